This design comes from an exercise in tuning for small area, a short achievable clock period and few clock cycles on the open sky130 flow, not from production work. Where RTL was checked, it was by simulation tests only, not by an equivalence proof against the original. Runs are listed by start time; runs that overlapped did not see each other's results, and the first one shown may already differ from the original design. Not every run is shown, and edits may drop behaviour that the tests do not exercise. Only the layout flow was run in runs 5, 7, 8 and 10; the RTL was not checked for function there.

$ cat flow/config.mk
export PLATFORM = sky130hd
export DESIGN_NAME = mips32_core
export DESIGN_NICKNAME = mips32_core
export VERILOG_FILES = /design/flow/design.v
export SDC_FILE = /design/flow/constraint.sdc
export NUM_CORES = 4
export LEC_CHECK = 0
export CAP_MARGIN = 20
export CORE_MARGIN = 2
export CORE_UTILIZATION = 40
export SLEW_MARGIN = 20
$ cat flow/constraint.sdc
create_clock -name core_clock -period 34.0 [get_ports {clk}]
set_input_delay 6.8000 -clock core_clock [delete_from_list [all_inputs] [get_ports {clk}]]
set_output_delay 6.8000 -clock core_clock [all_outputs]
set_load 0.01 [all_outputs]
$ cat flow/design.v
`timescale 1ns / 1ps
module ALU# (parameter WIDTH = 32)(input[WIDTH-1:0] a,
    input[WIDTH-1:0] b,
    output[WIDTH-1:0] Z,
    input[4:0] ALU_func
    );
wire [31:0] add_res, sub_res, and_res, or_res, xor_res, comp_res, shift_left_res,
            shift_right_log_res, shift_right_arith_res, add_4, sub_4;
wire slt_res,sgt_res,seq_res;
wire [31:0] nor_res;
wire [15:0] lui_res;
wire add_carry,add_4c;
wire [3:0] ALU;
wire [7:0] hamm_res;
assign ALU = ALU_func;
Adder_32 ADDER(add_res,add_carry,a,b,1'b0);
EightBitSubtractor SUB(a,b,sub_res);
AND_32 AND_inst(a,b,and_res);
OR_32 OR_inst(a,b,or_res);
XOR_32 XOR_inst(a,b,xor_res);
complementer COMP(comp_res,a);
left_shift_32bit sl(shift_left_res,a,{4'b0,b[0]});
logical_right_shift_32bit srl(shift_right_log_res,a,{4'b0,b[0]});
arithmetic_right_shift_32bit sra(shift_right_arith_res,a,{4'b0,b[0]});
Adder_32 ADDER_4(add_4,add_4c,a,32'd4,1'b0);
EightBitSubtractor Sub_4(a,32'd4,sub_4);
complementer COMP_nor(nor_res,or_res);
comparator_32 COMPARE(a,b,sgt_res,seq_res,slt_res);
HAMM_32bit h(hamm_res,a);
assign lui_res=a[31:16];
assign Z = (ALU_func == 5'b00000) ? add_res :                
       (ALU_func == 5'b00001) ? sub_res :                    
       (ALU_func == 5'b00010) ? and_res :                    
       (ALU_func == 5'b00011) ? or_res  :                    
       (ALU_func == 5'b00100) ? xor_res :                    
       (ALU_func == 5'b00101) ? nor_res :                    
       (ALU_func == 5'b00110) ? comp_res :                   
       (ALU_func == 5'b00111) ? shift_left_res  :            
       (ALU_func == 5'b01000) ? shift_right_log_res :        
       (ALU_func == 5'b01001) ? shift_right_arith_res :      
       (ALU_func == 5'b01010) ? add_4 :                      
       (ALU_func == 5'b01011) ? sub_4 :                      
       (ALU_func == 5'b01100) ? {31'b0,slt_res} :            
       (ALU_func == 5'b01101) ? {31'b0,sgt_res} :            
       (ALU_func == 5'b01110) ? {24'b0,hamm_res} :            
       (ALU_func == 5'b10001) ? {a} : 
       {ALU_func == 5'b10010} ? (b) :
       {ALU_func == 5'b10011} ? {16'b0,lui_res}    :
       {32'b0};
endmodule
`timescale 1ns / 1ps
module ALU_function(func,instr,AB_comp);
    output reg [4:0] func;
    input [31:0] instr;
    input [2:0] AB_comp;
    always @* begin 
        if(instr[31:27]==5'b00000) begin 
            if(instr[4:0]==5'b10000) begin 
                if(AB_comp[0]==1'b1)func=5'b10001;
                else func=5'b10010;
            end 
            else func=instr[4:0];
        end
        else begin 
            if(instr[31:27]<=5'b01010)func=instr[31:27]-1;
            else if(instr[31:27]<=5'b01100)func=instr[31:27]+1;
            else if(instr[31:27]==5'b01101)func=5'b10011;
            else if(instr[31:27]<=5'b10011)func=5'b00000;
            else if(instr[31:27]==5'b10100)func=5'b10001;
            else func=5'b01110;
        end
    end
endmodule
`timescale 1ns / 1ps
module AND # (parameter WIDTH = 8)(s,x,y);
    input[WIDTH-1:0] x,y;
    output [WIDTH-1:0] s;
    and(s[0],x[0],y[0]);
    and(s[1],x[1],y[1]);
    and(s[2],x[2],y[2]);
    and(s[3],x[3],y[3]);
    and(s[4],x[4],y[4]);
    and(s[5],x[5],y[5]);
    and(s[6],x[6],y[6]);
    and(s[7],x[7],y[7]);
endmodule
`timescale 1ns / 1ps
module AND_32 # (parameter WIDTH = 32) (input[WIDTH-1:0] x, 
    input[WIDTH-1:0] y,
    output[WIDTH-1:0] s
    );
    AND part1(s[7:0],x[7:0],y[7:0]);
    AND part2(s[15:8],x[15:8],y[15:8]);
    AND part3(s[23:16],x[23:16],y[23:16]);
    AND part4(s[31:24],x[31:24],y[31:24]);
endmodule
`timescale 1ns / 1ps
module Adder_32(s, cy32, x, y, cy_in);
    input [31:0] x, y;
    input cy_in;
    output [31:0] s;
    output cy32;
    wire cy_out;
    SixteenAdder lower_adder(s[15:0], cy_out, x[15:0], y[15:0], cy_in);
    SixteenAdder upper_adder(s[31:16], cy32, x[31:16], y[31:16], cy_out);
endmodule
`timescale 1ns / 1ps
module EightBitAdder(s, cy8, x, y, cy_in);
    input [7:0] x, y;
    input cy_in;
    output [7:0] s;
    output cy8;
    wire cy_out;
    FourBitAdder lower_adder(s[3:0], cy_out, x[3:0], y[3:0], cy_in);
    FourBitAdder upper_adder(s[7:4], cy8, x[7:4], y[7:4], cy_out);
endmodule
`timescale 1ns / 1ps
module EightBitSubtractor # (parameter WIDTH = 32) (
    input [WIDTH-1:0] x,   
    input [WIDTH-1:0] y,   
    output [WIDTH-1:0] s  
);
    wire [WIDTH-1:0] y_complement;  
    wire carry_out;  
    assign y_complement = ~y;
  wire tmp0;
  wire tmp1;
  assign tmp0=0;
  wire [WIDTH-1:0] partial;
    Adder_32 adder (
        .x(x),
        .y(y_complement),
      .cy_in(tmp0),  
      .s(partial),
        .cy32(carry_out)
    );
  wire [WIDTH-1:0] inp;
  assign inp=32'b1;
  Adder_32 adder1(s,carry_out,partial,inp,tmp0);
endmodule
`timescale 1ns / 1ps
module FourBitAdder(s, cy4, x, y, cy_in);
    input [3:0] x, y;
    input cy_in;
    output [3:0] s;
    output cy4;
    wire [2:0] cy_out;
    full_adder B0 (s[0],cy_out[0],x[0],y[0],cy_in);
    full_adder B1 (s[1],cy_out[1],x[1],y[1],cy_out[0]);
    full_adder B2 (s[2],cy_out[2],x[2],y[2],cy_out[1]);
    full_adder B3 (s[3],cy4,x[3],y[3],cy_out[2]);
endmodule
`timescale 1ns / 1ps
module HAMM(input[7:0] a,
    output [3:0] res
    );
    wire[3:0] s1,s2;
    assign s1[2]=0;
    assign s1[3]=0;
    assign s2[2]=0;
    assign s2[3]=0;
    full_adder FA1(s1[0],s1[1],a[7],a[6],a[5]);
    full_adder FA2(s2[0],s2[1],a[4],a[3],a[2]);
    wire[3:0] s3;
    wire cy;
    FourBitAdder F1(s3,cy,s1,s2,a[1]);
    wire[3:0] s4 = 4'b0;
    wire cy1;
    FourBitAdder F2(res,cy1,s3,s4,a[0]);
endmodule
`timescale 1ns / 1ps
module HAMM_32bit(res,in);
    input [31:0] in;
    output [7:0] res;
    wire [3:0] temp_res[3:0];
    HAMM h1(in[31:24],temp_res[0]);
    HAMM h2(in[23:16],temp_res[1]);
    HAMM h3(in[15:8],temp_res[2]);
    HAMM h4(in[7:0],temp_res[3]);
    wire cy[2:0];
    wire [7:0]partial_sum[1:0];
    EightBitAdder E0(partial_sum[0], cy[0], {4'b0,temp_res[0]}, {4'b0,temp_res[1]}, 1'b0);
    EightBitAdder E1(partial_sum[1], cy[1], {4'b0,temp_res[2]}, {4'b0,temp_res[3]}, 1'b0);
    EightBitAdder E(res,cy[2],partial_sum[0],partial_sum[1],1'b0);
endmodule
`timescale 1ns / 1ps
module IN_REG(input clk,
    input load_ir,
    input [31:0] inp_ins,
    output reg [31:0] out_ins
    );
    always @(posedge clk)
    begin
        if(load_ir) out_ins <= inp_ins;
        else out_ins <= out_ins;
    end
endmodule
`timescale 1ns / 1ps
module LMD(input clk,
    input lmd,
    input [31:0] d_in,
    output reg [31:0] d_out
    );
    always @(posedge clk)
    begin
        if(lmd) d_out <= d_in;
        else d_out <= d_out; 
    end
endmodule
`timescale 1ns / 1ps
module MUX(
    input [3:0] a,
    input [3:0] b,
    output [3:0] out,
    input sel
    );
    assign out = (sel == 1) ? a : b;
endmodule
`timescale 1ns / 1ps
module MUX1(
    input [31:0] a,
    input [31:0] b,
    output [31:0] out,
    input sel
    );
    assign out = (sel == 1) ? a : b;
endmodule
`timescale 1ns / 1ps
module MUX_2_to_1(out,sel,a);
    output out;
    input sel;
    input [1:0] a;
    wire t0,t1,tn;
    and A1(t1,a[1],sel);
    not N(tn,sel);
    and A0(t0,a[0],tn);
    or R(out,t0,t1);
endmodule
`timescale 1ns / 1ps
module MUX_4_to_1(out,sel,a);
    output out;
  	input [1:0] sel;
    input [3:0] a;
    wire [1:0] t;
    MUX_2_to_1 M0(t[0],sel[0],a[1:0]);
    MUX_2_to_1 M1(t[1],sel[0],a[3:2]);
    MUX_2_to_1 M(out,sel[1],t);
endmodule
`timescale 1ns / 1ps
module OR # (parameter WIDTH = 8)(s,x,y);
    input[WIDTH-1:0] x,y;
    output [WIDTH-1:0] s;
    or(s[0],x[0],y[0]);
    or(s[1],x[1],y[1]);
    or(s[2],x[2],y[2]);
    or(s[3],x[3],y[3]);
    or(s[4],x[4],y[4]);
    or(s[5],x[5],y[5]);
    or(s[6],x[6],y[6]);
    or(s[7],x[7],y[7]);
endmodule
`timescale 1ns / 1ps
module OR_32 #(parameter WIDTH = 32) (input[WIDTH-1:0] x, 
    input[WIDTH-1:0] y,
    output[WIDTH-1:0] s
    );
    OR part1(s[7:0],x[7:0],y[7:0]);
    OR part2(s[15:8],x[15:8],y[15:8]);
    OR part3(s[23:16],x[23:16],y[23:16]);
    OR part4(s[31:24],x[31:24],y[31:24]);
endmodule
`timescale 1ns / 1ps
module PC(input clk,
    input LoadPC,
    input [31:0] npc,
    input resetPC,
    output reg [31:0] pc
    );
    always @(posedge clk) 
    begin 
        if(resetPC) pc <= 32'b0;
        else if(LoadPC) pc <= npc;
    end 
endmodule
`timescale 1ns / 1ps
module RB(out1,out2,rs,rt,rd,in1,clk,read,enable,write,reset_all,out);
    input [3:0] rs;
    input [3:0] rt;
    input [3:0] rd;
    input clk;
    input [31:0] in1;
    input read,enable,write,reset_all;
    output reg [31:0] out1;
    output reg [31:0] out2;
    output [15:0] out;
    reg [31:0] R[15:0];
    assign out = {R[4][7:0],R[3][7:0]};
    always @(negedge clk) begin
      if(read && enable) 
      begin
            out1<=R[rs];
            out2<=R[rt];
       end        
    end
    always @(posedge clk) begin
    if(reset_all) begin
        R[0] <= 32'b0;
        R[1] <= 32'b0;
        R[2] <= 32'b0;
        R[3] <= 32'b0;
        R[4] <= 32'b0;
        R[5] <= 32'b0;
        R[6] <= 32'b0;
        R[7] <= 32'b0;
        R[8] <= 32'b0;
        R[9] <= 32'b0;
        R[14] <= 32'b0;
      end
    else if(write && enable) begin
            R[rd]<=in1;
        end
    end 
endmodule
`timescale 1ns / 1ps
module SixteenAdder(s, cy16, x, y, cy_in);
    input [15:0] x, y;
    input cy_in;
    output [15:0] s;
    output cy16;
    wire cy_out;
    EightBitAdder lower_adder(s[7:0], cy_out, x[7:0], y[7:0], cy_in);
    EightBitAdder upper_adder(s[15:8], cy16, x[15:8], y[15:8], cy_out);
endmodule
`timescale 1ns / 1ps
module XOR # (parameter WIDTH = 8)(s,x,y);
    input[WIDTH-1:0] x,y;
    output [WIDTH-1:0] s;
    xor(s[0],x[0],y[0]);
    xor(s[1],x[1],y[1]);
    xor(s[2],x[2],y[2]);
    xor(s[3],x[3],y[3]);
    xor(s[4],x[4],y[4]);
    xor(s[5],x[5],y[5]);
    xor(s[6],x[6],y[6]);
    xor(s[7],x[7],y[7]);
endmodule
`timescale 1ns / 1ps
module XOR_32#(parameter WIDTH = 32) (input[WIDTH-1:0] x, 
    input[WIDTH-1:0] y,
    output[WIDTH-1:0] s
    );
    XOR part1(s[7:0],x[7:0],y[7:0]);
    XOR part2(s[15:8],x[15:8],y[15:8]);
    XOR part3(s[23:16],x[23:16],y[23:16]);
    XOR part4(s[31:24],x[31:24],y[31:24]);
endmodule
`timescale 1ns / 1ps
module arithmetic_right_shift_32bit(out,a,b);
    input [31:0] a;
    input [4:0] b;
    output [31:0] out;
    assign out = $signed(a) >>> b;
endmodule
`timescale 1ns / 1ps
module comparator_32 (
    input [31:0] A,
    input [31:0] B,
    output reg A_gt_B,
    output reg A_eq_B,
    output reg A_lt_B
);
    always @* begin 
        if(A[31]!=B[31]) begin 
            A_eq_B=0;
            A_lt_B=A[31];
            A_gt_B=B[31];
        end
        else if(A[31]==1) begin 
            A_eq_B=(A==B);
            A_lt_B=(A>B);
            A_gt_B=(A<B);
        end
        else begin
            A_eq_B=(A==B);
            A_lt_B=(A<B);
            A_gt_B=(A>B);
        end
    end
endmodule
`timescale 1ns / 1ps
module complementer # (parameter WIDTH = 32)(output[WIDTH-1:0] y,
    input[WIDTH-1:0] x
    );
    assign y = ~x;
endmodule
`timescale 1ns / 1ps
module control_path(LoadIR,LoadPC,ResetPC,EN1,EN,R,W,Src1,Src2,func,SelComp,SelSignal,SelPC,EN2,WEA2,LoadLMD,WriteData,WritePort,isBranch,instr,AB_comp,reset_all,HALT_button,clk,halted);
    output reg LoadPC,ResetPC,EN1,LoadIR,EN,R,W,Src1,Src2;
    output [4:0] func;
    output reg SelComp;
    output reg [1:0] SelSignal;
    output reg SelPC, EN2,WEA2,LoadLMD;
    output reg WriteData,WritePort,isBranch;input [2:0] AB_comp; 
    input [31:0]instr;
    input reset_all,HALT_button,clk;
    output halted;
    wire run;
    wire [3:0] time_step, index;
    wire final_reset; 
    reg reset_SD; 
    step_decoder SD(time_step,final_reset,run,clk);
    instruction_decoder ID(index,instr);
    ALU_function F(func,instr,AB_comp);
    assign run=(((time_step==4'd3)&&(index==4'd10)&&(HALT_button==1'b0))?1'b0:1'b1);
    assign final_reset=(reset_all||reset_SD);
    assign halted=(time_step==4'd3)&&(index==4'd10);
    always @* begin
        LoadPC=1'b0;ResetPC=reset_all;EN1=1'b0;LoadIR=1'b0;EN=1'b0;R=1'b0;W=1'b0;Src1=1'b0;Src2=1'b0;SelComp=1'b0;EN2=1'b0;WEA2=1'b0;LoadLMD=1'b0;WritePort=1'b0;WriteData=1'b0;isBranch=1'b0;SelSignal=2'b00;SelPC=1'b0;reset_SD=1'b1;
        if(time_step<=4'd2)begin 
            LoadPC=1'b0;ResetPC=reset_all;EN1=1'b1;LoadIR=1'b1;
            EN=1'b0;R=1'b0;W=1'b0;Src1=1'b0;
            Src2=1'b0;SelComp=1'b0;EN2=1'b0;WEA2=1'b0;
            LoadLMD=1'b0;WritePort=1'b0;WriteData=1'b0;
            isBranch=1'b0;SelSignal=2'b00;SelPC=1'b0;
            reset_SD=1'b0;
        end
        else begin
            if(index==4'd1) begin 
                if(time_step==4'd3) begin 
                    LoadPC=1'b1;ResetPC=reset_all;EN1=1'b0;
                    LoadIR=1'b0;EN=1'b1;R=1'b0;W=1'b1;Src1=1'b1;Src2=1'b1;
                    SelComp=1'b0;EN2=1'b0;WEA2=1'b0;LoadLMD=1'b0;
                    WritePort=1'b0;WriteData=1'b0;isBranch=1'b1;SelSignal=2'b00;
                    SelPC=1'b1;reset_SD=1'b1; 
                end
                else begin
                    LoadPC=1'b0;ResetPC=reset_all;EN1=1'b0;LoadIR=1'b0;EN=1'b0;R=1'b0;W=1'b0;Src1=1'b0;Src2=1'b0;SelComp=1'b0;EN2=1'b0;WEA2=1'b0;LoadLMD=1'b0;WritePort=1'b0;WriteData=1'b0;isBranch=1'b0;SelSignal=2'b00;SelPC=1'b0;reset_SD=1'b1; 
                end
            end
            else if(index==4'd2) begin
                if(time_step==4'd3) begin 
                    LoadPC=1'b1;ResetPC=reset_all;EN1=1'b0;
                    LoadIR=1'b0;EN=1'b1;R=1'b1;
                    W=1'b1;Src1=1'b1;Src2=1'b1;SelComp=1'b0;EN2=1'b0;
                    WEA2=1'b0;LoadLMD=1'b0;WritePort=1'b0;
                    WriteData=1'b0;isBranch=1'b1;SelSignal=2'b01;
                    SelPC=1'b0;reset_SD=1'b1; 
                end
                else begin
                    LoadPC=1'b0;ResetPC=reset_all;EN1=1'b0;LoadIR=1'b0;EN=1'b0;R=1'b0;W=1'b0;Src1=1'b0;Src2=1'b0;SelComp=1'b0;EN2=1'b0;WEA2=1'b0;LoadLMD=1'b0;WritePort=1'b0;WriteData=1'b0;isBranch=1'b0;SelSignal=2'b00;SelPC=1'b0;reset_SD=1'b1; 
                end
            end
            else if(index==4'd3) begin
                if(time_step==4'd3) begin 
                    LoadPC=1'b1;ResetPC=reset_all;EN1=1'b0;LoadIR=1'b0;                    
                    EN=1'b1;R=1'b1;W=1'b1;Src1=1'b1;
                    Src2=1'b1;SelComp=1'b0;EN2=1'b0;WEA2=1'b0;LoadLMD=1'b0;WritePort=1'b0;
                    WriteData=1'b0;isBranch=1'b1;SelSignal=2'b11;
                    SelPC=1'b0;reset_SD=1'b1; 
                end
                else begin
                    LoadPC=1'b0;ResetPC=reset_all;EN1=1'b0;LoadIR=1'b0;EN=1'b0;R=1'b0;W=1'b0;Src1=1'b0;Src2=1'b0;SelComp=1'b0;EN2=1'b0;WEA2=1'b0;LoadLMD=1'b0;WritePort=1'b0;WriteData=1'b0;isBranch=1'b0;SelSignal=2'b00;SelPC=1'b0;reset_SD=1'b1; 
                end
            end
            else if(index==4'd4) begin
                if(time_step==4'd3) begin 
                    LoadPC=1'b1;ResetPC=reset_all;EN1=1'b0;LoadIR=1'b0;                    
                    EN=1'b1;R=1'b1;W=1'b1;Src1=1'b1;
                    Src2=1'b1;SelComp=1'b0;EN2=1'b0;
                    WEA2=1'b0;LoadLMD=1'b0;WritePort=1'b0;
                    WriteData=1'b0;isBranch=1'b1;
                    SelSignal=2'b10;SelPC=1'b0;
                    reset_SD=1'b1; 
                end
                else begin
                    LoadPC=1'b0;ResetPC=reset_all;EN1=1'b0;LoadIR=1'b0;EN=1'b0;R=1'b0;W=1'b0;Src1=1'b0;Src2=1'b0;SelComp=1'b0;EN2=1'b0;WEA2=1'b0;LoadLMD=1'b0;WritePort=1'b0;WriteData=1'b0;isBranch=1'b0;SelSignal=2'b00;SelPC=1'b0;reset_SD=1'b1; 
                end
            end
            else if(index==4'd5) begin
                if(time_step<=4'd5) begin 
                    LoadPC=1'b0;ResetPC=reset_all;EN1=1'b0;
                    LoadIR=1'b0;EN=1'b1;R=1'b1;W=1'b0;Src1=1'b0;
                    Src2=1'b1;SelComp=1'b0;EN2=1'b1;WEA2=1'b0;
                    LoadLMD=1'b1;WritePort=1'b0;WriteData=1'b0;isBranch=1'b1;
                    SelSignal=2'b10;SelPC=1'b0;reset_SD=1'b0; 
                end
                else if(time_step==4'd6) begin 
                    LoadPC=1'b1;ResetPC=reset_all;EN1=1'b0;
                    LoadIR=1'b0;EN=1'b1;R=1'b0;W=1'b1;Src1=1'b0;
                    Src2=1'b1;SelComp=1'b0;EN2=1'b0;
                    WEA2=1'b0;LoadLMD=1'b0;WritePort=1'b1;
                    WriteData=1'b1;isBranch=1'b0;SelSignal=2'b00;
                    SelPC=1'b0;reset_SD=1'b1; 
                end
                else begin
                    LoadPC=1'b0;ResetPC=reset_all;EN1=1'b0;LoadIR=1'b0;EN=1'b0;R=1'b0;W=1'b0;Src1=1'b0;Src2=1'b0;SelComp=1'b0;EN2=1'b0;WEA2=1'b0;LoadLMD=1'b0;WritePort=1'b0;WriteData=1'b0;isBranch=1'b0;SelSignal=2'b00;SelPC=1'b0;reset_SD=1'b1; 
                end
            end
            if(index==4'd6) begin 
                if(time_step==4'd3) begin 
                    LoadPC=1'b1;ResetPC=reset_all;EN1=1'b0;LoadIR=1'b0;
                    EN=1'b1;R=1'b1;W=1'b0;
                    Src1=1'b0;Src2=1'b1;SelComp=1'b0;EN2=1'b1;
                    WEA2=1'b1;LoadLMD=1'b0;WritePort=1'b0;
                    WriteData=1'b0;isBranch=1'b0;SelSignal=2'b00;
                    SelPC=1'b0;reset_SD=1'b0; 
                end
                else if(time_step==4'd4) begin 
                    LoadPC=1'b0;ResetPC=reset_all;EN1=1'b0;
                    LoadIR=1'b0;EN=1'b1;R=1'b1;W=1'b0;
                    Src1=1'b0;Src2=1'b1;SelComp=1'b0;EN2=1'b1;
                    WEA2=1'b1;LoadLMD=1'b0;WritePort=1'b0;
                    WriteData=1'b0;isBranch=1'b0;SelSignal=2'b00;
                    SelPC=1'b0;reset_SD=1'b1; 
                end
                else begin
                    LoadPC=1'b0;ResetPC=reset_all;EN1=1'b0;LoadIR=1'b0;EN=1'b0;R=1'b0;W=1'b0;Src1=1'b0;Src2=1'b0;SelComp=1'b0;EN2=1'b0;WEA2=1'b0;LoadLMD=1'b0;WritePort=1'b0;WriteData=1'b0;isBranch=1'b0;SelSignal=2'b00;SelPC=1'b0;reset_SD=1'b1; 
                end
            end
            if(index==4'd7) begin 
                if(time_step==4'd3) begin 
                    LoadPC=1'b1;ResetPC=reset_all;EN1=1'b0;
                    LoadIR=1'b0;EN=1'b1;R=1'b1;W=1'b1;
                    Src1=1'b0;Src2=1'b0;SelComp=1'b1;EN2=1'b0;WEA2=1'b0;
                    LoadLMD=1'b0;WritePort=1'b0;
                    WriteData=1'b0;isBranch=1'b0;SelSignal=2'b00;
                    SelPC=1'b0;reset_SD=1'b1; 
                end
                else begin
                    LoadPC=1'b0;ResetPC=reset_all;EN1=1'b0;LoadIR=1'b0;EN=1'b0;R=1'b0;W=1'b0;Src1=1'b0;Src2=1'b0;SelComp=1'b0;EN2=1'b0;WEA2=1'b0;LoadLMD=1'b0;WritePort=1'b0;WriteData=1'b0;isBranch=1'b0;SelSignal=2'b00;SelPC=1'b0;reset_SD=1'b1; 
                end
            end
            if(index==4'd8) begin 
                if(time_step==4'd3) begin 
                    LoadPC=1'b1;ResetPC=reset_all;EN1=1'b0;LoadIR=1'b0;
                    EN=1'b1;R=1'b1;W=1'b1;Src1=1'b0;
                    Src2=1'b0;SelComp=1'b1;EN2=1'b0;WEA2=1'b0;
                    LoadLMD=1'b0; WritePort=1'b0;WriteData=1'b0;isBranch=1'b0;
                    SelSignal=2'b00;SelPC=1'b0;reset_SD=1'b1; 
                end
                else begin
                    LoadPC=1'b0;ResetPC=reset_all;EN1=1'b0;LoadIR=1'b0;EN=1'b0;R=1'b0;W=1'b0;Src1=1'b0;Src2=1'b0;SelComp=1'b0;EN2=1'b0;WEA2=1'b0;LoadLMD=1'b0;WritePort=1'b0;WriteData=1'b0;isBranch=1'b0;SelSignal=2'b00;SelPC=1'b0;reset_SD=1'b1; 
                end
            end
            if(index==4'd9) begin 
                if(time_step==4'd3) begin 
                    LoadPC=1'b1;ResetPC=reset_all;EN1=1'b0;
                    LoadIR=1'b0;EN=1'b1;R=1'b1;
                    W=1'b1;Src1=1'b0;Src2=1'b1;SelComp=1'b1;
                    EN2=1'b0;WEA2=1'b0;LoadLMD=1'b0;WritePort=1'b1;
                    WriteData=1'b0;isBranch=1'b0;
                    SelSignal=2'b00;SelPC=1'b0;reset_SD=1'b1; 
                end
                else begin
                    LoadPC=1'b0;ResetPC=reset_all;EN1=1'b0;LoadIR=1'b0;EN=1'b0;R=1'b0;W=1'b0;Src1=1'b0;Src2=1'b0;SelComp=1'b0;EN2=1'b0;WEA2=1'b0;LoadLMD=1'b0;WritePort=1'b0;WriteData=1'b0;isBranch=1'b0;SelSignal=2'b00;SelPC=1'b0;reset_SD=1'b1; 
                end
            end
            if(index==4'd10) begin 
                if(HALT_button) begin reset_SD=1'b1;LoadPC=1'b1;ResetPC=reset_all;EN1=1'b0;LoadIR=1'b0;EN=1'b0;R=1'b0;W=1'b0;Src1=1'b0;Src2=1'b0;SelComp=1'b0;EN2=1'b0;WEA2=1'b0;LoadLMD=1'b0;WritePort=1'b0;WriteData=1'b0;isBranch=1'b0;SelSignal=2'b00;SelPC=1'b0; end
                else begin reset_SD=1'b0;LoadPC=1'b0;ResetPC=reset_all;EN1=1'b0;LoadIR=1'b0;EN=1'b0;R=1'b0;W=1'b0;Src1=1'b0;Src2=1'b0;SelComp=1'b0;EN2=1'b0;WEA2=1'b0;LoadLMD=1'b0;WritePort=1'b0;WriteData=1'b0;isBranch=1'b0;SelSignal=2'b00;SelPC=1'b0; end
            end
            if(index==4'd11) begin 
                if(time_step==4'd3) begin 
                    LoadPC=1'b0;ResetPC=reset_all;EN1=1'b0;LoadIR=1'b0;
                    EN=1'b0;R=1'b0;W=1'b0;Src1=1'b0;
                    Src2=1'b0;SelComp=1'b0;EN2=1'b0;
                    WEA2=1'b0;LoadLMD=1'b0;WritePort=1'b0;WriteData=1'b0;
                    isBranch=1'b0;SelSignal=2'b00;SelPC=1'b0;reset_SD=1'b1; 
                end
                else begin
                    LoadPC=1'b0;ResetPC=reset_all;EN1=1'b0;LoadIR=1'b0;EN=1'b0;R=1'b0;W=1'b0;Src1=1'b0;Src2=1'b0;SelComp=1'b0;EN2=1'b0;WEA2=1'b0;LoadLMD=1'b0;WritePort=1'b0;WriteData=1'b0;isBranch=1'b0;SelSignal=2'b00;SelPC=1'b0;reset_SD=1'b1; 
                end
            end
            if(index==4'd12) begin 
                if(time_step==4'd3) begin 
                    LoadPC=1'b1;ResetPC=reset_all;EN1=1'b0;
                    LoadIR=1'b0;EN=1'b1;R=1'b1;W=1'b0;
                    Src1=1'b0;Src2=1'b0;SelComp=1'b0;EN2=1'b0;
                    WEA2=1'b0;LoadLMD=1'b0;WritePort=1'b0;
                    WriteData=1'b0;isBranch=1'b0;SelSignal=2'b00;SelPC=1'b1;
                    reset_SD=1'b1; 
                end
                else begin
                    LoadPC=1'b0;ResetPC=reset_all;EN1=1'b0;LoadIR=1'b0;EN=1'b0;R=1'b0;W=1'b0;Src1=1'b0;Src2=1'b0;SelComp=1'b0;EN2=1'b0;WEA2=1'b0;LoadLMD=1'b0;WritePort=1'b0;WriteData=1'b0;isBranch=1'b0;SelSignal=2'b00;SelPC=1'b0;reset_SD=1'b1; 
                end
            end
        end
    end
endmodule
`timescale 1ns / 1ps
module data_path(
    input clk,en,read,write,
    input writeport,writedata,src1,src2,
    input ld_lmd,en_data_mem,wri_data_mem,
    input en_ins_mem,
    input [4:0] alu_func,
    input selcomp,
    input [1:0] selsig,
    input selPC,ld_pc,resetPC,reset_all, load_ir,
    input isbranch,
    output [31:0] out_ins,
    output [2:0] comp_res,
    output [15:0] out,
    output imem_en,
    output [10:0] imem_addr,
    input  [31:0] imem_rdata,
    output dmem_en,
    output dmem_we,
    output [10:0] dmem_addr,
    output [31:0] dmem_wdata,
    input  [31:0] dmem_rdata
    );
    wire [31:0] a,b;
    wire [3:0] rs,rt,rd;
    wire [3:0] m1_out;
    wire [31:0] m4_out,m2_out,m3_out,m7_out;
    wire [31:0] npc;
    wire [31:0] Z;
    wire [18:0] imm;
    wire [31:0] se_out, d_out, mux4_in, comp_in1, blue_out;
    wire [3:0]  yell_out;
    wire [31:0] instruction, pc;
    wire cout;    
    assign rs = instruction[26:23];
    assign rt = instruction[22:19];
    assign rd = instruction[18:15];
    assign imm = instruction[18:0];
    Adder_32 A1(npc,cout,pc,32'd1,1'b0);
    MUX M1(rt,rd,m1_out,writeport);
    MUX YELL_MUX(4'd15,m1_out,yell_out,isbranch);
    MUX1 M2(npc,a,m2_out,src1);
    RB rb(a,b,rs,rt,yell_out,blue_out,clk,read,en,write,reset_all,out);
    sign_ext SE(imm,se_out);
    ALU alu(m2_out,m3_out,Z,alu_func);
    MUX1 M3(se_out,b,m3_out,src2); 
    assign dmem_en = en_data_mem;
    assign dmem_we = wri_data_mem;
    assign dmem_addr = Z[10:0];
    assign dmem_wdata = b;
    assign d_out = dmem_rdata;
    LMD lmd(clk,ld_lmd,d_out,mux4_in);
    MUX1 M4(mux4_in,Z,m4_out,writedata);
    MUX1 BLUE_MUX(npc,m4_out,blue_out,isbranch);
    MUX1 M5(b,32'b0,comp_in1,selcomp);
    comparator_32 COMP(a,comp_in1,comp_res[2],comp_res[1],comp_res[0]);
    wire [3:0] temp = {comp_res[2],comp_res[1],comp_res[0],selPC};
    MUX_4_to_1 M6(m7_sel,selsig,temp);                
    MUX1 M7(Z,npc,m7_out,m7_sel);
    PC pc1(clk,ld_pc,m7_out,resetPC,pc);
    assign imem_en = en_ins_mem;
    assign imem_addr = pc[10:0];
    assign instruction = imem_rdata;
    IN_REG in_reg(clk,load_ir,instruction,out_ins); 
endmodule
`timescale 1ns / 1ps
module full_adder(S, Cy, A, B, C);
  input A, B, C;
  output S, Cy;
  wire S1, C1, C2;
  half_adder HA1 (S1, C1, A, B);
  half_adder HA2 (S, C2, S1, C);
  or g3 (Cy, C1, C2);
endmodule
`timescale 1ns / 1ps
module half_adder(S,Cy,A,B);
	input A,B;
	output S,Cy;
	xor g1 (S, A, B);
	and g2 (Cy, A, B); 
endmodule
`timescale 1ns / 1ps
module instruction_decoder(index,instr);
    output reg [3:0] index;
    input [31:0] instr;
    always @* begin 
        if(instr[31:27]==5'b00000) begin 
            if(instr[4:0]==5'b10000)index=4'd7;
            else index=4'd8;
        end
        else begin 
            if((instr[31:27]<=5'b01101)|| (instr[31:27]==5'b10101))index=4'd9;
            else if(instr[31:27]==5'b10110)index=4'd10;
            else if(instr[31:27]==5'b10111)index=4'd11;
            else if(instr[31:27]==5'b10100)index=4'd12;
            else if(instr[31:27]>=5'b10000)index=instr[31:27]-15;
            else if(instr[31:27]==5'b01110)index=4'd5;
            else index=4'd6;
        end
    end
endmodule
`timescale 1ns / 1ps
module left_shift_32bit(out,a,b);
    input [31:0] a;
    input [4:0] b;
    output [31:0] out;
    assign out = a << b;
endmodule
`timescale 1ns / 1ps
module logical_right_shift_32bit(out,a,b);
    input [31:0] a;
    input [4:0] b;
    output [31:0] out;
    assign out = a >> b;
endmodule
`timescale 1ns / 1ps
module sign_ext(input [18:0] imm,
    output [31:0] out
    );
    assign out = {{13{imm[18]}},imm};
endmodule
`timescale 1ns / 1ps
module step_decoder(out,reset,run,clk);
input reset,clk,run;
output reg [3:0]out;
always @(posedge clk) begin
   if(reset)out<=4'd0;
   else if(run) out<=out+1;
   else out<=out;
end
endmodule
`timescale 1ns / 1ps
module mips32_core(
    input clk,
    input reset_all,
    input HALT,
    output [15:0] out,
    output halted,
    output imem_en,
    output [10:0] imem_addr,
    input  [31:0] imem_rdata,
    output dmem_en,
    output dmem_we,
    output [10:0] dmem_addr,
    output [31:0] dmem_wdata,
    input  [31:0] dmem_rdata
    );
    wire resetPC,en,read,write;
    wire writeport,writedata,src1,src2,ld_lmd,en_data_mem;
    wire wri_data_mem,en_ins_mem;
    wire [4:0] alu_func;
    wire selcomp;
    wire [1:0] selsig;
    wire selPC,ld_pc,load_ir,isbranch;
    wire [31:0] out_ins;
    wire [2:0] comp_res;
    data_path DP(clk,en,read,write,writeport,writedata,src1,src2,ld_lmd,en_data_mem,wri_data_mem,en_ins_mem,alu_func,selcomp,selsig,selPC,ld_pc,resetPC,reset_all,load_ir,isbranch,out_ins,comp_res,out,
                 imem_en,imem_addr,imem_rdata,dmem_en,dmem_we,dmem_addr,dmem_wdata,dmem_rdata);
    control_path CP(load_ir,ld_pc,resetPC,en_ins_mem,en,read,write,src1,src2,alu_func,selcomp,selsig,selPC,en_data_mem,wri_data_mem,ld_lmd,writedata,writeport,isbranch,out_ins,comp_res,reset_all,HALT,clk,halted);
endmodule
$ cat flow/run.sh
#!/bin/bash
# synth_recipe.tcl (not shown) runs the flow's synth.tcl, then flattens the netlist and writes it again
# the make line also repeats each setting of config.mk as NAME=value (left out here)
make -C /OpenROAD-flow-scripts/flow DESIGN_CONFIG=/design/flow/config.mk WORK_HOME=/design/flow/orfs CLKGATE_MAP_FILE= SYNTH_SCRIPT=/design/flow/synth_recipe.tcl finish
==> results of run 1 <==
[routing by layer]
layer	GRT usage	up-vias	share of wire
met3	0.0938	553	0.14
li1	-	14900	-
met1	0.431	18200	0.37
met2	0.482	2851	0.43
met5	0	-	0.000069
met4	0.165	2	0.060
[critical path, cell delays in order (launching register included)]
cell and delay, ns:
edfxtp_1 0.43, a21boi_2 0.22, nor2_2 0.12, inv_1 0.57
ha_1 0.29, inv_1 0.06, fa_1 0.39, fa_1 0.42
fa_1 0.40, fa_1 0.43, fa_1 0.40, fa_1 0.39
fa_1 0.39, fa_1 0.42, fa_1 0.41, fa_1 0.47
o221ai_1 0.23, nor4b_1 0.08, and3_1 0.22, nor2_1 0.70
clkdlybuf4s50_1 0.69
[cells by family (layout without fill, tap and decap cells)]
family / Yosys count / after routing / share of synthesized area
and+or+nand+nor: 1024 / 1024 / 0.101
AOI/OAI and AO/OA: 872 / 872 / 0.128
DFF: 654 / 654 / 0.423
buffers and inverters: 494 / 650 / 0.0464
muxes: 388 / 388 / 0.178
adders and majority gates: 384 / 384 / 0.122
xor gates and xnor gates: 11 / 11 / 0.00215
other: 0 / 1 / 0
[final cells by class]
cell class | instances | area [um^2]
Fill cell | 10200 | 60200
Multi-Input combinational cell | 2679 | 24100
Sequential cell | 654 | 19000
Timing Repair Buffer | 264 | 2320
Clock buffer | 100 | 2120
Tap cell | 1488 | 1860
Inverter | 184 | 691
Clock inverter | 102 | 618
Antenna cell | 1 | 2.50
[placed cells by master (no fill, tap or decap), drive strengths merged, types with 10 or more instances in the layout]
master	netlist	routed
nor3	98	98
or3	14	14
clkbuf	181	102
clkinv	0	23
a211oi	44	44
mux2	31	31
nor4	19	19
and3	10	10
o31ai	10	10
o2111ai	10	10
a21oi	242	242
nand3	72	72
fa	86	86
a211o	10	10
o221ai	27	27
nand2b	11	11
o211ai	45	45
and2	10	10
clkdlybuf4s50	0	132
nor2b	12	12
inv	185	253
dfxtp	68	68
a221oi	31	31
o31a	12	12
nand4	19	19
nor2	448	448
mux4	320	320
ha	298	298
a31oi	38	38
o21ai	229	229
o22ai	31	31
mux2i	37	37
a22oi	13	13
edfxtp	586	586
a21o	11	11
buf	128	130
nand2	274	274
[metrics by stage]
stage	instance area [um^2]	setup WS, ns	utilization	cells
after global placement	47900	2.49	0.432	5270
final	50600	1.79	0.457	5472
after floorplan	44800	3.36	-	3827
after CTS	50600	2.01	0.457	5471
after global routing	50600	1.68	0.457	5471
after detailed placement	47900	2.46	0.432	5270
[state kept, by name, indices dropped and copies added, names as in the netlist]
register / count
DP.rb.out1: 32
DP.pc1.pc: 32
DP.lmd.d_out: 32
CP.SD.out: 4
DP.rb.out2: 32
DP.rb.R: 512
DP.in_reg.out_ins: 10
[cell usage after synthesis (9+ instances only)]
cell and number:
a31oi_1 36, a221oi_1 28, clkbuf_1 181, mux2i_1 34
and3_1 10, fa_1 86, o211ai_1 43, inv_1 175
nand3_1 72, o21ai_1 11, inv_2 10, o31ai_1 9
o31a_1 12, and2_1 10, mux2_2 26, a21o_1 11
or3_1 14, nor4_1 18, mux4_2 320, nand4_1 19
o22ai_1 31, edfxtp_1 586, nor2b_1 12, a211oi_1 39
nand2b_1 11, nor3_1 93, o21ai_0 213, a211o_1 9
o21bai_1 9, buf_1 32, nor2_1 447, dfxtp_1 68
buf_4 36, buf_2 58, ha_1 298, nand2_1 274
a21oi_1 239, o221ai_1 25, a22oi_1 11, o32ai_1 9
[worst paths after layout]
check	cells past startpoint	to	slack, ns	start
setup / recovery	20	dmem_addr[10]	1.79	DP.rb.out2[0]
setup reg to reg	48	DP.rb.R[11][31]	2.26	DP.rb.out2[0]
hold / removal	2	DP.pc1.pc[14]	0.47	DP.pc1.pc[14]
hold reg to reg	2	DP.pc1.pc[14]	0.47	DP.pc1.pc[14]
==> reports/summary.md, run 1 <==
The flow ran to the end and the layout has no timing, DRC or antenna violations. The area of the placeable core came out at 111000 um^2. Measured along the y axis, the die boundary spans 339 um. The final count of hold timing violations was 0; the via density per instance was 6.67. The clock passes through at most 3 buffers. For the number of resized instances in the post-cts repair step, the log shows 0. The congestion estimate from routability-driven global placement came to 1.04. The arrival time at the worst endpoint is 25.41 ns, and the area share of the largest cell type after synthesis is 0.393. The routed layout has 36500 vias. For the starting density of the core, the log shows 0.404. In this run the clock root is driven by a clkbuf_16.

For the via count of the first global-routing pass, the log shows 35300. STA classifies the critical path startpoint as a flop. Entering global routing, the biggest net connects 83 pins. The critical setup path kind is reg -> out.

Counting every instance in the synthesized netlist gives 3827. Setup repair after global routing left no endpoint under its margin. Main flop type after synthesis: edfxtp_1.

In this run the count of I/O pins placed on the die edge is 141. The relative max-transition margin came out at 0.131. The number of distinct library cells after synthesis is 106. After detailed routing, the total wire length is 189 mm. The H-tree depth is 3. The final HPWL from detailed placement was 127 mm; the number of antenna violations at the first check in global routing was 8.

During synthesis, Yosys emitted a total of 11 warnings. The first routing iteration left 5467 violations. After synthesis, the mean cell area works out to 11.7 um^2.

The final-report max-slew violation count was 0; the die width was 339 um. The run gives 115000 um^2 as the total die area. The run gives 0 as the number of failing setup endpoints in the final timing report.

The type of destination of the critical path is an output port. The detail route stage leaves a number of antenna-violating nets equal to 0. In the post-synthesis netlist, the biggest area contributors are edfxtp_1, mux4_2, ha_1, fa_1, nor2_1. The clock insertion delay at the later pin of the skew report is 0.68 ns.

Data on the critical path is required at its endpoint by 27.20 ns. The run gives 266 mm as the first-pass GRT wire length. The fraction of final layout cells with drive strength greater than 1 was 0.181; the largest fanout on the critical path was 12. The area growth from synthesis to layout was 13.0%.

The cell area that synthesis handed to floorplanning was 44800 um^2. The cell accounting for the most synthesized area is edfxtp_1. In this run, synthesis inferred 586 flip-flops with an integrated enable. The total global-route track usage was 0.324; the setup skew after layout was 0.0645 ns. Summed over all layers, the global routing overflow is 0.

Buffers placed on the I/O ports in this run total 140. The tools report the number of sinks driven by the clock tree as 654. Once the clock tree was built, the setup fixing pass inserted 0 buffers. After clock tree synthesis, the clock-pin slew on the worst setup and hold paths is 0.06 ns. Counting every net in the synthesized netlist gives 4278.

Across all hold checks on the routed design, the worst slack comes to 0.466 ns. The min-delay analysis places its worst path in the category reg -> reg. The sequential area share after synthesis is 0.423. The number of remaining DRC errors is 0. The number of hold-repair buffers added at the cts stage came out at 0. The first detailed-routing pass took 6 iterations.

The post-layout net count is 4373. The wire length per cell came out at 34.6 um. The synthesized flop and latch total was 654; the number of rows in the core area was 122. The number of maximum-capacitance constraint violations is 0, and the summed negative setup slack over all endpoints is 0 ns. TritonCTS built the clock tree. The share of synthesized registers carrying an async set or reset is 0, and the measured slew at the worst slew-check pin is 1.30 ns. The run gives 75 as the number of buffers created by CTS.
Testbench counts, summed over its fixed seeds: cycles 190,042.
Power of run 1 is not shown: the default activity estimate is doubtful for this run.
==> run 2, diff against run 1 <==
--- a/flow/design.v
+++ b/flow/design.v
@@ -736,14 +736,137 @@
     );
-    wire resetPC,en,read,write;
-    wire writeport,writedata,src1,src2,ld_lmd,en_data_mem;
-    wire wri_data_mem,en_ins_mem;
-    wire [4:0] alu_func;
-    wire selcomp;
-    wire [1:0] selsig;
-    wire selPC,ld_pc,load_ir,isbranch;
-    wire [31:0] out_ins;
-    wire [2:0] comp_res;
-    data_path DP(clk,en,read,write,writeport,writedata,src1,src2,ld_lmd,en_data_mem,wri_data_mem,en_ins_mem,alu_func,selcomp,selsig,selPC,ld_pc,resetPC,reset_all,load_ir,isbranch,out_ins,comp_res,out,
-                 imem_en,imem_addr,imem_rdata,dmem_en,dmem_we,dmem_addr,dmem_wdata,dmem_rdata);
-    control_path CP(load_ir,ld_pc,resetPC,en_ins_mem,en,read,write,src1,src2,alu_func,selcomp,selsig,selPC,en_data_mem,wri_data_mem,ld_lmd,writedata,writeport,isbranch,out_ins,comp_res,reset_all,HALT,clk,halted);
+    reg [31:0] R [0:15];
+    reg [31:0] pc;       
+    reg [31:0] ir;
+    reg        irv;      
+    reg        mv;       
+    reg [10:0] fa;       
+    reg        fen;      
+    reg        hlt;      
+    reg [1:0]  lds;      
+    reg [3:0]  ldr;      
+    reg        den, dwe;
+    reg [10:0] dad;
+    reg [31:0] dwd;
+    assign out = {R[4][7:0], R[3][7:0]};
+    assign halted = hlt;
+    assign imem_en = fen;
+    assign imem_addr = fa;
+    assign dmem_en = den;
+    assign dmem_we = dwe;
+    assign dmem_addr = dad;
+    assign dmem_wdata = dwd;
+    wire [4:0] op = ir[31:27];
+    wire [3:0] rs = ir[26:23];
+    wire [3:0] rt = ir[22:19];
+    wire [3:0] rd = ir[18:15];
+    wire [31:0] imm = {{13{ir[18]}}, ir[18:0]};
+    wire is_r   = (op == 5'd0);
+    wire is_i   = ((op >= 5'd1) && (op <= 5'd13)) || (op == 5'd21);
+    wire is_ld  = (op == 5'd14);
+    wire is_st  = (op == 5'd15);
+    wire is_br  = (op[4:2] == 3'b100);
+    wire is_ret = (op == 5'd20);
+    wire is_hlt = (op == 5'd22);
+    wire busy = (lds != 2'd0) || hlt;
+    wire ex   = irv && !busy;        
+    reg [4:0] fn;
+    always @* begin
+        if (is_r) fn = ir[4:0];
+        else if (op <= 5'd10) fn = op - 5'd1;
+        else if (op == 5'd11) fn = 5'd12;
+        else if (op == 5'd12) fn = 5'd13;
+        else if (op == 5'd13) fn = 5'd19;
+        else fn = 5'd14;
+    end
+    wire [31:0] A  = R[rs];
+    wire [31:0] B  = R[rt];
+    wire [31:0] B2 = is_r ? B : imm;
+    wire alu  = is_r | is_i;
+    wire inv  = alu && ((fn == 5'd1) || (fn == 5'd11) || (fn == 5'd12) || (fn == 5'd13) || (fn == 5'd16));
+    wire four = alu && ((fn == 5'd10) || (fn == 5'd11));
+    wire [31:0] ax = is_br ? pc : A;
+    wire [31:0] bx = four ? 32'd4 : B2;
+    wire [32:0] sum = {1'b0, ax} + {1'b0, inv ? ~bx : bx} + {32'd0, inv | is_br};
+    wire cout = sum[32];
+    wire eq  = (A == B2);
+    wire ugt = cout & ~eq;           
+    wire ult = ~cout;                
+    wire sd  = A[31] ^ B2[31];
+    wire lt  = sd ? A[31]  : (A[31] ? ugt : ult);
+    wire gt  = sd ? B2[31] : (A[31] ? ult : ugt);
+    reg [5:0] ham;
+    integer k;
+    always @* begin
+        ham = 6'd0;
+        for (k = 0; k < 32; k = k + 1) ham = ham + {5'd0, A[k]};
+    end
+    reg [31:0] res;
+    always @* begin
+        case (fn)
+            5'd0, 5'd1, 5'd10, 5'd11: res = sum[31:0];
+            5'd2:  res = A & B2;
+            5'd3:  res = A | B2;
+            5'd4:  res = A ^ B2;
+            5'd5:  res = ~(A | B2);
+            5'd6:  res = ~A;
+            5'd7:  res = B2[0] ? {A[30:0], 1'b0} : A;
+            5'd8:  res = B2[0] ? {1'b0, A[31:1]} : A;
+            5'd9:  res = B2[0] ? {A[31], A[31:1]} : A;
+            5'd12: res = {31'd0, lt};
+            5'd13: res = {31'd0, gt};
+            5'd14: res = {26'd0, ham};
+            5'd16: res = lt ? A : B2;
+            5'd17: res = A;
+            5'd18: res = B2;
+            5'd19: res = {16'd0, A[31:16]};
+            default: res = 32'd0;
+        endcase
+    end
+    wire [31:0] pc1 = pc + 32'd1;
+    wire taken = is_br && ((op[1:0] == 2'd0) ||
+                           ((op[1:0] == 2'd1) && A[31]) ||
+                           ((op[1:0] == 2'd2) && !A[31] && (A != 32'd0)) ||
+                           ((op[1:0] == 2'd3) && (A == 32'd0)));
+    wire redirect = ex && (taken || is_ret);
+    wire [31:0] target = is_ret ? A : sum[31:0];
+    wire        ldw = (lds == 2'd2);
+    wire        wen = ldw || (ex && (alu || is_br));
+    wire [3:0]  wa  = ldw ? ldr : (is_r ? rd : (is_br ? 4'd15 : rt));
+    wire [31:0] wd  = ldw ? dmem_rdata : (is_br ? pc1 : res);
+    wire adv = !irv || ex;           
+    wire hlt_n = hlt ? !HALT : (ex && is_hlt);
+    wire busy_n = (ex && is_ld) || (lds == 2'd1) || hlt_n;
+    always @(posedge clk) begin
+        if (reset_all) begin
+            pc <= 32'd0; irv <= 1'b0; mv <= 1'b0; fa <= 11'd0; fen <= 1'b1;
+            hlt <= 1'b0; lds <= 2'd0; den <= 1'b0;
+        end else begin
+            if (redirect) begin
+                fa <= target[10:0]; mv <= 1'b0; irv <= 1'b0; pc <= target;
+            end else begin
+                if (fen) fa <= fa + 11'd1;
+                mv <= fen | (mv & !adv);
+                if (adv) irv <= mv;
+                if (ex) pc <= pc1;
+            end
+            fen <= !busy_n;
+            hlt <= hlt_n;
+            if (ex && is_ld) lds <= 2'd1;
+            else if (lds == 2'd1) lds <= 2'd2;
+            else lds <= 2'd0;
+            den <= ex && (is_ld || is_st);
+        end
+        if (adv) ir <= imem_rdata;
+        if (ex && is_ld) ldr <= rt;
+        dwe <= is_st;
+        dad <= sum[10:0];
+        dwd <= B;
+    end
+    always @(posedge clk) begin
+        if (reset_all) begin
+            R[0] <= 32'd0; R[1] <= 32'd0; R[2] <= 32'd0; R[3] <= 32'd0;
+            R[4] <= 32'd0; R[5] <= 32'd0; R[6] <= 32'd0; R[7] <= 32'd0;
+            R[8] <= 32'd0; R[9] <= 32'd0; R[14] <= 32'd0;
+        end else if (wen) R[wa] <= wd;
+    end
 endmodule
==> reports/summary.md, run 2 <==
The flow ran to the end and the layout has no timing, DRC or antenna violations. The setup skew after layout is 0.0271 ns (-0.0374 ns). Final count of hold timing violations: 0 (unchanged). The tools report the number of cells produced by synthesis as 3458 (-9.6%). Number of distinct library cells after synthesis: 95 (-10%). Number of flip-flops under the largest register name: 512 (unchanged). Clock tree synthesis selected as its root buffer the cell clkbuf_16. The end-of-flow core utilization is 0.457 (about the same), and the compound-cell area share of the yosys netlist is 0.123 (-0.00484). The measured slew at the worst slew-check pin was 1.27 ns (-0.0364 ns). TritonCTS built the clock tree. The tools report the total global routing overflow as 0 (unchanged).

The starting density of the core is 0.403 (-0.00122). The share of synthesized registers carrying an async set or reset is 0 (unchanged), and the mux share of post-synthesis cell area is 0.176 (-0.00125). The post-layout net count was 3706 (-15%); the depth of the worst register-to-register path was 24 (-50%). The critical setup path kind was reg -> reg. The logs give 3662 (-14%) for the net count after synthesis and 141 (unchanged) for the number of primary I/O pins.

The synthesized area per cell was 11.5 um^2 (-2.2%); the fraction of final layout cells with drive strength greater than 1 was 0.174 (-0.00729). For the pre-CTS worst setup slack, the log shows 24.16 ns (+21.70 ns). The area share of and/or/nand/nor cells after synthesis was 0.123 (+0.0226); the final HPWL from detailed placement was 107 mm (-16%). Violation count after the first detailed-route iteration: 4927 (-9.9%). The slack of the worst reg-to-reg path is 24.49 ns (+22.23 ns), and the post-layout minimum cycle time is 9.51 ns. Number of antenna violations at the first check in global routing: 4 (-4). Via count of the first global-routing pass: 30400 (-14%).

For the synthesized area, the log shows 39600 um^2 (-12%). The area share of the largest cell type after synthesis was 0.391 (-0.00158). Setup repair after global routing left no endpoint under its margin. The wire length per cell came out at 31.2 um (-9.7%). The logs give 0.152 (+0.0203) for the relative max-transition margin and 6 (unchanged) for the first-pass iteration count of the detailed router.

The first-pass GRT wire length came out at 218 mm (-18%). The summed negative setup slack over all endpoints is 0 ns (unchanged). Among all flip-flop cells after synthesis, the most frequent one is edfxtp_1. The tools report the area of the placeable core as 98300 um^2 (-11%).

The routability congestion estimate was 0.999 (-4.2%); the largest fanout on the critical path was 43 (+31). The run gives 0.66 ns (-0.02 ns) as the clock insertion delay at the later pin of the skew report. Xor and xnor fraction of the mapped netlist area: 0.0223 (+0.0202). The tools report the count of warnings emitted by yosys as 1 (-10). For the number of sinks driven by the clock tree, the log shows 650 (-0.61%). From synthesis to final layout, the design area changed by 13.4%.

The top cell types in the final layout, fill and taps aside, are edfxtp_1, nor2_1, mux4_2. Number of enable flip-flop cells after synthesis: 516 (-12%). Maximum buffer depth of the clock tree: 3 (unchanged). Commonest non-fill, non-tap cell in the layout: edfxtp_1.

The run gives 115 (-5.7%) as the number of rows in the core area. The number of buffers created by CTS is 75 (unchanged), and the final-report max-slew violation count is 0 (unchanged). For the number of resized instances in the post-cts repair step, the log shows 0 (unchanged). The number of remaining DRC errors came out at 0 (unchanged). The arrival time at the worst endpoint came out at 9.88 ns (-15.53 ns). The worst register-to-register path ends at R[12][5]. The tools report the required arrival time at the worst endpoint as 34.37 ns (+7.17 ns). The number of failing setup endpoints in the final timing report was 0 (unchanged); the total die area was 102000 um^2 (-11%). The via density per instance was 6.51 (-2.5%); the pin count of the biggest net entering global routing was 72 (-13%). The post-CTS setup buffer count was 0 (unchanged). For the final worst setup slack, the log shows 24.49 ns (+22.70 ns). In this run the worst hold path is classified as reg -> reg. The height of the die was 319 um (-5.9%).

The tools report the startpoint type of the worst setup path as a flop. By area the synthesized netlist is led by edfxtp_1, mux4_2, dfxtp_1, nor2_1, ha_1. For the sequential area share after synthesis, the log shows 0.459 (+0.0358). After synthesis, the most frequently instantiated cells are edfxtp_1, nor2_1, mux4_2.

The type of destination of the critical path was a flop. The synthesized-area fraction occupied by adder cells was 0.0482 (-0.0735). The die width is 319 um (-5.9%). The combinational family with the most area after synthesis was multiplexers.

Number of hold-repair buffers added at the cts stage: 0 (unchanged). Cell accounting for the most synthesized area: edfxtp_1. The clock-pin slew of the registers on the worst-case setup and hold paths works out to 0.06 ns (about the same). The number of buffer cells added on primary ports is 140 (unchanged).

The maximum clock frequency was 0.105 GHz. The synthesized flop and latch total was 650 (-0.61%); the total global-route track usage was 0.295 (-0.0292). By instance count, the leading cell after synthesis is edfxtp_1. The final antenna-violating net count came out at 0 (unchanged). The via count was 31600 (-13%).

The run gives 0 (unchanged) as the number of maximum-capacitance constraint violations. The register containing the most flip-flops in the final layout was R. Share of the cycle needed by the critical path after routing: 0.280. The most critical setup path has its endpoint at R[12][5]. The total routed wirelength is 152 mm (-20%). For the H-tree depth, the log shows 3 (unchanged).
-- run 2: cell types whose count changed after synthesis, sizes merged, moves of 60 or more --
cell    change
edfxtp     -70
fa         -60
dfxtp      +66
a21oi      -72
ha        -187
xnor2      +71
-- run 2: final cells by class --
cell class | count | area [um^2]
tap | 1287 | 1610
multi-input combinational | 2379 | 19800
fill | 9020 | 53400
sequential | 650 | 18200
inverter | 140 | 526
clock buffer | 102 | 2080
antenna | 6 | 15.0
timing repair buffer | 256 | 2270
clock inverter | 36 | 410
-- run 2: how the worst min path moves through the flow --
stage            from  slack (ns)   end  cells past startpoint
6_report       ir[23]        0.43  flop                      2
5_1_grt        ir[24]        0.45  flop                      2
3_5_place_dp   ir[23]        0.43  flop                      2
3_3_place_gp   ir[23]        0.41  flop                      2
4_1_cts        ir[23]        0.44  flop                      2
2_1_floorplan  ir[23]        0.41  flop                      2
-- run 2: per-stage QoR --
step	hold WS [ns]	area (um^2)	std cells
6_report	0.431	44900	4856
3_5_place_dp	0.425	42400	4712
5_1_grt	0.452	44900	4850
4_1_cts	0.438	44900	4850
2_1_floorplan	0.408	39600	3458
3_3_place_gp	0.411	42400	4712
-- run 2: cell families after synthesis --
| kind of cell | after synthesis |
|---|---|
| muxes | 331 |
| AOI/OAI and AO/OA | 740 |
| xor gates and xnor gates | 101 |
| DFF | 650 |
| buffers and inverters | 429 |
| and+or+nand+nor | 1070 |
| adders and majority gates | 137 |
-- run 2: critical path, cell delays in order (launching register included) --
cell and delay, ns:
dfxtp_4 0.70, buf_4 0.62, buf_4 0.71, mux4_2 0.62, mux4_2 0.70, inv_1 0.27, fa_1 0.46, inv_1 0.11
fa_1 0.46, fa_1 0.52, fa_1 0.51, fa_1 0.52, inv_1 0.06, fa_1 0.53, inv_1 0.04, ha_1 0.22
a21o_1 0.18, a21oi_1 0.20, nor2b_1 0.07, o211ai_1 0.17, nand4_1 0.12, or4_1 0.51, o31ai_1 0.37, buf_4 0.28
inv_1 0.13
-- run 2: layer usage --
metal	share of wire	wire, um	GRT usage	vias up
li1	-	-	-	13300
met1	0.38	58200	0.400	15800
met2	0.45	68800	0.458	2062
met3	0.11	16500	0.0581	438
met4	0.054	8160	0.135	2
met5	0.000086	13	0	-
Testbench counts for the RTL of run 2, summed over its fixed seeds: cycles 61,412.
Power of run 2 is not shown: the default activity estimate is doubtful for this run.
==> run 3, diff against run 2 <==
--- a/flow/design.v
+++ b/flow/design.v
@@ -738,3 +738,4 @@
     reg [31:0] pc;       
-    reg [31:0] ir;
+    reg [31:0] ir;       
+    reg [15:0] rso, rto;
     reg        irv;      
@@ -744,4 +745,6 @@
     reg        hlt;      
-    reg [1:0]  lds;      
-    reg [3:0]  ldr;      
+    reg        l1v;      
+    reg [3:0]  l1r;      
+    reg        l2v;      
+    reg [3:0]  l2r;      
     reg        den, dwe;
@@ -758,4 +761,4 @@
     wire [4:0] op = ir[31:27];
-    wire [3:0] rs = ir[26:23];
-    wire [3:0] rt = ir[22:19];
+    wire [3:0] rt = {|rto[15:8], |{rto[15:12], rto[7:4]}, |{rto[15:14], rto[11:10], rto[7:6], rto[3:2]},
+                     |{rto[15], rto[13], rto[11], rto[9], rto[7], rto[5], rto[3], rto[1]}};
     wire [3:0] rd = ir[18:15];
@@ -769,4 +772,5 @@
     wire is_hlt = (op == 5'd22);
-    wire busy = (lds != 2'd0) || hlt;
-    wire ex   = irv && !busy;        
+    wire busy = l2v || hlt;
+    wire hz   = l1v && (rso[l1r] || ((is_r || is_st) && rto[l1r]) || is_hlt);
+    wire ex   = irv && !busy && !hz;    
     reg [4:0] fn;
@@ -780,4 +784,13 @@
     end
-    wire [31:0] A  = R[rs];
-    wire [31:0] B  = R[rt];
+    wire [15:0] rs_oh = rso;
+    wire [15:0] rt_oh = rto;
+    reg  [31:0] A, B;
+    integer q;
+    always @* begin
+        A = 32'd0; B = 32'd0;
+        for (q = 0; q < 16; q = q + 1) begin
+            A = A | (R[q] & {32{rs_oh[q]}});
+            B = B | (R[q] & {32{rt_oh[q]}});
+        end
+    end
     wire [31:0] B2 = is_r ? B : imm;
@@ -796,8 +809,21 @@
     wire gt  = sd ? B2[31] : (A[31] ? ult : ugt);
-    reg [5:0] ham;
-    integer k;
-    always @* begin
-        ham = 6'd0;
-        for (k = 0; k < 32; k = k + 1) ham = ham + {5'd0, A[k]};
-    end
+    function [2:0] pc4(input [3:0] x);
+        case (x)
+            4'h0: pc4 = 3'd0; 4'h1, 4'h2, 4'h4, 4'h8: pc4 = 3'd1;
+            4'h7, 4'hb, 4'hd, 4'he: pc4 = 3'd3; 4'hf: pc4 = 3'd4;
+            default: pc4 = 3'd2;
+        endcase
+    endfunction
+    wire [3:0] h3 [0:3];
+    wire [4:0] h4 [0:1];
+    genvar gh;
+    generate
+        for (gh = 0; gh < 4; gh = gh + 1) begin : hl3
+            assign h3[gh] = {1'b0, pc4(A[8*gh+3:8*gh])} + {1'b0, pc4(A[8*gh+7:8*gh+4])};
+        end
+        for (gh = 0; gh < 2; gh = gh + 1) begin : hl4
+            assign h4[gh] = {1'b0, h3[2*gh]} + {1'b0, h3[2*gh+1]};
+        end
+    endgenerate
+    wire [5:0] ham = {1'b0, h4[0]} + {1'b0, h4[1]};
     reg [31:0] res;
@@ -831,9 +857,15 @@
     wire [31:0] target = is_ret ? A : sum[31:0];
-    wire        ldw = (lds == 2'd2);
-    wire        wen = ldw || (ex && (alu || is_br));
-    wire [3:0]  wa  = ldw ? ldr : (is_r ? rd : (is_br ? 4'd15 : rt));
-    wire [31:0] wd  = ldw ? dmem_rdata : (is_br ? pc1 : res);
-    wire adv = !irv || ex;           
+    wire        xw  = ex && (alu || is_br);
+    wire [3:0]  xa  = is_r ? rd : (is_br ? 4'd15 : rt);
+    wire        wen = l2v || xw;
+    wire [3:0]  wa  = l2v ? l2r : xa;
+    wire [31:0] wd  = l2v ? dmem_rdata : (is_br ? pc1 : res);
+    wire [31:0] wdz = reset_all ? 32'd0 : wd;
+    wire adv  = !irv || ex;           
+    wire lost = fen && mv && !adv;    
     wire hlt_n = hlt ? !HALT : (ex && is_hlt);
-    wire busy_n = (ex && is_ld) || (lds == 2'd1) || hlt_n;
+    wire l2v_n = l1v && !(xw && (xa == l1r));    
+    wire mv_n  = !redirect && !lost && (fen || (mv && !adv));
+    wire irv_n = !redirect && (adv ? mv : irv);
+    wire busy_n = l2v_n || hlt_n;
     always @(posedge clk) begin
@@ -841,21 +873,24 @@
             pc <= 32'd0; irv <= 1'b0; mv <= 1'b0; fa <= 11'd0; fen <= 1'b1;
-            hlt <= 1'b0; lds <= 2'd0; den <= 1'b0;
+            hlt <= 1'b0; l1v <= 1'b0; l2v <= 1'b0; den <= 1'b0;
         end else begin
-            if (redirect) begin
-                fa <= target[10:0]; mv <= 1'b0; irv <= 1'b0; pc <= target;
-            end else begin
-                if (fen) fa <= fa + 11'd1;
-                mv <= fen | (mv & !adv);
-                if (adv) irv <= mv;
-                if (ex) pc <= pc1;
-            end
-            fen <= !busy_n;
+            if (redirect) fa <= target[10:0];
+            else if (lost) fa <= fa - 11'd1;
+            else if (fen) fa <= fa + 11'd1;
+            if (redirect) pc <= target;
+            else if (ex) pc <= pc1;
+            mv <= mv_n;
+            irv <= irv_n;
+            fen <= !(busy_n && irv_n && mv_n);
             hlt <= hlt_n;
-            if (ex && is_ld) lds <= 2'd1;
-            else if (lds == 2'd1) lds <= 2'd2;
-            else lds <= 2'd0;
+            l1v <= ex && is_ld;
+            l2v <= l2v_n;
             den <= ex && (is_ld || is_st);
         end
-        if (adv) ir <= imem_rdata;
-        if (ex && is_ld) ldr <= rt;
+        if (adv) begin
+            ir <= {imem_rdata[31:27], 8'd0, imem_rdata[18:0]};
+            rso <= 16'd1 << imem_rdata[26:23];
+            rto <= 16'd1 << imem_rdata[22:19];
+        end
+        l1r <= rt;
+        l2r <= l1r;
         dwe <= is_st;
@@ -864,9 +899,12 @@
     end
-    always @(posedge clk) begin
-        if (reset_all) begin
-            R[0] <= 32'd0; R[1] <= 32'd0; R[2] <= 32'd0; R[3] <= 32'd0;
-            R[4] <= 32'd0; R[5] <= 32'd0; R[6] <= 32'd0; R[7] <= 32'd0;
-            R[8] <= 32'd0; R[9] <= 32'd0; R[14] <= 32'd0;
-        end else if (wen) R[wa] <= wd;
-    end
+    genvar g;
+    generate for (g = 0; g < 16; g = g + 1) begin : rf
+        if (g <= 9 || g == 14) begin : z
+            always @(posedge clk)
+                if (reset_all || (wen && wa == g)) R[g] <= wdz;
+        end else begin : n
+            always @(posedge clk)
+                if (!reset_all && wen && wa == g) R[g] <= wd;
+        end
+    end endgenerate
 endmodule
--- a/flow/config.mk
+++ b/flow/config.mk
@@ -7,5 +7,5 @@
 export LEC_CHECK = 0
-export CAP_MARGIN = 20
+export CAP_MARGIN = 50
 export CORE_MARGIN = 2
 export CORE_UTILIZATION = 40
-export SLEW_MARGIN = 20
+export SLEW_MARGIN = 70
==> reports/summary.md, run 3 <==
The total die area was 98200 um^2 (-3.3%). Slack of the worst reg-to-reg path: 25.42 ns (+0.93 ns). The share of synthesized registers carrying an async set or reset works out to 0 (unchanged). The slowest cell on the critical path is clkdlybuf4s50_1.

The number of flip-flops under the largest register name came out at 512 (unchanged). Largest fanout on the critical path: 14 (-67%). The startpoint type of the worst setup path was a flop. The tools report the number of remaining DRC errors as 0 (unchanged). The flow ran to the end and the layout has no timing, DRC or antenna violations. The number of antenna violations at the first check in global routing was 4 (unchanged). For the starting density of the core, the log shows 0.404 (+0.000605). The terminus of the critical flop-to-flop path is R[4][23]. In this run the worst hold path is classified as reg -> reg. The tools report the number of sinks driven by the clock tree as 670 (+3.1%). The number of maximum-capacitance constraint violations was 0 (unchanged). The tools report the number of resized instances in the post-cts repair step as 0 (unchanged). STA classifies the critical path endpoint as an output port. Ranked by instance count, the synthesized netlist is headed by edfxtp_1, a22oi_1, nor2_1.

The tools report the maximum buffer depth of the clock tree as 3 (unchanged). The synthesized area per cell was 10.8 um^2 (-5.3%). The largest registers in the layout are R x512, dwd x32, pc x32. The tools report the H-tree depth as 3 (unchanged). For the number of failing setup endpoints in the final timing report, the log shows 0 (unchanged). The run gives 18900 um^2 (-4.7%) as the footprint of the multi-input gates.

The final HPWL from detailed placement came out at 113 mm (+5.8%). The summed negative setup slack over all endpoints was 0 ns (unchanged); the die width was 313 um (-1.7%). The logs give 2 (+1) for the count of warnings emitted by yosys and 94900 um^2 (-3.5%) for the area of the placeable core.

Cell family contributing the most delay on the critical path: buffers and inverters. The most used standard cell by instance count after synthesis is edfxtp_1. The register containing the most flip-flops in the final layout is R. Library cell used as clock root buffer: clkbuf_16.

The via count of the first global-routing pass was 33000 (+8.6%). The final antenna-violating net count was 0 (unchanged). The synthesized flop and latch total came out at 670 (+3.1%). After synthesis, the cell types taking the most area are edfxtp_1, a22oi_1, dfxtp_1, ha_1, a221oi_1. The number of buffers created by CTS was 75 (unchanged); the depth of the worst register-to-register path was 28 (+17%).

Main flop type after synthesis: edfxtp_1. The maximum clock frequency is 0.116 GHz (+10%), and the worst hold path cell count is 0 (-2). The logs give 1.84 ns (-8.04 ns) for the arrival time at the worst endpoint and 106 (+12%) for the number of distinct library cells after synthesis. The sequential cell area in the final layout came out at 19100 um^2 (+5.0%). The post-layout minimum cycle time is 8.64 ns (-0.870 ns). The start point of the worst hold path is l1r[3]. For the via count, the log shows 34400 (+8.9%). Walking the worst path, the cells encountered are clkdlybuf4s50_1. The number of buffer and inverter stages on the critical path was 1 (-7).

TritonCTS built the clock tree. Compared with the post-synthesis result, the final layout area differs by 20.7%. The relative max-transition margin came out at 0.630 (+0.479). The total routed wirelength was 173 mm (+14%). The post-layout net count was 3944 (+6.4%); the number of buffer cells added on primary ports was 140 (unchanged). The setup skew after layout was 0.0621 ns (+0.0350 ns); the number of enable flip-flop cells after synthesis was 568 (+10%). The clock-pin slew of the registers on the worst-case setup and hold paths is 0.06 ns (about the same).

The height of the die was 313 um (-1.7%); the number of rows in the core area was 113 (-1.7%). The pin count of the biggest net entering global routing came out at 64 (-11%). The required arrival time at the worst endpoint was 27.20 ns (-7.17 ns); the number of cells produced by synthesis was 3532 (+2.1%). The wire length per cell was 34.3 um (+9.9%).

The run gives 0 (unchanged) as the total global routing overflow. Cell accounting for the most synthesized area: edfxtp_1. The logs give 6002 (+22%) for the violation count after the first detailed-route iteration and 1.04 (+3.7%) for the routability congestion estimate. The run gives 241 mm (+10%) as the first-pass GRT wire length. Post-CTS setup buffer count: 0 (unchanged). The first-pass iteration count of the detailed router is 6 (unchanged), and the number of primary I/O pins is 141 (unchanged). The area share of the largest cell type after synthesis was 0.445 (+0.0542). Via density per instance: 6.84 (+5.0%). The library cells used most frequently in the layout, excluding fill and tap cells, are edfxtp_1, a22oi_1, nand2_1. The number of hold-repair buffers added at the cts stage came out at 0 (unchanged). The final count of hold timing violations was 0 (unchanged); the stage delay of the slowest cell on the critical path was 0.61 ns (-0.10 ns). The fill cell instance count of the final layout came out at 8483 (-6.0%). Final-report max-slew violation count: 0 (unchanged).

The share of the cycle needed by the critical path after routing was 0.254 (-0.0256); the measured slew at the worst slew-check pin was 0.554 ns (-0.713 ns). The tools report the clock insertion delay at the later pin of the skew report as 0.67 ns (about the same). By startpoint and endpoint, the worst setup path is classified as reg -> out. The tools report the total global-route track usage as 0.340 (+0.0455).

The capture endpoint of the worst hold path is l2r[3]. The sequential area share after synthesis was 0.499 (+0.0398); the fraction of final layout cells with drive strength greater than 1 was 0.167 (-0.00658). For the synthesized area, the log shows 38300 um^2 (-3.3%).

For the net count after synthesis, the log shows 3767 (+2.9%). The commonest non-fill, non-tap cell in the layout was edfxtp_1. The startpoint identified for the worst register-to-register timing path is ir[27]. Setup repair after global routing left no endpoint under its margin.
## run 3: cell count changes after synthesis, moves of 105 or more
cell	before	now
mux4_2	293	8
a22oi_1	59	312
nor2_1	453	227
a221oi_1	23	155
a22o_1	10	118
o21ai_0	185	80
## run 3: cells by family after synthesis
| group | Yosys count | share of synthesized area |
|---|---|---|
| simple gates | 924 | 0.120 |
| fa+ha+maj | 168 | 0.0588 |
| mux | 67 | 0.0205 |
| compound gates | 1144 | 0.226 |
| xor+xnor | 115 | 0.0263 |
| flops | 670 | 0.499 |
| buf+inv | 444 | 0.0494 |
## run 3: routing by layer
metal | global-route usage | part of all wire | vias to the layer above
li1 | - | - | 14200
met1 | 0.454 | 0.38 | 16600
met2 | 0.487 | 0.41 | 2980
met3 | 0.111 | 0.15 | 641
met4 | 0.187 | 0.065 | 8
met5 | 0.0111 | 0.00076 | -
## run 3: stage by stage
step                      worst slack [ns]  hold WS (ns)  area (um^2)   util  instances
final                                25.36         0.394        46200  0.487       5036
after detailed placement             25.00         0.384        43400  0.457       4885
after global placement               24.76         0.383        41200  0.434       4788
after global routing                 24.98         0.416        46200  0.487       5034
after floorplan                      24.09         0.326        38300      -       3532
after CTS                            25.35         0.392        45900  0.484       5022
## run 3: final cells by class
cell class	count	area share
sequential	670	0.414
clock inverter	39	0.00929
inverter	166	0.0136
timing repair buffer	378	0.0764
clock buffer	98	0.0445
multi-input combinational	2418	0.408
tap	1265	0.0343
antenna	2	0.000108
## run 3: how the worst max path moves through the flow
stage	slack (ns)	to	start	depth (start not counted)
2_1_floorplan	24.09	R[11][0]	reset_all	3
3_5_place_dp	25.00	R[15][6]	reset_all	6
4_1_cts	25.35	imem_en	fen	1
6_report	25.36	imem_en	fen	1
5_1_grt	24.98	R[4][23]	ir[27]	28
3_3_place_gp	24.76	R[12][5]	reset_all	6
Testbench counts for the RTL of run 3, summed over its fixed seeds: cycles 57,618.
Power of run 3 is not shown: the default activity estimate is doubtful for this run.
==> run 4, diff against run 3 <==
--- a/flow/design.v
+++ b/flow/design.v
@@ -738,4 +738,2 @@
     reg [31:0] pc;       
-    reg [31:0] ir;       
-    reg [15:0] rso, rto;
     reg        irv;      
@@ -760,28 +758,69 @@
     assign dmem_wdata = dwd;
-    wire [4:0] op = ir[31:27];
-    wire [3:0] rt = {|rto[15:8], |{rto[15:12], rto[7:4]}, |{rto[15:14], rto[11:10], rto[7:6], rto[3:2]},
-                     |{rto[15], rto[13], rto[11], rto[9], rto[7], rto[5], rto[3], rto[1]}};
-    wire [3:0] rd = ir[18:15];
-    wire [31:0] imm = {{13{ir[18]}}, ir[18:0]};
-    wire is_r   = (op == 5'd0);
-    wire is_i   = ((op >= 5'd1) && (op <= 5'd13)) || (op == 5'd21);
-    wire is_ld  = (op == 5'd14);
-    wire is_st  = (op == 5'd15);
-    wire is_br  = (op[4:2] == 3'b100);
-    wire is_ret = (op == 5'd20);
-    wire is_hlt = (op == 5'd22);
-    wire busy = l2v || hlt;
-    wire hz   = l1v && (rso[l1r] || ((is_r || is_st) && rto[l1r]) || is_hlt);
-    wire ex   = irv && !busy && !hz;    
-    reg [4:0] fn;
+    reg [4:0]  op;
+    reg [18:0] imm19;
+    reg [15:0] rso, rto;
+    reg [3:0]  xa;
+    wire c_r   = (op == 5'd0);
+    wire c_ld  = (op == 5'd14);
+    wire c_st  = (op == 5'd15);
+    wire c_br  = (op[4:2] == 3'b100);
+    wire c_ret = (op == 5'd20);
+    wire c_hlt = (op == 5'd22);
+    wire c_bal = (op == 5'd16);
+    wire c_bmi = (op == 5'd17);
+    wire c_bpl = (op == 5'd18);
+    wire c_bz  = (op == 5'd19);
+    reg [4:0] fn;        
     always @* begin
-        if (is_r) fn = ir[4:0];
-        else if (op <= 5'd10) fn = op - 5'd1;
-        else if (op == 5'd11) fn = 5'd12;
-        else if (op == 5'd12) fn = 5'd13;
-        else if (op == 5'd13) fn = 5'd19;
-        else fn = 5'd14;
+        case (op)
+            5'd0:  fn = imm19[4:0];
+            5'd1:  fn = 5'd0;
+            5'd2:  fn = 5'd1;
+            5'd3:  fn = 5'd2;
+            5'd4:  fn = 5'd3;
+            5'd5:  fn = 5'd4;
+            5'd6:  fn = 5'd5;
+            5'd7:  fn = 5'd6;
+            5'd8:  fn = 5'd7;
+            5'd9:  fn = 5'd8;
+            5'd10: fn = 5'd9;
+            5'd11: fn = 5'd12;
+            5'd12: fn = 5'd13;
+            5'd13: fn = 5'd19;
+            5'd21: fn = 5'd14;
+            default: fn = 5'd31;
+        endcase
     end
-    wire [15:0] rs_oh = rso;
-    wire [15:0] rt_oh = rto;
+    wire c_wr = c_br | c_r | (fn != 5'd31);
+    reg c_inv, c_four, c_sum, c_shl, c_shr, c_sra, c_lt, c_gt, c_ham, c_lui, c_cmov;
+    reg [3:0] c_tt;      
+    always @* begin
+        c_inv = 1'b0; c_four = 1'b0; c_sum = 1'b0; c_shl = 1'b0; c_shr = 1'b0; c_sra = 1'b0;
+        c_lt = 1'b0; c_gt = 1'b0; c_ham = 1'b0; c_lui = 1'b0; c_cmov = 1'b0; c_tt = 4'b0000;
+        case (fn)
+            5'd0:  c_sum = 1'b1;
+            5'd1:  begin c_sum = 1'b1; c_inv = 1'b1; end
+            5'd2:  c_tt = 4'b1000;
+            5'd3:  c_tt = 4'b1110;
+            5'd4:  c_tt = 4'b0110;
+            5'd5:  c_tt = 4'b0001;
+            5'd6:  c_tt = 4'b0011;
+            5'd7:  c_shl = 1'b1;
+            5'd8:  c_shr = 1'b1;
+            5'd9:  begin c_shr = 1'b1; c_sra = 1'b1; end
+            5'd10: begin c_sum = 1'b1; c_four = 1'b1; end
+            5'd11: begin c_sum = 1'b1; c_four = 1'b1; c_inv = 1'b1; end
+            5'd12: begin c_lt = 1'b1; c_inv = 1'b1; end
+            5'd13: begin c_gt = 1'b1; c_inv = 1'b1; end
+            5'd14: c_ham = 1'b1;
+            5'd16: begin c_cmov = 1'b1; c_inv = 1'b1; end
+            5'd17: c_tt = 4'b1100;
+            5'd18: c_tt = 4'b1010;
+            5'd19: c_lui = 1'b1;
+            default: ;
+        endcase
+    end
+    wire busy = l2v || hlt;
+    wire hz   = l1v && (rso[l1r] || ((c_r || c_st) && rto[l1r]) || c_hlt);
+    wire ex   = irv && !busy && !hz;
     reg  [31:0] A, B;
@@ -791,13 +830,11 @@
         for (q = 0; q < 16; q = q + 1) begin
-            A = A | (R[q] & {32{rs_oh[q]}});
-            B = B | (R[q] & {32{rt_oh[q]}});
+            A = A | (R[q] & {32{rso[q]}});
+            B = B | (R[q] & {32{rto[q]}});
         end
     end
-    wire [31:0] B2 = is_r ? B : imm;
-    wire alu  = is_r | is_i;
-    wire inv  = alu && ((fn == 5'd1) || (fn == 5'd11) || (fn == 5'd12) || (fn == 5'd13) || (fn == 5'd16));
-    wire four = alu && ((fn == 5'd10) || (fn == 5'd11));
-    wire [31:0] ax = is_br ? pc : A;
-    wire [31:0] bx = four ? 32'd4 : B2;
-    wire [32:0] sum = {1'b0, ax} + {1'b0, inv ? ~bx : bx} + {32'd0, inv | is_br};
+    wire [31:0] imm = {{13{imm19[18]}}, imm19};
+    wire [31:0] B2  = c_r ? B : imm;
+    wire [31:0] ax = c_br ? pc : A;
+    wire [31:0] bx = c_four ? 32'd4 : B2;
+    wire [32:0] sum = {1'b0, ax} + {1'b0, c_inv ? ~bx : bx} + {32'd0, c_inv | c_br};
     wire cout = sum[32];
@@ -828,36 +865,29 @@
     wire [5:0] ham = {1'b0, h4[0]} + {1'b0, h4[1]};
+    wire sh   = B2[0];
+    wire s_a  = (c_shl | c_shr) & ~sh;
+    wire s_sl = c_shl & sh;
+    wire s_sr = c_shr & sh;
+    wire msb  = c_sra & A[31];
     reg [31:0] res;
+    integer j;
     always @* begin
-        case (fn)
-            5'd0, 5'd1, 5'd10, 5'd11: res = sum[31:0];
-            5'd2:  res = A & B2;
-            5'd3:  res = A | B2;
-            5'd4:  res = A ^ B2;
-            5'd5:  res = ~(A | B2);
-            5'd6:  res = ~A;
-            5'd7:  res = B2[0] ? {A[30:0], 1'b0} : A;
-            5'd8:  res = B2[0] ? {1'b0, A[31:1]} : A;
-            5'd9:  res = B2[0] ? {A[31], A[31:1]} : A;
-            5'd12: res = {31'd0, lt};
-            5'd13: res = {31'd0, gt};
-            5'd14: res = {26'd0, ham};
-            5'd16: res = lt ? A : B2;
-            5'd17: res = A;
-            5'd18: res = B2;
-            5'd19: res = {16'd0, A[31:16]};
-            default: res = 32'd0;
-        endcase
+        for (j = 0; j < 32; j = j + 1)
+            res[j] = (A[j] ? (B2[j] ? c_tt[3] : c_tt[2]) : (B2[j] ? c_tt[1] : c_tt[0])) |
+                     (c_sum & sum[j]) | (s_a & A[j]) |
+                     (c_cmov & (lt ? A[j] : B2[j])) |
+                     (s_sl & ((j == 0) ? 1'b0 : A[(j + 31) % 32])) |
+                     (s_sr & ((j == 31) ? msb : A[(j + 1) % 32])) |
+                     (c_lui & ((j < 16) ? A[(j + 16) % 32] : 1'b0)) |
+                     (c_ham & ((j < 6) ? ham[j % 6] : 1'b0)) |
+                     ((j == 0) & ((c_lt & lt) | (c_gt & gt)));
     end
     wire [31:0] pc1 = pc + 32'd1;
-    wire taken = is_br && ((op[1:0] == 2'd0) ||
-                           ((op[1:0] == 2'd1) && A[31]) ||
-                           ((op[1:0] == 2'd2) && !A[31] && (A != 32'd0)) ||
-                           ((op[1:0] == 2'd3) && (A == 32'd0)));
-    wire redirect = ex && (taken || is_ret);
-    wire [31:0] target = is_ret ? A : sum[31:0];
-    wire        xw  = ex && (alu || is_br);
-    wire [3:0]  xa  = is_r ? rd : (is_br ? 4'd15 : rt);
+    wire az = (A == 32'd0);
+    wire taken = c_bal | (c_bmi & A[31]) | (c_bpl & ~A[31] & ~az) | (c_bz & az);
+    wire redirect = ex && (taken || c_ret);
+    wire [31:0] target = c_ret ? A : sum[31:0];
+    wire        xw  = ex && c_wr;
     wire        wen = l2v || xw;
     wire [3:0]  wa  = l2v ? l2r : xa;
-    wire [31:0] wd  = l2v ? dmem_rdata : (is_br ? pc1 : res);
+    wire [31:0] wd  = l2v ? dmem_rdata : (c_br ? pc1 : res);
     wire [31:0] wdz = reset_all ? 32'd0 : wd;
@@ -865,3 +895,3 @@
     wire lost = fen && mv && !adv;    
-    wire hlt_n = hlt ? !HALT : (ex && is_hlt);
+    wire hlt_n = hlt ? !HALT : (ex && c_hlt);
     wire l2v_n = l1v && !(xw && (xa == l1r));    
@@ -884,14 +914,16 @@
             hlt <= hlt_n;
-            l1v <= ex && is_ld;
+            l1v <= ex && c_ld;
             l2v <= l2v_n;
-            den <= ex && (is_ld || is_st);
+            den <= ex && (c_ld || c_st);
         end
         if (adv) begin
-            ir <= {imem_rdata[31:27], 8'd0, imem_rdata[18:0]};
+            op <= imem_rdata[31:27];
+            imm19 <= imem_rdata[18:0];
             rso <= 16'd1 << imem_rdata[26:23];
             rto <= 16'd1 << imem_rdata[22:19];
+            xa <= (imem_rdata[31:27] == 5'd0) ? imem_rdata[18:15] : ((imem_rdata[31:29] == 3'b100) ? 4'd15 : imem_rdata[22:19]);
         end
-        l1r <= rt;
+        l1r <= xa;
         l2r <= l1r;
-        dwe <= is_st;
+        dwe <= c_st;
         dad <= sum[10:0];
==> flow/flow/run.sh (new file) <==
#!/bin/bash
# The standard layout, with the port buffers made from buf_4 cells instead of
# the default delay-buffer cells.
cp standard.sh standard.sh.txt 2>/dev/null
export BUFFER_PORTS_ARGS="-buffer_cell sky130_fd_sc_hd__buf_4"
bash standard.sh > standard.log 2>&1
==> flow/standard.sh (new file) <==
#!/bin/bash
# synth_recipe.tcl (not shown) runs the flow's synth.tcl, then flattens the netlist and writes it again
# the make line also repeats each setting of config.mk as NAME=value (left out here)
make -C /OpenROAD-flow-scripts/flow DESIGN_CONFIG=/design/flow/config.mk WORK_HOME=/design/flow/orfs CLKGATE_MAP_FILE= SYNTH_SCRIPT=/design/flow/synth_recipe.tcl "${@:-finish}"
--- a/flow/config.mk
+++ b/flow/config.mk
@@ -9,3 +9,3 @@
 export CORE_MARGIN = 2
-export CORE_UTILIZATION = 40
+export CORE_UTILIZATION = 65
 export SLEW_MARGIN = 70
removed: flow/run.sh
==> reports/summary.md, run 4 <==
The logs give 0 (unchanged) for the number of resized instances in the post-cts repair step and 0.655 (+0.0248) for the relative max-transition margin. The slowest cell on the critical path was edfxtp_1. Among cell families on the critical path, the largest total delay comes from flip-flops.

The clock insertion delay at the later pin of the skew report was 0.65 ns (-0.02 ns); the first-pass GRT wire length was 220 mm (-8.5%). The number of buffer cells added on primary ports works out to 140 (unchanged). Number of antenna violations at the first check in global routing: 4 (unchanged). The run finished with no timing, DRC or antenna violations.

The wire length per cell was 36.9 um (+7.5%). The maximum clock frequency was 0.121 GHz (+4.2%); the via count of the first global-routing pass was 32600 (-1.2%). For the number of sinks driven by the clock tree, the log shows 674 (+0.60%). Startpoint type of the worst setup path: a flop. The type of destination of the critical path was an output port. The run gives 3273 (-7.3%) as the number of cells produced by synthesis. For the number of rows in the core area, the log shows 87 (-23%).

The main flop type after synthesis was edfxtp_1. The tools report the arrival time at the worst endpoint as 1.49 ns (-0.35 ns). The fraction of final layout cells with drive strength greater than 1 is 0.194 (+0.0268). Most used standard cell by instance count after synthesis: edfxtp_1. The logs give 0.522 (+0.0230) for the sequential area share after synthesis and 0.656 (+0.252) for the starting density of the core. The tools report the number of buffers created by CTS as 71 (-5.3%). The H-tree depth came out at 3 (unchanged). The largest fanout on the critical path was 4 (-10); the number of hold-repair buffers added at the cts stage was 0 (unchanged). The post-CTS setup buffer count was 0 (unchanged); the number of maximum-capacitance constraint violations was 0 (unchanged).

The setup skew after layout was 0.0388 ns (-0.0233 ns). The tools report the worst hold slack as 0.407 ns (+0.0134 ns). The run gives 34100 (-0.97%) as the via count.

The synthesized area came out at 36800 um^2 (-3.8%). Yosys attributes the largest share of cell area to edfxtp_1, a221oi_1, a22o_1, dfxtp_1, a21oi_1. The net count after synthesis came out at 3441 (-8.7%). Compound-cell area share of the yosys netlist: 0.233 (+0.00693).

The first-pass iteration count of the detailed router is 12 (+6). Kind of path behind the tightest hold check: reg -> reg. The summed negative setup slack over all endpoints is 0 ns (unchanged), and the area growth from synthesis to layout is 17.8%. The logs give 56200 um^2 (-41%) for the area of the placeable core and 0 (unchanged) for the final-report max-slew violation count. The library cell used most frequently in the layout, excluding fill and tap cells, is edfxtp_1. The stage delay of the slowest cell on the critical path is 0.64 ns (+0.03 ns), and the number of buffer and inverter stages on the critical path is 1 (unchanged).

The largest registers in the layout are R x512, dwd x32, pc x32. For the final HPWL from detailed placement, the log shows 95.4 mm (-16%). The pin count of the biggest net entering global routing was 73 (+14%); the measured slew at the worst slew-check pin was 0.514 ns (-0.0401 ns). The count of warnings emitted by yosys is 2 (unchanged).

The via density per instance came out at 8.09 (+18%). Total global-route track usage: 0.519 (+0.178). Clock tree synthesis selected as its root buffer the cell clkbuf_16. The number of flip-flops under the largest register name was 512 (unchanged); the final count of hold timing violations was 0 (unchanged). Post-layout net count: 3565 (-9.6%). The total global routing overflow is 0 (unchanged).

For the number of remaining DRC errors, the log shows 0 (unchanged). The final antenna-violating net count was 0 (unchanged); the number of enable flip-flop cells after synthesis was 572 (+0.70%). The clock-pin slew of the registers on the worst-case setup and hold paths was 0.06 ns (about the same).

The number of distinct library cells after synthesis was 83 (-22%); the area share of and/or/nand/nor cells after synthesis was 0.0976 (-0.0223). The maximum buffer depth of the clock tree is 3 (unchanged), and the synthesized flop and latch total is 674 (+0.60%). For the number of primary I/O pins, the log shows 141 (unchanged).

TritonCTS built the clock tree. Of all cell types, the one taking the most synthesized area is edfxtp_1. The run gives 6871 (+14%) as the violation count after the first detailed-route iteration. Setup repair after global routing left no endpoint under its margin. The share of synthesized registers carrying an async set or reset works out to 0 (unchanged). The xor and xnor fraction of the mapped netlist area was 0.0354 (+0.00913). The post-layout minimum cycle time works out to 8.29 ns (-0.350 ns). In the synthesized netlist, the cells that appear most often are edfxtp_1, a221oi_1, a22o_1. Register containing the most flip-flops in the final layout: R. The critical path is of the reg -> out type. The routability congestion estimate is 1.07 (+3.3%), and the share of the cycle needed by the critical path after routing is 0.244 (-0.0103). The required arrival time at the worst endpoint was 27.20 ns (about the same); the area share of the largest cell type after synthesis was 0.466 (+0.0209). The library cells used most frequently in the layout, excluding fill and tap cells, are edfxtp_1, a22o_1, a221oi_1. The total routed wirelength is 155 mm (-10%). The height of the die was 242 um (-23%); the total die area was 58600 um^2 (-40%). The signal on the critical path passes through buf_4.

The synthesized area per cell is 11.3 um^2 (+3.8%), and the die width is 242 um (-23%). The synthesized-area fraction occupied by adder cells works out to 0.0384 (-0.0204). Combinational family with the most area after synthesis: compound AO/OA/AOI/OAI gates. Number of failing setup endpoints in the final timing report: 0 (unchanged). Mux share of post-synthesis cell area: 0.0319 (+0.0115).
==> run 4: cell count changes in the layout (fill, tap and decap cells not counted), sizes merged, moves of 62 or more <==
cell           delta
a22oi           -267
clkdlybuf4s50   -138
a22o            +126
a221oi           +89
nand2            -74
ha               -67
buf              +66
inv              -65
nand3            -62
==> run 4: worst register-to-register path: cells and delay by family (launching register included) <==
family	cells	cell delay, ns
XOR/XNOR	1	0.16
adder cells (fa/ha/maj)	3	1.36
AND/OR/NAND/NOR	8	1.53
AO/OA/AOI/OAI	10	2.06
buffers and inverters	8	2.17
flip-flops	1	0.48
==> run 4: worst paths after layout <==
check,from,slack (ns),to,depth (start not counted)
setup / recovery,R[3][2],25.71,out[2],1
setup reg to reg,op[0],25.95,R[6][26],30
hold / removal,l1r[2],0.41,l2r[2],0
hold reg to reg,l1r[2],0.41,l2r[2],0
==> run 4: per-layer routing <==
metal / global-route usage / vias to the layer above / part of all wire
met5: 0.00980 / - / 0.0012
met4: 0.341 / 10 / 0.095
met3: 0.260 / 1092 / 0.19
met2: 0.700 / 3833 / 0.39
met1: 0.654 / 15900 / 0.32
li1: - / 13200 / -
==> run 4: cells by family (layout without fill, tap and decap cells) <==
family | count (synthesis) | after routing
other | 0 | 2
muxes | 103 | 103
AOI/OAI and AO/OA | 1152 | 1152
buffers and inverters | 366 | 548
DFF | 674 | 674
xor gates and xnor gates | 149 | 149
and+or+nand+nor | 728 | 728
adders and majority gates | 101 | 101
==> run 4: layout make-up <==
type	count	area, um^2
clock buffer	90	1960
inverter	98	375
tap	756	946
timing repair buffer	319	2800
fill	3542	12800
sequential	674	19200
antenna	2	5.00
clock inverter	41	490
multi-input combinational	2233	17600
==> run 4: through the flow <==
step	utilization	setup WS (ns)	cells	instance area (um^2)
2_1_floorplan	-	24.91	3273	36800
3_3_place_gp	0.689	25.13	4010	38700
3_5_place_dp	0.720	25.44	4057	40500
4_1_cts	0.764	25.79	4188	42900
5_1_grt	0.773	25.54	4211	43400
6_report	0.773	25.71	4213	43400
Testbench counts for the RTL of run 4, summed over its fixed seeds: cycles 57,618.
Power of run 4 is not shown: the default activity estimate is doubtful for this run.
==> run 5, diff against run 4 <==
--- a/flow/design.v
+++ b/flow/design.v
@@ -748,2 +748,3 @@
     reg        den, dwe;
+    reg        rq;       
     reg [10:0] dad;
@@ -762,6 +763,6 @@
     reg [3:0]  xa;
-    wire c_r   = (op == 5'd0);
+    wire c_r   = q_r;
     wire c_ld  = (op == 5'd14);
     wire c_st  = (op == 5'd15);
-    wire c_br  = (op[4:2] == 3'b100);
+    wire c_br  = q_br;
     wire c_ret = (op == 5'd20);
@@ -772,24 +773,26 @@
     wire c_bz  = (op == 5'd19);
-    reg [4:0] fn;        
-    always @* begin
-        case (op)
-            5'd0:  fn = imm19[4:0];
-            5'd1:  fn = 5'd0;
-            5'd2:  fn = 5'd1;
-            5'd3:  fn = 5'd2;
-            5'd4:  fn = 5'd3;
-            5'd5:  fn = 5'd4;
-            5'd6:  fn = 5'd5;
-            5'd7:  fn = 5'd6;
-            5'd8:  fn = 5'd7;
-            5'd9:  fn = 5'd8;
-            5'd10: fn = 5'd9;
-            5'd11: fn = 5'd12;
-            5'd12: fn = 5'd13;
-            5'd13: fn = 5'd19;
-            5'd21: fn = 5'd14;
-            default: fn = 5'd31;
+    function [4:0] fnof(input [4:0] o, input [4:0] f);
+        case (o)
+            5'd0:  fnof = f;
+            5'd1:  fnof = 5'd0;
+            5'd2:  fnof = 5'd1;
+            5'd3:  fnof = 5'd2;
+            5'd4:  fnof = 5'd3;
+            5'd5:  fnof = 5'd4;
+            5'd6:  fnof = 5'd5;
+            5'd7:  fnof = 5'd6;
+            5'd8:  fnof = 5'd7;
+            5'd9:  fnof = 5'd8;
+            5'd10: fnof = 5'd9;
+            5'd11: fnof = 5'd12;
+            5'd12: fnof = 5'd13;
+            5'd13: fnof = 5'd19;
+            5'd21: fnof = 5'd14;
+            default: fnof = 5'd31;
         endcase
-    end
-    wire c_wr = c_br | c_r | (fn != 5'd31);
+    endfunction
+    wire [4:0] fn = fnof(op, imm19[4:0]);
+    wire [4:0] nfn = fnof(imem_rdata[31:27], imem_rdata[4:0]);
+    reg q_r, q_br, q_inv, q_four;
+    wire c_wr = c_wr0;
     reg c_inv, c_four, c_sum, c_shl, c_shr, c_sra, c_lt, c_gt, c_ham, c_lui, c_cmov;
@@ -822,4 +825,6 @@
     end
-    wire busy = l2v || hlt;
-    wire hz   = l1v && (rso[l1r] || ((c_r || c_st) && rto[l1r]) || c_hlt);
+    wire c_wr0 = c_br | c_r | (fn != 5'd31);
+    wire busy = (l2v && c_wr0) || hlt;
+    wire hz   = (l1v && (rso[l1r] || ((c_r || c_st) && rto[l1r]) || c_hlt)) ||
+                (l2v && (rso[l2r] || ((c_r || c_st) && rto[l2r])));
     wire ex   = irv && !busy && !hz;
@@ -837,4 +842,4 @@
     wire [31:0] ax = c_br ? pc : A;
-    wire [31:0] bx = c_four ? 32'd4 : B2;
-    wire [32:0] sum = {1'b0, ax} + {1'b0, c_inv ? ~bx : bx} + {32'd0, c_inv | c_br};
+    wire [31:0] bx = q_four ? 32'd4 : B2;
+    wire [32:0] sum = {1'b0, ax} + {1'b0, q_inv ? ~bx : bx} + {32'd0, q_inv | c_br};
     wire cout = sum[32];
@@ -891,4 +896,12 @@
     wire [3:0]  wa  = l2v ? l2r : xa;
-    wire [31:0] wd  = l2v ? dmem_rdata : (c_br ? pc1 : res);
-    wire [31:0] wdz = reset_all ? 32'd0 : wd;
+    wire s_ld  = l2v & ~rq;
+    wire s_br  = ~l2v & c_br & ~rq;
+    wire s_alu = ~l2v & ~c_br & ~rq;
+    wire [31:0] wd  = ({32{s_ld}} & dmem_rdata) | ({32{s_br}} & pc1) | ({32{s_alu}} & res);
+    wire jump = ex && (taken || c_ret);
+    wire pj = jump & ~rq;
+    wire px = ex & ~jump & ~rq;
+    wire fr = redirect & ~rq;
+    wire fl = ~redirect & lost & ~rq;
+    wire fi = ~redirect & ~lost & fen & ~rq;
     wire adv  = !irv || ex;           
@@ -899,13 +912,15 @@
     wire irv_n = !redirect && (adv ? mv : irv);
-    wire busy_n = l2v_n || hlt_n;
+    wire [4:0] nop_ = imem_rdata[31:27];
+    wire nwr = adv ? ((nop_ <= 5'd13) || (nop_[4:2] == 3'b100) || (nop_ == 5'd21)) : c_wr0;
+    wire busy_n = (l2v_n && nwr) || hlt_n;
     always @(posedge clk) begin
-        if (reset_all) begin
-            pc <= 32'd0; irv <= 1'b0; mv <= 1'b0; fa <= 11'd0; fen <= 1'b1;
+        if (rq || jump || ex)
+            pc <= ({32{pj}} & target) | ({32{px}} & pc1);
+        if (rq || redirect || lost || fen)
+            fa <= ({11{fr}} & target[10:0]) | ({11{fl}} & (fa - 11'd1)) | ({11{fi}} & (fa + 11'd1));
+        rq <= reset_all;
+        if (reset_all || rq) begin
+            irv <= 1'b0; mv <= 1'b0; fen <= 1'b1;
             hlt <= 1'b0; l1v <= 1'b0; l2v <= 1'b0; den <= 1'b0;
         end else begin
-            if (redirect) fa <= target[10:0];
-            else if (lost) fa <= fa - 11'd1;
-            else if (fen) fa <= fa + 11'd1;
-            if (redirect) pc <= target;
-            else if (ex) pc <= pc1;
             mv <= mv_n;
@@ -920,2 +935,6 @@
             op <= imem_rdata[31:27];
+            q_r <= (imem_rdata[31:27] == 5'd0);
+            q_br <= (imem_rdata[31:29] == 3'b100);
+            q_inv <= (nfn == 5'd1) || (nfn == 5'd11) || (nfn == 5'd12) || (nfn == 5'd13) || (nfn == 5'd16);
+            q_four <= (nfn == 5'd10) || (nfn == 5'd11);
             imm19 <= imem_rdata[18:0];
@@ -935,6 +954,6 @@
             always @(posedge clk)
-                if (reset_all || (wen && wa == g)) R[g] <= wdz;
+                if (rq || (wen && wa == g)) R[g] <= wd;
         end else begin : n
             always @(posedge clk)
-                if (!reset_all && wen && wa == g) R[g] <= wd;
+                if (wen && wa == g) R[g] <= wd;
         end
==> flow/flow/run.sh (replaced) <==
#!/bin/bash
# The standard layout, with two changes after synthesis (which runs
# unchanged): the port buffers are buf_4 cells rather than the default
# delay-buffer cells, and the resizer may not use the clkdlybuf4s* /
# dlymetal6s* delay cells when it buffers nets.
set -o pipefail
bash standard.sh synth > synth.log 2>&1 || exit 1
export BUFFER_PORTS_ARGS="-buffer_cell sky130_fd_sc_hd__buf_4"
export DONT_USE_CELLS="sky130_fd_sc_hd__clkdlybuf4s15_1 sky130_fd_sc_hd__clkdlybuf4s15_2 sky130_fd_sc_hd__clkdlybuf4s18_1 sky130_fd_sc_hd__clkdlybuf4s18_2 sky130_fd_sc_hd__clkdlybuf4s25_1 sky130_fd_sc_hd__clkdlybuf4s25_2 sky130_fd_sc_hd__clkdlybuf4s50_1 sky130_fd_sc_hd__clkdlybuf4s50_2 sky130_fd_sc_hd__dlymetal6s2s_1 sky130_fd_sc_hd__dlymetal6s4s_1 sky130_fd_sc_hd__dlymetal6s6s_1"
bash standard.sh finish > layout.log 2>&1
--- a/flow/config.mk
+++ b/flow/config.mk
@@ -7,5 +7,5 @@
 export LEC_CHECK = 0
-export CAP_MARGIN = 50
+export CAP_MARGIN = 20
 export CORE_MARGIN = 2
 export CORE_UTILIZATION = 65
-export SLEW_MARGIN = 70
+export SLEW_MARGIN = 55
==> reports/summary.md, run 5 <==
The flow ran to the end and the layout has no timing, DRC or antenna violations. The synthesized design spends more area on one cell type than any other, namely edfxtp_1. The startpoint type of the worst setup path was an input pin. The synthesized area per cell is 11.5 um^2 (+2.2%).

The number of buffers created by CTS came out at 71 (unchanged). The measured slew at the worst slew-check pin is 0.828 ns (+0.315 ns). Arrival time at the worst endpoint: 8.58 ns (+7.09 ns).

The number of rows in the core area is 88 (+1.1%). The stage delay of the slowest cell on the critical path came out at 0.48 ns (-0.16 ns). The net count after synthesis was 3470 (+0.84%); the number of maximum-capacitance constraint violations was 0 (unchanged). The tools report the area of the placeable core as 57800 um^2 (+2.9%). Height of the die: 246 um (+1.6%).

Ranked by total cell area, the synthesized netlist is headed by edfxtp_1, a221oi_1, a22o_1, dfxtp_1, ha_1. The share of synthesized registers carrying an async set or reset is 0 (unchanged). The die width came out at 246 um (+1.6%). The setup skew after layout was 0.0297 ns (-0.00906 ns). The fill cell instance count of the final layout is 3729 (+5.3%).

The critical path is of the in -> reg type. Setup repair after global routing left no endpoint under its margin. Synthesized flop and latch total: 679 (+0.74%).

The critical path goes through buf_4 > nand2_1 > o21ai_0 > a221oi_1 > o21ai_0 > o32ai_1 > o221a_1 > nand3_2. The post-layout minimum cycle time was 8.33 ns (+0.0360 ns). The number of enable flip-flop cells after synthesis came out at 619 (+8.2%).

Register containing the most flip-flops in the final layout: R. The tools report the total global routing overflow as 0 (unchanged). The largest registers in the layout are R x512, dwd x32, pc x32. Final count of hold timing violations: 0 (unchanged). The number of primary I/O pins is 141 (unchanged), and the number of distinct library cells after synthesis is 107 (+29%). The tools report the final antenna-violating net count as 0 (unchanged). The cell repeated most along the worst path was o21ai_0.

The number of failing setup endpoints in the final timing report came out at 0 (unchanged). The via count came out at 35100 (+2.9%). The relative max-transition margin was 0.444 (-0.211); the total die area was 60500 um^2 (+3.3%). The number of remaining DRC errors was 0 (unchanged); the summed negative setup slack over all endpoints was 0 ns (unchanged).

The run gives 0.520 (-0.00196) as the sequential area share after synthesis. The clock insertion delay at the later pin of the skew report came out at 0.65 ns (about the same). The library cell used most frequently in the layout, excluding fill and tap cells, is edfxtp_1. The run gives 0.659 (+0.00282) as the starting density of the core. Post-layout net count: 3574 (+0.25%). Compared with the post-synthesis result, the final layout area differs by 12.3%. The number of hold-repair buffers added at the cts stage is 0 (unchanged), and the routability congestion estimate is 1.09 (+1.5%). The run gives 9 (+5) as the number of antenna violations at the first check in global routing. The number of resized instances in the post-cts repair step was 0 (unchanged); the number of buffer cells added on primary ports was 140 (unchanged).

The first-pass GRT wire length was 231 mm (+5.0%). The run gives 7396 (+7.6%) as the violation count after the first detailed-route iteration. Final-report max-slew violation count: 0 (unchanged). In the layout the commonest cells are edfxtp_1, buf_4, a221oi_1. The fraction of final layout cells with drive strength greater than 1 was 0.159 (-0.0349); the area share of the largest cell type after synthesis was 0.488 (+0.0219). TritonCTS built the clock tree. Kind of path behind the tightest hold check: reg -> reg. The slowest cell on the critical path was o32ai_1. The via count of the first global-routing pass is 33800 (+3.6%). The synthesized area is 38100 um^2 (+3.4%). The first-pass iteration count of the detailed router is 16 (+4). The sequential cell area in the final layout came out at 19800 um^2 (+3.0%).

Via density per instance: 8.28 (+2.3%). The pin count of the biggest net entering global routing came out at 67 (-8.2%). The type of destination of the critical path is a flop. The number of flip-flops under the largest register name was 512 (unchanged).

Main flop type after synthesis: edfxtp_1. The largest fanout on the critical path is 16 (+12), and the footprint of the multi-input gates is 16700 um^2 (-5.0%). The number of sinks driven by the clock tree was 679 (+0.74%); the count of warnings emitted by yosys was 2 (unchanged). edfxtp_1 is the most common cell in the netlist.

The H-tree depth is 3 (unchanged), and the post-CTS setup buffer count is 0 (unchanged). The tools report the number of cells produced by synthesis as 3311 (+1.2%). The maximum clock frequency is 0.120 GHz (-0.43%), and the required arrival time at the worst endpoint is 34.25 ns (+7.05 ns). The run gives 164 mm (+5.5%) as the total routed wirelength. The share of the cycle needed by the critical path after routing was 0.245 (+0.00106); the wire length per cell was 38.7 um (+4.8%). The tree is rooted in a clkbuf_16. The run gives 101 mm (+5.8%) as the final HPWL from detailed placement.

In the synthesized netlist, the cells that appear most often are edfxtp_1, nor2_1, a221oi_1. The clock-pin slew of the registers on the worst-case setup and hold paths came out at 0.06 ns (about the same). The total global-route track usage was 0.534 (+0.0152); the maximum buffer depth of the clock tree was 3 (unchanged).
## run 5: cell count changes after synthesis, sizes merged, moves of 18 or more
cell / delta
buf: +68
a21oi: -37
nand2: +31
nand3: +23
a22oi: +26
edfxtp: +47
o21ai: -18
dfxtp: -42
clkbuf: -60
a211oi: -19
## run 5: final cells by class
cell class,count,share of cell area
flip-flops and latches,679,0.463
clock buffers,99,0.0466
clock inverters,31,0.00939
inverters,106,0.00930
diodes,3,0.000176
multi-input cells,2250,0.391
repair buffers,307,0.0584
well taps,765,0.0224
## run 5: through the flow
stage / utilization / hold WS, ns / instance area [um^2] / worst slack (ns) / cells
after floorplan: - / 0.346 / 38100 / 25.59 / 3311
after global placement: 0.686 / 0.380 / 39700 / 24.97 / 4079
after detailed placement: 0.694 / 0.392 / 40100 / 24.90 / 4093
after CTS: 0.736 / 0.400 / 42500 / 25.53 / 4223
after global routing: 0.740 / 0.409 / 42800 / 25.63 / 4238
final: 0.740 / 0.400 / 42800 / 25.67 / 4240
## run 5: critical path: cells and delay by family
family	cells	cell delay, ns
AOI/OAI and AO/OA	5	1.26
and+or+nand+nor	2	0.39
buffers and inverters	1	0.11
## run 5: path summary, 6_finish.rpt
path	slack [ns]	to	cells past startpoint	startpoint
max reg2reg	26.02	R[7][4]	25	rso[14]
min reg2reg	0.40	l2r[3]	0	l1r[3]
max	25.67	R[1][0]	8	dmem_rdata[0]
min	0.40	l2r[3]	0	l1r[3]
## run 5: cell families (layout without fill, tap and decap cells)
group	count (synthesis)	count (layout)	synth area share
AOI/OAI and AO/OA	1087	1087	0.221
and+or+nand+nor	823	823	0.111
DFF	679	679	0.520
buffers and inverters	382	543	0.0513
xor gates and xnor gates	144	144	0.0331
muxes	104	104	0.0303
adders and majority gates	92	92	0.0340
other	0	3	0
## run 5: metal layers
metal	global-route usage	vias up	share of wire
met2	0.729	4125	0.39
met3	0.246	1352	0.19
met5	0.00327	-	0.00084
met4	0.406	12	0.10
li1	-	13300	-
met1	0.656	16300	0.31
Power of run 5 is not shown: the default activity estimate is doubtful for this run.
==> run 6, diff against run 5 <==
--- a/flow/design.v
+++ b/flow/design.v
@@ -763,6 +763,6 @@
     reg [3:0]  xa;
-    wire c_r   = q_r;
+    wire c_r   = (op == 5'd0);
     wire c_ld  = (op == 5'd14);
     wire c_st  = (op == 5'd15);
-    wire c_br  = q_br;
+    wire c_br  = (op[4:2] == 3'b100);
     wire c_ret = (op == 5'd20);
@@ -773,25 +773,23 @@
     wire c_bz  = (op == 5'd19);
-    function [4:0] fnof(input [4:0] o, input [4:0] f);
-        case (o)
-            5'd0:  fnof = f;
-            5'd1:  fnof = 5'd0;
-            5'd2:  fnof = 5'd1;
-            5'd3:  fnof = 5'd2;
-            5'd4:  fnof = 5'd3;
-            5'd5:  fnof = 5'd4;
-            5'd6:  fnof = 5'd5;
-            5'd7:  fnof = 5'd6;
-            5'd8:  fnof = 5'd7;
-            5'd9:  fnof = 5'd8;
-            5'd10: fnof = 5'd9;
-            5'd11: fnof = 5'd12;
-            5'd12: fnof = 5'd13;
-            5'd13: fnof = 5'd19;
-            5'd21: fnof = 5'd14;
-            default: fnof = 5'd31;
+    reg [4:0] fn;        
+    always @* begin
+        case (op)
+            5'd0:  fn = imm19[4:0];
+            5'd1:  fn = 5'd0;
+            5'd2:  fn = 5'd1;
+            5'd3:  fn = 5'd2;
+            5'd4:  fn = 5'd3;
+            5'd5:  fn = 5'd4;
+            5'd6:  fn = 5'd5;
+            5'd7:  fn = 5'd6;
+            5'd8:  fn = 5'd7;
+            5'd9:  fn = 5'd8;
+            5'd10: fn = 5'd9;
+            5'd11: fn = 5'd12;
+            5'd12: fn = 5'd13;
+            5'd13: fn = 5'd19;
+            5'd21: fn = 5'd14;
+            default: fn = 5'd31;
         endcase
-    endfunction
-    wire [4:0] fn = fnof(op, imm19[4:0]);
-    wire [4:0] nfn = fnof(imem_rdata[31:27], imem_rdata[4:0]);
-    reg q_r, q_br, q_inv, q_four;
+    end
     wire c_wr = c_wr0;
@@ -842,4 +840,4 @@
     wire [31:0] ax = c_br ? pc : A;
-    wire [31:0] bx = q_four ? 32'd4 : B2;
-    wire [32:0] sum = {1'b0, ax} + {1'b0, q_inv ? ~bx : bx} + {32'd0, q_inv | c_br};
+    wire [31:0] bx = c_four ? 32'd4 : B2;
+    wire [32:0] sum = {1'b0, ax} + {1'b0, c_inv ? ~bx : bx} + {32'd0, c_inv | c_br};
     wire cout = sum[32];
@@ -935,6 +933,2 @@
             op <= imem_rdata[31:27];
-            q_r <= (imem_rdata[31:27] == 5'd0);
-            q_br <= (imem_rdata[31:29] == 3'b100);
-            q_inv <= (nfn == 5'd1) || (nfn == 5'd11) || (nfn == 5'd12) || (nfn == 5'd13) || (nfn == 5'd16);
-            q_four <= (nfn == 5'd10) || (nfn == 5'd11);
             imm19 <= imem_rdata[18:0];
==> reports/summary.md, run 6 <==
The run finished with no timing, DRC or antenna violations. The tools report the library cell used as clock root buffer as clkbuf_16. The number of primary I/O pins was 141 (unchanged). The share of the cycle needed by the critical path after routing works out to 0.259 (+0.0144). Largest fanout on the critical path: 33 (+17). For the number of buffers created by CTS, the log shows 70 (-1.4%). The wire length per cell works out to 38.5 um (-0.46%).

Register containing the most flip-flops in the final layout: R. The tools report the post-CTS setup buffer count as 0 (unchanged). Die width: 240 um (-2.5%). The main flop type after synthesis is edfxtp_1. Number of flip-flops under the largest register name: 512 (unchanged). The net count after synthesis is 3282 (-5.4%). Among all stages on the critical path, the largest delay is contributed by edfxtp_1.

The arrival time at the worst endpoint is 9.31 ns (+0.73 ns), and the post-layout minimum cycle time is 8.82 ns (+0.489 ns). Most used standard cell by instance count after synthesis: edfxtp_1. In the final layout, the registers with the most flip-flops are R x512, dwd x32, pc x32. The count of warnings emitted by yosys came out at 2 (unchanged). The synthesized flop and latch total works out to 675 (-0.59%). The cell accounting for the most synthesized area is edfxtp_1. The run gives 33700 (-4.1%) as the via count. The number of hold-repair buffers added at the cts stage came out at 0 (unchanged). The tools report the violation count after the first detailed-route iteration as 7064 (-4.5%). For the total global-route track usage, the log shows 0.530 (-0.00385). The number of antenna violations at the first check in global routing is 9 (unchanged), and the post-layout net count is 3430 (-4.0%). For the total routed wirelength, the log shows 157 mm (-4.1%). The number of buffer and inverter stages on the critical path is 5 (+4). Leaving out fill and tap cells, the most frequent cell in the layout is edfxtp_1. The number of buffer cells added on primary ports is 140 (unchanged). Setup repair after global routing left no endpoint under its margin.

For the area of the placeable core, the log shows 55100 um^2 (-4.7%). Ranked by total cell area, the synthesized netlist is headed by edfxtp_1, a221oi_1, a22o_1, dfxtp_1, ha_1. The height of the die is 240 um (-2.5%).

The area share of the largest cell type after synthesis came out at 0.511 (+0.0223). Number of maximum-capacitance constraint violations: 0 (unchanged). The tools report the number of cells produced by synthesis as 3123 (-5.7%). By count the netlist is led by edfxtp_1, a221oi_1, nor2_1. The setup skew after layout is 0.0398 ns (+0.0101 ns), and the routability congestion estimate is 1.04 (-4.5%). The final-report max-slew violation count was 0 (unchanged); the synthesized area per cell was 11.6 um^2 (+0.73%).

Share of synthesized registers carrying an async set or reset: 0 (unchanged). The run gives 0.113 GHz (-5.5%) as the maximum clock frequency. Cell repeated most along the worst path: o21ai_0. STA classifies the critical path endpoint as a flop. The tools report the via count of the first global-routing pass as 32400 (-4.3%).

The stage delay of the slowest cell on the critical path came out at 0.61 ns (+0.13 ns). The logs give 675 (-0.59%) for the number of sinks driven by the clock tree and 0 (unchanged) for the final antenna-violating net count. Startpoint type of the worst setup path: a flop. The worst setup path is of the reg -> reg kind.

The total die area is 57500 um^2 (-4.9%). The fraction of final layout cells with drive strength greater than 1 is 0.169 (+0.00958). The relative max-transition margin is 0.439 (-0.00447). Kind of path behind the tightest hold check: reg -> reg.

TritonCTS built the clock tree. The via density per instance works out to 8.24 (-0.39%). The number of distinct library cells after synthesis was 83 (-22%). The H-tree depth was 3 (unchanged); the required arrival time at the worst endpoint was 34.49 ns (+0.24 ns). The pin count of the biggest net entering global routing is 84 (+25%). The logs give 0.656 (-0.00207) for the starting density of the core and 3 (unchanged) for the maximum buffer depth of the clock tree. For the first-pass GRT wire length, the log shows 217 mm (-6.2%). The first-pass iteration count of the detailed router is 10 (-6), and the summed negative setup slack over all endpoints is 0 ns (unchanged).

The clock-pin slew of the registers on the worst-case setup and hold paths is 0.06 ns (about the same). The library cells used most frequently in the layout, excluding fill and tap cells, are edfxtp_1, buf_4, a221oi_1. Total global routing overflow: 0 (unchanged). For the clock insertion delay at the later pin of the skew report, the log shows 0.66 ns (about the same). The final count of hold timing violations was 0 (unchanged); the number of rows in the core area was 86 (-2.3%).

The final HPWL from detailed placement came out at 95.0 mm (-5.8%). The run gives 0.544 (+0.0240) as the sequential area share after synthesis. For the number of remaining DRC errors, the log shows 0 (unchanged). Number of resized instances in the post-cts repair step: 0 (unchanged). The measured slew at the worst slew-check pin was 0.841 ns (+0.0127 ns); the synthesized area was 36200 um^2 (-5.0%). Compared with the post-synthesis result, the final layout area differs by 15.1%. The number of enable flip-flop cells after synthesis was 615 (-0.65%). The cell family contributing the most delay on the critical path is compound AO/OA/AOI/OAI gates. The number of failing setup endpoints in the final timing report is 0 (unchanged).
[run 6: changes by cell type after synthesis, moves of 14 or more]
cell	previous run	this run
a22o_1	230	209
a22oi_1	71	111
buf_1	6	36
buf_2	89	30
buf_4	38	17
buf_6	35	3
clkbuf_1	107	164
inv_1	102	79
nand2_1	179	152
nand3_1	76	62
nor2_1	241	218
o21ai_0	81	117
or3_1	25	11
[run 6: final timing paths]
| kind | from | endpoint | slack (ns) | cells after the start |
|---|---|---|---|---|
| min reg2reg | l1r[1] | l2r[1] | 0.44 | 0 |
| max | op[3] | R[5][11] | 25.18 | 27 |
| max reg2reg | op[3] | R[5][11] | 25.18 | 27 |
| min | l1r[1] | l2r[1] | 0.44 | 0 |
[run 6: logic make-up (layout without fill, tap and decap cells)]
family,after synthesis,in the layout,synth area share
compound gates,1100,1100,0.228
simple gates,705,705,0.0960
fa+ha+maj,92,92,0.0358
other cells,0,7,0
mux,81,81,0.0253
flops,675,675,0.544
buf+inv,332,537,0.0379
xor+xnor,138,138,0.0334
[run 6: per-stage QoR]
step	cell area [um^2]	setup WS, ns	hold slack (ns)	util	instances
4_1_cts	41300	25.38	0.435	0.750	4063
3_3_place_gp	38400	25.17	0.411	0.697	3902
6_report	41600	25.18	0.436	0.756	4083
2_1_floorplan	36200	25.95	0.329	-	3123
3_5_place_dp	38900	25.39	0.427	0.706	3934
5_1_grt	41600	24.73	0.450	0.755	4077
[run 6: final cells by class]
type | count | area, um^2
Clock buffer | 90 | 1930
Tap cell | 748 | 936
Inverter | 82 | 308
Timing Repair Buffer | 326 | 2620
Sequential cell | 675 | 19700
Antenna cell | 7 | 17.5
Clock inverter | 39 | 460
Multi-Input combinational cell | 2116 | 15700
Fill cell | 3458 | 13500
[run 6: per-layer routing]
metal / GRT usage / vias to the layer above / wire (um)
met5: 0 / - / 57
met4: 0.440 / 10 / 17400
met3: 0.233 / 1386 / 28900
met2: 0.743 / 4004 / 63400
met1: 0.628 / 15500 / 47400
li1: - / 12800 / -
[run 6: worst reg2reg max path: stages (launching register included)]
cell	delay, ns
edfxtp_1	0.61
buf_6	0.23
nor2b_1	0.28
nor3b_1	0.09
nor3_1	0.44
inv_1	0.17
ha_1	0.30
nand4_1	0.15
o21ai_0	0.11
a21oi_1	0.28
o21ai_4	0.07
buf_4	0.30
xnor2_1	0.24
fa_1	0.47
fa_1	0.48
nand2b_1	0.19
a211oi_1	0.33
o21ai_0	0.25
o21ai_0	0.58
a31o_2	0.31
a31oi_1	0.16
o21ai_1	0.47
o211a_4	0.43
nand2b_4	0.51
mux2_2	0.40
o211ai_1	0.39
buf_2	0.26
buf_2	0.17
Testbench counts for the RTL of run 6, summed over its fixed seeds: cycles 56,485.
Power of run 6 is not shown: the default activity estimate is doubtful for this run.
==> run 7, diff against run 6 <==
--- a/flow/design.v
+++ b/flow/design.v
@@ -763,6 +763,6 @@
     reg [3:0]  xa;
-    wire c_r   = (op == 5'd0);
+    wire c_r   = q_r;
     wire c_ld  = (op == 5'd14);
     wire c_st  = (op == 5'd15);
-    wire c_br  = (op[4:2] == 3'b100);
+    wire c_br  = q_br;
     wire c_ret = (op == 5'd20);
@@ -773,23 +773,25 @@
     wire c_bz  = (op == 5'd19);
-    reg [4:0] fn;        
-    always @* begin
-        case (op)
-            5'd0:  fn = imm19[4:0];
-            5'd1:  fn = 5'd0;
-            5'd2:  fn = 5'd1;
-            5'd3:  fn = 5'd2;
-            5'd4:  fn = 5'd3;
-            5'd5:  fn = 5'd4;
-            5'd6:  fn = 5'd5;
-            5'd7:  fn = 5'd6;
-            5'd8:  fn = 5'd7;
-            5'd9:  fn = 5'd8;
-            5'd10: fn = 5'd9;
-            5'd11: fn = 5'd12;
-            5'd12: fn = 5'd13;
-            5'd13: fn = 5'd19;
-            5'd21: fn = 5'd14;
-            default: fn = 5'd31;
+    function [4:0] fnof(input [4:0] o, input [4:0] f);
+        case (o)
+            5'd0:  fnof = f;
+            5'd1:  fnof = 5'd0;
+            5'd2:  fnof = 5'd1;
+            5'd3:  fnof = 5'd2;
+            5'd4:  fnof = 5'd3;
+            5'd5:  fnof = 5'd4;
+            5'd6:  fnof = 5'd5;
+            5'd7:  fnof = 5'd6;
+            5'd8:  fnof = 5'd7;
+            5'd9:  fnof = 5'd8;
+            5'd10: fnof = 5'd9;
+            5'd11: fnof = 5'd12;
+            5'd12: fnof = 5'd13;
+            5'd13: fnof = 5'd19;
+            5'd21: fnof = 5'd14;
+            default: fnof = 5'd31;
         endcase
-    end
+    endfunction
+    wire [4:0] fn = fnof(op, imm19[4:0]);
+    wire [4:0] nfn = fnof(imem_rdata[31:27], imem_rdata[4:0]);
+    reg q_r, q_br, q_inv, q_four;
     wire c_wr = c_wr0;
@@ -840,4 +842,4 @@
     wire [31:0] ax = c_br ? pc : A;
-    wire [31:0] bx = c_four ? 32'd4 : B2;
-    wire [32:0] sum = {1'b0, ax} + {1'b0, c_inv ? ~bx : bx} + {32'd0, c_inv | c_br};
+    wire [31:0] bx = q_four ? 32'd4 : B2;
+    wire [32:0] sum = {1'b0, ax} + {1'b0, q_inv ? ~bx : bx} + {32'd0, q_inv | c_br};
     wire cout = sum[32];
@@ -933,2 +935,6 @@
             op <= imem_rdata[31:27];
+            q_r <= (imem_rdata[31:27] == 5'd0);
+            q_br <= (imem_rdata[31:29] == 3'b100);
+            q_inv <= (nfn == 5'd1) || (nfn == 5'd11) || (nfn == 5'd12) || (nfn == 5'd13) || (nfn == 5'd16);
+            q_four <= (nfn == 5'd10) || (nfn == 5'd11);
             imm19 <= imem_rdata[18:0];
--- a/flow/config.mk
+++ b/flow/config.mk
@@ -10,2 +10,2 @@
 export CORE_UTILIZATION = 65
-export SLEW_MARGIN = 55
+export SLEW_MARGIN = 70
==> reports/summary.md, run 7 <==
The flow ran to the end and the layout has no timing, DRC or antenna violations. The stage delay of the slowest cell on the critical path is 0.59 ns (-0.02 ns), and the number of buffer cells added on primary ports is 140 (unchanged). The routability congestion estimate came out at 1.09 (+4.7%). The register containing the most flip-flops in the final layout is R.

The number of rows in the core area was 88 (+2.3%); the area growth from synthesis to layout was 15.5%. The largest registers in the layout are R x512, dwd x32, pc x32. The number of resized instances in the post-cts repair step was 0 (unchanged). The run gives 0 (unchanged) as the final count of hold timing violations.

Fraction of final layout cells with drive strength greater than 1: 0.188 (+0.0196). The total routed wirelength was 164 mm (+4.0%). The final antenna-violating net count was 0 (unchanged). The depth of the worst register-to-register path was 26 (-3.7%). The end-of-flow core utilization was 0.761 (+0.00504).

The logs give 57800 um^2 (+4.9%) for the area of the placeable core and 35100 (+4.2%) for the via count. By count the netlist is led by edfxtp_1, nor2_1, a221oi_1. The critical setup path kind is reg -> out.

The number of flip-flops under the largest register name is 512 (unchanged). The share of synthesized registers carrying an async set or reset is 0 (unchanged), and the number of buffers created by CTS is 70 (unchanged). The synthesized area per cell is 11.5 um^2 (-0.72%), and the number of distinct library cells after synthesis is 107 (+29%).

The total global routing overflow was 0 (unchanged); the via density per instance was 8.17 (-0.90%). The worst hold path cell count is 0 (unchanged). The startpoint type of the worst setup path was a flop. The number of failing setup endpoints in the final timing report came out at 0 (unchanged). The largest fanout on the critical path is 7 (-79%). The footprint of the multi-input gates was 17200 um^2 (+9.9%); the synthesized area was 38100 um^2 (+5.3%). The height of the die is 246 um (+2.6%), and the clock insertion delay at the later pin of the skew report is 0.64 ns (-0.02 ns). The post-layout minimum cycle time is 8.24 ns (-0.580 ns), and the fill cell instance count of the final layout is 3589 (+3.8%). The run gives 3470 (+5.7%) as the net count after synthesis. The tools report the count of warnings emitted by yosys as 2 (unchanged). The share of the cycle needed by the critical path after routing is 0.242 (-0.0171). The starting density of the core was 0.659 (+0.00207).

The tools report the type of destination of the critical path as an output port. The synthesized flop and latch total was 679 (+0.59%); the final HPWL from detailed placement was 103 mm (+8.3%). The logs give 33800 (+4.4%) for the via count of the first global-routing pass and 19800 um^2 (+0.62%) for the sequential cell area in the final layout.

The clock-pin slew of the registers on the worst-case setup and hold paths is 0.06 ns (about the same). The die width works out to 246 um (+2.6%). The wire length per cell is 38.1 um (-1.1%), and the number of antenna violations at the first check in global routing is 7 (-2). Sequential area share after synthesis: 0.520 (-0.0240). The post-layout net count was 3626 (+5.7%); the number of cells produced by synthesis was 3311 (+6.0%).

The reg-to-reg critical path startpoint was rso[14]. The number of remaining DRC errors is 0 (unchanged), and the total die area is 60500 um^2 (+5.2%). The number of enable flip-flop cells after synthesis was 619 (+0.65%). Final-report max-slew violation count: 0 (unchanged).

The measured slew at the worst slew-check pin was 0.518 ns (-0.323 ns); the total global-route track usage was 0.533 (+0.00315). The worst hold path begins at l1r[3]. The library cells used most frequently in the layout, excluding fill and tap cells, are edfxtp_1, buf_4, a221oi_1. Number of maximum-capacitance constraint violations: 0 (unchanged).

The area share of the largest cell type after synthesis is 0.488 (-0.0223). The run gives 3 (unchanged) as the H-tree depth. The tools report the library cell used as clock root buffer as clkbuf_16. The summed negative setup slack over all endpoints was 0 ns (unchanged). The critical path starts at fen. The commonest non-fill, non-tap cell in the layout is edfxtp_1.

Number of buffer and inverter stages on the critical path: 1 (-4). The arrival time at the worst endpoint was 1.44 ns (-7.87 ns). For the slack of the worst reg-to-reg path, the log shows 26.51 ns (+1.33 ns).

edfxtp_1 takes more of the synthesized area than any other cell. For this design, the slowest cell found on the critical path is dfxtp_1. The first-pass GRT wire length is 231 mm (+6.3%), and the maximum clock frequency is 0.121 GHz (+7.0%).

TritonCTS built the clock tree. The run gives 0.651 (+0.212) as the relative max-transition margin. Among cell families on the critical path, the largest total delay comes from flip-flops.

The cell count along the critical path works out to 1 (-96%). The most used standard cell by instance count after synthesis was edfxtp_1. By area the synthesized netlist is led by edfxtp_1, a221oi_1, a22o_1, dfxtp_1, ha_1. The first-pass iteration count of the detailed router is 10 (unchanged).

The required arrival time at the worst endpoint was 27.20 ns (-7.29 ns); the pin count of the biggest net entering global routing was 54 (-36%). The main flop type after synthesis is edfxtp_1. The maximum buffer depth of the clock tree came out at 3 (unchanged).

The signal on the critical path passes through buf_4. The tools report the setup skew after layout as 0.0281 ns (-0.0117 ns). For the number of primary I/O pins, the log shows 141 (unchanged). The kind of path behind the tightest hold check is reg -> reg.

For the number of hold-repair buffers added at the cts stage, the log shows 0 (unchanged). The run gives 0 (unchanged) as the post-CTS setup buffer count. For the number of sinks driven by the clock tree, the log shows 679 (+0.59%).

The violation count after the first detailed-route iteration is 7634 (+8.1%). Setup repair after global routing left no endpoint under its margin.
[run 7: path summary, 6_finish.rpt]
kind / end
max reg2reg: R[10][4]
min: l2r[3]
min reg2reg: l2r[3]
max: imem_en
[run 7: final cells by class]
class                           instances  share of cell area
Antenna cell                            5            0.000285
Clock buffer                           91              0.0433
Clock inverter                         38              0.0126
Inverter                              106             0.00908
Multi-Input combinational cell       2250               0.392
Sequential cell                       679               0.450
Tap cell                              765              0.0218
Timing Repair Buffer                  360              0.0709
[run 7: logic make-up (layout without fill, tap and decap cells)]
| logic type | after synthesis | in the layout | synth area share |
|---|---|---|---|
| AO/OA/AOI/OAI | 1087 | 1087 | 0.221 |
| XOR/XNOR | 144 | 144 | 0.0331 |
| adder cells (fa/ha/maj) | 92 | 92 | 0.0340 |
| buffers and inverters | 382 | 595 | 0.0513 |
| flip-flops | 679 | 679 | 0.520 |
| multiplexers | 104 | 104 | 0.0303 |
| other | 0 | 5 | 0 |
| AND/OR/NAND/NOR | 823 | 823 | 0.111 |
[run 7: metal layers]
| layer | GRT usage | up-vias | share of wire |
|---|---|---|---|
| li1 | - | 13500 | - |
| met1 | 0.653 | 16200 | 0.31 |
| met3 | 0.237 | 1327 | 0.19 |
| met5 | 0.00163 | - | 0.000080 |
| met2 | 0.723 | 4144 | 0.39 |
| met4 | 0.434 | 2 | 0.11 |
[run 7: through the flow]
step | instance area [um^2] | hold slack [ns] | setup WS [ns] | instances
2_1_floorplan | 38100 | 0.346 | 25.59 | 3311
3_3_place_gp | 39700 | 0.380 | 24.97 | 4079
3_5_place_dp | 41100 | 0.385 | 25.25 | 4146
4_1_cts | 43600 | 0.403 | 25.78 | 4275
5_1_grt | 44000 | 0.418 | 25.75 | 4290
6_report | 44000 | 0.407 | 25.76 | 4294
Power of run 7 is not shown: the default activity estimate is doubtful for this run.
==> run 8, diff against run 7 <==
--- a/flow/design.v
+++ b/flow/design.v
@@ -845,5 +845,23 @@
     wire cout = sum[32];
-    wire eq  = (A == B2);
-    wire ugt = cout & ~eq;           
-    wire ult = ~cout;                
+    function [2:0] ucmp(input [31:0] a, input [31:0] b);
+        reg [31:0] g, l, e;
+        reg [31:0] g2, l2, e2;
+        integer i, n;
+        begin
+            g = a & ~b; l = ~a & b; e = ~(a ^ b);
+            for (n = 16; n >= 1; n = n / 2) begin
+                g2 = 32'd0; l2 = 32'd0; e2 = 32'd0;
+                for (i = 0; i < n; i = i + 1) begin
+                    g2[i] = g[2*i+1] | (e[2*i+1] & g[2*i]);
+                    l2[i] = l[2*i+1] | (e[2*i+1] & l[2*i]);
+                    e2[i] = e[2*i+1] & e[2*i];
+                end
+                g = g2; l = l2; e = e2;
+            end
+            ucmp = {g[0], l[0], e[0]};
+        end
+    endfunction
+    wire [2:0] uc = ucmp(A, B2);
+    wire ugt = uc[2];                
+    wire ult = uc[1];                
     wire sd  = A[31] ^ B2[31];
@@ -937,3 +955,3 @@
             q_br <= (imem_rdata[31:29] == 3'b100);
-            q_inv <= (nfn == 5'd1) || (nfn == 5'd11) || (nfn == 5'd12) || (nfn == 5'd13) || (nfn == 5'd16);
+            q_inv <= (nfn == 5'd1) || (nfn == 5'd11);
             q_four <= (nfn == 5'd10) || (nfn == 5'd11);
==> reports/summary.md, run 8 <==
The flow ran to the end and the layout has no timing, DRC or antenna violations. The run gives 34200 (-2.6%) as the via count. The main flop type after synthesis was edfxtp_1. The startpoint type of the worst setup path is a flop. Share of the cycle needed by the critical path after routing: 0.240 (-0.00191). The required arrival time at the worst endpoint is 27.20 ns (about the same). The number of primary I/O pins was 141 (unchanged). For the number of non-filler instances in the completed layout, the log shows 4359 (+1.5%).

The share of synthesized registers carrying an async set or reset works out to 0 (unchanged). The root buffer cell chosen for the clock tree is clkbuf_16. The fraction of final layout cells with drive strength greater than 1 came out at 0.163 (-0.0256).

The summed negative setup slack over all endpoints is 0 ns (unchanged), and the wire length per cell is 35.4 um (-6.9%). For the arrival time at the worst endpoint, the log shows 1.37 ns (-0.07 ns). The final-report max-slew violation count was 0 (unchanged).

The first-pass GRT wire length was 219 mm (-5.0%). The tools report the first-pass iteration count of the detailed router as 12 (+2). Routability congestion estimate: 1.06 (-2.1%). The largest fanout on the critical path works out to 3 (-4).

Setup repair after global routing left no endpoint under its margin. The post-layout minimum cycle time was 8.17 ns (-0.0650 ns). The relative max-transition margin came out at 0.657 (+0.00611). For the fill cell instance count of the final layout, the log shows 3763 (+4.8%). The number of sinks driven by the clock tree was 679 (unchanged). The tools report the type of destination of the critical path as an output port. The worst hold slack is 0.403 ns (-0.00416 ns), and the number of buffer cells added on primary ports is 140 (unchanged). Cell accounting for the most synthesized area: edfxtp_1. The slack of the worst reg-to-reg path was 27.23 ns (+0.72 ns).

Ranked by instance count, the synthesized netlist is headed by edfxtp_1, a22oi_1, nor2_1. The final count of hold timing violations was 0 (unchanged); the clock insertion delay at the later pin of the skew report was 0.64 ns (about the same). On the critical path the largest part of the delay comes from flip-flops. The number of maximum-capacitance constraint violations came out at 0 (unchanged). The number of buffer and inverter stages on the critical path came out at 1 (unchanged). In the post-synthesis netlist, the cell with the most instances is edfxtp_1. TritonCTS built the clock tree. The area growth from synthesis to layout came out at 14.5%. The largest registers in the layout are R x512, dwd x32, pc x32.

The number of cells produced by synthesis is 3415 (+3.1%). Number of remaining DRC errors: 0 (unchanged). The tools report the number of failing setup endpoints in the final timing report as 0 (unchanged). The post-CTS setup buffer count was 0 (unchanged); the net count after synthesis was 3634 (+4.7%). The via density per instance came out at 7.84 (-4.0%). The cell count after placement is 4220 (+1.8%), and the number of resized instances in the post-cts repair step is 0 (unchanged). The starting density of the core came out at 0.657 (-0.00191).

The count of warnings emitted by yosys is 2 (unchanged), and the number of antenna violations at the first check in global routing is 5 (-2). The height of the die came out at 245 um (-0.24%). The synthesized area was 37900 um^2 (-0.48%).

The critical path goes through buf_4. Number of enable flip-flop cells after synthesis: 619 (unchanged). Stage delay of the slowest cell on the critical path: 0.53 ns (-0.06 ns). Kind of path behind the tightest hold check: reg -> reg. Clock-pin slew of the registers on the worst-case setup and hold paths: 0.06 ns (about the same).

The tools report the area of the placeable core as 57700 um^2 (-0.19%). The number of rows in the core area came out at 88 (unchanged). The synthesized flop and latch total was 679 (unchanged). The measured slew at the worst slew-check pin works out to 0.514 ns (-0.00369 ns).

The pin count of the biggest net entering global routing came out at 38 (-30%). The violation count after the first detailed-route iteration is 6535 (-14%). The critical setup path kind is reg -> out. The register containing the most flip-flops in the final layout is R. The tools report the total global-route track usage as 0.502 (-0.0310). Leaving out fill and tap cells, the most frequent cells in the layout are edfxtp_1, a22oi_1, nor2_1. The maximum buffer depth of the clock tree is 3 (unchanged). For the H-tree depth, the log shows 3 (unchanged).

The via count of the first global-routing pass was 33200 (-1.7%). The die width came out at 245 um (-0.24%). The logs give 0 (unchanged) for the number of hold-repair buffers added at the cts stage and 40900 um^2 (-0.58%) for the placement-stage cell area.

The total global routing overflow is 0 (unchanged), and the total die area is 60200 um^2 (-0.47%). Total routed wirelength: 154 mm (-5.5%). The number of distinct library cells after synthesis came out at 87 (-19%). Yosys attributes the largest share of cell area to edfxtp_1, a22oi_1, ha_1, dfxtp_1, a221oi_1. For the post-layout net count, the log shows 3754 (+3.5%). For this design, the slowest cell found on the critical path is edfxtp_1.

The area share of the largest cell type after synthesis was 0.491 (+0.00235). The final antenna-violating net count was 0 (unchanged); the final HPWL from detailed placement was 95.2 mm (-7.5%). The tools report the sequential area share after synthesis as 0.522 (+0.00251). Maximum clock frequency: 0.122 GHz (+0.80%). For the setup skew after layout, the log shows 0.0330 ns (+0.00484 ns). Leaving out fill and tap cells, the most frequent cell in the layout is edfxtp_1. The number of buffers created by CTS is 71 (+1.4%).

The synthesized area per cell is 11.1 um^2 (-3.5%), and the number of flip-flops under the largest register name is 512 (unchanged). The tools report the summed area of non-filler cells in the final layout as 43400 um^2 (-1.3%).
==> run 8: cell types whose count changed after synthesis, sizes merged, moves of 41 or more <==
cell    change
a221oi    -126
inv        +76
a22oi     +238
buf        -48
a21o       +41
ha         +60
a22o      -117
==> run 8: per-layer routing <==
metal / up-vias / share of wire / track usage / wire [um]
met5: - / 0.00027 / 0 / 41
met4: 4 / 0.092 / 0.339 / 14200
met3: 1102 / 0.18 / 0.182 / 27100
met2: 3602 / 0.41 / 0.718 / 63300
met1: 15900 / 0.32 / 0.641 / 49900
li1: 13500 / - / - / -
==> run 8: worst paths after layout <==
kind         startpoint        to  cells past startpoint
max             R[3][7]    out[7]                      1
min              l1r[0]    l2r[0]                      0
max reg2reg     rso[13]  R[12][3]                     21
min reg2reg      l1r[0]    l2r[0]                      0
==> run 8: worst register-to-register path, stage by stage, from the launching register on <==
cell	delay [ns]
edfxtp_1	0.43
buf_8	0.25
a22o_1	0.35
a221oi_1	0.29
and4_2	0.53
clkinv_1	0.35
ha_1	0.29
nand3_1	0.07
nand3_1	0.12
fa_1	0.53
fa_1	0.52
fa_1	0.39
inv_1	0.09
fa_1	0.42
ha_1	0.24
fa_1	0.48
inv_1	0.07
o22ai_1	0.11
a2111o_1	0.38
a21oi_1	0.21
o211ai_1	0.15
buf_4	0.24
==> run 8: area by class of cell <==
class | instances | area [um^2] | share of cell area
diodes | 1 | 2.50 | 0.0000577
flip-flops and latches | 679 | 19800 | 0.456
inverters | 185 | 697 | 0.0161
clock buffers | 95 | 1900 | 0.0437
multi-input cells | 2289 | 17000 | 0.391
well taps | 765 | 957 | 0.0221
clock inverters | 36 | 388 | 0.00894
repair buffers | 309 | 2670 | 0.0615
==> run 8: cell families (layout without fill, tap and decap cells) <==
| family | after synthesis | count (layout) | share of synthesized area |
|---|---|---|---|
| buffers and inverters | 447 | 625 | 0.0505 |
| other | 0 | 1 | 0 |
| AO/OA/AOI/OAI | 1118 | 1118 | 0.215 |
| XOR/XNOR | 113 | 113 | 0.0261 |
| flip-flops | 679 | 679 | 0.522 |
| adder cells (fa/ha/maj) | 152 | 152 | 0.0540 |
| multiplexers | 94 | 94 | 0.0267 |
| AND/OR/NAND/NOR | 812 | 812 | 0.106 |
==> run 8: per-stage QoR <==
step                      setup WS, ns   util
after floorplan                  25.64      -
after global placement           25.42  0.687
after detailed placement         25.53  0.708
after CTS                        25.85  0.748
after global routing             25.84  0.752
final                            25.83  0.752
Power of run 8 is not shown: the default activity estimate is doubtful for this run.
==> run 9, diff against run 8 <==
==> flow/design.v: back to that of run 6 <==
==> reports/summary.md, run 9 <==
Starting density of the core: 0.656 (about the same). The run finished with no timing, DRC or antenna violations. Busiest layer in global routing: met2.

The via count of the first global-routing pass was 32600 (-1.8%); the largest fanout on the critical path was 3 (unchanged). The worst setup path is launched from a flop. The largest registers in the layout are R x512, dwd x32, pc x32. The end-of-flow core utilization is 0.768 (+0.0158). The worst register-to-register path ends at R[2][28]. The final antenna-violating net count came out at 0 (unchanged).

The tools report the H-tree depth as 3 (unchanged). Setup repair after global routing left no endpoint under its margin. CTS placed an instance of clkbuf_16 at the clock tree root. The slowest cell on the critical path is edfxtp_1.

The maximum clock frequency was 0.121 GHz (-1.5%); the setup skew after layout was 0.0356 ns (+0.00263 ns). The main flop type after synthesis is edfxtp_1. The number of distinct library cells after synthesis is 83 (-4.6%), and the area share of the largest cell type after synthesis is 0.511 (+0.0200). For the relative max-transition margin, the log shows 0.632 (-0.0250). The post-layout minimum cycle time is 8.29 ns (+0.121 ns), and the stage delay of the slowest cell on the critical path is 0.64 ns (+0.11 ns). The fraction of final layout cells with drive strength greater than 1 was 0.194 (+0.0318); the total die area was 57500 um^2 (-4.5%). Relative to the synthesized area, the layout overhead comes to 17.0%. The number of antenna violations at the first check in global routing is 9 (+4). The maximum buffer depth of the clock tree is 3 (unchanged), and the share of synthesized registers carrying an async set or reset is 0 (unchanged). In this run the critical register-to-register path is launched from op[2].

The violation count after the first detailed-route iteration is 7134 (+9.2%). For the total routed wirelength, the log shows 157 mm (+1.6%). The number of buffer cells added on primary ports is 140 (unchanged). Cell accounting for the most synthesized area: edfxtp_1. The number of cells produced by synthesis was 3123 (-8.6%); the measured slew at the worst slew-check pin was 0.552 ns (+0.0375 ns).

The wire length per cell is 37.9 um (+7.0%). For the global routing met3 resource utilization, the log shows 0.236 (+0.0540). In the layout the commonest cells are edfxtp_1, buf_4, a221oi_1. The synthesized flop and latch total is 675 (-0.59%), and the final HPWL from detailed placement is 97.2 mm (+2.1%). On the critical path the largest part of the delay comes from flip-flops. The post-layout net count was 3497 (-6.8%).

TritonCTS built the clock tree. The height of the die works out to 240 um (-2.3%). The tools report the number of resized instances in the post-cts repair step as 0 (unchanged). The tools report the sequential area share after synthesis as 0.544 (+0.0215). The share of the cycle needed by the critical path after routing was 0.244 (+0.00355); the final count of hold timing violations was 0 (unchanged). The summed negative setup slack over all endpoints is 0 ns (unchanged), and the fill cell instance count of the final layout is 3353 (-11%). Total global routing overflow: 0 (unchanged).

The tools report the number of remaining DRC errors as 0 (unchanged). The tools report the via count as 33700 (-1.5%). The net count after synthesis was 3282 (-9.7%); the number of buffer and inverter stages on the critical path was 1 (unchanged). The count of warnings emitted by yosys was 2 (unchanged); the number of primary I/O pins was 141 (unchanged).

Number of hold-repair buffers added at the cts stage: 0 (unchanged). The area of the placeable core is 55100 um^2 (-4.5%). The depth of the worst register-to-register path works out to 28 (+33%). The first-pass GRT wire length came out at 218 mm (-0.27%). The tools report the first-pass iteration count of the detailed router as 12 (unchanged). Routability congestion estimate: 1.04 (-2.5%).

The critical path in this run is classified as reg -> out. Arrival time at the worst endpoint: 1.49 ns (+0.12 ns). The number of enable flip-flop cells after synthesis was 615 (-0.65%); the clock-pin slew of the registers on the worst-case setup and hold paths was 0.07 ns (about the same).

The number of failing setup endpoints in the final timing report is 0 (unchanged). The commonest cells after synthesis are edfxtp_1, a221oi_1, nor2_1. The cell count along the critical path was 1 (unchanged); the number of flip-flops under the largest register name was 512 (unchanged). The met1 track demand over resource was 0.621 (-0.0206); the number of maximum-capacitance constraint violations was 0 (unchanged).

Pin count of the biggest net entering global routing: 53 (+39%). Number of buffers created by CTS: 69 (-2.8%). Type of destination of the critical path: an output port. The met2 capacity usage during global routing came out at 0.761 (+0.0438).

The via density per instance was 8.14 (+3.8%). The most critical setup path has its endpoint at out[7]. The number of rows in the core area came out at 86 (-2.3%). The number of sinks driven by the clock tree is 675 (-0.59%), and the synthesized area is 36200 um^2 (-4.5%). The final-report max-slew violation count came out at 0 (unchanged).

The signal on the critical path passes through buf_4. The most used standard cell by instance count after synthesis was edfxtp_1. The required arrival time at the worst endpoint is 27.20 ns (about the same). The post-CTS setup buffer count is 0 (unchanged), and the synthesized area per cell is 11.6 um^2 (+4.4%). The library cell used most frequently in the layout, excluding fill and tap cells, is edfxtp_1.

Sorting the synthesized cells by area gives the leading types as edfxtp_1, a221oi_1, a22o_1, dfxtp_1, ha_1. R holds more flip-flops than any other register. The min-delay analysis places its worst path in the category reg -> reg. Slack of the worst reg-to-reg path: 25.78 ns (-1.45 ns).

The run gives 0.532 (+0.0302) as the total global-route track usage. In this run the worst setup path begins at R[3][7]. The die width came out at 240 um (-2.3%). The tools report the clock insertion delay at the later pin of the skew report as 0.65 ns (about the same).
==> run 9: logic make-up (layout without fill, tap and decap cells) <==
group           Yosys count  after routing  synth area share
mux                      81             81            0.0253
flops                   675            675             0.544
compound gates         1100           1100             0.228
fa+ha+maj                92             92            0.0358
simple gates            705            705            0.0960
buf+inv                 332            595            0.0379
xor+xnor                138            138            0.0334
other cells               0              3                 0
==> run 9: worst min path at each step <==
stage / start / endpoint / slack (ns) / cells past startpoint
5_1_grt: l1r[1] / l2r[1] / 0.44 / 0
3_5_place_dp: l1r[0] / l2r[0] / 0.43 / 0
3_3_place_gp: l1r[0] / l2r[0] / 0.41 / 0
2_1_floorplan: l1r[2] / l2r[2] / 0.33 / 0
6_report: l1r[0] / l2r[0] / 0.42 / 0
4_1_cts: l1r[1] / l2r[1] / 0.43 / 0
==> run 9: final cells by class <==
| class | instances | area, um^2 | area share |
|---|---|---|---|
| multi-input combinational | 2116 | 16000 | 0.378 |
| inverter | 82 | 310 | 0.00733 |
| antenna | 3 | 7.51 | 0.000177 |
| sequential | 675 | 19700 | 0.465 |
| timing repair buffer | 394 | 3180 | 0.0753 |
| clock buffer | 85 | 1850 | 0.0437 |
| clock inverter | 34 | 339 | 0.00802 |
| tap | 748 | 936 | 0.0221 |
==> run 9: through the flow <==
| stage | hold WS (ns) | std cells | setup slack [ns] | cell area, um^2 |
|---|---|---|---|---|
| 3_5_place_dp | 0.430 | 3991 | 25.61 | 39800 |
| 3_3_place_gp | 0.411 | 3902 | 25.17 | 38400 |
| 2_1_floorplan | 0.329 | 3123 | 25.95 | 36200 |
| 4_1_cts | 0.429 | 4110 | 25.82 | 42000 |
| 5_1_grt | 0.444 | 4135 | 25.51 | 42300 |
| 6_report | 0.422 | 4137 | 25.71 | 42300 |
==> run 9: worst register-to-register path, delay by kind of cell, from the launching register on <==
| family | cells | cell delay, ns |
|---|---|---|
| AO/OA/AOI/OAI | 12 | 3.13 |
| buffers and inverters | 8 | 1.91 |
| XOR/XNOR | 1 | 0.18 |
| flip-flops | 1 | 0.48 |
| adder cells (fa/ha/maj) | 2 | 0.95 |
| AND/OR/NAND/NOR | 5 | 1.43 |
==> run 9: metal layers <==
| layer | up-vias | part of all wire |
|---|---|---|
| met5 | - | 0.00052 |
| met4 | 8 | 0.11 |
| met3 | 1275 | 0.18 |
| met2 | 3943 | 0.41 |
| met1 | 15500 | 0.30 |
| li1 | 12900 | - |
Testbench counts for the RTL of run 9, summed over its fixed seeds: cycles 56,485.
Power of run 9 is not shown: the default activity estimate is doubtful for this run.
==> run 10, diff against run 9 <==
==> flow/design.v: back to that of run 8 <==
==> flow/flow/run.sh (replaced) <==
#!/bin/bash
# The standard layout, with two changes after synthesis (which runs
# unchanged): the port buffers are buf_2 cells rather than the default
# delay-buffer cells, and the resizer may not use the clkdlybuf4s* /
# dlymetal6s* delay cells when it buffers nets.
set -o pipefail
bash standard.sh synth > synth.log 2>&1 || exit 1
export BUFFER_PORTS_ARGS="-buffer_cell sky130_fd_sc_hd__buf_2"
export DONT_USE_CELLS="sky130_fd_sc_hd__clkdlybuf4s15_1 sky130_fd_sc_hd__clkdlybuf4s15_2 sky130_fd_sc_hd__clkdlybuf4s18_1 sky130_fd_sc_hd__clkdlybuf4s18_2 sky130_fd_sc_hd__clkdlybuf4s25_1 sky130_fd_sc_hd__clkdlybuf4s25_2 sky130_fd_sc_hd__clkdlybuf4s50_1 sky130_fd_sc_hd__clkdlybuf4s50_2 sky130_fd_sc_hd__dlymetal6s2s_1 sky130_fd_sc_hd__dlymetal6s4s_1 sky130_fd_sc_hd__dlymetal6s6s_1"
bash standard.sh finish > layout.log 2>&1
--- a/flow/config.mk
+++ b/flow/config.mk
@@ -9,3 +9,3 @@
 export CORE_MARGIN = 2
-export CORE_UTILIZATION = 65
+export CORE_UTILIZATION = 70
 export SLEW_MARGIN = 70
==> reports/summary.md, run 10 <==
The share of synthesized registers carrying an async set or reset was 0 (unchanged). The tools report the number of hold-repair buffers added at the cts stage as 0 (unchanged). The tools report the summed negative setup slack over all endpoints as 0 ns (unchanged).

Number of buffer and inverter stages on the critical path: 1 (unchanged). The tightest min-delay check is of the reg -> reg type. The number of sinks driven by the clock tree was 679 (+0.59%).

For the maximum buffer depth of the clock tree, the log shows 3 (unchanged). By count the netlist is led by edfxtp_1, a22oi_1, nor2_1. The logs give 33800 (+3.7%) for the via count of the first global-routing pass and 27.20 ns (about the same) for the required arrival time at the worst endpoint. The logs give 141 (unchanged) for the number of primary I/O pins and 3085 (-8.0%) for the fill cell instance count of the final layout. The met1 layer wirelength in the final routing was 47.2 mm (+0.53%); the number of antenna violations at the first check in global routing was 5 (-4). The number of rows in the core area is 85 (-1.2%), and the number of distinct library cells after synthesis is 87 (+4.8%). The synthesized area was 37900 um^2 (+4.8%); the final count of hold timing violations was 0 (unchanged).

The end-of-flow core utilization was 0.799 (+0.0315); the number of maximum-capacitance constraint violations was 0 (unchanged). The run finished, with violations left. The tools report the arrival time at the worst endpoint as 1.43 ns (-0.06 ns).

Total die area: 56000 um^2 (-2.7%). The library cells used most frequently in the layout, excluding fill and tap cells, are edfxtp_1, a22oi_1, nor2_1. The count of warnings emitted by yosys came out at 2 (unchanged). The die width is 237 um (-1.4%).

The largest fanout on the critical path is 3 (unchanged), and the first-pass iteration count of the detailed router is 11 (-1). The tools report the relative max-transition margin as 0.609 (-0.0235). The logs give 154 mm (-2.2%) for the total routed wirelength and 0 (unchanged) for the total global routing overflow. The measured slew at the worst slew-check pin came out at 0.587 ns (+0.0352 ns). The logs give 3 (unchanged) for the H-tree depth and 7574 (+6.2%) for the violation count after the first detailed-route iteration.

The total global-route track usage is 0.534 (+0.00163). The number of enable flip-flop cells after synthesis is 619 (+0.65%). The setup skew after layout came out at 0.0355 ns (-0.000133 ns).

The logs give 0.705 (+0.0489) for the starting density of the core and 0 (unchanged) for the number of resized instances in the post-cts repair step. The share of the cycle needed by the critical path after routing was 0.242 (-0.00181). The via count came out at 34800 (+3.3%).

The synthesized flop and latch total is 679 (+0.59%), and the final-report max-slew violation count is 0 (unchanged). Ranked by flip-flop count, first place goes to R. The stage delay of the slowest cell on the critical path is 0.59 ns (-0.05 ns), and the number of cells produced by synthesis is 3415 (+9.3%).

Setup repair after global routing left no endpoint under its margin. The first-pass GRT wire length was 218 mm (-0.21%). The number of remaining DRC errors was 0 (unchanged). Clock tree synthesis selected as its root buffer the cell clkbuf_16. The tools report the clock insertion delay at the later pin of the skew report as 0.65 ns (about the same).

The via density per instance is 8.11 (-0.30%). The startpoint type of the worst setup path was a flop. By area the synthesized netlist is led by edfxtp_1, a22oi_1, ha_1, dfxtp_1, a221oi_1. The number of failing setup endpoints in the final timing report is 0 (unchanged).

TritonCTS built the clock tree. Walking the worst path, the cells encountered are buf_2. The fraction of final layout cells with drive strength greater than 1 works out to 0.163 (-0.0317). The area of the placeable core is 53700 um^2 (-2.5%). Cell family contributing the most delay on the critical path: flip-flops.

The run gives 29.0 mm (+0.28%) as the wire length on met3. The area share of the largest cell type after synthesis came out at 0.491 (-0.0200). The cell accounting for the most synthesized area was edfxtp_1.

The final antenna-violating net count is 1 (+1), and the pin count of the biggest net entering global routing is 61 (+15%). The critical setup path kind was reg -> out. The violated checks flagged are antenna violations.

The sequential area share after synthesis is 0.522 (-0.0215). The post-layout net count is 3743 (+7.0%). The number of buffers created by CTS is 70 (+1.4%). The uppermost layer routed is met5. The maximum clock frequency is 0.122 GHz (+0.75%). Number of buffer cells added on primary ports: 140 (unchanged). The slowest cell on the critical path was edfxtp_1. The most used flip-flop cell after synthesis is edfxtp_1.

STA classifies the critical path endpoint as an output port. The logs give 90.8 mm (-6.6%) for the final HPWL from detailed placement and 63.2 mm (-1.8%) for the wire length on met2. The run gives 1.02 (-1.8%) as the routability congestion estimate.

The wire length per cell is 35.8 um (-5.6%), and the area growth from synthesis to layout is 13.3%. Clock-pin slew of the registers on the worst-case setup and hold paths: 0.07 ns (about the same). The height of the die came out at 237 um (-1.4%). Most used standard cell by instance count after synthesis: edfxtp_1.

In the final layout, the registers with the most flip-flops are R x512, dwd x32, pc x32. The number of flip-flops under the largest register name came out at 512 (unchanged). Commonest non-fill, non-tap cell in the layout: edfxtp_1. The post-CTS setup buffer count was 0 (unchanged).

The post-layout minimum cycle time is 8.23 ns (-0.0617 ns). The net count after synthesis is 3634 (+11%). The synthesized area per cell works out to 11.1 um^2 (-4.2%).
==> run 10: layout make-up <==
type / count / area, um^2 / area share
well taps: 696 / 871 / 0.0203
inverters: 185 / 697 / 0.0162
clock buffers: 82 / 1820 / 0.0423
diodes: 11 / 27.5 / 0.000641
flip-flops and latches: 679 / 19800 / 0.461
repair buffers: 299 / 2300 / 0.0536
clock inverters: 45 / 452 / 0.0105
multi-input cells: 2289 / 17000 / 0.395
==> run 10: through the flow <==
stage               setup slack, ns  hold WS [ns]  instance area [um^2]  instances
floorplan                     25.64         0.329                 37900       3415
global placement              25.67         0.391                 39200       4103
detailed placement            25.64         0.403                 40300       4140
CTS                           25.81         0.407                 42600       4267
global route                  25.79         0.416                 42900       4278
finish                        25.77         0.409                 42900       4286
==> run 10: logic make-up after synthesis <==
logic type / Yosys count / share of synthesized area
and+or+nand+nor: 812 / 0.106
buffers and inverters: 447 / 0.0505
adders and majority gates: 152 / 0.0540
DFF: 679 / 0.522
muxes: 94 / 0.0267
AOI/OAI and AO/OA: 1118 / 0.215
xor gates and xnor gates: 113 / 0.0261
==> run 10: final timing paths <==
| check | start | end | slack, ns | depth (start not counted) |
|---|---|---|---|---|
| worst max-delay path | R[3][1] | out[1] | 25.77 | 1 |
| worst min-delay path | l1r[0] | l2r[0] | 0.41 | 0 |
| worst max register to register | rso[7] | R[13][3] | 27.14 | 21 |
| worst min register to register | l1r[0] | l2r[0] | 0.41 | 0 |
==> run 10: routing by layer <==
layer	GRT usage	up-vias
met1	0.655	16100
met4	0.392	2
met2	0.761	3967
li1	-	13500
met3	0.218	1197
met5	0.00952	-
Power of run 10 is not shown: the default activity estimate is doubtful for this run.
==> run 11, diff against run 10 <==
--- a/flow/design.v
+++ b/flow/design.v
@@ -763,2 +763,3 @@
     reg [3:0]  xa;
+    reg        q_r, q_br, q_inv, q_four;     
     wire c_r   = q_r;
@@ -795,4 +796,3 @@
     wire [4:0] nfn = fnof(imem_rdata[31:27], imem_rdata[4:0]);
-    reg q_r, q_br, q_inv, q_four;
-    wire c_wr = c_wr0;
+    wire c_wr = c_br | c_r | (fn != 5'd31);
     reg c_inv, c_four, c_sum, c_shl, c_shr, c_sra, c_lt, c_gt, c_ham, c_lui, c_cmov;
@@ -825,4 +825,3 @@
     end
-    wire c_wr0 = c_br | c_r | (fn != 5'd31);
-    wire busy = (l2v && c_wr0) || hlt;
+    wire busy = (l2v && c_wr) || hlt;
     wire hz   = (l1v && (rso[l1r] || ((c_r || c_st) && rto[l1r]) || c_hlt)) ||
@@ -918,2 +917,4 @@
     wire [31:0] wd  = ({32{s_ld}} & dmem_rdata) | ({32{s_br}} & pc1) | ({32{s_alu}} & res);
+    wire adv  = !irv || ex;           
+    wire lost = fen && mv && !adv;    
     wire jump = ex && (taken || c_ret);
@@ -924,4 +925,2 @@
     wire fi = ~redirect & ~lost & fen & ~rq;
-    wire adv  = !irv || ex;           
-    wire lost = fen && mv && !adv;    
     wire hlt_n = hlt ? !HALT : (ex && c_hlt);
@@ -931,3 +930,3 @@
     wire [4:0] nop_ = imem_rdata[31:27];
-    wire nwr = adv ? ((nop_ <= 5'd13) || (nop_[4:2] == 3'b100) || (nop_ == 5'd21)) : c_wr0;
+    wire nwr = adv ? ((nop_ <= 5'd13) || (nop_[4:2] == 3'b100) || (nop_ == 5'd21)) : c_wr;
     wire busy_n = (l2v_n && nwr) || hlt_n;
==> flow/flow/run.sh (replaced) <==
#!/bin/bash
# The standard layout, with two changes after synthesis (which runs
# unchanged): the port buffers are buf_4 cells rather than the default
# delay-buffer cells, and the resizer may not use the clkdlybuf4s* /
# dlymetal6s* delay cells when it buffers nets.
set -o pipefail
bash standard.sh synth > synth.log 2>&1 || exit 1
export BUFFER_PORTS_ARGS="-buffer_cell sky130_fd_sc_hd__buf_4"
export DONT_USE_CELLS="sky130_fd_sc_hd__clkdlybuf4s15_1 sky130_fd_sc_hd__clkdlybuf4s15_2 sky130_fd_sc_hd__clkdlybuf4s18_1 sky130_fd_sc_hd__clkdlybuf4s18_2 sky130_fd_sc_hd__clkdlybuf4s25_1 sky130_fd_sc_hd__clkdlybuf4s25_2 sky130_fd_sc_hd__clkdlybuf4s50_1 sky130_fd_sc_hd__clkdlybuf4s50_2 sky130_fd_sc_hd__dlymetal6s2s_1 sky130_fd_sc_hd__dlymetal6s4s_1 sky130_fd_sc_hd__dlymetal6s6s_1"
bash standard.sh finish > layout.log 2>&1
--- a/flow/config.mk
+++ b/flow/config.mk
@@ -9,3 +9,3 @@
 export CORE_MARGIN = 2
-export CORE_UTILIZATION = 70
+export CORE_UTILIZATION = 65
 export SLEW_MARGIN = 70
==> reports/summary.md, run 11 <==
The share of synthesized registers carrying an async set or reset was 0 (unchanged). Setup repair after global routing left no endpoint under its margin. The measured slew at the worst slew-check pin was 0.514 ns (-0.0727 ns); the number of buffer and inverter stages on the critical path was 1 (unchanged). The via density per instance was 7.84 (-3.3%).

The post-CTS setup buffer count is 0 (unchanged). The share of the cycle needed by the critical path after routing works out to 0.240 (-0.00174). The pin count of the biggest net entering global routing came out at 38 (-38%).

For the number of cells produced by synthesis, the log shows 3415 (unchanged). The number of remaining DRC errors is 0 (unchanged), and the synthesized area per cell is 11.1 um^2 (unchanged). Number of failing setup endpoints in the final timing report: 0 (unchanged). Final-report max-slew violation count: 0 (unchanged).

In the synthesized netlist, the cells that appear most often are edfxtp_1, a22oi_1, nor2_1. The area share of the largest cell type after synthesis was 0.491 (unchanged). The largest fanout on the critical path was 3 (unchanged); the total global routing overflow was 0 (unchanged). The area growth from synthesis to layout is 14.5%. By area the synthesized netlist is led by edfxtp_1, a22oi_1, ha_1, dfxtp_1, a221oi_1. The number of buffers created by CTS was 71 (+1.4%).

The number of enable flip-flop cells after synthesis came out at 619 (unchanged). The post-layout net count came out at 3754 (+0.29%). TritonCTS built the clock tree. The arrival time at the worst endpoint is 1.37 ns (-0.06 ns). The worst hold path belongs to the class reg -> reg. The tools report the total global-route track usage as 0.502 (-0.0319). The height of the die is 245 um (+3.7%), and the via count is 34200 (-1.7%).

The run gives 95.2 mm (+4.9%) as the final HPWL from detailed placement. The most used flip-flop cell after synthesis is edfxtp_1. The synthesized flop and latch total is 679 (unchanged), and the number of resized instances in the post-cts repair step is 0 (unchanged). The via count of the first global-routing pass was 33200 (-1.8%); the xor and xnor fraction of the mapped netlist area was 0.0261 (unchanged). The final antenna-violating net count is 0 (-1), and the area share of and/or/nand/nor cells after synthesis is 0.106 (unchanged). The synthesized-area fraction occupied by adder cells is 0.0540 (unchanged), and the number of flip-flops under the largest register name is 512 (unchanged). The critical path goes through buf_4. The run gives 87 (unchanged) as the number of distinct library cells after synthesis. The commonest non-fill, non-tap cell in the layout was edfxtp_1. The tools report the start point of the worst hold path as l1r[0]. For the violation count after the first detailed-route iteration, the log shows 6535 (-14%). The wire length per cell works out to 35.4 um (-1.1%). The clock insertion delay at the later pin of the skew report came out at 0.64 ns (about the same). The root buffer cell chosen for the clock tree is clkbuf_16. The number of buffer cells added on primary ports is 140 (unchanged), and the total die area is 60200 um^2 (+7.6%).

The stage delay of the slowest cell on the critical path was 0.53 ns (-0.06 ns); the number of maximum-capacitance constraint violations was 0 (unchanged). Register containing the most flip-flops in the final layout: R. Reg-to-reg critical path startpoint: rso[13].

The post-layout minimum cycle time is 8.17 ns (-0.0591 ns). The slowest cell on the critical path was edfxtp_1. The tools report the number of sinks driven by the clock tree as 679 (unchanged). The compound-cell area share of the yosys netlist came out at 0.215 (unchanged). The required arrival time at the worst endpoint came out at 27.20 ns (about the same). Setup skew after layout: 0.0330 ns (-0.00249 ns). For the routability congestion estimate, the log shows 1.06 (+4.5%).

The largest registers in the layout are R x512, dwd x32, pc x32. Leaving out fill and tap cells, the most frequent cells in the layout are edfxtp_1, a22oi_1, nor2_1. The combinational family with the most area after synthesis was compound AO/OA/AOI/OAI gates. The run gives 141 (unchanged) as the number of primary I/O pins. The first-pass iteration count of the detailed router was 12 (+1).

The tools report the total routed wirelength as 154 mm (+0.62%). The worst setup path is launched from a flop. The mux share of post-synthesis cell area came out at 0.0267 (unchanged). The critical setup path kind was reg -> out.

The largest total area in the synthesized netlist belongs to edfxtp_1. The die width was 245 um (+3.7%); the maximum clock frequency was 0.122 GHz (+0.72%). The flow ran to the end and the layout has no timing, DRC or antenna violations. The fill cell instance count of the final layout was 3763 (+22%). The area of the placeable core was 57700 um^2 (+7.4%).

The relative max-transition margin was 0.657 (+0.0485). The cell family contributing the most delay on the critical path is flip-flops. The summed negative setup slack over all endpoints was 0 ns (unchanged). The run gives 219 mm (+0.49%) as the first-pass GRT wire length. Final count of hold timing violations: 0 (unchanged). The H-tree depth was 3 (unchanged). The number of antenna violations at the first check in global routing is 5 (unchanged), and the net count after synthesis is 3634 (unchanged).

The tools report the number of rows in the core area as 88 (+3.5%). Fraction of final layout cells with drive strength greater than 1: 0.163 (about the same). The logs give 0.657 (-0.0487) for the starting density of the core and 0.522 (unchanged) for the sequential area share after synthesis. For the number of hold-repair buffers added at the cts stage, the log shows 0 (unchanged).

The tools report the count of warnings emitted by yosys as 2 (unchanged). Type of destination of the critical path: an output port. Most used standard cell by instance count after synthesis: edfxtp_1. The start point of the critical path is R[3][7]. The clock-pin slew of the registers on the worst-case setup and hold paths was 0.06 ns (about the same); the maximum buffer depth of the clock tree was 3 (unchanged). For the synthesized area, the log shows 37900 um^2 (unchanged).
==> run 11: layout make-up <==
| cell class | instances | area [um^2] | area share |
|---|---|---|---|
| Antenna cell | 1 | 2.50 | 0.0000577 |
| Clock inverter | 36 | 388 | 0.00894 |
| Clock buffer | 95 | 1900 | 0.0437 |
| Timing Repair Buffer | 309 | 2670 | 0.0615 |
| Sequential cell | 679 | 19800 | 0.456 |
| Inverter | 185 | 697 | 0.0161 |
| Tap cell | 765 | 957 | 0.0221 |
| Multi-Input combinational cell | 2289 | 17000 | 0.391 |
==> run 11: path summary, 6_finish.rpt <==
check | to | slack (ns) | cells past startpoint
setup / recovery | out[7] | 25.83 | 1
hold / removal | l2r[0] | 0.40 | 0
setup reg to reg | R[12][3] | 27.23 | 21
hold reg to reg | l2r[0] | 0.40 | 0
==> run 11: metrics by stage <==
| step | instances | hold WS [ns] | utilization | worst slack [ns] | cell area (um^2) |
|---|---|---|---|---|---|
| after floorplan | 3415 | 0.329 | - | 25.64 | 37900 |
| after global placement | 4172 | 0.387 | 0.687 | 25.42 | 39600 |
| after detailed placement | 4220 | 0.390 | 0.708 | 25.53 | 40900 |
| after CTS | 4351 | 0.403 | 0.748 | 25.85 | 43200 |
| after global routing | 4359 | 0.409 | 0.752 | 25.84 | 43400 |
| final | 4359 | 0.403 | 0.752 | 25.83 | 43400 |
==> run 11: cells by family after synthesis <==
logic type | count (synthesis)
AO/OA/AOI/OAI | 1118
XOR/XNOR | 113
adder cells (fa/ha/maj) | 152
buffers and inverters | 447
flip-flops | 679
multiplexers | 94
AND/OR/NAND/NOR | 812
==> run 11: routing by layer <==
metal | track usage | vias up | wire [um]
li1 | - | 13500 | -
met1 | 0.641 | 15900 | 49900
met3 | 0.182 | 1102 | 27100
met5 | 0 | - | 41
met4 | 0.339 | 4 | 14200
met2 | 0.718 | 3602 | 63300
Testbench counts for the RTL of run 11, summed over its fixed seeds: cycles 56,485.
Power of run 11 is not shown: the default activity estimate is doubtful for this run.
==> run 12, diff against run 11 <==
==> flow/flow/run.sh (replaced) <==
#!/bin/bash
# The standard layout, with two changes after synthesis (which runs
# unchanged): the port buffers are buf_2 cells rather than the default
# delay-buffer cells, and the resizer may not use the clkdlybuf4s* /
# dlymetal6s* delay cells when it buffers nets.
set -o pipefail
bash standard.sh synth > synth.log 2>&1 || exit 1
export BUFFER_PORTS_ARGS="-buffer_cell sky130_fd_sc_hd__buf_2"
export DONT_USE_CELLS="sky130_fd_sc_hd__clkdlybuf4s15_1 sky130_fd_sc_hd__clkdlybuf4s15_2 sky130_fd_sc_hd__clkdlybuf4s18_1 sky130_fd_sc_hd__clkdlybuf4s18_2 sky130_fd_sc_hd__clkdlybuf4s25_1 sky130_fd_sc_hd__clkdlybuf4s25_2 sky130_fd_sc_hd__clkdlybuf4s50_1 sky130_fd_sc_hd__clkdlybuf4s50_2 sky130_fd_sc_hd__dlymetal6s2s_1 sky130_fd_sc_hd__dlymetal6s4s_1 sky130_fd_sc_hd__dlymetal6s6s_1"
bash standard.sh finish > layout.log 2>&1
==> reports/summary.md, run 12 <==
The maximum clock frequency came out at 0.122 GHz (about the same). The signal on the critical path passes through buf_2. In this run the most critical hold path is launched from l1r[0]. The number of non-filler instances in the completed layout is 4346 (-0.30%). The type of destination of the critical path is an output port. The via count of the first global-routing pass is 33400 (+0.77%), and the clock insertion delay at the later pin of the skew report is 0.63 ns (about the same). The final count of hold timing violations was 0 (unchanged).

The count of warnings emitted by yosys is 2 (unchanged), and the number of primary I/O pins is 141 (unchanged). The slack of the worst reg-to-reg path came out at 27.15 ns (-0.08 ns). Commonest non-fill, non-tap cell in the layout: edfxtp_1. The number of antenna violations at the first check in global routing was 6 (+1). The stage delay of the slowest cell on the critical path works out to 0.53 ns (about the same). Setup repair after global routing left no endpoint under its margin. Share of synthesized registers carrying an async set or reset: 0 (unchanged). Critical setup path kind: reg -> out.

The number of hold-repair buffers added at the cts stage is 0 (unchanged), and the net count after synthesis is 3634 (unchanged). For the synthesized area, the log shows 37900 um^2 (unchanged). For the via count, the log shows 34400 (+0.78%).

The number of distinct library cells after synthesis was 87 (unchanged). Leaving out fill and tap cells, the most frequent cells in the layout are edfxtp_1, a22oi_1, nor2_1. Required arrival time at the worst endpoint: 27.20 ns (about the same).

Total global-route track usage: 0.513 (+0.0105). TritonCTS built the clock tree. The cell count after placement came out at 4213 (-0.17%). Number of remaining DRC errors: 0 (unchanged). The worst register-to-register path begins at rso[13]. The relative max-transition margin was 0.658 (+0.00124). The slowest stage of the critical path belongs to the cell edfxtp_1. The measured slew at the worst slew-check pin came out at 0.510 ns (-0.00464 ns). Library cell used as clock root buffer: clkbuf_16. The number of buffer cells added on primary ports was 140 (unchanged). The number of enable flip-flop cells after synthesis is 619 (unchanged).

The summed negative setup slack over all endpoints was 0 ns (unchanged); the violation count after the first detailed-route iteration was 6635 (+1.5%). The post-layout minimum cycle time works out to 8.17 ns (+0.00110 ns). For the number of failing setup endpoints in the final timing report, the log shows 0 (unchanged). Startpoint type of the worst setup path: a flop. The area growth from synthesis to layout is 13.4%. The number of flip-flops under the largest register name was 512 (unchanged).

The final-report max-slew violation count was 0 (unchanged). The run gives 25.83 ns (-0.00110 ns) as the final worst setup slack. Main flop type after synthesis: edfxtp_1. In the final layout, the registers with the most flip-flops are R x512, dwd x32, pc x32.

The area share of the largest cell type after synthesis works out to 0.491 (unchanged). The die width was 245 um (unchanged); the depth of the worst register-to-register path was 21 (unchanged). The maximum buffer depth of the clock tree came out at 3 (unchanged). The capture endpoint of the worst hold path was l2r[0].

By area the synthesized netlist is led by edfxtp_1, a22oi_1, ha_1, dfxtp_1, a221oi_1. The number of resized instances in the post-cts repair step was 0 (unchanged). In this design, the largest share of critical-path delay is due to flip-flops. The logs give 0.411 ns (+0.00828 ns) for the worst hold slack and 0 (unchanged) for the final antenna-violating net count. More flip-flops sit in one register than any other, and that register is R. The run gives 3 (unchanged) as the H-tree depth. The tools report the post-CTS setup buffer count as 0 (unchanged). The height of the die came out at 245 um (unchanged).

Among all cell types in the netlist, the one instantiated most often is edfxtp_1. The share of the cycle needed by the critical path after routing is 0.240 (about the same). Setup skew after layout: 0.0269 ns (-0.00613 ns).

The tools report the routability congestion estimate as 1.01 (-5.2%). The cell accounting for the most synthesized area was edfxtp_1. The first-pass iteration count of the detailed router is 13 (+1). The flow ran to the end and the layout has no timing, DRC or antenna violations. The number of rows in the core area is 88 (unchanged). The kind of path behind the tightest hold check was reg -> reg.

The sequential cell area in the final layout was 19800 um^2 (unchanged); the fraction of final layout cells with drive strength greater than 1 was 0.161 (-0.00155). The logs give 96.1 mm (+0.89%) for the final HPWL from detailed placement and 3742 (-0.32%) for the post-layout net count. Synthesized flop and latch total: 679 (unchanged). The total routed wirelength is 157 mm (+1.7%), and the number of buffer and inverter stages on the critical path is 1 (unchanged).

The endpoint identified for the worst register-to-register timing path is R[5][3]. The commonest cells after synthesis are edfxtp_1, a22oi_1, nor2_1. The first-pass GRT wire length is 223 mm (+1.7%), and the footprint of the multi-input gates is 17000 um^2 (+0.21%). For the fill cell instance count of the final layout, the log shows 3704 (-1.6%). The clock-pin slew of the registers on the worst-case setup and hold paths was 0.06 ns (about the same). The synthesized area per cell was 11.1 um^2 (unchanged).

The wire length per cell is 36.1 um (+2.0%), and the pre-CTS worst setup slack is 25.61 ns (+0.0783 ns). The tools report the pin count of the biggest net entering global routing as 44 (+16%). The run gives 3415 (unchanged) as the number of cells produced by synthesis.

Sequential area share after synthesis: 0.522 (unchanged). The largest fanout on the critical path was 3 (unchanged). The arrival time at the worst endpoint is 1.37 ns (about the same).

The number of maximum-capacitance constraint violations was 0 (unchanged). The logs give 0.657 (unchanged) for the starting density of the core and 0 (unchanged) for the total global routing overflow. The via density per instance is 7.93 (+1.1%), and the number of sinks driven by the clock tree is 679 (unchanged). The logs give 60200 um^2 (unchanged) for the total die area and 68 (-4.2%) for the number of buffers created by CTS.

The worst hold path cell count was 0 (unchanged). For the area of the placeable core, the log shows 57700 um^2 (unchanged).
==> run 12: cell counts after synthesis <==
Identical to the previous run, type by type.
==> run 12: metal layers <==
metal,GRT usage,share of wire
met1,0.635,0.32
met2,0.738,0.42
met3,0.197,0.18
met4,0.363,0.089
met5,0,0.00029
==> run 12: kinds of logic after synthesis <==
kind of cell	after synthesis	synth area share
AO/OA/AOI/OAI	1118	0.215
AND/OR/NAND/NOR	812	0.106
flip-flops	679	0.522
buffers and inverters	447	0.0505
adder cells (fa/ha/maj)	152	0.0540
XOR/XNOR	113	0.0261
multiplexers	94	0.0267
==> run 12: layout make-up <==
type,instances,share of cell area
Antenna cell,3,0.000175
Clock buffer,87,0.0425
Clock inverter,38,0.0102
Inverter,185,0.0162
Multi-Input combinational cell,2289,0.396
Sequential cell,679,0.461
Tap cell,765,0.0223
Timing Repair Buffer,300,0.0517
==> run 12: how the worst max path moves through the flow <==
stage / endpoint / start / slack [ns] / cells after the start
detailed placement: q_inv / imem_rdata[29] / 25.61 / 7
global placement: xa[1] / imem_rdata[29] / 25.37 / 4
CTS: out[14] / R[4][6] / 25.85 / 1
global route: out[6] / R[3][6] / 25.84 / 1
floorplan: xa[0] / imem_rdata[29] / 25.64 / 4
finish: out[6] / R[3][6] / 25.83 / 1
==> run 12: through the flow <==
| step | area (um^2) | utilization |
|---|---|---|
| 3_5_place_dp | 40500 | 0.702 |
| 4_1_cts | 42800 | 0.741 |
| 3_3_place_gp | 39200 | 0.680 |
| 2_1_floorplan | 37900 | - |
| 5_1_grt | 43000 | 0.745 |
| 6_report | 43000 | 0.745 |
Power of run 12 is not shown: the default activity estimate is doubtful for this run.
==> run 13, diff against run 12 <==
==> flow/flow/run.sh (replaced) <==
#!/bin/bash
# The standard layout, with two changes after synthesis (which runs
# unchanged): the port buffers are buf_4 cells rather than the default
# delay-buffer cells, and the resizer may not use the clkdlybuf4s* /
# dlymetal6s* delay cells when it buffers nets.
set -o pipefail
bash standard.sh synth > synth.log 2>&1 || exit 1
export BUFFER_PORTS_ARGS="-buffer_cell sky130_fd_sc_hd__buf_4"
export DONT_USE_CELLS="sky130_fd_sc_hd__clkdlybuf4s15_1 sky130_fd_sc_hd__clkdlybuf4s15_2 sky130_fd_sc_hd__clkdlybuf4s18_1 sky130_fd_sc_hd__clkdlybuf4s18_2 sky130_fd_sc_hd__clkdlybuf4s25_1 sky130_fd_sc_hd__clkdlybuf4s25_2 sky130_fd_sc_hd__clkdlybuf4s50_1 sky130_fd_sc_hd__clkdlybuf4s50_2 sky130_fd_sc_hd__dlymetal6s2s_1 sky130_fd_sc_hd__dlymetal6s4s_1 sky130_fd_sc_hd__dlymetal6s6s_1"
bash standard.sh finish > layout.log 2>&1
--- a/flow/config.mk
+++ b/flow/config.mk
@@ -10,2 +10,4 @@
 export CORE_UTILIZATION = 65
+export CTS_CLUSTER_DIAMETER = 60
+export CTS_CLUSTER_SIZE = 30
 export SLEW_MARGIN = 70
==> reports/summary.md, run 13 <==
The tools report the setup skew after layout as 0.0466 ns (+0.0198 ns). The largest registers in the layout are R x512, dwd x32, pc x32. The measured slew at the worst slew-check pin is 0.513 ns (+0.00371 ns), and the number of primary I/O pins is 141 (unchanged). The number of buffers created by CTS was 45 (-34%). The area share of the largest cell type after synthesis came out at 0.491 (unchanged). The via density per instance came out at 7.81 (-1.4%). The depth of the worst register-to-register path is 20 (-4.8%). The logs give 33700 (-2.1%) for the via count and 0 (unchanged) for the final-report max-slew violation count. The synthesized area per cell was 11.1 um^2 (unchanged). The total global routing overflow is 0 (unchanged), and the starting density of the core is 0.657 (unchanged). The mux share of post-synthesis cell area is 0.0267 (unchanged), and the post-layout minimum cycle time is 8.22 ns (+0.0523 ns). The arrival time at the worst endpoint came out at 1.42 ns (+0.05 ns). Reg-to-reg critical path startpoint: rso[0]. Number of distinct library cells after synthesis: 87 (unchanged). The clock-pin slew of the registers on the worst-case setup and hold paths works out to 0.11 ns (+0.05 ns).

By count the netlist is led by edfxtp_1, a22oi_1, nor2_1. The tools report the terminus of the critical flop-to-flop path as R[4][4]. The number of hold-repair buffers added at the cts stage is 0 (unchanged).

The run gives 2 (-1) as the H-tree depth. The largest total area in the synthesized netlist belongs to edfxtp_1. The share of synthesized registers carrying an async set or reset was 0 (unchanged). The largest fanout on the critical path was 3 (unchanged). The total die area was 60200 um^2 (unchanged).

For the cell count after placement, the log shows 4220 (+0.17%). The summed negative setup slack over all endpoints is 0 ns (unchanged). Setup repair after global routing left no endpoint under its margin. The maximum buffer depth of the clock tree was 3 (unchanged). Leaving out fill and tap cells, the most frequent cell in the layout is edfxtp_1. The wire length per cell was 35.4 um (-2.2%). The number of enable flip-flop cells after synthesis works out to 619 (unchanged). The cell count along the critical path came out at 1 (unchanged). The tools report the synthesized area as 37900 um^2 (unchanged). The final HPWL from detailed placement was 95.2 mm (-0.88%); the height of the die was 245 um (unchanged). The post-layout net count is 3730 (-0.32%). For the met2 capacity usage during global routing, the log shows 0.712 (-0.0256). The synthesized flop and latch total was 679 (unchanged). For the maximum clock frequency, the log shows 0.122 GHz (-0.64%).

TritonCTS built the clock tree. The net count after synthesis is 3634 (unchanged), and the first-pass GRT wire length is 216 mm (-3.0%). The share of the cycle needed by the critical path after routing was 0.242 (+0.00154); the number of buffer and inverter stages on the critical path was 1 (unchanged). The tools report the routability congestion estimate as 1.06 (+5.5%). In the synthesized netlist the dominant register cell turns out to be edfxtp_1.

Ranked by total cell area, the synthesized netlist is headed by edfxtp_1, a22oi_1, ha_1, dfxtp_1, a221oi_1. Cell family contributing the most delay on the critical path: flip-flops. The first-pass iteration count of the detailed router is 9 (-4), and the slack of the worst reg-to-reg path is 27.29 ns (+0.14 ns). The tools report the clock insertion delay at the later pin of the skew report as 0.67 ns (+0.04 ns). The total routed wirelength was 153 mm (-2.9%). The sequential area share after synthesis was 0.522 (unchanged). The run gives 0 (unchanged) as the final count of hold timing violations. The tools report the total global-route track usage as 0.497 (-0.0160). The count of warnings emitted by yosys came out at 2 (unchanged). The number of remaining DRC errors was 0 (unchanged). edfxtp_1 is the most common cell in the netlist.

STA classifies the critical path endpoint as an output port. The run gives 679 (unchanged) as the number of sinks driven by the clock tree. The xor and xnor fraction of the mapped netlist area was 0.0261 (unchanged); the final antenna-violating net count was 0 (unchanged).

Register containing the most flip-flops in the final layout: R. The tools report the via count of the first global-routing pass as 32700 (-2.2%). The slowest stage of the critical path is the edfxtp_1 cell.

The global routing stage identified its most utilized layer as met2. The tree is rooted in a clkbuf_16. Fraction of final layout cells with drive strength greater than 1: 0.158 (-0.00315).

Compared with the post-synthesis result, the final layout area differs by 13.1%. For the required arrival time at the worst endpoint, the log shows 27.20 ns (about the same). The relative max-transition margin is 0.658 (about the same), and the area of the placeable core is 57700 um^2 (unchanged).

The stage delay of the slowest cell on the critical path was 0.55 ns (+0.02 ns). The global routing met3 resource utilization was 0.173 (-0.0239); the number of failing setup endpoints in the final timing report was 0 (unchanged). The tools report the end point of the critical path as out[6]. The signal on the critical path passes through buf_4. Combinational family with the most area after synthesis: compound AO/OA/AOI/OAI gates.

The placement-stage cell area was 40900 um^2 (+0.89%); the number of maximum-capacitance constraint violations was 0 (unchanged). The area share of and/or/nand/nor cells after synthesis works out to 0.106 (unchanged). The min-delay analysis places its worst path in the category reg -> reg.

The number of rows in the core area was 88 (unchanged); the die width was 245 um (unchanged). The tools report the violation count after the first detailed-route iteration as 6419 (-3.3%). The pin count of the biggest net entering global routing was 38 (-14%); the number of non-filler instances in the completed layout was 4315 (-0.71%). The tools report the post-CTS setup buffer count as 0 (unchanged).

Start point of the critical path: R[3][6]. Compound-cell area share of the yosys netlist: 0.215 (unchanged). The number of cells produced by synthesis came out at 3415 (unchanged).

The number of flip-flops under the largest register name came out at 512 (unchanged). The critical setup path kind is reg -> out. The synthesized-area fraction occupied by adder cells is 0.0540 (unchanged), and the summed area of non-filler cells in the final layout is 42800 um^2 (-0.29%). The fill cell instance count of the final layout came out at 3865 (+4.3%). The flow ran to the end and the layout has no timing, DRC or antenna violations. STA classifies the critical path startpoint as a flop.

In this run the most critical hold path is launched from l1r[0]. The met1 track demand over resource was 0.632 (-0.00321); the number of antenna violations at the first check in global routing was 5 (-1). The number of buffer cells added on primary ports was 140 (unchanged); the number of resized instances in the post-cts repair step was 0 (unchanged). In the layout the commonest cells are edfxtp_1, a22oi_1, nor2_1.
-- run 13: metrics by stage --
step | setup slack, ns | utilization | hold WS [ns]
after floorplan | 25.64 | - | 0.329
after global placement | 25.42 | 0.687 | 0.387
after detailed placement | 25.53 | 0.708 | 0.390
after CTS | 25.81 | 0.738 | 0.407
after global routing | 25.79 | 0.742 | 0.414
final | 25.78 | 0.742 | 0.406
-- run 13: cells by family after synthesis --
kind of cell    Yosys count
compound gates         1118
flops                   679
fa+ha+maj               152
mux                      94
simple gates            812
xor+xnor                113
buf+inv                 447
-- run 13: final cells by class --
| type | count | area [um^2] | area share |
|---|---|---|---|
| diodes | 2 | 5.00 | 0.000117 |
| clock buffers | 48 | 1150 | 0.0268 |
| clock inverters | 36 | 579 | 0.0135 |
| inverters | 185 | 697 | 0.0163 |
| multi-input cells | 2289 | 17000 | 0.396 |
| flip-flops and latches | 679 | 19800 | 0.462 |
| well taps | 765 | 957 | 0.0223 |
| repair buffers | 311 | 2680 | 0.0627 |
-- run 13: layer usage --
layer	routed length [um]	vias up
met5	149	-
met4	13900	2
met3	26400	1008
met2	62900	3498
met1	49300	15700
li1	-	13500
-- run 13: worst min path at each step --
stage	to	slack (ns)	cells after the start
3_3_place_gp	l2r[0]	0.39	0
2_1_floorplan	l2r[1]	0.33	0
3_5_place_dp	l2r[0]	0.39	0
5_1_grt	l2r[0]	0.41	0
6_report	l2r[0]	0.41	0
4_1_cts	l2r[0]	0.41	0
Power of run 13 is not shown: the default activity estimate is doubtful for this run.
==> run 14, diff against run 13 <==
==> flow/flow/run.sh (replaced) <==
#!/bin/bash
# The standard layout, with two changes after synthesis (which runs
# unchanged): the port buffers are buf_2 cells rather than the default
# delay-buffer cells, and the resizer may not use the clkdlybuf4s* /
# dlymetal6s* delay cells when it buffers nets.
set -o pipefail
bash standard.sh synth > synth.log 2>&1 || exit 1
export BUFFER_PORTS_ARGS="-buffer_cell sky130_fd_sc_hd__buf_2"
export DONT_USE_CELLS="sky130_fd_sc_hd__clkdlybuf4s15_1 sky130_fd_sc_hd__clkdlybuf4s15_2 sky130_fd_sc_hd__clkdlybuf4s18_1 sky130_fd_sc_hd__clkdlybuf4s18_2 sky130_fd_sc_hd__clkdlybuf4s25_1 sky130_fd_sc_hd__clkdlybuf4s25_2 sky130_fd_sc_hd__clkdlybuf4s50_1 sky130_fd_sc_hd__clkdlybuf4s50_2 sky130_fd_sc_hd__dlymetal6s2s_1 sky130_fd_sc_hd__dlymetal6s4s_1 sky130_fd_sc_hd__dlymetal6s6s_1"
bash standard.sh finish > layout.log 2>&1
--- a/flow/config.mk
+++ b/flow/config.mk
@@ -10,4 +10,4 @@
 export CORE_UTILIZATION = 65
-export CTS_CLUSTER_DIAMETER = 60
-export CTS_CLUSTER_SIZE = 30
+export CTS_CLUSTER_DIAMETER = 50
+export CTS_CLUSTER_SIZE = 25
 export SLEW_MARGIN = 70
==> reports/summary.md, run 14 <==
The flow ran to the end and the layout has no timing, DRC or antenna violations. For the net count after synthesis, the log shows 3634 (unchanged). Number of buffer cells added on primary ports: 140 (unchanged).

The largest fanout on the critical path works out to 3 (unchanged). Cell family contributing the most delay on the critical path: flip-flops. Number of failing setup endpoints in the final timing report: 0 (unchanged). More flip-flops sit in one register than any other, and that register is R. The logs give 0 (unchanged) for the final count of hold timing violations and 0.508 (+0.0111) for the total global-route track usage.

The synthesized area is 37900 um^2 (unchanged). The post-layout minimum cycle time is 8.22 ns (-0.00620 ns), and the fill cell instance count of the final layout is 3741 (-3.2%). The run gives 57700 um^2 (unchanged) as the area of the placeable core.

The logs give 6557 (+2.1%) for the violation count after the first detailed-route iteration and 17000 um^2 (+0.32%) for the footprint of the multi-input gates. The synthesized-area fraction occupied by adder cells was 0.0540 (unchanged); the final-report max-slew violation count was 0 (unchanged). The number of hold-repair buffers added at the cts stage was 0 (unchanged).

Number of buffer and inverter stages on the critical path: 1 (unchanged). The final antenna-violating net count was 0 (unchanged); the clock-pin slew of the registers on the worst-case setup and hold paths was 0.09 ns (-0.02 ns). Area share of the largest cell type after synthesis: 0.491 (unchanged). The measured slew at the worst slew-check pin came out at 0.527 ns (+0.0141 ns).

The via density per instance is 7.91 (+1.2%), and the sequential cell area in the final layout is 19800 um^2 (about the same). The xor and xnor fraction of the mapped netlist area was 0.0261 (unchanged). The tools report the sequential area share after synthesis as 0.522 (unchanged). The final HPWL from detailed placement is 96.1 mm (+0.89%), and the area share of and/or/nand/nor cells after synthesis is 0.106 (unchanged). The number of distinct library cells after synthesis is 87 (unchanged), and the total global routing overflow is 0 (unchanged). The total die area was 60200 um^2 (unchanged); the clock insertion delay at the later pin of the skew report was 0.69 ns (+0.02 ns). The main flop type after synthesis is edfxtp_1. For the pin count of the biggest net entering global routing, the log shows 44 (+16%). The tools report the routability congestion estimate as 1.01 (-5.2%).

The most used standard cell by instance count after synthesis is edfxtp_1. The compound-cell area share of the yosys netlist came out at 0.215 (unchanged). The number of enable flip-flop cells after synthesis is 619 (unchanged). Setup repair after global routing left no endpoint under its margin. Wire length per cell: 36.0 um (+1.9%). The logs give 0.657 (unchanged) for the starting density of the core and 0 (unchanged) for the number of remaining DRC errors.

The stage delay of the slowest cell on the critical path works out to 0.53 ns (-0.02 ns). The logs give 0.648 (-0.00942) for the relative max-transition margin and 2 (unchanged) for the H-tree depth. The largest registers in the layout are R x512, dwd x32, pc x32. In this run the worst hold path is classified as reg -> reg.

The share of synthesized registers carrying an async set or reset came out at 0 (unchanged). The area growth from synthesis to layout works out to 13.2% (about the same). TritonCTS built the clock tree. Post-CTS setup buffer count: 0 (unchanged).

The first-pass GRT wire length was 221 mm (+2.2%); the fraction of final layout cells with drive strength greater than 1 was 0.162 (+0.00387). The cell accounting for the most synthesized area is edfxtp_1. The run gives 10 (+1) as the first-pass iteration count of the detailed router. The via count of the first global-routing pass was 33300 (+1.8%); the number of resized instances in the post-cts repair step was 0 (unchanged). Combinational family with the most area after synthesis: compound AO/OA/AOI/OAI gates.

Walking the worst path, the cells encountered are buf_2. The synthesized flop and latch total is 679 (unchanged), and the number of cells produced by synthesis is 3415 (unchanged). The maximum buffer depth of the clock tree was 3 (unchanged); the share of the cycle needed by the critical path after routing was 0.242 (about the same). The run gives 0.122 GHz (about the same) as the maximum clock frequency. The die width was 245 um (unchanged). STA classifies the critical path startpoint as a flop.

The number of buffers created by CTS was 57 (+27%). The slowest cell on the critical path was edfxtp_1. In the layout the commonest cells are edfxtp_1, a22oi_1, nor2_1.

The number of maximum-capacitance constraint violations was 0 (unchanged). The commonest non-fill, non-tap cell in the layout is edfxtp_1. The run gives 156 mm (+2.2%) as the total routed wirelength.

The via count came out at 34200 (+1.5%). The setup path with the least slack is of type reg -> out. Height of the die: 245 um (unchanged). The arrival time at the worst endpoint came out at 1.42 ns (about the same). The run gives 141 (unchanged) as the number of primary I/O pins. The count of warnings emitted by yosys was 2 (unchanged); the required arrival time at the worst endpoint was 27.20 ns (about the same).

The logs give 679 (unchanged) for the number of sinks driven by the clock tree and 3732 (+0.054%) for the post-layout net count. The number of antenna violations at the first check in global routing is 5 (unchanged). The setup skew after layout came out at 0.100 ns (+0.0535 ns).

The mux share of post-synthesis cell area works out to 0.0267 (unchanged). The tools report the summed negative setup slack over all endpoints as 0 ns (unchanged). Sorting the synthesized cells by how often they occur yields edfxtp_1, a22oi_1, nor2_1. The tools report the type of destination of the critical path as an output port.

The run gives 88 (unchanged) as the number of rows in the core area. After synthesis, the cell types taking the most area are edfxtp_1, a22oi_1, ha_1, dfxtp_1, a221oi_1. CTS placed an instance of clkbuf_16 at the clock tree root. The number of flip-flops under the largest register name is 512 (unchanged), and the synthesized area per cell is 11.1 um^2 (unchanged).
[run 14: final timing paths]
kind	depth (start not counted)	slack, ns	from	end
worst min-delay path	0	0.42	l1r[0]	l2r[0]
worst max-delay path	1	25.78	R[3][6]	out[6]
worst min register to register	0	0.42	l1r[0]	l2r[0]
worst max register to register	21	27.14	rso[1]	R[0][3]
[run 14: stage by stage]
step           hold slack (ns)  instance area [um^2]  cells  utilization  setup WS [ns]
5_1_grt                  0.433                 42900   4328        0.743          25.78
6_report                 0.421                 42900   4328        0.743          25.78
3_5_place_dp             0.391                 40500   4213        0.702          25.61
3_3_place_gp             0.391                 39200   4164        0.680          25.37
4_1_cts                  0.413                 42700   4321        0.740          25.78
2_1_floorplan            0.329                 37900   3415            -          25.64
[run 14: final cells by class]
| type | instances | share of cell area |
|---|---|---|
| Tap cell | 765 | 0.0223 |
| Clock buffer | 62 | 0.0337 |
| Timing Repair Buffer | 301 | 0.0519 |
| Sequential cell | 679 | 0.462 |
| Multi-Input combinational cell | 2289 | 0.397 |
| Clock inverter | 46 | 0.0170 |
| Inverter | 185 | 0.0163 |
| Antenna cell | 1 | 0.0000584 |
[run 14: cells by family (layout without fill, tap and decap cells)]
group / Yosys count / count (layout)
buffers and inverters: 447 / 594
adders and majority gates: 152 / 152
AOI/OAI and AO/OA: 1118 / 1118
xor gates and xnor gates: 113 / 113
and+or+nand+nor: 812 / 812
muxes: 94 / 94
DFF: 679 / 679
other: 0 / 1
[run 14: metal layers]
metal,vias up,routed length (um),global-route usage
li1,13500,-,-
met1,16000,50200,0.630
met2,3725,65500,0.739
met3,1010,27400,0.201
met4,6,12800,0.329
met5,-,70,0.00163
Power of run 14 is not shown: the default activity estimate is doubtful for this run.

-- what the ideal ports hide --
The results above use ideal ports. As a check the final layouts listed here were re-extracted and re-timed, cells and wires unchanged. Step 1, drivers: a clkbuf_16 drives clk and a buf_2 each remaining input, both assumed. Step 2 moves the port delays by t, midway between the first and last clock arrival at a register: inputs arrive t later, outputs are due t later. That takes back most of the time a late clock gives input paths. Slacks: ideal ports / drivers / drivers and shift; pairs: ideal ports / drivers.
run	shift t [ns]	setup WS [ns]	worst setup path at the end	worst data-port slew with drivers (ns)	cell pins on the clock port's net
run 2	0.710	24.489 / 24.489 / 24.015	input to register	0.04	1
run 3	0.699	25.359 / 25.295 / 24.970	input to register	0.06	1
run 4	0.698	25.709 / 25.644 / 25.271	input to register	0.12	1
run 5	0.705	25.673 / 25.719 / 25.014	input to register	0.06	1
run 6	0.704	25.184 / 25.184 / 25.184	register to register	0.10	1
run 7	0.695	25.764 / 25.696 / 25.124	input to register	0.06	1
run 8	0.691	25.829 / 25.765 / 25.500	input to register	0.08	1
run 9	0.694	25.708 / 25.645 / 25.405	input to register	0.11	1
run 10	0.693	25.770 / 25.708 / 25.579	input to register	0.08	1
run 11	0.691	25.829 / 25.765 / 25.500	input to register	0.08	1
run 12	0.688	25.828 / 25.761 / 25.578	input to register	0.07	1
run 13	0.711	25.776 / 25.710 / 25.530	input to register	0.08	1
run 14	0.709	25.782 / 25.716 / 25.543	input to register	0.09	1
The setup slack of run 5, which loses most, moves by +0.046 ns with the drivers and by -0.659 ns with both steps.
